This design comes from an exercise in tuning for small area on the open sky130 flow, not from production work.
Where RTL was checked, it was by simulation tests only, not by an equivalence proof against the original.
Runs are listed by start time; runs that overlapped did not see each other's results, and the first one shown may already differ from the original design.
Some runs may be left out. An edit can pass the tests and still lose a function that they never use.
The RTL of runs 1 and 5 was laid out without a check of its function.
In runs 15 to 19 the design's own scripts or RTL, not TritonCTS, make the clock network.
The clock input has no modelled driver; a real chip could not lean on it and would need a root buffer or a full tree.
Power and IR drop assume default switching activity.

## flow/design.v

```verilog
module rising_edge_detector (
    input clk,
    input rst,
    input signal_in,
    output reg pulse_out
);
    reg signal_prev;
    always @(posedge clk) begin
        if (rst) begin
            pulse_out <= 0;
            signal_prev <= 0;
        end else begin
        pulse_out <= (signal_in && !signal_prev);  
        signal_prev <= signal_in;  
        end
    end
endmodule
module debounce(
    input clock, 
    input reset,
    input enable,
    input [4:0] button, 
    output reg [4:0] out
);
reg [18:0] cnt0, cnt1, cnt2, cnt3, cnt4;
reg [4:0] IV;
parameter dbTime = 10;
always @ (posedge(clock))begin
    if(reset==1)begin
        cnt0<=0;
        cnt1<=0;
        cnt2<=0;
        cnt3<=0;
        cnt4<=0;
        out<=0;
    end
    else if(enable) begin
        if(button[0]==IV[0]) begin 
            if (cnt0==dbTime) begin
                out[0]<=IV[0];
                end
            else begin
                cnt0<=cnt0+1;
                end
        end
        else begin
            cnt0<=0;
            IV[0]<=button[0];
            end
        if(button[1]==IV[1]) begin 
            if (cnt1==dbTime) begin
                out[1]<=IV[1];
            end
            else begin
                cnt1<=cnt1+1;
            end
        end
        else begin
            cnt1<=0;
            IV[1]<=button[1];
        end
        if(button[2]==IV[2]) begin 
            if (cnt2==dbTime) begin
                out[2]<=IV[2];
            end
            else begin
                cnt2<=cnt2+1;
            end
        end
        else begin
            cnt2<=0;
            IV[2]<=button[2];
        end
        if(button[3]==IV[3]) begin 
            if (cnt3==dbTime) begin
                out[3]<=IV[3];
            end
            else begin
                cnt3<=cnt3+1;
            end
        end
        else begin
            cnt3<=0;
            IV[3]<=button[3];
        end
        if(button[4]==IV[4]) begin 
            if (cnt4==dbTime) begin
                out[4]<=IV[4];
                end
            else begin
                cnt4<=cnt4+1;
                end
        end
        else begin
            cnt4<=0;
            IV[4]<=button[4];
            end
        end else begin
            out <= button;
        end
end
endmodule
module coincidence_detector (
    input clk,
    input rst,
    input button_A,   
    input button_B,   
    output wire coincidence_detected
);
    reg coincidence;
    rising_edge_detector coincidence_edge (
        .clk(clk),
        .rst(rst),
        .signal_in(coincidence),
        .pulse_out(coincidence_detected)
    );
    always @(posedge clk) begin
        if (rst)
            coincidence <= 0;
        else
            coincidence <= button_A & button_B;  
    end
endmodule
module suspension_control #(
    parameter SUSPEND_CYCLES = 500_000_000  
)(
    input clk,                    
    input rst,                    
    input coincidence_detected,    
    output reg enable_A_out,       
    output reg enable_B_out        
);
    reg [31:0] suspend_counter;  
    reg suspend;
    always @(posedge clk) begin
        if (rst) begin
            suspend <= 0;
            suspend_counter <= 0;
            enable_A_out <= 1;
            enable_B_out <= 1;
        end else begin
        if (coincidence_detected && !suspend) begin
            suspend <= 1;   
            suspend_counter <= SUSPEND_CYCLES;  
        end
        if (suspend) begin
            enable_A_out <= 0;  
            enable_B_out <= 0;  
            if (suspend_counter > 0) begin
                suspend_counter <= suspend_counter - 1;
            end else begin
                suspend <= 0;
                enable_A_out <= 1;  
                enable_B_out <= 1;  
            end
        end else begin
            enable_A_out <= 1;
            enable_B_out <= 1;
        end
        end
    end
endmodule
module coincidence_system #(
    parameter SUSPEND_CYCLES = 660
)(
    input clk,            
    input rst,            
    input button_A,       
    input button_B,       
    output wire coincidence_detected,  
    output wire enable_A,  
    output wire enable_B   
);
    coincidence_detector coincidence_inst (
        .clk(clk),
        .rst(rst),
        .button_A(button_A),
        .button_B(button_B),
        .coincidence_detected(coincidence_detected)
    );
    suspension_control #(.SUSPEND_CYCLES(SUSPEND_CYCLES)
    ) suspension_inst (
        .clk(clk),
        .rst(rst),
        .coincidence_detected(coincidence_detected),
        .enable_A_out(enable_A),
        .enable_B_out(enable_B)
    );
endmodule
module button_counter (
    input clk,         
    input reset,       
    input button,      
    input enable,      
    output reg [15:0] digits  
);
    reg button_state, button_prev;   
    always @(posedge clk) begin
        if (reset) begin
            digits <= 16'h0000;   
            button_prev <= 0;
            button_state <= 0;
        end else if (enable) begin
            button_prev <= button_state;
            button_state <= button;
            if (button_prev == 0 && button_state == 1) begin
                if (digits[3:0] < 4'd9) begin
                    digits[3:0] <= digits[3:0] + 1;  
                end else begin
                    digits[3:0] <= 4'd0;  
                    if (digits[7:4] < 4'd9) begin
                        digits[7:4] <= digits[7:4] + 1;  
                    end else begin
                        digits[7:4] <= 4'd0;  
                        if (digits[11:8] < 4'd9) begin
                            digits[11:8] <= digits[11:8] + 1;  
                        end else begin
                            digits[11:8] <= 4'd0;  
                            if (digits[15:12] < 4'd9) begin
                                digits[15:12] <= digits[15:12] + 1;  
                            end else begin
                                digits[15:12] <= 4'd0;  
                            end
                        end
                    end
                end
            end
        end
    end
endmodule
module binary_to_bcd (
    input [15:0] binary,   
    output reg [15:0] bcd  
);
    integer i;
    reg [31:0] shift_reg;  
    always @(*) begin
        shift_reg = {16'd0, binary};  
        for (i = 0; i < 16; i = i + 1) begin
            if (shift_reg[19:16] >= 5) shift_reg[19:16] = shift_reg[19:16] + 3;
            if (shift_reg[23:20] >= 5) shift_reg[23:20] = shift_reg[23:20] + 3;
            if (shift_reg[27:24] >= 5) shift_reg[27:24] = shift_reg[27:24] + 3;
            if (shift_reg[31:28] >= 5) shift_reg[31:28] = shift_reg[31:28] + 3;
            shift_reg = shift_reg << 1;
        end
        bcd = shift_reg[31:16];  
    end
endmodule
module tdc_measurement #(
    parameter TIMEOUT_CYCLES = 230   
)(
    input clk,            
    input rst,            
    input coincidence,    
    input button_C,       
    output wire [15:0] time_measurement  
);
    reg [15:0] bin_time_measurement;
    reg [31:0] counter;       
    reg measuring;            
    wire button_C_pulse;       
    rising_edge_detector button_C_edge (
        .clk(clk),
        .rst(rst),
        .signal_in(button_C),
        .pulse_out(button_C_pulse)
    );
    binary_to_bcd bcd_conversion (
        .binary(bin_time_measurement),
        .bcd(time_measurement)
    );
    always @(posedge clk) begin
        if (rst) begin
            bin_time_measurement <= 16'h0000;
            counter <= 0;
            measuring <= 0;
        end else begin
        if (coincidence) begin
            measuring <= 1;   
            counter <= 0;
        end 
        if (measuring) begin
            if (button_C_pulse) begin
                bin_time_measurement <= counter[15:0];   
                measuring <= 0;   
            end 
            else if (counter >= TIMEOUT_CYCLES) begin
                bin_time_measurement <= TIMEOUT_CYCLES[15:0];   
                measuring <= 0;   
            end 
            else begin
                counter <= counter + 1;   
            end
        end
        end
    end
endmodule
module top_core (
    input clk,             
    input rst,             
    input [2:0] buttons,   
    output [15:0] digits_A,  
    output [15:0] digits_B,  
    output [15:0] digits_C,  
    output [15:0] digits_D   
);
    wire [4:0] debounced_buttons;   
    wire coincidence_detected;      
    wire enable_A, enable_B;        
    debounce debounce_inst (
        .clock(clk),
        .reset(1'b0),
        .enable(1'b0),
        .button({2'b00, buttons}),
        .out(debounced_buttons)
    );
    coincidence_system coincidence_inst (
        .clk(clk),
        .rst(rst),
        .button_A(debounced_buttons[0]),
        .button_B(debounced_buttons[1]),
        .coincidence_detected(coincidence_detected),
        .enable_A(enable_A),
        .enable_B(enable_B)
    );
    button_counter counter_A (
        .clk(clk),
        .reset(rst),
        .button(debounced_buttons[0]),
        .enable(enable_A),
        .digits(digits_A)
    );
    button_counter counter_B (
        .clk(clk),
        .reset(rst),
        .button(debounced_buttons[1]),
        .enable(enable_B),
        .digits(digits_B)
    );
    button_counter counter_C (
        .clk(clk),
        .reset(rst),
        .button(coincidence_detected),  
        .enable(1'b1),                  
        .digits(digits_C)
    );
    tdc_measurement #(.TIMEOUT_CYCLES(660)) tdc (
        .clk(clk),
        .rst(rst),
        .coincidence(coincidence_detected),
        .button_C(debounced_buttons[2]),
        .time_measurement(digits_D)
    );
endmodule
module slow_clock (
    input clk,
    input rst,
    output reg clk_1kHz,
    output wire tick_1kHz   
);
    reg [16:0] counter;
    assign tick_1kHz = (counter == 100) && !clk_1kHz;
    always @(posedge clk) begin
        if (rst) begin
            counter <= 0;
            clk_1kHz <= 0;
        end else if (counter == 100) begin  
            counter <= 0;
            clk_1kHz <= ~clk_1kHz;
        end else begin
            counter <= counter + 1;
        end
    end
endmodule
module display_mux (
    input clk,             
    input rst,             
    input tick_1kHz,       
    output reg [7:0] anodes,    
    output reg [2:0] current_digit  
);
    always @(posedge clk) begin
        if (rst)
            current_digit <= 0;
        else if (tick_1kHz)
            current_digit <= current_digit + 1;
    end
    always @(*) begin
        anodes = ~(8'b00000001 << current_digit);  
    end
endmodule
module digit_extractor (
    input [15:0] digits_A,   
    input [15:0] digits_B,   
    input [2:0] digit_index,  
    output reg [3:0] extracted_digit  
);
    always @(*) begin
        if (digit_index < 4) begin
            case (digit_index)
                3'd0: extracted_digit = digits_A[3:0];  
                3'd1: extracted_digit = digits_A[7:4];
                3'd2: extracted_digit = digits_A[11:8];
                3'd3: extracted_digit = digits_A[15:12];
                default: extracted_digit = digits_A[3:0];
            endcase
        end else begin
            case (digit_index - 4)   
                3'd0: extracted_digit = digits_B[3:0];  
                3'd1: extracted_digit = digits_B[7:4];
                3'd2: extracted_digit = digits_B[11:8];
                3'd3: extracted_digit = digits_B[15:12];
                default: extracted_digit = digits_B[3:0];
            endcase
        end
    end
endmodule
module seven_segment_decoder (
	input [3:0] digit,
	output reg [6:0] segments
);
	always @(*) begin
		case (digit)
			4'd0: segments = 7'b0000001;
			4'd1: segments = 7'b1001111;
			4'd2: segments = 7'b0010010;
			4'd3: segments = 7'b0000110;
			4'd4: segments = 7'b1001100;
			4'd5: segments = 7'b0100100;
			4'd6: segments = 7'b0100000;
			4'd7: segments = 7'b0001111;
			4'd8: segments = 7'b0000000;
			4'd9: segments = 7'b0000100;
			default: segments = 7'b1111111;  
		endcase
	end
endmodule
module dual_display_controller (
    input clk,
    input rst,
    input [15:0] digits_A,   
    input [15:0] digits_B,   
    output [6:0] segments,   
    output [7:0] anodes     
);
    wire [3:0] extracted_digit;
    wire [2:0] current_digit;  
    wire clk_1kHz;
    wire tick_1kHz;
    slow_clock slow_clk_inst (
        .clk(clk),
        .rst(rst),
        .clk_1kHz(clk_1kHz),
        .tick_1kHz(tick_1kHz)
    );
    display_mux disp_mux_inst (
        .clk(clk),
        .rst(rst),
        .tick_1kHz(tick_1kHz),
        .anodes(anodes),
        .current_digit(current_digit)
    );
    digit_extractor digit_extract_inst (
        .digits_A(digits_A),
        .digits_B(digits_B),
        .digit_index(current_digit),
        .extracted_digit(extracted_digit)
    );
    seven_segment_decoder decoder_inst (
        .digit(extracted_digit),
        .segments(segments)
    );
endmodule
module mode_select (
    input sw_left,    
    input sw_right,   
    output reg [1:0] mode   
);
    always @(*) begin
        case ({sw_left, sw_right})
            2'b00: mode = 2'b00;   
            2'b01: mode = 2'b01;   
            2'b10: mode = 2'b10;   
            2'b11: mode = 2'b11;   
            default: mode = 2'b00;  
        endcase
    end
endmodule
module mode_mux (
    input [1:0] mode,    
    input [6:0] segments_mode_0, segments_mode_1, segments_mode_2,
    input [7:0] anodes_mode_0, anodes_mode_1, anodes_mode_2,
    output reg [6:0] segments,
    output reg [7:0] anodes
);
    always @(*) begin
        case (mode)
            2'b00: begin
                segments = segments_mode_0;
                anodes = anodes_mode_0;
            end
            2'b01: begin
                segments = segments_mode_1;
                anodes = anodes_mode_1;
            end
            2'b10: begin
                segments = segments_mode_2;
                anodes = anodes_mode_2;
            end
            2'b11: begin
                segments = 7'b1111111;   
                anodes = 8'b11111111;    
            end
            default: begin
                segments = segments_mode_0;
                anodes = anodes_mode_0;
            end
        endcase
    end
endmodule
module display_mode_selector (
    input clk,
    input rst,
    input sw_left,    
    input sw_right,    
    input [15:0] digits_A,   
    input [15:0] digits_B,   
    input [15:0] digits_C,   
    input [15:0] digits_D,   
    output [6:0] segments,   
    output [7:0] anodes      
);
    wire [1:0] mode;   
    wire [6:0] segments_mode_0, segments_mode_1, segments_mode_2;
    wire [7:0] anodes_mode_0, anodes_mode_1, anodes_mode_2;
    mode_select mode_ctrl (
        .sw_left(sw_left),
        .sw_right(sw_right),
        .mode(mode)
    );
    mode_mux mode_select_mux (
        .mode(mode),
        .segments_mode_0(segments_mode_0),
        .segments_mode_1(segments_mode_1),
        .segments_mode_2(segments_mode_2),
        .anodes_mode_0(anodes_mode_0),
        .anodes_mode_1(anodes_mode_1),
        .anodes_mode_2(anodes_mode_2),
        .segments(segments),
        .anodes(anodes)
    );
    dual_display_controller counter_display (
        .clk(clk),
        .rst(rst),
        .digits_A(digits_A),
        .digits_B(digits_B),
        .segments(segments_mode_0),
        .anodes(anodes_mode_0)
    );
    dual_display_controller coincidences_display (
        .clk(clk),
        .rst(rst),
        .digits_A(digits_C),    
        .digits_B(16'hFFFF),    
        .segments(segments_mode_1),
        .anodes(anodes_mode_1)
    );
    dual_display_controller tdc_display (
        .clk(clk),
        .rst(rst),
        .digits_A(digits_D),    
        .digits_B(16'hFFFF),    
        .segments(segments_mode_2),
        .anodes(anodes_mode_2)
    );
endmodule
module top_display (
    input clk,              
    input rst,              
    input sw_left,          
    input sw_right,         
    input [15:0] digits_A,  
    input [15:0] digits_B,  
    input [15:0] digits_C,  
    input [15:0] digits_D,  
    output [6:0] segments,  
    output [7:0] anodes     
);
    display_mode_selector display_selector (
        .clk(clk),
        .rst(rst),
        .sw_left(sw_left),
        .sw_right(sw_right),
        .digits_A(digits_A),
        .digits_B(digits_B),
        .digits_C(digits_C),
        .digits_D(digits_D),
        .segments(segments),
        .anodes(anodes)
    );
endmodule
module top (
    input clk,              
    input rst,              
    input [2:0] buttons,    
    input sw_left,          
    input sw_right,         
    output [6:0] segments,  
    output [7:0] anodes     
);
    wire [15:0] digits_A, digits_B, digits_C;  
    wire [15:0] digits_D;  
    top_core core_inst (
        .clk(clk),
        .rst(rst),
        .buttons(buttons),
        .digits_A(digits_A),
        .digits_B(digits_B),
        .digits_C(digits_C),
        .digits_D(digits_D)
    );
    top_display display_inst (
        .clk(clk),
        .rst(rst),
        .sw_left(sw_left),
        .sw_right(sw_right),
        .digits_A(digits_A),
        .digits_B(digits_B),
        .digits_C(digits_C),
        .digits_D(digits_D),
        .segments(segments),
        .anodes(anodes)
    );
endmodule
```

## flow/constraint.sdc

```tcl
create_clock -name core_clock -period 20.0 [get_ports {clk}]
set_input_delay 4.0000 -clock core_clock [delete_from_list [all_inputs] [get_ports {clk}]]
set_output_delay 4.0000 -clock core_clock [all_outputs]
set_load 0.01 [all_outputs]
```

## flow/run.sh

```bash
#!/bin/bash
# synth_recipe.tcl (not shown) runs the flow's synth.tcl, then flattens the netlist and writes it again
# the make line also repeats each setting of config.mk as NAME=value (left out here)
make -C /OpenROAD-flow-scripts/flow DESIGN_CONFIG=/design/flow/config.mk WORK_HOME=/design/flow/orfs CLKGATE_MAP_FILE= SYNTH_SCRIPT=/design/flow/synth_recipe.tcl finish
```

## flow/config.mk

```make
export PLATFORM = sky130hd
export DESIGN_NAME = top
export DESIGN_NICKNAME = top
export VERILOG_FILES = /design/flow/design.v
export SDC_FILE = /design/flow/constraint.sdc
export NUM_CORES = 4
export LEC_CHECK = 0
export CAP_MARGIN = 20
export CORE_MARGIN = 2
export CORE_UTILIZATION = 40
export SLEW_MARGIN = 20
```

==> impl_metrics.csv, run 1 <==
group,metric,value,unit
clocking,cts.clk_slew.worst_paths,60,ps
floorplanning,start_util,40.4,%
timing,setup_ws,1180,ps
yosys,syn_area_per_cell,7.65,um2
pwr,p_per_area,54.8,mW/mm2
cells_and_area,nets,2114,
timing,relSlewSlack,34.5,%
critical_path,worst_r2r_path_depth,12,
cells_and_area,multi_input_area,0.0105,mm2
yosys,synth_edf_count,0,
drt,vias_per_cell,5.64,
timing,final-setup-viol-count,0,
yosys,ys_seq_area_share,26.7,%
place,globalplace.congestion,0.873,
critical_path,rrSetupSlack,15630,ps
clocking,hold_buffers,0,
pwr,power_frac_seq,46.2,%
yosys,synth.net_count,2149,
pwr,p_switching,0.221,mW
yosys,synth_area,0.0156,mm2
pwr,power_frac_clock,45.0,%
critical_path,required,16000,ps
drt,finalWirelength,35.1,mm
floorplanning,die_y,201,um
clocking,cts_made_buffers,23,
drt,drtAntennaViolNets,0,
cells_and_area,drive_above_1_share,6.99,%
critical_path,crit_type,"reg -> out",
timing,period_share,94.1,%
grt,grt_antenna_before_repair,0,
yosys,ys_warn_count,13,
timing,max_clock_freq,53.1,MHz
yosys,synth_flop_cell,"dfxtp_1",
drt,wire_per_inst,13.9,um
cells_and_area,stdcell_count,2536,
timing,tns,0,ps
floorplanning,die_width,201,um
pwr,p_sw_share,23.8,%
critical_path,worstSetupStartpointType,"register",
cells_and_area,regArea,0.00417,mm2
pwr,p_leak,6.55,nW
place,port_buffers,21,
grt,overflow,0,
critical_path,max_stage_delay,500,ps
critical_path,crit_start,"core_inst.tdc.bin_time_measurement[13]",
cells_and_area,fin_area,0.0169,mm2
floorplanning,coreArea,0.0386,mm2
grt,grt_use_total,17.0,%
timing,worst_slew_pin_slew,978,ps
drt,drcViolationCount,0,
clocking,root_buffer,"clkbuf_16",
clocking,clock_path_buffers,3,
critical_path,path_buf_inv,11,
grt,grt_max_degree,91,
pwr,power.internal,0.707,mW
pwr,comb_power_share,8.9,%
pwr,peakVddDrop,0.0517,mV
floorplanning,die_area,0.0406,mm2
timing,timing.hold.ws,380,ps
place,pre_cts_slack,1010,ps
cells_and_area,syn_to_final_growth,8.60,%
grt,grt_pass1_vias,13400,
floorplanning,ios,22,
critical_path,cpMaxStageDelayCell,"clkdlybuf4s50_1",
flow_run,max-cap-violations,0,
clocking,cts_tree,"done",
timing,period_needed,18820,ps
critical_path,arrival,14820,ps
yosys,ys_ff_latch,208,
critical_path,end_kind,"output port",
critical_path,crit_fanout,12,
place,place_area,0.0161,mm2
drt,vias,14300,
yosys,ys_types,118,
timing,fin_worst_skew,18.6,ps
clocking,htree_levels,1,
min_path,worstHoldPathCells,1,
timing,drv_slew,0,
yosys,synth_async_sr_flop_share,0,%
cells_and_area,fill_cells,3948,
min_path,hold_class,"reg -> reg",
clocking,cts.sinks,208,
status,outcome,"timing/DRC/antenna clean",
clocking,clkLatencyLatePin,510,ps
critical_path,cp_top_family,"compound AO/OA/AOI/OAI gates",
critical_path,worst_path_most_repeated_cell,"ha_1",
drt,drt-initial-drc-count,902,
cells_and_area,n_antenna_cell,0,
yosys,netlist_instances,2039,
drt,dr.pass1.iters,5,
timing,finalHoldViolations,0,
place,dp_hpwl,25.6,mm
place,dp.cells,2494,
grt,grt_pass1_wl,61.7,mm
floorplanning,rows,72,
[synthesized netlist by cell type, types with 16 or more instances]
master / count / area [um2]
nand3_1: 77 / 385
a21oi_1: 143 / 716
o211ai_1: 31 / 233
a31oi_1: 27 / 169
o21a_1: 19 / 143
ha_1: 103 / 1290
nand2b_1: 22 / 138
nand4_1: 25 / 156
nor4_1: 32 / 200
and3_1: 34 / 213
nor3_1: 76 / 380
o21ai_0: 87 / 435
xnor2_1: 41 / 359
a22o_1: 18 / 158
nor2_1: 259 / 972
or3_1: 19 / 119
and2_1: 28 / 175
nand2_1: 129 / 484
clkbuf_1: 70 / 263
xor2_1: 37 / 324
inv_1: 141 / 529
o21ai_1: 16 / 80.1
mux2i_1: 33 / 330
a211oi_1: 27 / 203
nor2b_1: 16 / 100
dfxtp_1: 208 / 4160
[cells in the final DEF, fill, tap and decap left out, types with 26 or more instances in the layout]
master,netlist,layout
a211oi_1,27,26
a21oi_1,143,143
a31oi_1,27,27
and2_1,28,28
and3_1,34,34
dfxtp_1,208,207
ha_1,103,101
inv_1,141,141
mux2i_1,33,32
nand2_1,129,129
nand3_1,77,77
nor2_1,259,259
nor3_1,76,76
nor4_1,32,32
o211ai_1,31,31
o21ai_0,87,87
xnor2_1,41,40
xor2_1,37,37
[kinds of logic (layout without fill, tap and decap cells)]
group                    after synthesis  after routing  synth area share [%]
AND/OR/NAND/NOR                      785            785                  24.7
flip-flops                           208            208                  26.7
adder cells (fa/ha/maj)              104            104                  8.33
multiplexers                          49             49                  3.40
buffers and inverters                239            218                  5.89
AO/OA/AOI/OAI                        571            571                  26.0
XOR/XNOR                              83             83                  4.94
[power by group through the flow]
stage / Clock (mW) / Sequential [mW] / Combinational (mW)
2_1_floorplan: 0 / 0.435 / 0.0644
3_3_place_gp: 0 / 0.437 / 0.0807
4_1_cts: 0.430 / 0.428 / 0.0821
5_1_grt: 0.449 / 0.429 / 0.0935
3_5_place_dp: 0 / 0.437 / 0.0817
6_report: 0.417 / 0.428 / 0.0822
[layout make-up]
cell class	instances	share of cell area, %
clock buffers	27	3.55
clock inverters	12	0.850
inverters	149	3.30
multi-input cells	1592	62.2
flip-flops and latches	208	24.6
well taps	518	3.83
repair buffers	30	1.63
[routing by layer]
layer / global-route usage [%] / routed length, um
met5: 0 / 0
met4: 3.26 / 385
met3: 1.54 / 1050
met2: 29.6 / 16700
met1: 22.9 / 17000
[worst max path at each step]
stage                   to  depth (start not counted)
2_1_floorplan  segments[5]                         70
3_3_place_gp   segments[5]                         66
3_5_place_dp   segments[5]                         66
4_1_cts        segments[5]                         66
5_1_grt        segments[5]                         65
6_report       segments[5]                         65
[stage by stage]
step           total power [mW]  utilization [%]
4_1_cts                   0.941             43.8
5_1_grt                   0.972             43.9
3_3_place_gp              0.518             41.8
2_1_floorplan             0.500                -
6_report                  0.928             43.9
3_5_place_dp              0.519             41.8
[repair_timing]
item / 4_1_cts / 5_1_grt
setup buffers: 0 / 3
gates resized for setup: 0 / 9
setup endpoints to repair: 0 / 7
==> run 2, diff against run 1 <==
==> flow/design.v (replaced) <==
module button_counter (
    input clk,
    input reset,
    input inc,
    output reg [3:0] q,
    output carry
);
    assign carry = inc & q[0] & q[3];
    always @(posedge clk) begin
        if (reset)
            q <= 4'd0;
        else begin
            q[0] <= q[0] ^ inc;
            q[1] <= q[1] ^ (inc & q[0] & ~q[3]);
            q[2] <= q[2] ^ (inc & q[0] & q[1]);
            q[3] <= q[3] ^ (inc & q[0] & (q[3] | (q[1] & q[2])));
        end
    end
endmodule
module top (
    input clk,              
    input rst,              
    input [2:0] buttons,    
    input sw_left,          
    input sw_right,         
    output [6:0] segments,  
    output [7:0] anodes     
);
    reg a_d, b_d, c_d;
    always @(posedge clk) begin
        a_d <= buttons[0];
        b_d <= buttons[1];
        c_d <= buttons[2];
    end
    reg coinc, coinc_prev, cp, cp_d;
    always @(posedge clk) begin
        if (rst) begin
            coinc <= 1'b0;
            coinc_prev <= 1'b0;
            cp <= 1'b0;
            cp_d <= 1'b0;
        end else begin
            coinc <= a_d & b_d;
            coinc_prev <= coinc;
            cp <= coinc & ~coinc_prev;
            cp_d <= cp;
        end
    end
    localparam [9:0] SUSP_FIRST = 10'd124;
    reg [9:0] susp;
    wire susp_idle = (susp & 10'b0011011011) == 10'b0000000000;
    wire susp_last = (susp & 10'b0100110111) == 10'b0000000001;
    wire susp_first = (susp & 10'b1011111011) == 10'b0001111000;
    wire susp_start = cp & susp_idle;
    always @(posedge clk) begin
        if (rst | susp_last)
            susp <= 10'd0;
        else
            susp <= {susp[8:0], susp[9] ^ susp[2]} | (susp_start ? SUSP_FIRST : 10'd0);
    end
    wire en = susp_idle | susp_first;
    reg a_state, a_prev, b_state, b_prev;
    always @(posedge clk) begin
        if (rst) begin
            a_state <= 1'b0;
            a_prev <= 1'b0;
            b_state <= 1'b0;
            b_prev <= 1'b0;
        end else if (en) begin
            a_state <= a_d;
            a_prev <= a_state;
            b_state <= b_d;
            b_prev <= b_state;
        end
    end
    wire inc_a = en & a_state & ~a_prev;
    wire inc_b = en & b_state & ~b_prev;
    wire [15:0] digits_a, digits_b, digits_c;
    wire [4:0] carry_a, carry_b, carry_c;
    assign carry_a[0] = inc_a;
    assign carry_b[0] = inc_b;
    assign carry_c[0] = cp_d;
    genvar i;
    generate
        for (i = 0; i < 4; i = i + 1) begin : bcd
            button_counter ca (.clk(clk), .reset(rst), .inc(carry_a[i]),
                               .q(digits_a[4*i+3:4*i]), .carry(carry_a[i+1]));
            button_counter cb (.clk(clk), .reset(rst), .inc(carry_b[i]),
                               .q(digits_b[4*i+3:4*i]), .carry(carry_b[i+1]));
            button_counter cc (.clk(clk), .reset(rst), .inc(carry_c[i]),
                               .q(digits_c[4*i+3:4*i]), .carry(carry_c[i+1]));
        end
    endgenerate
    reg c_prev, c_pulse;
    always @(posedge clk) begin
        if (rst) begin
            c_prev <= 1'b0;
            c_pulse <= 1'b0;
        end else begin
            c_prev <= c_d;
            c_pulse <= c_d & ~c_prev;
        end
    end
    reg measuring;
    reg [2:0] t_hun, s_hun;
    reg [3:0] t_ten, t_one, s_ten, s_one;
    wire timeout = t_hun[2] & t_hun[1] & t_ten[2] & t_ten[1];  
    wire stop = measuring & (c_pulse | timeout);
    wire run = measuring & ~stop;
    wire one9 = t_one[3] & t_one[0];
    wire ten9 = t_ten[3] & t_ten[0];
    always @(posedge clk) begin
        if (rst)
            measuring <= 1'b0;
        else
            measuring <= measuring ? ~(c_pulse | timeout) : cp;
        if (rst | ~run) begin
            t_one <= 4'd0;
            t_ten <= 4'd0;
            t_hun <= 3'd0;
        end else begin
            t_one <= one9 ? 4'd0 : t_one + 4'd1;
            if (one9) begin
                t_ten <= ten9 ? 4'd0 : t_ten + 4'd1;
                if (ten9)
                    t_hun <= t_hun + 3'd1;
            end
        end
        if (rst) begin
            s_one <= 4'd0;
            s_ten <= 4'd0;
            s_hun <= 3'd0;
        end else if (stop) begin
            s_one <= t_one;
            s_ten <= t_ten;
            s_hun <= t_hun;
        end
    end
    wire [15:0] digits_d = {4'd0, 1'b0, s_hun, s_ten, s_one};
    localparam [7:0] SCAN_RESET = 8'd156;
    localparam [7:0] SCAN_FIRST = 8'd188;
    reg [7:0] scan;
    reg [2:0] cur;
    wire tick = (scan & 8'b11111010) == 8'b10010010;
    always @(posedge clk) begin
        if (rst) begin
            scan <= SCAN_RESET;
            cur <= 3'd0;
        end else begin
            scan <= tick ? SCAN_FIRST : {scan[6:0], scan[7] ^ scan[2]};
            cur <= cur + {2'b00, tick};
        end
    end
    wire [1:0] mode = {sw_left, sw_right};
    reg [3:0] digit;
    always @(*) begin
        case (mode)
            2'b00: digit = cur[2] ? digits_b[4*cur[1:0] +: 4] : digits_a[4*cur[1:0] +: 4];
            2'b01: digit = digits_c[4*cur[1:0] +: 4];
            default: digit = digits_d[4*cur[1:0] +: 4];
        endcase
    end
    wire blank = (sw_left & sw_right) | ((sw_left | sw_right) & cur[2]);
    reg [6:0] seg;
    always @(*) begin
        case (digit)
            4'd0: seg = 7'b0000001;
            4'd1: seg = 7'b1001111;
            4'd2: seg = 7'b0010010;
            4'd3: seg = 7'b0000110;
            4'd4: seg = 7'b1001100;
            4'd5: seg = 7'b0100100;
            4'd6: seg = 7'b0100000;
            4'd7: seg = 7'b0001111;
            4'd8: seg = 7'b0000000;
            4'd9: seg = 7'b0000100;
            default: seg = 7'b1111111;
        endcase
    end
    assign segments = seg | {7{blank}};
    assign anodes = (sw_left & sw_right) ? 8'hFF : ~(8'b00000001 << cur);
endmodule
==> impl_metrics.csv, run 2 <==
group,metric,value,unit
yosys,syn_area_per_cell,9.28,um2
yosys,synth_flop_cell,"dfxtp_1",
cells_and_area,nets,548,
cells_and_area,layout_common_cells,"dfxtp_1 (105), nor2_1 (60), nand2_1 (38), nor2b_1 (37)",
yosys,synth_top_area_share,44.8,%
min_path,min_from,"c_prev",
cells_and_area,drive_above_1_share,6.12,%
yosys,ys_seq_area_share,44.8,%
min_path,hold_class,"reg -> reg",
yosys,synth.net_count,535,
clocking,clkLatencyLatePin,350,ps
min_path,min_to,"c_pulse",
critical_path,required,16000,ps
pwr,p_per_area,81.4,mW/mm2
critical_path,cpMaxStageDelayCell,"nor4_2",
cells_and_area,n_antenna_cell,0,
critical_path,worstSetupStartpointType,"input port",
floorplanning,rows,39,
grt,overflow,0,
grt,grt_antenna_before_repair,0,
critical_path,r2r-end,"bcd[3].ca.q[1]",
cells_and_area,fill_cells,1140,
timing,max_clock_freq,86.6,MHz
pwr,peakVddDrop,0.0502,mV
drt,dr.pass1.iters,4,
timing,relSlewSlack,41.5,%
clocking,cts.sinks,105,
floorplanning,die_width,112,um
floorplanning,die_area,0.0126,mm2
pwr,power_frac_seq,49.6,%
critical_path,worst_path_most_repeated_cell,"clkdlybuf4s50_1",
timing,final-setup-viol-count,0,
place,dp_hpwl,6.26,mm
place,port_buffers,21,
floorplanning,ios,22,
clocking,root_buffer,"clkbuf_16",
yosys,synth_edf_count,0,
drt,drt-initial-drc-count,245,
drt,finalWirelength,8.77,mm
yosys,ys_types,47,
floorplanning,die_y,112,um
drt,dr.max_layer_used,"met4",
critical_path,rrSetupSlack,16730,ps
pwr,comb_power_share,5.5,%
yosys,ys_warn_count,2,
timing,tns,0,ps
place,globalplace.congestion,0.832,
drt,wl_met2,4.01,mm
timing,fin_worst_skew,6.11,ps
critical_path,path_cells,"clkdlybuf4s50_1, nor2_1, a21oi_1, nor4_2, inv_1, ha_1, mux2_4, a32oi_1, clkdlybuf4s50_1",
critical_path,arrival,7550,ps
clocking,post_cts_resized,0,
timing,finalHoldViolations,0,
yosys,synth_most_common_cell,"dfxtp_1",
pwr,p_switching,0.0970,mW
drt,drcViolationCount,0,
drt,wire_per_inst,13.2,um
critical_path,worst_r2r_path_depth,14,
critical_path,max_stage_delay,780,ps
clocking,clock_path_buffers,2,
min_path,worstHoldPathCells,1,
critical_path,crit_fanout,19,
clocking,htree_levels,3,
floorplanning,start_util,41.1,%
yosys,synth_async_sr_flop_share,0,%
critical_path,cp_top_family,"buffers and inverters",
yosys,netlist_instances,505,
yosys,synth_area,0.00469,mm2
cells_and_area,syn_to_final_growth,13.5,%
flow_run,max-cap-violations,0,
clocking,hold_buffers,0,
timing,rsz0062_at_grt,"false",
yosys,synth_area_leader_cell,"dfxtp_1",
cells_and_area,fin_util,46.6,%
pwr,power_frac_clock,44.9,%
yosys,synth.area.top_cells,"dfxtp_1 (45%), ha_1 (6.1%), mux2i_1 (6.0%), nor2b_1 (4.9%), nor2_1 (4.8%)",
pwr,p_leak,2.14,nW
yosys,ys_top_cells_by_count,"dfxtp_1 (105), nor2_1 (60), nand2_1 (38)",
cells_and_area,final_common_cell,"dfxtp_1",
clocking,cts_tree,"done",
critical_path,crit_type,"in -> out",
grt,grt_pass1_vias,3205,
grt,grt_pass1_wl,15.2,mm
critical_path,path_buf_inv,3,
clocking,cts.clk_slew.worst_paths,70,ps
status,outcome,"timing/DRC/antenna clean",
pwr,power.internal,0.336,mW
drt,vias,3365,
critical_path,end_kind,"output port",
floorplanning,coreArea,0.0114,mm2
grt,grt_use_total,15.1,%
drt,met3WireLength,420,um
clocking,cts_made_buffers,9,
cells_and_area,largestRegisters,"bcd.ca.q: 16 flops, bcd.cb.q: 16 flops, bcd.cc.q: 16 flops",
clocking,cts_setup_buffers,0,
critical_path,rr_startpoint,"susp[4]",
timing,drv_slew,0,
yosys,ys_ff_latch,105,
place,dp.cells,650,
drt,wl_met1,4.15,mm
timing,period_needed,11550,ps
cells_and_area,stdcell_count,666,
timing,period_share,57.8,%
grt,grt_max_degree,82,
pwr,p_sw_share,22.4,%
drt,drtAntennaViolNets,0,
timing,worst_slew_pin_slew,871,ps
drt,vias_per_cell,5.05,
## run 2: cell count changes after synthesis, sizes merged, moves of 74 or more
| cell | previous run | this run |
|---|---|---|
| o21ai | 106 | 8 |
| ha | 103 | 23 |
| inv | 148 | 11 |
| nand2 | 129 | 38 |
| dfxtp | 208 | 105 |
| a21oi | 148 | 28 |
| nor3 | 78 | 4 |
| nor2 | 264 | 60 |
## run 2: through the flow
step                      total power, mW  instance area (um2)  worst slack (ps)  hold WS, ps
after floorplan                     0.236                 4690              9900          367
after global placement              0.243                 4980              8650          375
after detailed placement            0.244                 4980              8480          371
after CTS                           0.440                 5320              8480          382
after global routing                0.451                 5320              8180          393
final                               0.433                 5320              8450          381
## run 2: cell type report
| cell class | count | area (um2) | area share (%) |
|---|---|---|---|
| clock buffers | 9 | 225 | 4.23 |
| clock inverters | 7 | 113 | 2.12 |
| inverters | 12 | 45.0 | 0.846 |
| multi-input cells | 367 | 2440 | 45.8 |
| flip-flops and latches | 105 | 2100 | 39.5 |
| well taps | 143 | 179 | 3.36 |
| repair buffers | 23 | 220 | 4.14 |
## run 2: kinds of logic after synthesis
kind of cell / synth area share [%]
adders and majority gates: 6.14
AOI/OAI and AO/OA: 8.86
DFF: 44.8
xor gates and xnor gates: 6.16
and+or+nand+nor: 22.8
buffers and inverters: 3.18
muxes: 7.98
## run 2: power by group through the flow
stage                     registers (mW)  clock network, mW  logic, mW
after floorplan                    0.219                  0     0.0172
after global placement             0.220                  0     0.0236
after detailed placement           0.220                  0     0.0240
after CTS                          0.215              0.201     0.0242
after global routing               0.215              0.209     0.0269
final                              0.215              0.195     0.0239
## run 2: how the worst max path moves through the flow
stage	startpoint	to	slack, ps	cells past startpoint
finish	sw_right	segments[2]	8450	9
detailed placement	sw_right	segments[2]	8480	9
floorplan	sw_left	segments[2]	9900	10
global placement	sw_right	segments[2]	8650	9
global route	sw_right	segments[2]	8180	9
CTS	sw_right	segments[2]	8480	9
## run 2: metal layers
layer | track usage [%] | vias up
met2 | 23.5 | 56
met3 | 4.37 | 11
li1 | - | 1729
met1 | 19.8 | 1569
met4 | 6.26 | 0
met5 | 0 | -
==> run 3, diff against run 2 <==
--- a/flow/config.mk
+++ b/flow/config.mk
@@ -10,2 +10,4 @@
 export CORE_UTILIZATION = 40
+export CTS_BUF_LIST = sky130_fd_sc_hd__clkbuf_8
+export CTS_CLUSTER_SIZE = 20
 export SLEW_MARGIN = 20
==> impl_metrics.csv, run 3 <==
group,metric,value,unit
critical_path,worst_path_most_repeated_cell,"clkdlybuf4s50_1",
clocking,clock_path_buffers,2,
timing,period_share,57.7,%
floorplanning,die_width,112,um
drt,dr.pass1.iters,4,
critical_path,required,16000,ps
timing,setup_ws,8460,ps
critical_path,worst_r2r_path_depth,14,
yosys,ys_top_cells_by_count,"dfxtp_1 (105), nor2_1 (60), nand2_1 (38)",
yosys,synth.net_count,535,
min_path,hold_class,"reg -> reg",
cells_and_area,regArea,0.00210,mm2
timing,period_needed,11540,ps
drt,wire_per_inst,13.1,um
yosys,synth_edf_count,0,
drt,vias_per_cell,5.02,
cells_and_area,stdcell_count,666,
floorplanning,start_util,41.1,%
clocking,clkLatencyLatePin,390,ps
cells_and_area,n_antenna_cell,0,
critical_path,path_buf_inv,3,
clocking,root_buffer,"clkbuf_8",
yosys,synth_most_common_cell,"dfxtp_1",
timing,tns,0,ps
clocking,cts_tree,"done",
cells_and_area,fin_util,45.7,%
clocking,post_cts_resized,0,
grt,grt_antenna_before_repair,0,
cells_and_area,final_common_cell,"dfxtp_1",
timing,fin_worst_skew,15.3,ps
grt,grt_pass1_vias,3159,
critical_path,max_stage_delay,780,ps
yosys,ys_ff_latch,105,
clocking,hold_buffers,0,
cells_and_area,largestRegisters,"bcd.ca.q: 16 flops, bcd.cb.q: 16 flops, bcd.cc.q: 16 flops",
timing,rsz0062_at_grt,"false",
pwr,p_leak,2.09,nW
timing,max_clock_freq,86.6,MHz
cells_and_area,multi_input_area,0.00244,mm2
grt,grt_use_total,15.0,%
yosys,synth_top_family_by_area,"simple AND/OR/NAND/NOR gates",
yosys,synthXorXnorAreaFrac,6.16,%
floorplanning,rows,39,
pwr,p_per_area,74.4,mW/mm2
clocking,cts_setup_buffers,0,
drt,drtAntennaViolNets,0,
cells_and_area,syn_to_final_growth,11.3,%
critical_path,cp_top_family,"buffers and inverters",
yosys,ys_seq_area_share,44.8,%
critical_path,cpMaxStageDelayCell,"nor4_2",
critical_path,worstSetupStartpointType,"input port",
yosys,syn_area_per_cell,9.28,um2
clocking,htree_levels,3,
critical_path,crit_type,"in -> out",
clocking,cts.sinks,105,
cells_and_area,layout_common_cells,"dfxtp_1 (105), nor2_1 (60), nand2_1 (38), nor2b_1 (37)",
floorplanning,die_area,0.0126,mm2
timing,worst_slew_pin_slew,867,ps
timing,final-setup-viol-count,0,
timing,finalHoldViolations,0,
critical_path,rrSetupSlack,16770,ps
yosys,synth_compound_area_share,8.86,%
critical_path,rr_startpoint,"susp[4]",
critical_path,arrival,7540,ps
critical_path,r2r-end,"bcd[3].ca.q[1]",
critical_path,crit_end,"segments[2]",
grt,grt_pass1_wl,15.1,mm
pwr,p_total,0.389,mW
critical_path,crit_start,"sw_right",
timing,relSlewSlack,41.7,%
place,dp_hpwl,6.26,mm
yosys,synth_async_sr_flop_share,0,%
yosys,synth_flop_cell,"dfxtp_1",
timing,drv_slew,0,
yosys,synth.area.mux_share,7.98,%
floorplanning,die_y,112,um
floorplanning,ios,22,
floorplanning,coreArea,0.0114,mm2
clocking,cts_made_buffers,9,
yosys,yosys.area_share.simple,22.8,%
yosys,synth_top_area_share,44.8,%
place,port_buffers,21,
drt,vias,3340,
place,pre_cts_slack,8480,ps
yosys,ys_types,47,
cells_and_area,fill_cells,1145,
critical_path,path_cells,"clkdlybuf4s50_1, nor2_1, a21oi_1, nor4_2, inv_1, ha_1, mux2_4, a32oi_1, clkdlybuf4s50_1",
pwr,peakVddDrop,0.0595,mV
cells_and_area,nets,548,
place,dp.cells,650,
place,globalplace.congestion,0.832,
drt,drcViolationCount,0,
clocking,cts.clk_slew.worst_paths,100,ps
yosys,netlist_instances,505,
critical_path,crit_fanout,19,
grt,grt_max_degree,82,
cells_and_area,drive_above_1_share,6.12,%
yosys,synth_adder_area_share,6.14,%
yosys,synth_area_leader_cell,"dfxtp_1",
drt,drt-initial-drc-count,215,
flow_run,max-cap-violations,0,
grt,overflow,0,
critical_path,crit_cells,9,
status,outcome,"timing/DRC/antenna clean",
yosys,synth_area,0.00469,mm2
yosys,ys_warn_count,2,
drt,finalWirelength,8.75,mm
yosys,synth.area.top_cells,"dfxtp_1 (45%), ha_1 (6.1%), mux2i_1 (6.0%), nor2b_1 (4.9%), nor2_1 (4.8%)",
critical_path,end_kind,"output port",
[run 3: metrics by stage]
stage | hold WS, ps | instance area [um2]
after floorplan | 367 | 4690
after global placement | 375 | 4980
after detailed placement | 371 | 4980
after CTS | 387 | 5220
after global routing | 399 | 5220
final | 385 | 5220
[run 3: where the power goes]
group / switching [mW] / internal (mW) / total [mW]
logic: 0.0128 / 0.0112 / 0.0239
clock network: 0.0770 / 0.0729 / 0.150
registers: 0.00203 / 0.213 / 0.215
[run 3: area by class of cell]
class	instances	share of cell area, %
clock buffer	9	2.37
multi-input combinational	367	46.7
clock inverter	7	2.16
inverter	12	0.863
sequential	105	40.3
timing repair buffer	23	4.22
tap	143	3.43
[run 3: metal layers]
layer  vias up  track usage [%]  part of all wire [%]
met1      1553             19.6                    49
met2        48             23.5                    45
met5         -                0                     0
li1       1728                -                     -
met3        11             4.97                   4.7
met4         0             5.12                   1.5
[run 3: cells by family (layout without fill, tap and decap cells)]
| group | count (synthesis) | after routing |
|---|---|---|
| compound gates | 67 | 67 |
| xor+xnor | 33 | 33 |
| fa+ha+maj | 23 | 23 |
| buf+inv | 33 | 51 |
| flops | 105 | 105 |
| mux | 35 | 35 |
| simple gates | 209 | 209 |
[run 3: how the worst min path moves through the flow]
stage                start       to  slack (ps)  cells past startpoint
CTS                 c_prev  c_pulse         390                      1
floorplan           c_prev  c_pulse         370                      1
finish              c_prev  c_pulse         390                      1
global placement    c_prev  c_pulse         370                      1
global route        c_prev  c_pulse         400                      1
detailed placement  c_prev  c_pulse         370                      1
==> run 4, diff against run 3 <==
--- a/flow/config.mk
+++ b/flow/config.mk
@@ -10,4 +10,4 @@
 export CORE_UTILIZATION = 40
-export CTS_BUF_LIST = sky130_fd_sc_hd__clkbuf_8
-export CTS_CLUSTER_SIZE = 20
+export CTS_CLUSTER_DIAMETER = 200
+export CTS_CLUSTER_SIZE = 30
 export SLEW_MARGIN = 20
==> impl_metrics.csv, run 4 <==
group,metric,value,unit
status,outcome,"timing/DRC/antenna clean",
cells_and_area,nets,548,
floorplanning,die_width,112,um
critical_path,worst_path_most_repeated_cell,"clkdlybuf4s50_1",
drt,finalWirelength,8.77,mm
clocking,htree_levels,3,
clocking,clkLatencyLatePin,350,ps
critical_path,required,16000,ps
yosys,ys_ff_latch,105,
timing,worst_slew_pin_slew,871,ps
grt,grt_pass1_wl,15.2,mm
pwr,peakVddDrop,0.0502,mV
pwr,p_per_area,81.4,mW/mm2
timing,tns,0,ps
critical_path,worstSetupStartpointType,"input port",
cells_and_area,largestRegisters,"bcd.ca.q: 16 flops, bcd.cb.q: 16 flops, bcd.cc.q: 16 flops",
timing,drv_slew,0,
place,globalplace.congestion,0.832,
clocking,cts_setup_buffers,0,
flow_run,max-cap-violations,0,
floorplanning,rows,39,
drt,vias,3365,
clocking,root_buffer,"clkbuf_16",
drt,vias_per_cell,5.05,
yosys,synth_most_common_cell,"dfxtp_1",
timing,period_needed,11550,ps
drt,drtAntennaViolNets,0,
timing,period_share,57.8,%
timing,final-setup-viol-count,0,
clocking,cts_tree,"done",
grt,grt_max_degree,82,
cells_and_area,fill_cells,1140,
clocking,clock_path_buffers,2,
floorplanning,die_area,0.0126,mm2
critical_path,max_stage_delay,780,ps
critical_path,end_kind,"output port",
yosys,synth.area.top_cells,"dfxtp_1 (45%), ha_1 (6.1%), mux2i_1 (6.0%), nor2b_1 (4.9%), nor2_1 (4.8%)",
place,port_buffers,21,
grt,grt_use_total,15.1,%
grt,overflow,0,
cells_and_area,syn_to_final_growth,13.5,%
cells_and_area,drive_above_1_share,6.12,%
pwr,p_leak,2.14,nW
grt,grt_antenna_before_repair,0,
yosys,synth_area_leader_cell,"dfxtp_1",
timing,fin_worst_skew,6.11,ps
drt,drcViolationCount,0,
timing,timing.hold.ws,381,ps
critical_path,crit_type,"in -> out",
yosys,ys_types,47,
floorplanning,die_y,112,um
grt,grt_pass1_vias,3205,
timing,rsz0062_at_grt,"false",
cells_and_area,fin_util,46.6,%
floorplanning,ios,22,
yosys,synth.net_count,535,
timing,max_clock_freq,86.6,MHz
floorplanning,coreArea,0.0114,mm2
drt,dr.pass1.iters,4,
cells_and_area,final_common_cell,"dfxtp_1",
cells_and_area,n_antenna_cell,0,
place,dp_hpwl,6.26,mm
timing,setup_ws,8450,ps
critical_path,cpMaxStageDelayCell,"nor4_2",
cells_and_area,layout_common_cells,"dfxtp_1 (105), nor2_1 (60), nand2_1 (38), nor2b_1 (37)",
min_path,hold_class,"reg -> reg",
yosys,synth_flop_cell,"dfxtp_1",
clocking,cts_made_buffers,9,
yosys,ys_top_cells_by_count,"dfxtp_1 (105), nor2_1 (60), nand2_1 (38)",
yosys,synth_top_area_share,44.8,%
clocking,cts.sinks,105,
yosys,synth_async_sr_flop_share,0,%
clocking,cts.clk_slew.worst_paths,70,ps
clocking,hold_buffers,0,
drt,wire_per_inst,13.2,um
timing,relSlewSlack,41.5,%
yosys,netlist_instances,505,
critical_path,crit_fanout,19,
yosys,ys_seq_area_share,44.8,%
yosys,synth_edf_count,0,
critical_path,arrival,7550,ps
yosys,syn_area_per_cell,9.28,um2
yosys,ys_warn_count,2,
floorplanning,start_util,41.1,%
place,pre_cts_slack,8480,ps
drt,drt-initial-drc-count,245,
yosys,synth_area,0.00469,mm2
timing,finalHoldViolations,0,
clocking,post_cts_resized,0,
critical_path,path_cells,"clkdlybuf4s50_1, nor2_1, a21oi_1, nor4_2, inv_1, ha_1, mux2_4, a32oi_1, clkdlybuf4s50_1",
[run 4: changes by cell type in the layout (fill, tap and decap cells not counted)]
cell / before / now
clkbuf_16: 0 / 9
clkbuf_8: 9 / 0
[run 4: final timing paths]
kind / startpoint / to / slack, ps / cells after the start
worst max-delay path: sw_right / segments[2] / 8450 / 9
worst min-delay path: c_prev / c_pulse / 380 / 1
worst max register to register: susp[4] / bcd[3].ca.q[1] / 16730 / 14
worst min register to register: c_prev / c_pulse / 380 / 1
[run 4: power breakdown]
| part | switching (mW) | internal (mW) |
|---|---|---|
| clock | 0.0823 | 0.112 |
| combinational | 0.0127 | 0.0112 |
| sequential | 0.00203 | 0.213 |
[run 4: per-stage QoR]
stage	power (mW)	instance area, um2	std cells
finish	0.433	5320	666
CTS	0.440	5320	666
detailed placement	0.244	4980	650
floorplan	0.236	4690	505
global placement	0.243	4980	650
global route	0.451	5320	666
[run 4: worst max-delay path: cells and delay by family]
family          cells  cell delay (ps)
compound gates      2              300
fa+ha+maj           1              250
buf+inv             3             1470
mux                 1              250
simple gates        2             1290
[run 4: final cells by class]
class / instances / area (um2) / share of cell area, %
sequential: 105 / 2100 / 39.5
tap: 143 / 179 / 3.36
clock inverter: 7 / 113 / 2.12
clock buffer: 9 / 225 / 4.23
inverter: 12 / 45.0 / 0.846
timing repair buffer: 23 / 220 / 4.14
multi-input combinational: 367 / 2440 / 45.8
[run 4: kinds of logic after synthesis]
group / share of synthesized area (%)
compound gates: 8.86
xor+xnor: 6.16
fa+ha+maj: 6.14
buf+inv: 3.18
flops: 44.8
mux: 7.98
simple gates: 22.8
[run 4: per-layer routing]
layer / GRT usage (%) / wire length (um)
met2: 23.5 / 4010
met1: 19.8 / 4150
met3: 4.37 / 420
met5: 0 / 0
met4: 6.26 / 193
==> run 5, diff against run 4 <==
--- a/flow/design.v
+++ b/flow/design.v
@@ -37,13 +37,23 @@
         if (rst) begin
-            coinc <= 1'b0;
-            coinc_prev <= 1'b0;
-            cp <= 1'b0;
-            cp_d <= 1'b0;
+            coinc <= 1'b0; coinc_prev <= 1'b0; cp <= 1'b0; cp_d <= 1'b0;
         end else begin
-            coinc <= a_d & b_d;
-            coinc_prev <= coinc;
-            cp <= coinc & ~coinc_prev;
-            cp_d <= cp;
+            coinc <= a_d & b_d; coinc_prev <= coinc; cp <= coinc & ~coinc_prev; cp_d <= cp;
         end
     end
+    wire en;
+    m_susp u_susp (.clk(clk), .rst(rst), .cp(cp), .en(en));
+    wire inc_a, inc_b;
+    m_edge u_edge (.clk(clk), .rst(rst), .en(en), .a_d(a_d), .b_d(b_d), .inc_a(inc_a), .inc_b(inc_b));
+    wire [15:0] digits_a, digits_b, digits_c;
+    m_cnt u_cnta (.clk(clk), .rst(rst), .inc(inc_a), .q(digits_a));
+    m_cnt u_cntb (.clk(clk), .rst(rst), .inc(inc_b), .q(digits_b));
+    m_cnt u_cntc (.clk(clk), .rst(rst), .inc(cp_d), .q(digits_c));
+    wire [10:0] digits_d;
+    m_tdc u_tdc (.clk(clk), .rst(rst), .cp(cp), .c_d(c_d), .q(digits_d));
+    wire [2:0] cur;
+    m_scan u_scan (.clk(clk), .rst(rst), .cur(cur));
+    m_disp u_disp (.sw_left(sw_left), .sw_right(sw_right), .cur(cur), .da(digits_a), .db(digits_b),
+                   .dc(digits_c), .dd(digits_d), .segments(segments), .anodes(anodes));
+endmodule
+module m_susp (input clk, input rst, input cp, output en);
     localparam [9:0] SUSP_FIRST = 10'd124;
@@ -60,3 +70,5 @@
     end
-    wire en = susp_idle | susp_first;
+    assign en = susp_idle | susp_first;
+endmodule
+module m_edge (input clk, input rst, input en, input a_d, input b_d, output inc_a, output inc_b);
     reg a_state, a_prev, b_state, b_prev;
@@ -64,20 +76,13 @@
         if (rst) begin
-            a_state <= 1'b0;
-            a_prev <= 1'b0;
-            b_state <= 1'b0;
-            b_prev <= 1'b0;
+            a_state <= 1'b0; a_prev <= 1'b0; b_state <= 1'b0; b_prev <= 1'b0;
         end else if (en) begin
-            a_state <= a_d;
-            a_prev <= a_state;
-            b_state <= b_d;
-            b_prev <= b_state;
+            a_state <= a_d; a_prev <= a_state; b_state <= b_d; b_prev <= b_state;
         end
     end
-    wire inc_a = en & a_state & ~a_prev;
-    wire inc_b = en & b_state & ~b_prev;
-    wire [15:0] digits_a, digits_b, digits_c;
-    wire [4:0] carry_a, carry_b, carry_c;
-    assign carry_a[0] = inc_a;
-    assign carry_b[0] = inc_b;
-    assign carry_c[0] = cp_d;
+    assign inc_a = en & a_state & ~a_prev;
+    assign inc_b = en & b_state & ~b_prev;
+endmodule
+module m_cnt (input clk, input rst, input inc, output [15:0] q);
+    wire [4:0] c;
+    assign c[0] = inc;
     genvar i;
@@ -85,10 +90,7 @@
         for (i = 0; i < 4; i = i + 1) begin : bcd
-            button_counter ca (.clk(clk), .reset(rst), .inc(carry_a[i]),
-                               .q(digits_a[4*i+3:4*i]), .carry(carry_a[i+1]));
-            button_counter cb (.clk(clk), .reset(rst), .inc(carry_b[i]),
-                               .q(digits_b[4*i+3:4*i]), .carry(carry_b[i+1]));
-            button_counter cc (.clk(clk), .reset(rst), .inc(carry_c[i]),
-                               .q(digits_c[4*i+3:4*i]), .carry(carry_c[i+1]));
+            button_counter d (.clk(clk), .reset(rst), .inc(c[i]), .q(q[4*i+3:4*i]), .carry(c[i+1]));
         end
     endgenerate
+endmodule
+module m_tdc (input clk, input rst, input cp, input c_d, output [10:0] q);
     reg c_prev, c_pulse;
@@ -96,7 +98,5 @@
         if (rst) begin
-            c_prev <= 1'b0;
-            c_pulse <= 1'b0;
+            c_prev <= 1'b0; c_pulse <= 1'b0;
         end else begin
-            c_prev <= c_d;
-            c_pulse <= c_d & ~c_prev;
+            c_prev <= c_d; c_pulse <= c_d & ~c_prev;
         end
@@ -106,3 +106,3 @@
     reg [3:0] t_ten, t_one, s_ten, s_one;
-    wire timeout = t_hun[2] & t_hun[1] & t_ten[2] & t_ten[1];  
+    wire timeout = t_hun[2] & t_hun[1] & t_ten[2] & t_ten[1];
     wire stop = measuring & (c_pulse | timeout);
@@ -117,5 +117,3 @@
         if (rst | ~run) begin
-            t_one <= 4'd0;
-            t_ten <= 4'd0;
-            t_hun <= 3'd0;
+            t_one <= 4'd0; t_ten <= 4'd0; t_hun <= 3'd0;
         end else begin
@@ -129,12 +127,10 @@
         if (rst) begin
-            s_one <= 4'd0;
-            s_ten <= 4'd0;
-            s_hun <= 3'd0;
+            s_one <= 4'd0; s_ten <= 4'd0; s_hun <= 3'd0;
         end else if (stop) begin
-            s_one <= t_one;
-            s_ten <= t_ten;
-            s_hun <= t_hun;
+            s_one <= t_one; s_ten <= t_ten; s_hun <= t_hun;
         end
     end
-    wire [15:0] digits_d = {4'd0, 1'b0, s_hun, s_ten, s_one};
+    assign q = {s_hun, s_ten, s_one};
+endmodule
+module m_scan (input clk, input rst, output reg [2:0] cur);
     localparam [7:0] SCAN_RESET = 8'd156;
@@ -142,3 +138,2 @@
     reg [7:0] scan;
-    reg [2:0] cur;
     wire tick = (scan & 8'b11111010) == 8'b10010010;
@@ -146,4 +141,3 @@
         if (rst) begin
-            scan <= SCAN_RESET;
-            cur <= 3'd0;
+            scan <= SCAN_RESET; cur <= 3'd0;
         end else begin
@@ -153,2 +147,6 @@
     end
+endmodule
+module m_disp (input sw_left, input sw_right, input [2:0] cur, input [15:0] da, input [15:0] db,
+               input [15:0] dc, input [10:0] dd, output [6:0] segments, output [7:0] anodes);
+    wire [15:0] digits_d = {5'd0, dd};
     wire [1:0] mode = {sw_left, sw_right};
@@ -157,4 +155,4 @@
         case (mode)
-            2'b00: digit = cur[2] ? digits_b[4*cur[1:0] +: 4] : digits_a[4*cur[1:0] +: 4];
-            2'b01: digit = digits_c[4*cur[1:0] +: 4];
+            2'b00: digit = cur[2] ? db[4*cur[1:0] +: 4] : da[4*cur[1:0] +: 4];
+            2'b01: digit = dc[4*cur[1:0] +: 4];
             default: digit = digits_d[4*cur[1:0] +: 4];
==> flow/flow/run.sh (new file) <==
#!/bin/bash
# Own flow: the standard layout with an area-oriented ABC script in synthesis,
# buf_1 port buffers and a clock tree without dummy loads.
set -euo pipefail
export FLOW_SYNTH_TCL="$PWD/synth_recipe.tcl"
bash standard.sh \
  "SYNTH_SCRIPT=$PWD/flow/synth.tcl" \
  "BUFFER_PORTS_ARGS=-buffer_cell sky130_fd_sc_hd__buf_1" \
  "CTS_ARGS=-sink_clustering_enable -repair_clock_nets -dont_use_dummy_load -buf_list sky130_fd_sc_hd__clkbuf_8 -sink_clustering_size 20" \
  finish > standard.log 2>&1
==> flow/flow/area.abc (new file) <==
strash
dch
amap
topo
==> flow/flow/synth.tcl (new file) <==
# The standard synthesis (synth_recipe.tcl) with ABC run on an area-oriented script.
# Registers are mapped before ABC runs, so they come out as in the standard synthesis.
set area_script [file join [file dirname [info script]] area.abc]
proc abc {args} {
  global area_script
  set i [lsearch -exact $args -script]
  if { $i >= 0 } {
    set args [lreplace $args [expr {$i + 1}] [expr {$i + 1}] $area_script]
  }
  yosys abc {*}$args
}
source $::env(FLOW_SYNTH_TCL)
==> flow/standard.sh (new file) <==
#!/bin/bash
# synth_recipe.tcl (not shown) runs the flow's synth.tcl, then flattens the netlist and writes it again
# the make line also repeats each setting of config.mk as NAME=value (left out here)
make -C /OpenROAD-flow-scripts/flow DESIGN_CONFIG=/design/flow/config.mk WORK_HOME=/design/flow/orfs CLKGATE_MAP_FILE= SYNTH_SCRIPT=/design/flow/synth_recipe.tcl "${@:-finish}"
--- a/flow/config.mk
+++ b/flow/config.mk
@@ -10,4 +10,2 @@
 export CORE_UTILIZATION = 40
-export CTS_CLUSTER_DIAMETER = 200
-export CTS_CLUSTER_SIZE = 30
 export SLEW_MARGIN = 20
removed: flow/run.sh
==> impl_metrics.csv, run 5 <==
group,metric,value,unit
yosys,ys_top_cells_by_count,"dfxtp_1 (105), nor2_1 (95), clkinv_1 (46)",
yosys,synth_edf_count,0,
critical_path,arrival,6910,ps
yosys,synth_flop_cell,"dfxtp_1",
floorplanning,coreArea,0.0103,mm2
critical_path,crit_type,"in -> out",
grt,grt_pass1_vias,3198,
critical_path,worstSetupStartpointType,"input port",
clocking,clkLatencyLatePin,360,ps
cells_and_area,largestRegisters,"u_cnta.bcd.d.q: 16 flops, u_cntb.bcd.d.q: 16 flops, u_cntc.bcd.d.q: 16 flops",
grt,grt_use_total,16.4,%
drt,drcViolationCount,0,
yosys,synth_area_leader_cell,"dfxtp_1",
drt,finalWirelength,8.79,mm
timing,fin_worst_skew,28.1,ps
clocking,cts.sinks,105,
cells_and_area,stdcell_count,655,
cells_and_area,layout_common_cells,"dfxtp_1 (105), nor2_1 (95), clkinv_1 (46), nor3_1 (27), nand2_1 (25)",
critical_path,required,16000,ps
yosys,ys_types,29,
floorplanning,die_width,107,um
critical_path,end_kind,"output port",
clocking,clock_path_buffers,2,
clocking,root_buffer,"clkbuf_8",
yosys,synth_async_sr_flop_share,0,%
yosys,synth_top_area_share,49.3,%
place,dp.cells,645,
min_path,min_to,"cp",
drt,drtAntennaViolNets,0,
drt,vias_per_cell,5.39,
pwr,p_total,0.335,mW
pwr,peakVddDrop,0.0541,mV
min_path,hold_class,"reg -> reg",
yosys,synth_area,0.00426,mm2
floorplanning,rows,37,
clocking,cts.clk_slew.worst_paths,100,ps
clocking,cts_made_buffers,9,
timing,period_share,54.6,%
critical_path,rr_startpoint,"u_susp.susp[1]",
pwr,p_leak,1.69,nW
place,dp_hpwl,6.33,mm
timing,drv_slew,0,
clocking,cts_tree,"done",
timing,relSlewSlack,45.9,%
critical_path,rrSetupSlack,16660,ps
status,outcome,"timing/DRC/antenna clean",
timing,rsz0062_at_grt,"false",
yosys,synth.area.top_cells,"dfxtp_1 (49%), nor2_1 (8.4%), ha_1 (6.8%), clkinv_1 (4.1%), a211oi_1 (3.7%)",
grt,grt_antenna_before_repair,0,
drt,vias,3533,
pwr,p_per_area,72.1,mW/mm2
grt,grt_max_degree,77,
timing,finalHoldViolations,0,
timing,max_clock_freq,91.6,MHz
timing,tns,0,ps
floorplanning,die_area,0.0115,mm2
cells_and_area,n_antenna_cell,0,
clocking,post_cts_resized,0,
yosys,ys_ff_latch,105,
floorplanning,ios,22,
flow_run,max-cap-violations,0,
yosys,netlist_instances,487,
clocking,htree_levels,3,
cells_and_area,final_common_cell,"dfxtp_1",
drt,drt-initial-drc-count,225,
cells_and_area,nets,551,
cells_and_area,syn_to_final_growth,9.13,%
clocking,hold_buffers,0,
yosys,synth.net_count,517,
clocking,cts_setup_buffers,0,
place,globalplace.congestion,0.932,
grt,grt_pass1_wl,15.1,mm
cells_and_area,drive_above_1_share,2.31,%
timing,final-setup-viol-count,0,
cells_and_area,fill_cells,1025,
grt,overflow,0,
critical_path,crit_fanout,14,
drt,wire_per_inst,13.4,um
floorplanning,die_y,107,um
drt,dr.pass1.iters,7,
yosys,synth_most_common_cell,"dfxtp_1",
critical_path,r2r-end,"u_cnta.bcd[3].d.q[3]",
yosys,ys_seq_area_share,49.3,%
critical_path,worst_r2r_path_depth,21,
timing,worst_slew_pin_slew,809,ps
place,port_buffers,21,
timing,period_needed,10910,ps
min_path,worstHoldPathCells,1,
min_path,min_from,"coinc_prev",
yosys,ys_warn_count,7,
floorplanning,start_util,41.3,%
cells_and_area,fin_util,45.0,%
yosys,syn_area_per_cell,8.75,um2
## run 5: cell count changes in the layout (fill, tap and decap cells not counted), moves of 18 or more
cell             delta
a211oi_1           +18
buf_1              +20
clkdlybuf4s50_1    -20
clkinv_1           +45
mux2i_1            -28
nand2b_1           -19
nor2_1             +35
nor3_1             +23
## run 5: power by group
group | internal [mW] | switching [mW] | total [mW] | leakage [nW]
Combinational | 0.00622 | 0.0116 | 0.0178 | 0.770
Clock | 0.0405 | 0.0622 | 0.103 | 0.0647
Sequential | 0.213 | 0.00214 | 0.215 | 0.851
Total | 0.259 | 0.0759 | 0.335 | 1.69
## run 5: kinds of logic (layout without fill, tap and decap cells)
kind of cell	after synthesis	in the layout	synth area share, %
buf+inv	46	78	4.05
simple gates	203	203	21.7
fa+ha+maj	23	23	6.75
flops	105	105	49.3
compound gates	110	110	18.1
## run 5: layer usage
metal  wire (um)  vias to the layer above  GRT usage (%)  share of wire [%]
met5           0                        -              0                  0
met4         161                        0           5.57                1.8
met3         482                       11           5.17                5.5
met2        3910                       72           24.5                 45
met1        4230                     1642           22.3                 48
li1            -                     1808              -                  -
## run 5: final cells by class
type / count / area (um2) / area share (%)
clock buffers: 9 / 124 / 2.66
multi-input cells: 336 / 1990 / 42.7
repair buffers: 23 / 95.1 / 2.05
flip-flops and latches: 105 / 2100 / 45.2
well taps: 136 / 170 / 3.66
inverters: 46 / 173 / 3.71
## run 5: worst max path at each step
stage | from | end | slack [ps] | cells past startpoint
floorplan | sw_right | segments[0] | 9780 | 11
global placement | sw_left | segments[0] | 9260 | 12
detailed placement | sw_left | segments[0] | 9060 | 12
CTS | sw_left | segments[0] | 9050 | 12
global route | sw_left | segments[0] | 8670 | 12
finish | sw_left | segments[0] | 9090 | 12
## run 5: through the flow
step | hold slack [ps] | setup WS, ps | area, um2
4_1_cts | 395 | 9050 | 4640
5_1_grt | 416 | 8670 | 4650
2_1_floorplan | 371 | 9780 | 4260
6_report | 390 | 9090 | 4650
3_5_place_dp | 380 | 9060 | 4520
3_3_place_gp | 377 | 9260 | 4520
## run 5: critical path, cell delays in order
cell	delay, ps
buf_1	220
nor2_1	690
clkinv_1	240
o22ai_1	210
a31oi_1	70
o221ai_1	370
clkinv_1	250
ha_1	240
o21ai_0	230
a21oi_1	60
or2_0	200
buf_1	130
==> run 6, diff against run 5 <==
--- a/flow/design.v
+++ b/flow/design.v
@@ -150,30 +150,25 @@
                input [15:0] dc, input [10:0] dd, output [6:0] segments, output [7:0] anodes);
-    wire [15:0] digits_d = {5'd0, dd};
-    wire [1:0] mode = {sw_left, sw_right};
-    reg [3:0] digit;
+    wire [15:0] ddx = {5'd0, dd};
+    wire m0 = ~sw_left & ~sw_right;
+    wire sa = m0 & ~cur[2];
+    wire sb = m0 & cur[2];
+    wire sc = ~sw_left & sw_right & ~cur[2];
+    wire sd = sw_left & ~sw_right & ~cur[2];
+    reg [3:0] xa, xb, xc, xd;
     always @(*) begin
-        case (mode)
-            2'b00: digit = cur[2] ? db[4*cur[1:0] +: 4] : da[4*cur[1:0] +: 4];
-            2'b01: digit = dc[4*cur[1:0] +: 4];
-            default: digit = digits_d[4*cur[1:0] +: 4];
+        case (cur[1:0])
+            2'd0: begin xa = da[3:0]; xb = db[3:0]; xc = dc[3:0]; xd = ddx[3:0]; end
+            2'd1: begin xa = da[7:4]; xb = db[7:4]; xc = dc[7:4]; xd = ddx[7:4]; end
+            2'd2: begin xa = da[11:8]; xb = db[11:8]; xc = dc[11:8]; xd = ddx[11:8]; end
+            default: begin xa = da[15:12]; xb = db[15:12]; xc = dc[15:12]; xd = ddx[15:12]; end
         endcase
     end
-    wire blank = (sw_left & sw_right) | ((sw_left | sw_right) & cur[2]);
-    reg [6:0] seg;
-    always @(*) begin
-        case (digit)
-            4'd0: seg = 7'b0000001;
-            4'd1: seg = 7'b1001111;
-            4'd2: seg = 7'b0010010;
-            4'd3: seg = 7'b0000110;
-            4'd4: seg = 7'b1001100;
-            4'd5: seg = 7'b0100100;
-            4'd6: seg = 7'b0100000;
-            4'd7: seg = 7'b0001111;
-            4'd8: seg = 7'b0000000;
-            4'd9: seg = 7'b0000100;
-            default: seg = 7'b1111111;
-        endcase
-    end
-    assign segments = seg | {7{blank}};
+    wire [3:0] d = (xa | {4{~sa}}) & (xb | {4{~sb}}) & (xc | {4{~sc}}) & (xd | {4{~sd}});
+    assign segments[6] = (~d[3] & ~d[2] & ~d[1] & d[0]) | (d[2] & ~d[1] & ~d[0]) | (d[3] & d[2]);
+    assign segments[5] = d[2] & ((d[1] ^ d[0]) | d[3]);
+    assign segments[4] = (~d[2] & d[1] & ~d[0]) | (d[3] & d[2]);
+    assign segments[3] = (~d[3] & ~d[2] & ~d[1] & d[0]) | (d[2] & ~d[1] & ~d[0]) | (d[2] & d[1] & d[0]);
+    assign segments[2] = d[0] | (d[2] & ~d[1]);
+    assign segments[1] = (~d[2] & d[1]) | (d[1] & d[0]) | (~d[3] & ~d[2] & d[0]);
+    assign segments[0] = (~d[3] & ~d[2] & ~d[1]) | (d[2] & d[1] & d[0]);
     assign anodes = (sw_left & sw_right) ? 8'hFF : ~(8'b00000001 << cur);
--- a/flow/flow/run.sh
+++ b/flow/flow/run.sh
@@ -6,3 +6,3 @@
 bash standard.sh \
-  "SYNTH_SCRIPT=$PWD/flow/synth.tcl" \
+  "SYNTH_SCRIPT=$PWD/flow/synth.tcl" "ADDER_MAP_FILE=" \
   "BUFFER_PORTS_ARGS=-buffer_cell sky130_fd_sc_hd__buf_1" \
==> flow/flow/area.abc (replaced) <==
strash
dch -f
amap
topo
==> impl_metrics.csv, run 6 <==
group,metric,value,unit
clocking,cts.sinks,105,
pwr,p_sw_share,22.8,%
place,globalplace.congestion,0.837,
critical_path,worst_r2r_path_depth,14,
clocking,post_cts_resized,0,
status,outcome,"timing/DRC/antenna clean",
clocking,clock_path_buffers,2,
yosys,synth.net_count,506,
clocking,hold_buffers,0,
floorplanning,die_area,0.0110,mm2
drt,wire_per_inst,13.0,um
critical_path,r2r-end,"u_cntb.bcd[3].d.q[2]",
pwr,p_leak,1.46,nW
yosys,ys_warn_count,7,
clocking,cts_tree,"done",
pwr,p_switching,0.0767,mW
yosys,netlist_instances,499,
pwr,p_per_area,75.1,mW/mm2
drt,finalWirelength,8.62,mm
yosys,synth.area.top_cells,"dfxtp_1 (51%), nor2_1 (9.6%), a211oi_1 (5.0%), clkinv_1 (4.8%), nand2_1 (3.8%)",
timing,final-setup-viol-count,0,
timing,max_clock_freq,98.6,MHz
pwr,peakVddDrop,0.0455,mV
yosys,synth_area_leader_cell,"dfxtp_1",
flow_run,max-cap-violations,0,
critical_path,required,16000,ps
critical_path,worstSetupStartpointType,"input port",
drt,drcViolationCount,0,
critical_path,arrival,6140,ps
yosys,synth_flop_cell,"dfxtp_1",
timing,rsz0062_at_grt,"false",
timing,timing.hold.ws,380,ps
floorplanning,ios,22,
timing,period_needed,10140,ps
clocking,root_buffer,"clkbuf_8",
timing,tns,0,ps
yosys,ys_seq_area_share,51.4,%
clocking,htree_levels,3,
drt,vias_per_cell,5.19,
floorplanning,die_y,105,um
clocking,cts.clk_slew.worst_paths,70,ps
grt,grt_antenna_before_repair,0,
grt,overflow,0,
yosys,synth_async_sr_flop_share,0,%
timing,finalHoldViolations,0,
clocking,cts_made_buffers,9,
critical_path,rr_startpoint,"u_susp.susp[7]",
cells_and_area,syn_to_final_growth,9.43,%
grt,grt_use_total,16.4,%
drt,drtAntennaViolNets,0,
cells_and_area,largestRegisters,"u_cnta.bcd.d.q: 16 flops, u_cntb.bcd.d.q: 16 flops, u_cntc.bcd.d.q: 16 flops",
place,port_buffers,21,
drt,vias,3447,
critical_path,crit_fanout,5,
floorplanning,start_util,41.4,%
grt,grt_max_degree,67,
cells_and_area,layout_common_cells,"nor2_1 (105), dfxtp_1 (105), clkinv_1 (52), nand2_1 (41), nor3_1 (30)",
critical_path,crit_type,"in -> out",
cells_and_area,n_antenna_cell,0,
cells_and_area,nets,540,
yosys,ys_top_cells_by_count,"dfxtp_1 (105), nor2_1 (105), clkinv_1 (52)",
pwr,p_total,0.336,mW
critical_path,rrSetupSlack,16580,ps
yosys,ys_ff_latch,105,
min_path,min_from,"coinc_prev",
cells_and_area,drive_above_1_share,2.26,%
yosys,synth_area,0.00409,mm2
critical_path,end_kind,"output port",
timing,drv_slew,0,
grt,grt_pass1_vias,3089,
pwr,power.internal,0.259,mW
clocking,cts_setup_buffers,0,
min_path,min_to,"cp",
place,dp_hpwl,6.19,mm
timing,relSlewSlack,28.8,%
min_path,worstHoldPathCells,1,
clocking,clkLatencyLatePin,370,ps
min_path,hold_class,"reg -> reg",
pwr,comb_power_share,5.6,%
yosys,syn_area_per_cell,8.19,um2
yosys,synth_edf_count,0,
critical_path,max_stage_delay,610,ps
drt,dr.pass1.iters,5,
pwr,power_frac_clock,30.5,%
floorplanning,coreArea,0.00986,mm2
pwr,power_frac_seq,63.9,%
yosys,synth_top_area_share,51.4,%
critical_path,cpMaxStageDelayCell,"nor4_1",
floorplanning,rows,36,
timing,fin_worst_skew,24.9,ps
grt,grt_pass1_wl,14.5,mm
critical_path,path_cells,"buf_1, clkinv_1, nand3_1, a2111oi_0, nor4_1, clkinv_1, o21ai_0, o21a_1, or2_0, buf_1",
floorplanning,die_width,105,um
yosys,ys_types,34,
timing,period_share,50.7,%
drt,drt-initial-drc-count,145,
timing,worst_slew_pin_slew,1060,ps
[run 6: how the worst max path moves through the flow]
| stage | from | end | slack (ps) | cells past startpoint |
|---|---|---|---|---|
| after floorplan | sw_right | segments[3] | 10280 | 8 |
| after global placement | sw_right | segments[3] | 10080 | 10 |
| after detailed placement | sw_right | segments[3] | 9890 | 10 |
| after CTS | sw_right | segments[3] | 9880 | 10 |
| after global routing | sw_right | segments[3] | 9520 | 10 |
| final | sw_right | segments[3] | 9860 | 10 |
[run 6: metal layers]
layer,vias to the layer above,GRT usage (%),wire (um)
met5,-,0,0
met4,0,5.43,120
met3,11,4.37,386
met2,69,26.3,3810
met1,1546,21.5,4310
li1,1821,-,-
[run 6: critical path: cells and delay by family]
family	cells	cell delay (ps)
buf+inv	4	660
compound gates	3	580
simple gates	3	910
[run 6: cell families (layout without fill, tap and decap cells)]
| family | count (synthesis) | count (layout) | synth area share [%] |
|---|---|---|---|
| buffers and inverters | 52 | 84 | 4.78 |
| AOI/OAI and AO/OA | 116 | 116 | 19.2 |
| and+or+nand+nor | 226 | 226 | 24.6 |
| DFF | 105 | 105 | 51.4 |
[run 6: cell type report]
cell class              count  area (um2)
repair buffers             23        95.1
inverters                  52         195
well taps                 133         166
multi-input cells         342        1790
clock buffers               9         124
flip-flops and latches    105        2100
fillers                  1012        5390
[run 6: power groups by stage]
stage | clock network (mW) | logic [mW] | registers [mW]
floorplan | 0 | 0.0122 | 0.219
global placement | 0 | 0.0183 | 0.219
detailed placement | 0 | 0.0191 | 0.219
CTS | 0.108 | 0.0191 | 0.215
global route | 0.115 | 0.0214 | 0.215
finish | 0.103 | 0.0189 | 0.215
[run 6: metrics by stage]
| step | util, % | instance area (um2) | std cells | worst slack [ps] |
|---|---|---|---|---|
| 6_report | 45.3 | 4470 | 664 | 9860 |
| 5_1_grt | 45.3 | 4470 | 664 | 9520 |
| 4_1_cts | 45.3 | 4470 | 664 | 9880 |
| 3_5_place_dp | 44.1 | 4350 | 655 | 9890 |
| 3_3_place_gp | 44.1 | 4350 | 655 | 10080 |
| 2_1_floorplan | - | 4090 | 499 | 10280 |
==> run 7, diff against run 6 <==
--- a/flow/flow/run.sh
+++ b/flow/flow/run.sh
@@ -8,3 +8,3 @@
   "BUFFER_PORTS_ARGS=-buffer_cell sky130_fd_sc_hd__buf_1" \
-  "CTS_ARGS=-sink_clustering_enable -repair_clock_nets -dont_use_dummy_load -buf_list sky130_fd_sc_hd__clkbuf_8 -sink_clustering_size 20" \
+  "CTS_ARGS=-sink_clustering_enable -repair_clock_nets -dont_use_dummy_load -buf_list sky130_fd_sc_hd__clkbuf_8 -sink_clustering_size 30" \
   finish > standard.log 2>&1
==> impl_metrics.csv, run 7 <==
group,metric,value,unit
status,outcome,"timing/DRC/antenna clean",
floorplanning,die_width,105,um
pwr,p_switching,0.0767,mW
timing,period_needed,10140,ps
yosys,synth.net_count,506,
clocking,root_buffer,"clkbuf_8",
yosys,synth_area,0.00409,mm2
critical_path,worstSetupStartpointType,"input port",
drt,drtAntennaViolNets,0,
critical_path,crit_fanout,5,
drt,drcViolationCount,0,
drt,drt-initial-drc-count,145,
place,place_area,0.00435,mm2
critical_path,arrival,6140,ps
clocking,cts.clk_slew.worst_paths,70,ps
pwr,power.internal,0.259,mW
floorplanning,coreArea,0.00986,mm2
clocking,post_cts_resized,0,
critical_path,crit_start,"sw_right",
cells_and_area,fill_cells,1012,
pwr,p_per_area,75.1,mW/mm2
grt,grt_use_total,16.4,%
yosys,netlist_instances,499,
timing,relSlewSlack,28.8,%
grt,grt_pass1_wl,14.5,mm
yosys,synth_area_leader_cell,"dfxtp_1",
yosys,synth_flop_cell,"dfxtp_1",
yosys,synth_edf_count,0,
timing,final-setup-viol-count,0,
timing,period_share,50.7,%
yosys,synth_top_area_share,51.4,%
grt,overflow,0,
clocking,cts_setup_buffers,0,
pwr,peakVddDrop,0.0455,mV
clocking,hold_buffers,0,
drt,wire_per_inst,13.0,um
clocking,cts.sinks,105,
timing,fin_worst_skew,24.9,ps
critical_path,end_kind,"output port",
drt,vias_per_cell,5.19,
clocking,clock_path_buffers,2,
pwr,p_sw_share,22.8,%
floorplanning,ios,22,
cells_and_area,layout_common_cells,"nor2_1 (105), dfxtp_1 (105), clkinv_1 (52), nand2_1 (41), nor3_1 (30)",
min_path,hold_class,"reg -> reg",
place,dp_hpwl,6.19,mm
drt,vias,3447,
clocking,clkLatencyLatePin,370,ps
clocking,cts_made_buffers,9,
clocking,cts_tree,"done",
yosys,ys_seq_area_share,51.4,%
timing,rsz0062_at_grt,"false",
cells_and_area,largestRegisters,"u_cnta.bcd.d.q: 16 flops, u_cntb.bcd.d.q: 16 flops, u_cntc.bcd.d.q: 16 flops",
place,globalplace.congestion,0.837,
yosys,ys_ff_latch,105,
min_path,min_from,"coinc_prev",
critical_path,crit_type,"in -> out",
drt,finalWirelength,8.62,mm
critical_path,required,16000,ps
critical_path,rr_startpoint,"u_susp.susp[7]",
timing,timing.hold.ws,380,ps
grt,grt_antenna_before_repair,0,
cells_and_area,fin_area,0.00447,mm2
cells_and_area,nets,540,
yosys,ys_warn_count,7,
floorplanning,rows,36,
timing,tns,0,ps
flow_run,max-cap-violations,0,
timing,finalHoldViolations,0,
drt,dr.pass1.iters,5,
critical_path,rrSetupSlack,16580,ps
yosys,ys_types,34,
grt,grt_pass1_vias,3089,
timing,worst_slew_pin_slew,1060,ps
pwr,power_frac_seq,63.9,%
cells_and_area,n_antenna_cell,0,
yosys,synth.area.top_cells,"dfxtp_1 (51%), nor2_1 (9.6%), a211oi_1 (5.0%), clkinv_1 (4.8%), nand2_1 (3.8%)",
yosys,synth_async_sr_flop_share,0,%
timing,drv_slew,0,
timing,max_clock_freq,98.6,MHz
cells_and_area,syn_to_final_growth,9.43,%
clocking,htree_levels,3,
grt,grt_max_degree,67,
yosys,ys_top_cells_by_count,"dfxtp_1 (105), nor2_1 (105), clkinv_1 (52)",
floorplanning,die_y,105,um
floorplanning,die_area,0.0110,mm2
place,port_buffers,21,
pwr,power_frac_clock,30.5,%
floorplanning,start_util,41.4,%
pwr,p_leak,1.46,nW
pwr,comb_power_share,5.6,%
yosys,syn_area_per_cell,8.19,um2
cells_and_area,drive_above_1_share,2.26,%
==> run 7: cell counts in the layout (fill, tap and decap cells not counted) <==
Identical to the previous run, type by type.
==> run 7: final cells by class <==
cell class | instances | area, um2 | share of cell area [%]
Clock buffer | 9 | 124 | 2.77
Timing Repair Buffer | 23 | 95.1 | 2.13
Sequential cell | 105 | 2100 | 47.0
Inverter | 52 | 195 | 4.36
Multi-Input combinational cell | 342 | 1790 | 40.0
Tap cell | 133 | 166 | 3.72
==> run 7: cells by family (layout without fill, tap and decap cells) <==
group	after synthesis	in the layout	synth area share [%]
compound gates	116	116	19.2
buf+inv	52	84	4.78
flops	105	105	51.4
simple gates	226	226	24.6
==> run 7: stage by stage <==
stage | instances | util (%) | total power, mW | setup slack, ps
2_1_floorplan | 499 | - | 0.231 | 10280
3_3_place_gp | 655 | 44.1 | 0.238 | 10080
3_5_place_dp | 655 | 44.1 | 0.239 | 9890
4_1_cts | 664 | 45.3 | 0.341 | 9880
5_1_grt | 664 | 45.3 | 0.351 | 9520
6_report | 664 | 45.3 | 0.336 | 9860
==> run 7: power by group through the flow <==
| stage | Sequential (mW) | Combinational (mW) | Clock [mW] |
|---|---|---|---|
| after floorplan | 0.219 | 0.0122 | 0 |
| after global placement | 0.219 | 0.0183 | 0 |
| after detailed placement | 0.219 | 0.0191 | 0 |
| after CTS | 0.215 | 0.0191 | 0.108 |
| after global routing | 0.215 | 0.0214 | 0.115 |
| final | 0.215 | 0.0189 | 0.103 |
==> run 7: critical path, cell delays in order <==
cell	delay (ps)
buf_1	130
clkinv_1	140
nand3_1	200
a2111oi_0	120
nor4_1	610
clkinv_1	240
o21ai_0	290
o21a_1	170
or2_0	100
buf_1	150
==> run 7: worst paths after layout <==
kind                                             end  cells after the start
worst max-delay path                     segments[3]                     10
worst min-delay path                              cp                      1
worst max register to register  u_cntb.bcd[3].d.q[2]                     14
worst min register to register                    cp                      1
==> run 7: metal layers <==
layer | track usage, % | part of all wire, % | vias up
met5 | 0 | 0 | -
met1 | 21.5 | 50 | 1546
met2 | 26.3 | 44 | 69
li1 | - | - | 1821
met3 | 4.37 | 4.5 | 11
met4 | 5.43 | 1.4 | 0
==> run 8, diff against run 7 <==
--- a/flow/flow/run.sh
+++ b/flow/flow/run.sh
@@ -8,3 +8,3 @@
   "BUFFER_PORTS_ARGS=-buffer_cell sky130_fd_sc_hd__buf_1" \
-  "CTS_ARGS=-sink_clustering_enable -repair_clock_nets -dont_use_dummy_load -buf_list sky130_fd_sc_hd__clkbuf_8 -sink_clustering_size 30" \
+  "CTS_ARGS=-sink_clustering_enable -repair_clock_nets -dont_use_dummy_load -buf_list sky130_fd_sc_hd__clkbuf_8 -sink_clustering_size 20" \
   finish > standard.log 2>&1
--- a/flow/config.mk
+++ b/flow/config.mk
@@ -9,3 +9,3 @@
 export CORE_MARGIN = 2
-export CORE_UTILIZATION = 40
+export CORE_UTILIZATION = 65
 export SLEW_MARGIN = 20
==> impl_metrics.csv, run 8 <==
group,metric,value,unit
status,outcome,"timing/DRC/antenna clean",
cells_and_area,largestRegisters,"u_cnta.bcd.d.q: 16 flops, u_cntb.bcd.d.q: 16 flops, u_cntc.bcd.d.q: 16 flops",
cells_and_area,fill_cells,471,
grt,grt_max_degree,67,
drt,dr.pass1.iters,5,
critical_path,crit_type,"in -> out",
place,port_buffers,21,
grt,grt_pass1_vias,3244,
drt,vias_per_cell,5.93,
grt,grt_use_total,26.0,%
yosys,ys_ff_latch,105,
clocking,cts.clk_slew.worst_paths,100,ps
yosys,synth_area_leader_cell,"dfxtp_1",
grt,grt_pass1_wl,14.8,mm
grt,grt_antenna_before_repair,0,
critical_path,arrival,6210,ps
timing,setup_ws,9790,ps
timing,finalHoldViolations,0,
cells_and_area,layout_common_cells,"nor2_1 (105), dfxtp_1 (105), clkinv_1 (52), nand2_1 (41), nor3_1 (30)",
timing,tns,0,ps
timing,rsz0062_at_grt,"false",
floorplanning,rows,28,
place,place_area,0.00427,mm2
clocking,clkLatencyLatePin,370,ps
pwr,p_per_area,76.3,mW/mm2
yosys,ys_types,34,
drt,wire_per_inst,14.1,um
timing,final-setup-viol-count,0,
drt,drcViolationCount,0,
floorplanning,die_y,83.3,um
floorplanning,coreArea,0.00599,mm2
timing,period_share,51.1,%
critical_path,cpMaxStageDelayCell,"nor4_1",
critical_path,end_kind,"output port",
clocking,cts_made_buffers,9,
cells_and_area,drive_above_1_share,2.26,%
timing,max_clock_freq,97.9,MHz
flow_run,max-cap-violations,0,
place,dp_hpwl,6.18,mm
clocking,cts_setup_buffers,0,
cells_and_area,syn_to_final_growth,7.59,%
place,pre_cts_slack,9860,ps
yosys,synth_async_sr_flop_share,0,%
yosys,synth.net_count,506,
yosys,syn_area_per_cell,8.19,um2
place,globalplace.congestion,0.884,
critical_path,worstSetupStartpointType,"input port",
yosys,synth_flop_cell,"dfxtp_1",
timing,fin_worst_skew,28.5,ps
yosys,synth.area.top_cells,"dfxtp_1 (51%), nor2_1 (9.6%), a211oi_1 (5.0%), clkinv_1 (4.8%), nand2_1 (3.8%)",
drt,vias,3588,
drt,finalWirelength,8.53,mm
yosys,netlist_instances,499,
yosys,synth_edf_count,0,
floorplanning,start_util,68.2,%
clocking,cts.sinks,105,
cells_and_area,n_antenna_cell,0,
yosys,ys_top_cells_by_count,"dfxtp_1 (105), nor2_1 (105), clkinv_1 (52)",
cells_and_area,fin_area,0.00440,mm2
floorplanning,die_width,83.3,um
timing,relSlewSlack,31.1,%
critical_path,path_buf_inv,4,
floorplanning,die_area,0.00694,mm2
drt,drtAntennaViolNets,0,
clocking,cts_tree,"done",
yosys,ys_seq_area_share,51.4,%
pwr,p_leak,1.45,nW
clocking,post_cts_resized,0,
critical_path,crit_fanout,5,
pwr,p_total,0.336,mW
critical_path,path_cells,"buf_1, clkinv_1, nand3_1, a2111oi_0, nor4_1, clkinv_1, o21ai_0, o21a_1, or2_0, buf_1",
grt,overflow,0,
yosys,ys_warn_count,7,
clocking,root_buffer,"clkbuf_8",
timing,timing.hold.ws,392,ps
critical_path,required,16000,ps
yosys,synth_area,0.00409,mm2
clocking,hold_buffers,0,
drt,drt-initial-drc-count,343,
yosys,synth_top_area_share,51.4,%
clocking,htree_levels,3,
cells_and_area,nets,539,
critical_path,max_stage_delay,620,ps
min_path,hold_class,"reg -> reg",
timing,period_needed,10210,ps
clocking,clock_path_buffers,2,
pwr,peakVddDrop,0.0681,mV
timing,worst_slew_pin_slew,1030,ps
critical_path,cp_top_family,"simple AND/OR/NAND/NOR gates",
floorplanning,ios,22,
timing,drv_slew,0,
==> run 8: cell counts after synthesis <==
No cell type changed its count.
==> run 8: kinds of logic (layout without fill, tap and decap cells) <==
group           Yosys count  count (layout)  synth area share, %
simple gates            226             226                 24.6
compound gates          116             116                 19.2
buf+inv                  52              83                 4.78
flops                   105             105                 51.4
==> run 8: routing by layer <==
metal  vias up  wire, um  GRT usage, %
met3        17       560          6.06
met4         0       183          12.1
met1      1637      3770          34.6
li1       1809         -             -
met2       125      4010          40.2
met5         -         0             0
==> run 8: final timing paths <==
kind / slack, ps / end / cells after the start / from
setup / recovery: 9790 / segments[3] / 10 / sw_right
hold / removal: 390 / u_tdc.c_pulse / 1 / u_tdc.c_prev
setup reg to reg: 16620 / u_cntb.bcd[3].d.q[2] / 14 / u_susp.susp[7]
hold reg to reg: 390 / u_tdc.c_pulse / 1 / u_tdc.c_prev
==> run 8: where the power goes <==
part / total [mW] / internal, mW / switching, mW
Combinational: 0.0196 / 0.00630 / 0.0133
Clock: 0.101 / 0.0405 / 0.0607
Sequential: 0.215 / 0.213 / 0.00206
Total: 0.336 / 0.259 / 0.0761
==> run 8: worst reg2reg max path, delay by kind of cell (launching register included) <==
| kind | cells | cell delay (ps) |
|---|---|---|
| AND/OR/NAND/NOR | 12 | 1970 |
| AO/OA/AOI/OAI | 2 | 1010 |
| flip-flops | 1 | 330 |
==> run 8: through the flow <==
stage / std cells / utilization (%)
3_3_place_gp: 596 / 71.3
2_1_floorplan: 499 / -
5_1_grt: 605 / 73.4
3_5_place_dp: 596 / 71.3
6_report: 605 / 73.4
4_1_cts: 605 / 73.3
==> run 8: layout make-up <==
type	instances	area (um2)	share of cell area, %
Multi-Input combinational cell	342	1800	40.8
Sequential cell	105	2100	47.8
Tap cell	75	93.8	2.13
Timing Repair Buffer	22	87.6	1.99
Clock buffer	9	124	2.82
Inverter	52	195	4.44
==> run 9, diff against run 8 <==
--- a/flow/flow/run.sh
+++ b/flow/flow/run.sh
@@ -8,3 +8,3 @@
   "BUFFER_PORTS_ARGS=-buffer_cell sky130_fd_sc_hd__buf_1" \
-  "CTS_ARGS=-sink_clustering_enable -repair_clock_nets -dont_use_dummy_load -buf_list sky130_fd_sc_hd__clkbuf_8 -sink_clustering_size 20" \
+  "CTS_ARGS=-sink_clustering_enable -repair_clock_nets -dont_use_dummy_load -buf_list {sky130_fd_sc_hd__clkbuf_4 sky130_fd_sc_hd__clkbuf_8} -root_buf sky130_fd_sc_hd__clkbuf_8 -sink_clustering_size 10" \
   finish > standard.log 2>&1
==> impl_metrics.csv, run 9 <==
group,metric,value,unit
status,outcome,"timing/DRC/antenna clean",
drt,drtAntennaViolNets,0,
floorplanning,rows,28,
place,place_area,0.00427,mm2
grt,grt_max_degree,67,
yosys,synth.area.top_cells,"dfxtp_1 (51%), nor2_1 (9.6%), a211oi_1 (5.0%), clkinv_1 (4.8%), nand2_1 (3.8%)",
cells_and_area,regArea,0.00210,mm2
yosys,netlist_instances,499,
yosys,ys_warn_count,7,
floorplanning,die_area,0.00694,mm2
timing,max_clock_freq,97.9,MHz
pwr,p_leak,1.45,nW
critical_path,end_kind,"output port",
critical_path,path_cells,"buf_1, clkinv_1, nand3_1, a2111oi_0, nor4_1, clkinv_1, o21ai_0, o21a_1, or2_0, buf_1",
critical_path,arrival,6210,ps
cells_and_area,largestRegisters,"u_cnta.bcd.d.q: 16 flops, u_cntb.bcd.d.q: 16 flops, u_cntc.bcd.d.q: 16 flops",
clocking,post_cts_resized,0,
grt,overflow,0,
cells_and_area,fin_area,0.00440,mm2
drt,drcViolationCount,0,
yosys,ys_ff_latch,105,
clocking,hold_buffers,0,
yosys,ys_top_cells_by_count,"dfxtp_1 (105), nor2_1 (105), clkinv_1 (52)",
place,port_buffers,21,
grt,grt_pass1_wl,14.8,mm
timing,worst_slew_pin_slew,1030,ps
critical_path,crit_type,"in -> out",
critical_path,path_buf_inv,4,
clocking,cts.clk_slew.worst_paths,100,ps
floorplanning,start_util,68.2,%
critical_path,rr_startpoint,"u_susp.susp[7]",
cells_and_area,fill_cells,471,
place,globalplace.congestion,0.884,
drt,vias,3588,
clocking,cts_tree,"done",
yosys,synth.net_count,506,
cells_and_area,syn_to_final_growth,7.59,%
yosys,ys_types,34,
critical_path,crit_fanout,5,
yosys,synth_area,0.00409,mm2
yosys,synth_flop_cell,"dfxtp_1",
critical_path,max_stage_delay,620,ps
clocking,htree_levels,3,
grt,grt_pass1_vias,3244,
cells_and_area,multi_input_area,0.00180,mm2
min_path,min_from,"u_tdc.c_prev",
yosys,synth_top_area_share,51.4,%
clocking,root_buffer,"clkbuf_8",
yosys,synth_area_leader_cell,"dfxtp_1",
min_path,hold_class,"reg -> reg",
clocking,clock_path_buffers,2,
critical_path,required,16000,ps
drt,finalWirelength,8.53,mm
clocking,cts_made_buffers,9,
timing,final-setup-viol-count,0,
cells_and_area,nets,539,
critical_path,cp_top_family,"simple AND/OR/NAND/NOR gates",
timing,fin_worst_skew,28.5,ps
drt,vias_per_cell,5.93,
cells_and_area,drive_above_1_share,2.26,%
clocking,clkLatencyLatePin,370,ps
critical_path,crit_start,"sw_right",
timing,period_share,51.1,%
drt,drt-initial-drc-count,343,
floorplanning,coreArea,0.00599,mm2
timing,drv_slew,0,
timing,rsz0062_at_grt,"false",
yosys,ys_seq_area_share,51.4,%
clocking,cts_setup_buffers,0,
drt,dr.pass1.iters,5,
critical_path,cpMaxStageDelayCell,"nor4_1",
cells_and_area,n_antenna_cell,0,
yosys,synth_edf_count,0,
critical_path,worstSetupStartpointType,"input port",
place,dp_hpwl,6.18,mm
floorplanning,die_width,83.3,um
grt,grt_use_total,26.0,%
floorplanning,die_y,83.3,um
timing,relSlewSlack,31.1,%
floorplanning,ios,22,
timing,period_needed,10210,ps
pwr,peakVddDrop,0.0681,mV
cells_and_area,fin_util,73.4,%
grt,grt_antenna_before_repair,0,
cells_and_area,layout_common_cells,"nor2_1 (105), dfxtp_1 (105), clkinv_1 (52), nand2_1 (41), nor3_1 (30)",
yosys,syn_area_per_cell,8.19,um2
drt,wire_per_inst,14.1,um
yosys,synth_async_sr_flop_share,0,%
timing,finalHoldViolations,0,
clocking,cts.sinks,105,
timing,tns,0,ps
pwr,p_per_area,76.3,mW/mm2
flow_run,max-cap-violations,0,
run 9: cell counts in the layout (fill, tap and decap cells not counted):
No cell type changed its count.
run 9: final timing paths:
| check | to | slack (ps) | depth (start not counted) |
|---|---|---|---|
| hold reg to reg | u_tdc.c_pulse | 390 | 1 |
| setup / recovery | segments[3] | 9790 | 10 |
| setup reg to reg | u_cntb.bcd[3].d.q[2] | 16620 | 14 |
| hold / removal | u_tdc.c_pulse | 390 | 1 |
run 9: cell families (layout without fill, tap and decap cells):
family          count (synthesis)  after routing  synth area share, %
compound gates                116            116                 19.2
flops                         105            105                 51.4
simple gates                  226            226                 24.6
buf+inv                        52             83                 4.78
run 9: layer usage:
layer,track usage [%],vias to the layer above,part of all wire (%)
li1,-,1809,-
met4,12.1,0,2.1
met3,6.06,17,6.6
met2,40.2,125,47
met5,0,-,0
met1,34.6,1637,44
run 9: area by class of cell:
class	count	share of cell area, %
Sequential cell	105	47.8
Multi-Input combinational cell	342	40.8
Inverter	52	4.44
Clock buffer	9	2.82
Tap cell	75	2.13
Timing Repair Buffer	22	1.99
run 9: stage by stage:
step	total power, mW	hold slack (ps)	worst slack (ps)	instances
6_report	0.336	392	9790	605
5_1_grt	0.347	399	9600	605
4_1_cts	0.336	394	9850	605
3_5_place_dp	0.239	381	9860	596
3_3_place_gp	0.238	374	9960	596
2_1_floorplan	0.231	371	10280	499
run 9: report_power, final:
group	total (mW)	switching, mW	internal [mW]
sequential	0.215	0.00206	0.213
combinational	0.0196	0.0133	0.00630
clock	0.101	0.0607	0.0405
total	0.336	0.0761	0.259
==> run 10, diff against run 9 <==
--- a/flow/flow/run.sh
+++ b/flow/flow/run.sh
@@ -8,3 +8,3 @@
   "BUFFER_PORTS_ARGS=-buffer_cell sky130_fd_sc_hd__buf_1" \
-  "CTS_ARGS=-sink_clustering_enable -repair_clock_nets -dont_use_dummy_load -buf_list {sky130_fd_sc_hd__clkbuf_4 sky130_fd_sc_hd__clkbuf_8} -root_buf sky130_fd_sc_hd__clkbuf_8 -sink_clustering_size 10" \
+  "CTS_ARGS=-sink_clustering_enable -repair_clock_nets -dont_use_dummy_load -buf_list sky130_fd_sc_hd__clkbuf_8 -sink_clustering_size 20" \
   finish > standard.log 2>&1
--- a/flow/config.mk
+++ b/flow/config.mk
@@ -7,5 +7,5 @@
 export LEC_CHECK = 0
-export CAP_MARGIN = 20
+export CAP_MARGIN = 0
 export CORE_MARGIN = 2
-export CORE_UTILIZATION = 65
-export SLEW_MARGIN = 20
+export CORE_UTILIZATION = 40
+export SLEW_MARGIN = 0
==> impl_metrics.csv, run 10 <==
group,metric,value,unit
yosys,synth_area_leader_cell,"dfxtp_1",
cells_and_area,nets,540,
floorplanning,die_width,105,um
clocking,cts.sinks,105,
clocking,root_buffer,"clkbuf_8",
timing,tns,0,ps
clocking,cts_setup_buffers,0,
timing,relSlewSlack,28.8,%
place,globalplace.congestion,0.837,
cells_and_area,drive_above_1_share,2.26,%
floorplanning,start_util,41.4,%
pwr,power_frac_clock,30.5,%
critical_path,path_cells,"buf_1, clkinv_1, nand3_1, a2111oi_0, nor4_1, clkinv_1, o21ai_0, o21a_1, or2_0, buf_1",
grt,overflow,0,
place,place_area,0.00435,mm2
clocking,clkLatencyLatePin,370,ps
cells_and_area,layout_common_cells,"nor2_1 (105), dfxtp_1 (105), clkinv_1 (52), nand2_1 (41), nor3_1 (30)",
pwr,peakVddDrop,0.0455,mV
critical_path,crit_fanout,5,
critical_path,crit_type,"in -> out",
grt,grt_pass1_vias,3089,
timing,rsz0062_at_grt,"false",
clocking,cts_tree,"done",
yosys,ys_seq_area_share,51.4,%
drt,finalWirelength,8.62,mm
pwr,p_total,0.336,mW
drt,drtAntennaViolNets,0,
drt,dr.pass1.iters,5,
cells_and_area,syn_to_final_growth,9.43,%
timing,finalHoldViolations,0,
place,dp_hpwl,6.19,mm
yosys,synth.area.top_cells,"dfxtp_1 (51%), nor2_1 (9.6%), a211oi_1 (5.0%), clkinv_1 (4.8%), nand2_1 (3.8%)",
clocking,post_cts_resized,0,
yosys,synth_async_sr_flop_share,0,%
timing,period_needed,10140,ps
drt,wire_per_inst,13.0,um
cells_and_area,n_antenna_cell,0,
status,outcome,"timing/DRC/antenna clean",
critical_path,path_buf_inv,4,
clocking,clock_path_buffers,2,
critical_path,cp_top_family,"simple AND/OR/NAND/NOR gates",
yosys,synth.net_count,506,
pwr,p_leak,1.46,nW
clocking,hold_buffers,0,
critical_path,cpMaxStageDelayCell,"nor4_1",
flow_run,max-cap-violations,0,
clocking,cts_made_buffers,9,
floorplanning,rows,36,
floorplanning,die_area,0.0110,mm2
grt,grt_antenna_before_repair,0,
min_path,hold_class,"reg -> reg",
grt,grt_use_total,16.4,%
critical_path,end_kind,"output port",
cells_and_area,multi_input_area,0.00179,mm2
grt,grt_pass1_wl,14.5,mm
yosys,synth_edf_count,0,
yosys,synth_top_area_share,51.4,%
floorplanning,ios,22,
cells_and_area,fin_area,0.00447,mm2
drt,drt-initial-drc-count,145,
floorplanning,coreArea,0.00986,mm2
pwr,power.internal,0.259,mW
yosys,syn_area_per_cell,8.19,um2
floorplanning,die_y,105,um
critical_path,required,16000,ps
timing,drv_slew,0,
yosys,netlist_instances,499,
pwr,comb_power_share,5.6,%
timing,final-setup-viol-count,0,
pwr,p_switching,0.0767,mW
clocking,htree_levels,3,
yosys,synth_flop_cell,"dfxtp_1",
critical_path,arrival,6140,ps
pwr,power_frac_seq,63.9,%
timing,period_share,50.7,%
drt,vias_per_cell,5.19,
timing,max_clock_freq,98.6,MHz
yosys,ys_warn_count,7,
cells_and_area,regArea,0.00210,mm2
pwr,p_per_area,75.1,mW/mm2
critical_path,max_stage_delay,610,ps
drt,vias,3447,
yosys,ys_types,34,
cells_and_area,fill_cells,1012,
yosys,synth_area,0.00409,mm2
grt,grt_max_degree,67,
place,port_buffers,21,
pwr,p_sw_share,22.8,%
critical_path,worstSetupStartpointType,"input port",
drt,drcViolationCount,0,
timing,worst_slew_pin_slew,1060,ps
cells_and_area,largestRegisters,"u_cnta.bcd.d.q: 16 flops, u_cntb.bcd.d.q: 16 flops, u_cntc.bcd.d.q: 16 flops",
timing,fin_worst_skew,24.9,ps
yosys,ys_ff_latch,105,
clocking,cts.clk_slew.worst_paths,70,ps
yosys,ys_top_cells_by_count,"dfxtp_1 (105), nor2_1 (105), clkinv_1 (52)",
==> run 10: final timing paths <==
kind | from | endpoint | depth (start not counted) | slack, ps
setup reg to reg | u_susp.susp[7] | u_cntb.bcd[3].d.q[2] | 14 | 16580
setup / recovery | sw_right | segments[3] | 10 | 9860
hold reg to reg | coinc_prev | cp | 1 | 380
hold / removal | coinc_prev | cp | 1 | 380
==> run 10: stage by stage <==
step	hold slack, ps	worst slack, ps	std cells	utilization (%)
floorplan	371	10280	499	-
global placement	380	10080	655	44.1
detailed placement	379	9890	655	44.1
CTS	383	9880	664	45.3
global route	406	9520	664	45.3
finish	380	9860	664	45.3
==> run 10: cells by family (layout without fill, tap and decap cells) <==
group / count (synthesis) / in the layout / synth area share [%]
and+or+nand+nor: 226 / 226 / 24.6
AOI/OAI and AO/OA: 116 / 116 / 19.2
DFF: 105 / 105 / 51.4
buffers and inverters: 52 / 84 / 4.78
==> run 10: layer usage <==
layer  vias up  part of all wire [%]  GRT usage, %  routed length, um
met5         -                     0             0                  0
met4         0                   1.4          5.43                120
met3        11                   4.5          4.37                386
met2        69                    44          26.3               3810
met1      1546                    50          21.5               4310
li1       1821                     -             -                  -
==> run 10: worst reg2reg max path: stages, from the launching register on <==
cell and delay, ps:
dfxtp_1 320, or2_0 210, o41ai_1 820, nand2_1 160, nor2_1 260, nand2_1 120, nor2_1 180, nand2_1 140
nor2_1 180, nand2_1 120, nor2b_1 250, nand2_1 140, nor2_1 170, nor2_1 60, a211oi_1 200
==> run 10: power groups by stage <==
stage	clock (mW)	sequential, mW	combinational [mW]
finish	0.103	0.215	0.0189
CTS	0.108	0.215	0.0191
global route	0.115	0.215	0.0214
global placement	0	0.219	0.0183
floorplan	0	0.219	0.0122
detailed placement	0	0.219	0.0191
==> run 10: cell type report <==
cell class / instances / share of cell area [%]
sequential: 105 / 47.0
multi-input combinational: 342 / 40.0
inverter: 52 / 4.36
tap: 133 / 3.72
clock buffer: 9 / 2.77
timing repair buffer: 23 / 2.13
==> run 11, diff against run 10 <==
==> flow/flow/area.abc (replaced) <==
&get -n
&st
&dch -f
&nf -p -R 1000
&put
&get -n
&st
&dch -f
&nf -p -R 1000
&put
topo
--- a/flow/config.mk
+++ b/flow/config.mk
@@ -7,5 +7,6 @@
 export LEC_CHECK = 0
-export CAP_MARGIN = 0
+export CAP_MARGIN = 20
 export CORE_MARGIN = 2
 export CORE_UTILIZATION = 40
-export SLEW_MARGIN = 0
+export GPL_TIMING_DRIVEN = 0
+export SLEW_MARGIN = 20
==> impl_metrics.csv, run 11 <==
group,metric,value,unit
pwr,p_leak,1.60,nW
min_path,min_from,"u_tdc.c_prev",
pwr,comb_power_share,5.8,%
grt,grt_pass1_vias,3160,
floorplanning,coreArea,0.00982,mm2
drt,dr.pass1.iters,6,
critical_path,crit_fanout,6,
pwr,power.internal,0.260,mW
cells_and_area,nets,507,
floorplanning,die_width,105,um
critical_path,rrSetupSlack,16820,ps
place,globalplace.congestion,0.801,
cells_and_area,regArea,0.00210,mm2
clocking,cts_tree,"done",
timing,max_clock_freq,98.8,MHz
critical_path,worstSetupStartpointType,"input port",
pwr,p_total,0.335,mW
critical_path,required,16000,ps
cells_and_area,final_common_cell,"dfxtp_1",
yosys,synth_top_area_share,51.7,%
pwr,p_sw_share,22.3,%
drt,finalWirelength,8.47,mm
floorplanning,die_y,105,um
floorplanning,die_area,0.0110,mm2
cells_and_area,multi_input_area,0.00194,mm2
yosys,syn_area_per_cell,8.73,um2
drt,drcViolationCount,0,
floorplanning,start_util,41.4,%
cells_and_area,layout_common_cells,"dfxtp_1 (105), nand2_1 (58), a21oi_1 (50), nor2_1 (48), nor3_1 (39)",
yosys,synth_area_leader_cell,"dfxtp_1",
clocking,cts.clk_slew.worst_paths,80,ps
yosys,synth_async_sr_flop_share,0,%
yosys,ys_warn_count,7,
critical_path,crit_end,"segments[6]",
yosys,synth.net_count,473,
floorplanning,ios,22,
grt,grt_pass1_wl,14.5,mm
yosys,synth.area.top_cells,"dfxtp_1 (52%), a21oi_1 (6.2%), nand2_1 (5.4%), nor3_1 (4.8%), nor2_1 (4.5%)",
pwr,power_frac_seq,64.1,%
place,port_buffers,21,
grt,grt_use_total,15.9,%
pwr,power_frac_clock,30.1,%
critical_path,worst_path_most_repeated_cell,"o21ai_0",
place,pre_cts_slack,9860,ps
grt,grt_antenna_before_repair,0,
flow_run,max-cap-violations,0,
yosys,synth_area,0.00407,mm2
critical_path,cpMaxStageDelayCell,"nor4_1",
critical_path,crit_type,"in -> out",
timing,timing.hold.ws,387,ps
clocking,clock_path_buffers,2,
timing,setup_ws,9880,ps
timing,final-setup-viol-count,0,
drt,drt-initial-drc-count,185,
clocking,cts_setup_buffers,0,
yosys,synth_most_common_cell,"dfxtp_1",
floorplanning,rows,36,
yosys,ys_seq_area_share,51.7,%
critical_path,rr_startpoint,"u_susp.susp[1]",
cells_and_area,syn_to_final_growth,9.90,%
yosys,synth_edf_count,0,
cells_and_area,fill_cells,1026,
pwr,peakVddDrop,0.0368,mV
critical_path,end_kind,"output port",
timing,finalHoldViolations,0,
pwr,p_switching,0.0747,mW
drt,vias_per_cell,5.42,
cells_and_area,n_antenna_cell,0,
critical_path,path_cells,"buf_1, nor3b_1, o21ai_0, a21oi_1, nor4_1, clkinv_1, o21ai_0, o21ai_0, nand2_1, buf_1",
clocking,cts.sinks,105,
clocking,hold_buffers,0,
grt,overflow,0,
critical_path,crit_start,"sw_left",
status,outcome,"timing/DRC/antenna clean",
timing,tns,0,ps
clocking,root_buffer,"clkbuf_8",
timing,relSlewSlack,26.2,%
place,dp_hpwl,5.94,mm
critical_path,cp_top_family,"simple AND/OR/NAND/NOR gates",
critical_path,path_buf_inv,3,
critical_path,worst_r2r_path_depth,11,
yosys,ys_ff_latch,105,
yosys,netlist_instances,466,
yosys,synth_flop_cell,"dfxtp_1",
critical_path,crit_cells,10,
drt,wire_per_inst,13.4,um
cells_and_area,drive_above_1_share,2.81,%
min_path,worstHoldPathCells,1,
yosys,ys_types,34,
critical_path,max_stage_delay,710,ps
cells_and_area,largestRegisters,"u_cnta.bcd.d.q: 16 flops, u_cntb.bcd.d.q: 16 flops, u_cntc.bcd.d.q: 16 flops",
clocking,clkLatencyLatePin,350,ps
grt,grt_max_degree,43,
clocking,post_cts_resized,0,
critical_path,r2r-end,"u_cnta.bcd[3].d.q[2]",
pwr,p_per_area,74.9,mW/mm2
timing,period_share,50.6,%
drt,drtAntennaViolNets,0,
critical_path,arrival,6120,ps
timing,rsz0062_at_grt,"false",
min_path,hold_class,"reg -> reg",
timing,fin_worst_skew,20.7,ps
timing,drv_slew,0,
clocking,htree_levels,3,
timing,period_needed,10120,ps
drt,vias,3421,
timing,worst_slew_pin_slew,1100,ps
clocking,cts_made_buffers,9,
yosys,ys_top_cells_by_count,"dfxtp_1 (105), nand2_1 (58), a21oi_1 (50)",
==> run 11: final cells by class <==
class	instances	share of cell area (%)
clock buffers	9	2.77
flip-flops and latches	105	47.0
well taps	133	3.72
multi-input cells	353	43.4
repair buffers	23	2.41
inverters	8	0.672
==> run 11: per-layer routing <==
metal	wire length [um]	GRT usage, %	vias to the layer above
li1	-	-	1744
met1	4190	21.0	1605
met2	3880	26.0	70
met3	367	3.49	2
met4	33	4.67	0
met5	0	0	-
==> run 11: worst min path at each step <==
stage,end
detailed placement,u_tdc.c_pulse
floorplan,cp
finish,u_tdc.c_pulse
global placement,cp
CTS,cp
global route,u_tdc.c_pulse
==> run 11: cell families (layout without fill, tap and decap cells) <==
family	count (synthesis)	count (layout)	synth area share, %
xor gates and xnor gates	12	12	2.58
muxes	2	2	0.492
DFF	105	105	51.7
buffers and inverters	8	40	0.738
AOI/OAI and AO/OA	102	102	16.0
and+or+nand+nor	237	237	28.5
==> run 11: metrics by stage <==
step	instance area, um2	instances	util [%]
4_1_cts	4460	630	45.4
5_1_grt	4470	631	45.5
3_3_place_gp	4310	620	43.9
6_report	4470	631	45.5
2_1_floorplan	4070	466	-
3_5_place_dp	4340	621	44.2
==> run 11: power groups by stage <==
stage / clock (mW) / combinational [mW] / sequential [mW]
2_1_floorplan: 0 / 0.0120 / 0.219
3_3_place_gp: 0 / 0.0186 / 0.220
3_5_place_dp: 0 / 0.0195 / 0.220
4_1_cts: 0.107 / 0.0196 / 0.215
5_1_grt: 0.112 / 0.0222 / 0.215
6_report: 0.101 / 0.0196 / 0.215
==> run 12, diff against run 11 <==
--- a/flow/flow/run.sh
+++ b/flow/flow/run.sh
@@ -8,3 +8,3 @@
   "BUFFER_PORTS_ARGS=-buffer_cell sky130_fd_sc_hd__buf_1" \
-  "CTS_ARGS=-sink_clustering_enable -repair_clock_nets -dont_use_dummy_load -buf_list sky130_fd_sc_hd__clkbuf_8 -sink_clustering_size 20" \
+  "CTS_ARGS=-sink_clustering_enable -repair_clock_nets -dont_use_dummy_load -buf_list sky130_fd_sc_hd__clkbuf_4" \
   finish > standard.log 2>&1
--- a/flow/config.mk
+++ b/flow/config.mk
@@ -9,3 +9,3 @@
 export CORE_MARGIN = 2
-export CORE_UTILIZATION = 40
+export CORE_UTILIZATION = 85
 export GPL_TIMING_DRIVEN = 0
==> impl_metrics.csv, run 12 <==
group,metric,value,unit
yosys,synth_area,0.00407,mm2
yosys,syn_area_per_cell,8.73,um2
yosys,ys_warn_count,7,
yosys,ys_types,34,
yosys,ys_seq_area_share,51.7,%
yosys,synth_top_area_share,51.7,%
yosys,synth.net_count,473,
yosys,synth_most_common_cell,"dfxtp_1",
yosys,synth_flop_cell,"dfxtp_1",
floorplanning,die_width,73.2,um
floorplanning,start_util,87.3,%
floorplanning,rows,25,
floorplanning,die_y,73.2,um
yosys,synth_area_leader_cell,"dfxtp_1",
yosys,synth_edf_count,0,
yosys,synth_async_sr_flop_share,0,%
status,stop_stage,"global placement",
yosys,synth.area.top_cells,"dfxtp_1 (52%), a21oi_1 (6.2%), nand2_1 (5.4%), nor3_1 (4.8%), nor2_1 (4.5%)",
status,first-error,"[ERROR GPL-0301] Utilization 101.085 % exceeds 100%.",
yosys,netlist_instances,466,
yosys,ys_top_cells_by_count,"dfxtp_1 (105), nand2_1 (58), a21oi_1 (50)",
status,outcome,"aborted with a tool error",
floorplanning,ios,22,
place,port_buffers,21,
yosys,ys_ff_latch,105,
run 12: cell families after synthesis:
family	share of synthesized area [%]
muxes	0.492
DFF	51.7
buffers and inverters	0.738
AOI/OAI and AO/OA	16.0
and+or+nand+nor	28.5
xor gates and xnor gates	2.58
==> run 13, diff against run 12 <==
--- a/flow/design.v
+++ b/flow/design.v
@@ -36,6 +36,7 @@
     always @(posedge clk) begin
+        coinc_prev <= coinc;
         if (rst) begin
-            coinc <= 1'b0; coinc_prev <= 1'b0; cp <= 1'b0; cp_d <= 1'b0;
+            coinc <= 1'b0; cp <= 1'b0; cp_d <= 1'b0;
         end else begin
-            coinc <= a_d & b_d; coinc_prev <= coinc; cp <= coinc & ~coinc_prev; cp_d <= cp;
+            coinc <= a_d & b_d; cp <= coinc & ~coinc_prev; cp_d <= cp;
         end
@@ -75,6 +76,9 @@
     always @(posedge clk) begin
+        if (en) begin
+            a_prev <= a_state; b_prev <= b_state;
+        end
         if (rst) begin
-            a_state <= 1'b0; a_prev <= 1'b0; b_state <= 1'b0; b_prev <= 1'b0;
+            a_state <= 1'b0; b_state <= 1'b0;
         end else if (en) begin
-            a_state <= a_d; a_prev <= a_state; b_state <= b_d; b_prev <= b_state;
+            a_state <= a_d; b_state <= b_d;
         end
@@ -97,7 +101,3 @@
     always @(posedge clk) begin
-        if (rst) begin
-            c_prev <= 1'b0; c_pulse <= 1'b0;
-        end else begin
-            c_prev <= c_d; c_pulse <= c_d & ~c_prev;
-        end
+        c_prev <= c_d; c_pulse <= c_d & ~c_prev;
     end
@@ -116,3 +116,3 @@
             measuring <= measuring ? ~(c_pulse | timeout) : cp;
-        if (rst | ~run) begin
+        if (~run) begin
             t_one <= 4'd0; t_ten <= 4'd0; t_hun <= 3'd0;
==> flow/flow/run.sh (replaced) <==
#!/bin/bash
# Own flow: the standard layout with area-oriented ABC scripts in synthesis (synth.tcl),
# buf_1 port buffers and a clock tree without dummy loads.
set -euo pipefail
export FLOW_SYNTH_TCL="$PWD/synth_recipe.tcl"
bash standard.sh \
  "SYNTH_SCRIPT=$PWD/flow/synth.tcl" "ADDER_MAP_FILE=" \
  "BUFFER_PORTS_ARGS=-buffer_cell sky130_fd_sc_hd__buf_1" \
  "CTS_ARGS=-sink_clustering_enable -repair_clock_nets -dont_use_dummy_load -buf_list sky130_fd_sc_hd__clkbuf_8 -sink_clustering_size 20" \
  finish > standard.log 2>&1
==> flow/flow/a1.abc (new file) <==
strash
dch -f
amap
topo
==> flow/flow/a2.abc (new file) <==
&get -n
&st
&dch -f
&nf -p -R 1000 -F 8 -A 8
&put
topo
==> flow/flow/a3.abc (new file) <==
strash
fraig
dch -f
amap
topo
==> flow/flow/a4.abc (new file) <==
&get -n
&st
&dch -f
&nf -p -R 1000
&put
&get -n
&st
&dch -f
&nf -p -R 1000
&put
topo
==> flow/flow/a5.abc (new file) <==
strash
dch
amap
topo
==> flow/flow/a6.abc (new file) <==
strash
if -K 4 -a
mfs2 -a
strash
dc2
dch -f
amap
topo
==> flow/flow/synth.tcl (replaced) <==
# The standard synthesis (synth_recipe.tcl), but ABC maps the logic with each of a
# few area-oriented scripts (a*.abc here) and the smallest result is kept.
# Registers are mapped before ABC runs, so they come out as in the standard synthesis.
set abc_scripts [lsort [glob [file join [file dirname [file normalize [info script]]] a*.abc]]]
proc abc {args} {
  global abc_scripts
  set i [lsearch -exact $args -script]
  set j [lsearch -exact $args -liberty]
  set lib [lindex $args [expr {$j + 1}]]
  set best_area 1e18
  set best_script ""
  yosys design -save before_abc
  foreach s $abc_scripts {
    yosys design -load before_abc
    yosys abc {*}[lreplace $args [expr {$i + 1}] [expr {$i + 1}] $s]
    set report [yosys tee -q -s result.string stat -liberty $lib]
    regexp {Chip area for [^:]*: ([0-9.]+)} $report -> area
    puts "abc script $s: area $area"
    if { $area < $best_area } {
      set best_area $area
      set best_script $s
    }
  }
  yosys design -load before_abc
  puts "abc script kept: $best_script (area $best_area)"
  yosys abc {*}[lreplace $args [expr {$i + 1}] [expr {$i + 1}] $best_script]
}
source $::env(FLOW_SYNTH_TCL)
--- a/flow/config.mk
+++ b/flow/config.mk
@@ -9,3 +9,3 @@
 export CORE_MARGIN = 2
-export CORE_UTILIZATION = 85
+export CORE_UTILIZATION = 40
 export GPL_TIMING_DRIVEN = 0
removed: flow/flow/area.abc
==> impl_metrics.csv, run 13 <==
group,metric,value,unit
clocking,clkLatencyLatePin,370,ps
clocking,cts_tree,"done",
drt,vias,3332,
yosys,ys_ff_latch,105,
yosys,netlist_instances,456,
drt,vias_per_cell,5.37,
pwr,power_frac_seq,64.0,%
critical_path,crit_start,"sw_left",
clocking,htree_levels,3,
yosys,synth_flop_cell,"dfxtp_1",
clocking,hold_buffers,0,
floorplanning,start_util,41.3,%
clocking,cts_setup_buffers,0,
place,globalplace.congestion,0.802,
cells_and_area,n_antenna_cell,0,
grt,grt_max_degree,39,
place,port_buffers,21,
cells_and_area,stdcell_count,621,
yosys,synth_area_leader_cell,"dfxtp_1",
floorplanning,die_y,105,um
timing,setup_ws,10240,ps
min_path,min_from,"c_d",
timing,relSlewSlack,36.9,%
pwr,p_per_area,75.3,mW/mm2
drt,drcViolationCount,0,
cells_and_area,fin_area,0.00448,mm2
yosys,synth_top_area_share,50.8,%
drt,drtAntennaViolNets,0,
grt,grt_pass1_wl,14.3,mm
min_path,hold_class,"reg -> reg",
grt,overflow,0,
cells_and_area,fin_util,45.6,%
pwr,power.internal,0.262,mW
critical_path,required,16000,ps
cells_and_area,drive_above_1_share,3.07,%
place,place_area,0.00436,mm2
timing,finalHoldViolations,0,
place,dp.cells,612,
critical_path,end_kind,"output port",
yosys,synth.area.top_cells,"dfxtp_1 (51%), a21oi_1 (6.2%), nand2_1 (5.0%), nor2_1 (4.5%), nor3_1 (3.3%)",
floorplanning,ios,22,
critical_path,worstSetupStartpointType,"input port",
pwr,power_frac_clock,30.1,%
cells_and_area,syn_to_final_growth,10.4,%
clocking,root_buffer,"clkbuf_8",
timing,max_clock_freq,103,MHz
yosys,synth_async_sr_flop_share,0,%
cells_and_area,final_common_cell,"dfxtp_1",
flow_run,max-cap-violations,0,
drt,finalWirelength,8.29,mm
clocking,post_cts_resized,0,
timing,period_needed,9760,ps
pwr,p_leak,1.57,nW
drt,wire_per_inst,13.4,um
status,outcome,"timing/DRC/antenna clean",
floorplanning,die_area,0.0110,mm2
grt,grt_antenna_before_repair,0,
pwr,p_switching,0.0760,mW
pwr,p_sw_share,22.5,%
floorplanning,die_width,105,um
critical_path,rr_startpoint,"u_susp.susp[1]",
yosys,synth_edf_count,2,
cells_and_area,layout_common_cells,"dfxtp_1 (103), nand2_1 (54), a21oi_1 (50), nor2_1 (48), nor3_1 (27)",
critical_path,arrival,5760,ps
cells_and_area,largestRegisters,"u_cnta.bcd.d.q: 16 flops, u_cntb.bcd.d.q: 16 flops, u_cntc.bcd.d.q: 16 flops",
yosys,synth_area,0.00406,mm2
drt,dr.pass1.iters,5,
place,dp_hpwl,5.80,mm
clocking,cts.sinks,105,
grt,grt_pass1_vias,3086,
timing,rsz0062_at_grt,"false",
floorplanning,rows,36,
yosys,ys_types,38,
floorplanning,coreArea,0.00982,mm2
place,pre_cts_slack,10260,ps
critical_path,crit_type,"in -> out",
pwr,peakVddDrop,0.0475,mV
clocking,cts.clk_slew.worst_paths,80,ps
timing,period_share,48.8,%
clocking,clock_path_buffers,2,
grt,grt_use_total,16.1,%
timing,drv_slew,0,
timing,tns,0,ps
timing,fin_worst_skew,29.7,ps
yosys,synth.net_count,463,
pwr,comb_power_share,5.9,%
yosys,synth_most_common_cell,"dfxtp_1",
yosys,syn_area_per_cell,8.90,um2
critical_path,crit_fanout,7,
yosys,ys_top_cells_by_count,"dfxtp_1 (103), nand2_1 (54), a21oi_1 (50)",
yosys,ys_seq_area_share,52.3,%
timing,final-setup-viol-count,0,
clocking,cts_made_buffers,9,
drt,drt-initial-drc-count,166,
yosys,ys_warn_count,7,
timing,worst_slew_pin_slew,945,ps
cells_and_area,nets,497,
-- run 13: changes by cell type after synthesis, moves of 4 or more --
| cell | previous run | this run |
|---|---|---|
| nor2b_1 | 18 | 10 |
| and2_0 | 16 | 9 |
| a211oi_1 | 1 | 12 |
| and3_1 | 26 | 16 |
| xor2_1 | 3 | 13 |
| nand2_1 | 58 | 54 |
| nor3b_1 | 6 | 10 |
| nor3_1 | 39 | 27 |
| nand3_1 | 10 | 15 |
| a31oi_1 | 3 | 7 |
| xnor2_1 | 9 | 5 |
-- run 13: per-layer routing --
layer	global-route usage (%)	part of all wire, %	vias up
met2	25.6	46	42
met4	5.24	1.3	0
met5	0	0	-
li1	-	-	1712
met1	21.1	49	1566
met3	4.55	3.7	12
-- run 13: cells by family (layout without fill, tap and decap cells) --
logic type      Yosys count  count (layout)  share of synthesized area, %
simple gates            205             205                          24.4
compound gates          115             115                          17.9
flops                   105             105                          52.3
xor+xnor                 18              18                          3.88
buf+inv                  11              43                          1.02
mux                       2               2                         0.493
-- run 13: worst paths after layout --
| kind | slack, ps | to | depth (start not counted) |
|---|---|---|---|
| worst min register to register | 350 | u_tdc.c_prev | 0 |
| worst max-delay path | 10240 | segments[3] | 10 |
| worst max register to register | 16560 | u_cnta.bcd[3].d.q[3] | 13 |
| worst min-delay path | 350 | u_tdc.c_prev | 0 |
-- run 13: per-stage QoR --
step	total power, mW	hold slack, ps
finish	0.338	355
detailed placement	0.241	333
CTS	0.343	355
floorplan	0.232	323
global placement	0.239	335
global route	0.354	369
-- run 13: worst max-delay path: stages --
cell and delay [ps]:
buf_1 130, or3_1 430, a21oi_1 140, o21ai_0 140, nand4_1 270, nand2b_1 130, o21ai_0 160, nand2_1 80
o21ai_0 90, buf_1 180
-- run 13: area by class of cell --
class | count | area (um2)
clock buffer | 9 | 124
fill | 1006 | 5340
inverter | 11 | 41.3
multi-input combinational | 340 | 1910
sequential | 105 | 2120
tap | 133 | 166
timing repair buffer | 23 | 120
-- run 13: power by group through the flow --
| stage | Sequential (mW) | Clock (mW) | Combinational (mW) |
|---|---|---|---|
| 6_report | 0.216 | 0.102 | 0.0198 |
| 5_1_grt | 0.217 | 0.115 | 0.0222 |
| 4_1_cts | 0.216 | 0.107 | 0.0199 |
| 3_5_place_dp | 0.221 | 0 | 0.0198 |
| 3_3_place_gp | 0.221 | 0 | 0.0183 |
| 2_1_floorplan | 0.220 | 0 | 0.0120 |
==> run 14, diff against run 13 <==
--- a/flow/flow/run.sh
+++ b/flow/flow/run.sh
@@ -2,7 +2,11 @@
 # Own flow: the standard layout with area-oriented ABC scripts in synthesis (synth.tcl),
-# buf_1 port buffers and a clock tree without dummy loads.
+# buf_1 port buffers, a clock tree without dummy loads, and no buffers above buf_4
+# for the resizer to insert (the platform's don't-use cells stay don't-use).
 set -euo pipefail
 export FLOW_SYNTH_TCL="$PWD/synth_recipe.tcl"
+PLATFORM_DONT_USE="sky130_fd_sc_hd__probe_p_8 sky130_fd_sc_hd__probec_p_8 sky130_fd_sc_hd__lpflow_bleeder_1 sky130_fd_sc_hd__lpflow_clkbufkapwr_1 sky130_fd_sc_hd__lpflow_clkbufkapwr_16 sky130_fd_sc_hd__lpflow_clkbufkapwr_2 sky130_fd_sc_hd__lpflow_clkbufkapwr_4 sky130_fd_sc_hd__lpflow_clkbufkapwr_8 sky130_fd_sc_hd__lpflow_clkinvkapwr_1 sky130_fd_sc_hd__lpflow_clkinvkapwr_16 sky130_fd_sc_hd__lpflow_clkinvkapwr_2 sky130_fd_sc_hd__lpflow_clkinvkapwr_4 sky130_fd_sc_hd__lpflow_clkinvkapwr_8 sky130_fd_sc_hd__lpflow_decapkapwr_12 sky130_fd_sc_hd__lpflow_decapkapwr_3 sky130_fd_sc_hd__lpflow_decapkapwr_4 sky130_fd_sc_hd__lpflow_decapkapwr_6 sky130_fd_sc_hd__lpflow_decapkapwr_8 sky130_fd_sc_hd__lpflow_inputiso0n_1 sky130_fd_sc_hd__lpflow_inputiso0p_1 sky130_fd_sc_hd__lpflow_inputiso1n_1 sky130_fd_sc_hd__lpflow_inputiso1p_1 sky130_fd_sc_hd__lpflow_inputisolatch_1 sky130_fd_sc_hd__lpflow_isobufsrc_1 sky130_fd_sc_hd__lpflow_isobufsrc_16 sky130_fd_sc_hd__lpflow_isobufsrc_2 sky130_fd_sc_hd__lpflow_isobufsrc_4 sky130_fd_sc_hd__lpflow_isobufsrc_8 sky130_fd_sc_hd__lpflow_isobufsrckapwr_16 sky130_fd_sc_hd__lpflow_lsbuf_lh_hl_isowell_tap_1 sky130_fd_sc_hd__lpflow_lsbuf_lh_hl_isowell_tap_2 sky130_fd_sc_hd__lpflow_lsbuf_lh_hl_isowell_tap_4 sky130_fd_sc_hd__lpflow_lsbuf_lh_isowell_4 sky130_fd_sc_hd__lpflow_lsbuf_lh_isowell_tap_1 sky130_fd_sc_hd__lpflow_lsbuf_lh_isowell_tap_2 sky130_fd_sc_hd__lpflow_lsbuf_lh_isowell_tap_4 "
+EXTRA_DONT_USE="sky130_fd_sc_hd__buf_6 sky130_fd_sc_hd__buf_8 sky130_fd_sc_hd__buf_12 sky130_fd_sc_hd__buf_16 sky130_fd_sc_hd__bufbuf_8 sky130_fd_sc_hd__bufbuf_16 sky130_fd_sc_hd__bufinv_8 sky130_fd_sc_hd__bufinv_16"
 bash standard.sh \
   "SYNTH_SCRIPT=$PWD/flow/synth.tcl" "ADDER_MAP_FILE=" \
+  "DONT_USE_CELLS=$PLATFORM_DONT_USE $EXTRA_DONT_USE" \
   "BUFFER_PORTS_ARGS=-buffer_cell sky130_fd_sc_hd__buf_1" \
==> impl_metrics.csv, run 14 <==
group,metric,value,unit
yosys,synth_flop_cell,"dfxtp_1",
yosys,syn_area_per_cell,8.90,um2
yosys,synth_area,0.00406,mm2
place,dp.cells,612,
grt,grt_antenna_before_repair,0,
timing,worst_slew_pin_slew,957,ps
timing,drv_slew,0,
timing,period_share,48.7,%
clocking,cts_setup_buffers,0,
timing,timing.hold.ws,323,ps
yosys,synth_top_area_share,50.8,%
clocking,cts_tree,"done",
timing,finalHoldViolations,0,
clocking,hold_buffers,0,
pwr,p_total,0.338,mW
drt,vias_per_cell,5.35,
floorplanning,rows,36,
drt,drcViolationCount,0,
clocking,cts_made_buffers,9,
drt,finalWirelength,8.34,mm
pwr,power.internal,0.261,mW
yosys,synth_most_common_cell,"dfxtp_1",
timing,relSlewSlack,36.1,%
critical_path,arrival,5740,ps
cells_and_area,nets,497,
flow_run,max-cap-violations,0,
yosys,synth_edf_count,2,
pwr,p_per_area,75.8,mW/mm2
floorplanning,ios,22,
floorplanning,coreArea,0.00982,mm2
timing,period_needed,9740,ps
pwr,power_frac_seq,64.0,%
drt,drt-initial-drc-count,161,
pwr,power_frac_clock,30.3,%
grt,grt_pass1_vias,3128,
timing,fin_worst_skew,34.1,ps
cells_and_area,fin_area,0.00446,mm2
clocking,clock_path_buffers,2,
critical_path,required,16000,ps
cells_and_area,largestRegisters,"u_cnta.bcd.d.q: 16 flops, u_cntb.bcd.d.q: 16 flops, u_cntc.bcd.d.q: 16 flops",
grt,grt_pass1_wl,14.4,mm
yosys,synth_async_sr_flop_share,0,%
critical_path,end_kind,"output port",
cells_and_area,n_antenna_cell,0,
floorplanning,die_area,0.0110,mm2
drt,wire_per_inst,13.4,um
place,port_buffers,21,
floorplanning,die_width,105,um
floorplanning,die_y,105,um
pwr,p_switching,0.0766,mW
critical_path,crit_type,"in -> out",
cells_and_area,layout_common_cells,"dfxtp_1 (103), nand2_1 (54), a21oi_1 (50), nor2_1 (48), nor3_1 (27)",
yosys,ys_ff_latch,105,
yosys,netlist_instances,456,
cells_and_area,stdcell_count,621,
yosys,synth_area_leader_cell,"dfxtp_1",
place,dp_hpwl,5.76,mm
place,globalplace.congestion,0.802,
cells_and_area,syn_to_final_growth,9.80,%
pwr,comb_power_share,5.7,%
clocking,cts.sinks,105,
drt,vias,3322,
yosys,ys_types,38,
pwr,p_sw_share,22.7,%
pwr,p_leak,1.56,nW
clocking,root_buffer,"clkbuf_8",
timing,tns,0,ps
grt,grt_max_degree,44,
pwr,peakVddDrop,0.0485,mV
clocking,post_cts_resized,0,
floorplanning,start_util,41.3,%
yosys,synth.area.top_cells,"dfxtp_1 (51%), a21oi_1 (6.2%), nand2_1 (5.0%), nor2_1 (4.5%), nor3_1 (3.3%)",
drt,drtAntennaViolNets,0,
critical_path,worstSetupStartpointType,"input port",
cells_and_area,final_common_cell,"dfxtp_1",
yosys,ys_warn_count,7,
grt,grt_use_total,16.1,%
place,place_area,0.00433,mm2
drt,dr.pass1.iters,4,
cells_and_area,drive_above_1_share,3.07,%
timing,max_clock_freq,103,MHz
clocking,clkLatencyLatePin,380,ps
critical_path,crit_fanout,7,
status,outcome,"timing/DRC/antenna clean",
clocking,htree_levels,3,
yosys,synth.net_count,463,
min_path,hold_class,"reg -> reg",
clocking,cts.clk_slew.worst_paths,100,ps
yosys,ys_seq_area_share,52.3,%
grt,overflow,0,
timing,rsz0062_at_grt,"false",
timing,final-setup-viol-count,0,
yosys,ys_top_cells_by_count,"dfxtp_1 (103), nand2_1 (54), a21oi_1 (50)",
==> run 14: cell counts after synthesis <==
No cell type changed its count.
==> run 14: final timing paths <==
| kind | startpoint | to | slack, ps | cells past startpoint |
|---|---|---|---|---|
| worst max-delay path | sw_left | segments[3] | 10260 | 10 |
| worst min-delay path | coinc | coinc_prev | 320 | 0 |
| worst max register to register | u_susp.susp[1] | u_cnta.bcd[3].d.q[3] | 16570 | 13 |
| worst min register to register | coinc | coinc_prev | 320 | 0 |
==> run 14: power by group through the flow <==
stage | Sequential, mW | Clock [mW] | Combinational [mW]
detailed placement | 0.221 | 0 | 0.0192
global route | 0.217 | 0.114 | 0.0216
finish | 0.216 | 0.102 | 0.0192
global placement | 0.221 | 0 | 0.0183
floorplan | 0.220 | 0 | 0.0120
CTS | 0.216 | 0.107 | 0.0193
==> run 14: cell families after synthesis <==
family / synth area share, %
compound gates: 17.9
buf+inv: 1.02
simple gates: 24.4
mux: 0.493
flops: 52.3
xor+xnor: 3.88
==> run 14: cell type report <==
type	count	area [um2]
clock buffer	9	124
fill	1009	5360
sequential	105	2120
multi-input combinational	340	1910
timing repair buffer	23	95.1
inverter	11	41.3
tap	133	166
==> run 14: worst max-delay path, cell delays in order <==
cell and delay [ps]:
buf_1 130, or3_1 430, a21oi_1 150, o21ai_0 140
nand4_1 250, nand2b_1 130, o21ai_0 160, nand2_1 90
o21ai_0 90, buf_1 170
==> run 14: routing by layer <==
| layer | part of all wire [%] | vias up | track usage (%) |
|---|---|---|---|
| li1 | - | 1709 | - |
| met4 | 1.6 | 0 | 6.29 |
| met1 | 49 | 1568 | 20.7 |
| met5 | 0 | - | 0 |
| met3 | 2.9 | 13 | 4.37 |
| met2 | 46 | 32 | 25.6 |
==> run 14: stage by stage <==
step                      worst slack (ps)  utilization, %
final                                10260            45.4
after global routing                 10070            45.4
after CTS                            10260            45.4
after detailed placement             10280            44.1
after global placement               10320            43.8
after floorplan                      10610               -
==> run 15, diff against run 14 <==
==> flow/flow/run.sh (replaced) <==
#!/bin/bash
# Own flow: the standard layout with area-oriented ABC scripts in synthesis (synth.tcl),
# buf_1 port buffers, and the clock buffered by flow/clkbuf.tcl instead of TritonCTS.
set -euo pipefail
export FLOW_SYNTH_TCL="$PWD/synth_recipe.tcl"
export CLK_GROUPS=4
export CLK_GROUP_CELL=sky130_fd_sc_hd__clkbuf_16
bash standard.sh \
  "SYNTH_SCRIPT=$PWD/flow/synth.tcl" "ADDER_MAP_FILE=" \
  "BUFFER_PORTS_ARGS=-buffer_cell sky130_fd_sc_hd__buf_1" \
  "PRE_CTS_TCL=$PWD/flow/clkbuf.tcl" \
  finish > standard.log 2>&1
==> flow/flow/clkbuf.tcl (new file) <==
# Clock buffering in place of TritonCTS (sourced as the PRE_CTS hook): the flip-flops
# are split by location into groups (k-means), each driven by one clock buffer placed
# at the group's centre; the clock port drives these buffers directly.
set nclusters $::env(CLK_GROUPS)
set cell $::env(CLK_GROUP_CELL)

set db [ord::get_db]
set block [ord::get_db_block]
set clk_net [$block findNet clk]
set sinks {}
set xs {}
set ys {}
foreach it [$clk_net getITerms] {
  set bb [[$it getInst] getBBox]
  lappend sinks $it
  lappend xs [expr {([$bb xMin] + [$bb xMax]) / 2.0}]
  lappend ys [expr {([$bb yMin] + [$bb yMax]) / 2.0}]
}
set n [llength $sinks]
set order [lsort -real -indices [lmap x $xs y $ys {expr {$x + $y}}]]
set cx {}
set cy {}
for {set k 0} {$k < $nclusters} {incr k} {
  set idx [lindex $order [expr {int(($k + 0.5) * $n / $nclusters)}]]
  lappend cx [lindex $xs $idx]
  lappend cy [lindex $ys $idx]
}
set assign [lrepeat $n 0]
for {set iter 0} {$iter < 100} {incr iter} {
  for {set i 0} {$i < $n} {incr i} {
    set best 0
    set bd 1e30
    for {set k 0} {$k < $nclusters} {incr k} {
      set d [expr {abs([lindex $xs $i] - [lindex $cx $k]) + abs([lindex $ys $i] - [lindex $cy $k])}]
      if {$d < $bd} {
        set bd $d
        set best $k
      }
    }
    lset assign $i $best
  }
  for {set k 0} {$k < $nclusters} {incr k} {
    set sx 0.0
    set sy 0.0
    set c 0
    for {set i 0} {$i < $n} {incr i} {
      if {[lindex $assign $i] == $k} {
        set sx [expr {$sx + [lindex $xs $i]}]
        set sy [expr {$sy + [lindex $ys $i]}]
        incr c
      }
    }
    if {$c > 0} {
      lset cx $k [expr {$sx / $c}]
      lset cy $k [expr {$sy / $c}]
    }
  }
}
set master [$db findMaster $cell]
for {set k 0} {$k < $nclusters} {incr k} {
  set inst [odb::dbInst_create $block $master "clkbuf_group_$k"]
  set net [odb::dbNet_create $block "clk_group_$k"]
  $net setSigType CLOCK
  [$inst findITerm A] connect $clk_net
  [$inst findITerm X] connect $net
  set c 0
  for {set i 0} {$i < $n} {incr i} {
    if {[lindex $assign $i] == $k} {
      set it [lindex $sinks $i]
      $it disconnect
      $it connect $net
      incr c
    }
  }
  $inst setLocation [expr {int([lindex $cx $k])}] [expr {int([lindex $cy $k])}]
  $inst setPlacementStatus PLACED
  puts "clock group $k: $c flip-flops, $cell"
}
set_propagated_clock [all_clocks]

# The clock tree is built; skip TritonCTS.
rename clock_tree_synthesis tritoncts_unused
proc clock_tree_synthesis {args} {
  puts "clock_tree_synthesis skipped: the clock is buffered by clkbuf.tcl"
}
--- a/flow/config.mk
+++ b/flow/config.mk
@@ -9,3 +9,3 @@
 export CORE_MARGIN = 2
-export CORE_UTILIZATION = 40
+export CORE_UTILIZATION = 72
 export GPL_TIMING_DRIVEN = 0
==> impl_metrics.csv, run 15 <==
group,metric,value,unit
yosys,synth_most_common_cell,"dfxtp_1",
drt,drtAntennaViolNets,0,
clocking,hold_buffers,0,
timing,worst_slew_pin_slew,1210,ps
grt,grt_use_total,26.2,%
timing,finalHoldViolations,0,
floorplanning,die_area,0.00625,mm2
cells_and_area,largestRegisters,"u_cnta.bcd.d.q: 16 flops, u_cntb.bcd.d.q: 16 flops, u_cntc.bcd.d.q: 16 flops",
critical_path,rrSetupSlack,16660,ps
yosys,synth_area_leader_cell,"dfxtp_1",
timing,final-setup-viol-count,0,
cells_and_area,layout_common_cells,"dfxtp_1 (103), nand2_1 (54), a21oi_1 (50), nor2_1 (48), nor3_1 (27)",
grt,grt_pass1_wl,13.8,mm
clocking,clkLatencyLatePin,170,ps
drt,finalWirelength,8.20,mm
critical_path,end_kind,"output port",
timing,period_needed,9780,ps
yosys,ys_top_cells_by_count,"dfxtp_1 (103), nand2_1 (54), a21oi_1 (50)",
pwr,p_switching,0.0645,mW
drt,drt-initial-drc-count,217,
timing,period_share,48.9,%
timing,max_clock_freq,102,MHz
place,place_area,0.00426,mm2
timing,drv_slew,0,
yosys,synth.area.top_cells,"dfxtp_1 (51%), a21oi_1 (6.2%), nand2_1 (5.0%), nor2_1 (4.5%), nor3_1 (3.3%)",
cells_and_area,n_antenna_cell,0,
timing,relSlewSlack,19.3,%
yosys,synth.net_count,463,
yosys,ys_seq_area_share,52.3,%
yosys,syn_area_per_cell,8.90,um2
place,port_buffers,21,
cells_and_area,drive_above_1_share,1.66,%
critical_path,crit_fanout,7,
floorplanning,ios,22,
yosys,synth_async_sr_flop_share,0,%
clocking,cts_setup_buffers,0,
place,dp_hpwl,5.77,mm
cells_and_area,multi_input_area,0.00191,mm2
pwr,comb_power_share,6.1,%
timing,fin_worst_skew,24.9,ps
cells_and_area,syn_to_final_growth,7.40,%
grt,grt_antenna_before_repair,0,
drt,dr.pass1.iters,5,
cells_and_area,regArea,0.00212,mm2
pwr,p_per_area,73.9,mW/mm2
pwr,power_frac_seq,67.2,%
grt,grt_max_degree,41,
drt,drcViolationCount,0,
cells_and_area,stdcell_count,554,
floorplanning,die_width,79.1,um
place,globalplace.congestion,0.816,
clocking,post_cts_resized,0,
critical_path,arrival,5780,ps
cells_and_area,fin_area,0.00436,mm2
pwr,p_sw_share,20.0,%
cells_and_area,nets,491,
timing,tns,0,ps
pwr,power_frac_clock,26.8,%
yosys,synth_top_area_share,50.8,%
yosys,ys_types,38,
floorplanning,coreArea,0.00547,mm2
critical_path,required,16000,ps
flow_run,max-cap-violations,0,
pwr,power.internal,0.258,mW
yosys,ys_ff_latch,105,
grt,grt_pass1_vias,3058,
grt,overflow,0,
min_path,hold_class,"reg -> reg",
pwr,p_total,0.322,mW
critical_path,worstSetupStartpointType,"input port",
floorplanning,rows,27,
status,outcome,"timing/DRC/antenna clean",
timing,rsz0062_at_grt,"false",
cells_and_area,fill_cells,374,
yosys,netlist_instances,456,
critical_path,crit_type,"in -> out",
pwr,p_leak,1.54,nW
yosys,synth_flop_cell,"dfxtp_1",
drt,wire_per_inst,14.8,um
drt,vias,3409,
floorplanning,die_y,79.1,um
yosys,synth_area,0.00406,mm2
yosys,ys_warn_count,7,
place,dp.cells,550,
drt,vias_per_cell,6.15,
yosys,synth_edf_count,2,
clocking,cts.clk_slew.worst_paths,90,ps
cells_and_area,final_common_cell,"dfxtp_1",
floorplanning,start_util,74.2,%
pwr,peakVddDrop,0.0729,mV
## run 15: cell count changes in the layout (fill, tap and decap cells not counted), sizes merged
cell    delta
clkbuf     -5
buf        -1
## run 15: path summary, 6_finish.rpt
| path | startpoint | to | cells after the start |
|---|---|---|---|
| hold / removal | c_d | u_tdc.c_prev | 0 |
| hold reg to reg | c_d | u_tdc.c_prev | 0 |
| setup reg to reg | u_susp.susp[1] | u_cnta.bcd[3].d.q[3] | 13 |
| setup / recovery | sw_left | segments[3] | 10 |
## run 15: layout make-up
| type | instances | share of cell area, % |
|---|---|---|
| Multi-Input combinational cell | 340 | 43.7 |
| Tap cell | 72 | 2.07 |
| Buffer | 4 | 2.30 |
| Timing Repair Buffer | 22 | 2.30 |
| Sequential cell | 105 | 48.7 |
| Inverter | 11 | 0.947 |
## run 15: cells by family (layout without fill, tap and decap cells)
logic type,after synthesis,after routing,synth area share [%]
and+or+nand+nor,205,205,24.4
AOI/OAI and AO/OA,115,115,17.9
DFF,105,105,52.3
xor gates and xnor gates,18,18,3.88
buffers and inverters,11,37,1.02
muxes,2,2,0.493
## run 15: through the flow
stage,worst slack [ps],util [%],hold WS (ps)
after floorplan,10610,-,323
after global placement,10280,77.3,333
after detailed placement,10250,77.8,336
after CTS,10240,79.7,357
after global routing,10050,79.7,367
final,10220,79.7,354
## run 15: worst max-delay path: stages
cell and delay, ps:
buf_1 150, or3_1 440, a21oi_1 130, o21ai_0 170, nand4_1 280, nand2b_1 130
o21ai_0 150, nand2_1 90, o21ai_0 90, buf_1 170
## run 15: power by group through the flow
stage               clock network [mW]  registers [mW]  logic (mW)
floorplan                            0           0.220      0.0120
global placement                     0           0.221      0.0179
detailed placement                   0           0.221      0.0195
CTS                             0.0863           0.216      0.0196
global route                    0.0945           0.217      0.0219
finish                          0.0861           0.216      0.0196
## run 15: layer usage
layer	track usage, %	vias to the layer above	part of all wire, %	wire [um]
li1	-	1708	-	-
met1	35.8	1625	47	3820
met2	47.1	67	48	3970
met3	2.16	9	4.1	337
met4	2.93	0	1.0	82
met5	0	-	0	0
==> run 16, diff against run 15 <==
==> flow/flow/run.sh (replaced) <==
#!/bin/bash
# Own flow: the standard layout with
# - area-oriented ABC scripts in synthesis (synth.tcl),
# - buf_1 port buffers,
# - no buffers above buf_4 for the resizer to insert (the platform's don't-use cells stay don't-use),
# - the clock buffered by flow/clkbuf.tcl (one clock buffer per group of nearby flip-flops)
#   instead of TritonCTS.
set -euo pipefail
export FLOW_SYNTH_TCL="$PWD/synth_recipe.tcl"
export CLK_GROUPS=4
export CLK_GROUP_CELL=sky130_fd_sc_hd__clkbuf_16
PLATFORM_DONT_USE="sky130_fd_sc_hd__probe_p_8 sky130_fd_sc_hd__probec_p_8 sky130_fd_sc_hd__lpflow_bleeder_1 sky130_fd_sc_hd__lpflow_clkbufkapwr_1 sky130_fd_sc_hd__lpflow_clkbufkapwr_16 sky130_fd_sc_hd__lpflow_clkbufkapwr_2 sky130_fd_sc_hd__lpflow_clkbufkapwr_4 sky130_fd_sc_hd__lpflow_clkbufkapwr_8 sky130_fd_sc_hd__lpflow_clkinvkapwr_1 sky130_fd_sc_hd__lpflow_clkinvkapwr_16 sky130_fd_sc_hd__lpflow_clkinvkapwr_2 sky130_fd_sc_hd__lpflow_clkinvkapwr_4 sky130_fd_sc_hd__lpflow_clkinvkapwr_8 sky130_fd_sc_hd__lpflow_decapkapwr_12 sky130_fd_sc_hd__lpflow_decapkapwr_3 sky130_fd_sc_hd__lpflow_decapkapwr_4 sky130_fd_sc_hd__lpflow_decapkapwr_6 sky130_fd_sc_hd__lpflow_decapkapwr_8 sky130_fd_sc_hd__lpflow_inputiso0n_1 sky130_fd_sc_hd__lpflow_inputiso0p_1 sky130_fd_sc_hd__lpflow_inputiso1n_1 sky130_fd_sc_hd__lpflow_inputiso1p_1 sky130_fd_sc_hd__lpflow_inputisolatch_1 sky130_fd_sc_hd__lpflow_isobufsrc_1 sky130_fd_sc_hd__lpflow_isobufsrc_16 sky130_fd_sc_hd__lpflow_isobufsrc_2 sky130_fd_sc_hd__lpflow_isobufsrc_4 sky130_fd_sc_hd__lpflow_isobufsrc_8 sky130_fd_sc_hd__lpflow_isobufsrckapwr_16 sky130_fd_sc_hd__lpflow_lsbuf_lh_hl_isowell_tap_1 sky130_fd_sc_hd__lpflow_lsbuf_lh_hl_isowell_tap_2 sky130_fd_sc_hd__lpflow_lsbuf_lh_hl_isowell_tap_4 sky130_fd_sc_hd__lpflow_lsbuf_lh_isowell_4 sky130_fd_sc_hd__lpflow_lsbuf_lh_isowell_tap_1 sky130_fd_sc_hd__lpflow_lsbuf_lh_isowell_tap_2 sky130_fd_sc_hd__lpflow_lsbuf_lh_isowell_tap_4 "
EXTRA_DONT_USE="sky130_fd_sc_hd__buf_6 sky130_fd_sc_hd__buf_8 sky130_fd_sc_hd__buf_12 sky130_fd_sc_hd__buf_16 sky130_fd_sc_hd__bufbuf_8 sky130_fd_sc_hd__bufbuf_16 sky130_fd_sc_hd__bufinv_8 sky130_fd_sc_hd__bufinv_16"
bash standard.sh \
  "SYNTH_SCRIPT=$PWD/flow/synth.tcl" "ADDER_MAP_FILE=" \
  "DONT_USE_CELLS=$PLATFORM_DONT_USE $EXTRA_DONT_USE" \
  "BUFFER_PORTS_ARGS=-buffer_cell sky130_fd_sc_hd__buf_1" \
  "PRE_CTS_TCL=$PWD/flow/clkbuf.tcl" \
  finish > standard.log 2>&1
==> impl_metrics.csv, run 16 <==
group,metric,value,unit
grt,overflow,0,
floorplanning,start_util,74.2,%
place,dp.cells,550,
yosys,synth_area_leader_cell,"dfxtp_1",
floorplanning,ios,22,
drt,dr.pass1.iters,5,
critical_path,required,16000,ps
clocking,cts.clk_slew.worst_paths,90,ps
yosys,yosys.area_share.simple,24.4,%
drt,drtAntennaViolNets,0,
status,outcome,"timing/DRC/antenna clean",
place,dp_hpwl,5.75,mm
drt,wire_per_inst,15.0,um
drt,vias_per_cell,6.13,
yosys,syn_area_per_cell,8.90,um2
yosys,synth_async_sr_flop_share,0,%
pwr,peakVddDrop,0.0690,mV
clocking,post_cts_resized,0,
critical_path,rr_startpoint,"u_susp.susp[1]",
cells_and_area,fill_cells,385,
yosys,ys_seq_area_share,52.3,%
timing,rsz0062_at_grt,"false",
yosys,synth_adder_area_share,0,%
timing,drv_slew,0,
timing,timing.hold.ws,362,ps
yosys,synth_most_common_cell,"dfxtp_1",
floorplanning,coreArea,0.00547,mm2
grt,grt_pass1_wl,13.8,mm
critical_path,end_kind,"output port",
clocking,clkLatencyLatePin,170,ps
min_path,worstHoldPathCells,0,
place,port_buffers,21,
yosys,ys_warn_count,7,
timing,finalHoldViolations,0,
timing,relSlewSlack,22.9,%
critical_path,worstSetupStartpointType,"input port",
drt,vias,3396,
pwr,p_per_area,74.1,mW/mm2
pwr,p_total,0.322,mW
drt,drcViolationCount,0,
yosys,synth_area,0.00406,mm2
drt,finalWirelength,8.32,mm
timing,period_share,48.9,%
min_path,hold_class,"reg -> reg",
timing,fin_worst_skew,23.2,ps
clocking,hold_buffers,0,
place,globalplace.congestion,0.816,
yosys,ys_ff_latch,105,
yosys,synth_compound_area_share,17.9,%
min_path,min_from,"coinc",
drt,drt-initial-drc-count,240,
floorplanning,rows,27,
timing,period_needed,9770,ps
critical_path,arrival,5770,ps
yosys,synth.area.mux_share,0.493,%
grt,grt_use_total,26.5,%
timing,tns,0,ps
grt,grt_max_degree,41,
grt,grt_pass1_vias,3029,
floorplanning,die_y,79.1,um
yosys,synth.area.top_cells,"dfxtp_1 (51%), a21oi_1 (6.2%), nand2_1 (5.0%), nor2_1 (4.5%), nor3_1 (3.3%)",
cells_and_area,stdcell_count,554,
cells_and_area,layout_common_cells,"dfxtp_1 (103), nand2_1 (54), a21oi_1 (50), nor2_1 (48), nor3_1 (27)",
yosys,synth_top_family_by_area,"simple AND/OR/NAND/NOR gates",
floorplanning,die_width,79.1,um
timing,max_clock_freq,102,MHz
timing,final-setup-viol-count,0,
yosys,synth_top_area_share,50.8,%
yosys,ys_top_cells_by_count,"dfxtp_1 (103), nand2_1 (54), a21oi_1 (50)",
floorplanning,die_area,0.00625,mm2
cells_and_area,fin_util,79.4,%
critical_path,r2r-end,"u_cnta.bcd[3].d.q[1]",
cells_and_area,nets,491,
critical_path,crit_fanout,7,
clocking,cts_setup_buffers,0,
yosys,synth_flop_cell,"dfxtp_1",
cells_and_area,largestRegisters,"u_cnta.bcd.d.q: 16 flops, u_cntb.bcd.d.q: 16 flops, u_cntc.bcd.d.q: 16 flops",
timing,worst_slew_pin_slew,1150,ps
yosys,synth.net_count,463,
critical_path,rrSetupSlack,16650,ps
cells_and_area,syn_to_final_growth,7.09,%
cells_and_area,drive_above_1_share,1.66,%
yosys,synth_edf_count,2,
cells_and_area,final_common_cell,"dfxtp_1",
yosys,ys_types,38,
min_path,min_to,"coinc_prev",
yosys,synthXorXnorAreaFrac,3.88,%
yosys,netlist_instances,456,
flow_run,max-cap-violations,0,
grt,grt_antenna_before_repair,0,
pwr,p_leak,1.54,nW
cells_and_area,n_antenna_cell,0,
critical_path,crit_type,"in -> out",
critical_path,worst_r2r_path_depth,13,
[run 16: cell counts after synthesis]
No cell type changed its count.
[run 16: metrics by stage]
step	cell area [um2]	setup WS, ps
6_report	4350	10230
5_1_grt	4350	10070
4_1_cts	4350	10230
3_5_place_dp	4250	10240
3_3_place_gp	4230	10280
2_1_floorplan	4060	10610
[run 16: worst max-delay path by stage]
stage / slack [ps] / from / to
global placement: 10280 / sw_left / segments[3]
CTS: 10230 / sw_left / segments[3]
global route: 10070 / sw_right / segments[4]
finish: 10230 / sw_left / segments[3]
detailed placement: 10240 / sw_left / segments[3]
floorplan: 10610 / sw_left / segments[3]
[run 16: logic make-up (layout without fill, tap and decap cells)]
logic type,after synthesis,in the layout
simple gates,205,205
compound gates,115,115
mux,2,2
buf+inv,11,37
flops,105,105
xor+xnor,18,18
[run 16: final cells by class]
class,count,area [um2],area share (%)
Buffer,4,100,2.30
Multi-Input combinational cell,340,1910,43.8
Tap cell,72,90.1,2.07
Inverter,11,41.3,0.950
Timing Repair Buffer,22,87.6,2.01
Sequential cell,105,2120,48.8
[run 16: worst max-delay path: stages]
cell,delay (ps)
buf_1,150
or3_1,450
a21oi_1,130
o21ai_0,150
nand4_1,270
nand2b_1,130
o21ai_0,160
nand2_1,90
o21ai_0,80
buf_1,170
[run 16: where the power goes]
group | internal (mW) | switching (mW) | total [mW]
Sequential | 0.214 | 0.00250 | 0.216
Clock | 0.0368 | 0.0496 | 0.0864
Combinational | 0.00675 | 0.0125 | 0.0192
Total | 0.257 | 0.0646 | 0.322
[run 16: metal layers]
metal	part of all wire (%)	GRT usage (%)
met5	0	0
met4	1.3	3.45
met3	3.9	1.70
met2	49	48.1
met1	46	35.9
==> run 17, diff against run 16 <==
--- a/flow/design.v
+++ b/flow/design.v
@@ -59,7 +59,6 @@
 module m_susp (input clk, input rst, input cp, output en);
-    localparam [9:0] SUSP_FIRST = 10'd124;
     reg [9:0] susp;
-    wire susp_idle = (susp & 10'b0011011011) == 10'b0000000000;
-    wire susp_last = (susp & 10'b0100110111) == 10'b0000000001;
-    wire susp_first = (susp & 10'b1011111011) == 10'b0001111000;
+    wire susp_idle = (susp & 10'd411) == 10'd0;
+    wire susp_last = (susp & 10'd891) == 10'd872;
+    wire susp_first = (susp & 10'd223) == 10'd4;
     wire susp_start = cp & susp_idle;
@@ -69,3 +68,3 @@
         else
-            susp <= {susp[8:0], susp[9] ^ susp[2]} | (susp_start ? SUSP_FIRST : 10'd0);
+            susp <= {susp[8:0], susp[9] ^ susp[2]} | (susp_start ? 10'd292 : 10'd0);
     end
==> flow/flow/a7.abc (new file) <==
strash
if -K 6 -a
mfs2 -a
strash
dch -f
amap
topo
==> flow/flow/a8.abc (new file) <==
strash
&get -n
&st
&dch
&nf -R 1000
&put
topo
==> impl_metrics.csv, run 17 <==
group,metric,value,unit
status,outcome,"timing/DRC/antenna clean",
cells_and_area,multi_input_area,0.00190,mm2
critical_path,worstSetupStartpointType,"input port",
yosys,netlist_instances,451,
drt,drcViolationCount,0,
timing,fin_worst_skew,30.7,ps
grt,grt_antenna_before_repair,0,
timing,final-setup-viol-count,0,
cells_and_area,largestRegisters,"u_cnta.bcd.d.q: 16 flops, u_cntb.bcd.d.q: 16 flops, u_cntc.bcd.d.q: 16 flops",
cells_and_area,fill_cells,403,
place,dp_hpwl,5.78,mm
pwr,p_switching,0.0638,mW
yosys,synth_async_sr_flop_share,0,%
grt,grt_use_total,26.4,%
yosys,ys_ff_latch,105,
timing,drv_slew,0,
drt,vias_per_cell,6.06,
floorplanning,die_width,78.9,um
place,globalplace.congestion,0.815,
yosys,ys_seq_area_share,52.6,%
pwr,power_frac_seq,67.3,%
pwr,p_total,0.320,mW
clocking,clkLatencyLatePin,170,ps
floorplanning,rows,27,
timing,period_share,49.8,%
grt,grt_max_degree,45,
drt,dr.pass1.iters,5,
floorplanning,die_y,78.9,um
pwr,comb_power_share,5.6,%
timing,tns,0,ps
yosys,ys_warn_count,7,
yosys,ys_types,35,
yosys,synth_edf_count,2,
flow_run,max-cap-violations,0,
pwr,p_sw_share,19.9,%
timing,finalHoldViolations,0,
yosys,synth_area_leader_cell,"dfxtp_1",
timing,relSlewSlack,39.6,%
min_path,hold_class,"reg -> reg",
drt,drtAntennaViolNets,0,
timing,max_clock_freq,100,MHz
grt,grt_pass1_vias,3058,
critical_path,crit_type,"in -> out",
drt,finalWirelength,8.13,mm
cells_and_area,nets,487,
critical_path,rr_startpoint,"u_susp.susp[1]",
yosys,syn_area_per_cell,8.94,um2
yosys,synth.net_count,458,
place,port_buffers,21,
pwr,power.internal,0.257,mW
floorplanning,die_area,0.00622,mm2
yosys,ys_top_cells_by_count,"dfxtp_1 (103), nand2_1 (56), nor2_1 (45)",
drt,wire_per_inst,14.8,um
min_path,min_from,"coinc",
drt,vias,3334,
cells_and_area,regArea,0.00212,mm2
clocking,cts_setup_buffers,0,
critical_path,arrival,5950,ps
yosys,synth_most_common_cell,"dfxtp_1",
yosys,synth_top_area_share,51.1,%
critical_path,crit_start,"sw_left",
pwr,power_frac_clock,27.2,%
timing,period_needed,9950,ps
yosys,synth_flop_cell,"dfxtp_1",
yosys,synth.area.top_cells,"dfxtp_1 (51%), nand2_1 (5.2%), a21oi_1 (5.1%), nor3_1 (4.8%), and3_1 (4.8%)",
cells_and_area,n_antenna_cell,0,
critical_path,end_kind,"output port",
critical_path,crit_fanout,8,
grt,overflow,0,
floorplanning,start_util,73.7,%
drt,drt-initial-drc-count,225,
critical_path,required,16000,ps
pwr,p_leak,1.55,nW
clocking,hold_buffers,0,
timing,rsz0062_at_grt,"false",
clocking,post_cts_resized,0,
grt,grt_pass1_wl,13.7,mm
floorplanning,coreArea,0.00547,mm2
cells_and_area,final_common_cell,"dfxtp_1",
clocking,cts.clk_slew.worst_paths,100,ps
pwr,p_per_area,74.0,mW/mm2
cells_and_area,syn_to_final_growth,7.26,%
place,pre_cts_slack,10100,ps
cells_and_area,layout_common_cells,"dfxtp_1 (103), nand2_1 (56), nor2_1 (44), a21oi_1 (41), nor3_1 (39)",
pwr,peakVddDrop,0.0828,mV
timing,worst_slew_pin_slew,904,ps
yosys,synth_area,0.00403,mm2
floorplanning,ios,22,
timing,setup_ws,10050,ps
cells_and_area,drive_above_1_share,2.09,%
-- run 17: stage by stage --
stage	area [um2]	utilization (%)	cells	hold WS [ps]
floorplan	4030	-	451	323
global placement	4200	76.8	544	333
detailed placement	4220	77.1	546	338
CTS	4320	79.0	550	359
global route	4330	79.1	550	373
finish	4330	79.1	550	359
-- run 17: worst paths after layout --
check	to	slack, ps	cells past startpoint
worst max-delay path	segments[3]	10050	10
worst min-delay path	coinc_prev	360	0
worst max register to register	u_cnta.bcd[3].d.q[3]	16890	10
worst min register to register	coinc_prev	360	0
-- run 17: area by class of cell --
class,count,share of cell area [%]
repair buffers,23,2.20
inverters,6,0.521
plain buffers,4,2.31
multi-input cells,340,43.8
well taps,72,2.08
flip-flops and latches,105,49.0
-- run 17: power groups by stage --
stage               Combinational, mW  Clock, mW  Sequential (mW)
floorplan                      0.0109          0            0.220
global placement               0.0167          0            0.220
detailed placement             0.0177          0            0.220
CTS                            0.0178     0.0878            0.215
global route                   0.0199     0.0957            0.216
finish                         0.0179     0.0870            0.216
-- run 17: per-layer routing --
layer  global-route usage [%]  vias to the layer above  share of wire, %  wire, um
li1                         -                     1676                 -         -
met1                     35.4                     1576                47      3790
met2                     48.0                       71                48      3930
met3                     1.59                       11               3.5       286
met4                     4.14                        0               1.5       119
met5                        0                        -                 0         0
-- run 17: critical path: stages --
cell	delay, ps
buf_1	170
nor3b_1	440
o21ai_0	170
a21oi_1	200
a31oi_1	70
and3_1	280
o21ai_0	260
nand2_1	110
o21ai_0	80
buf_1	170
-- run 17: kinds of logic after synthesis --
family          synth area share (%)
flops                           52.6
compound gates                  14.0
mux                            0.496
simple gates                    29.3
buf+inv                        0.558
xor+xnor                        3.04
==> run 18, diff against run 17 <==
--- a/flow/flow/run.sh
+++ b/flow/flow/run.sh
@@ -3,3 +3,3 @@
 # - area-oriented ABC scripts in synthesis (synth.tcl),
-# - buf_1 port buffers,
+# - buf_1 port buffers (buf_4 for the reset, flow/rstbuf.tcl),
 # - no buffers above buf_4 for the resizer to insert (the platform's don't-use cells stay don't-use),
@@ -18,2 +18,3 @@
   "PRE_CTS_TCL=$PWD/flow/clkbuf.tcl" \
+  "PRE_RESIZE_TCL=$PWD/flow/rstbuf.tcl" \
   finish > standard.log 2>&1
==> flow/flow/a9.abc (new file) <==
strash
&get -n
&st
&dch -f
&nf -p -R 1000 -E 100
&put
topo
==> flow/flow/rstbuf.tcl (new file) <==
# PRE_RESIZE hook: the reset port fans out to most flip-flops, so its port buffer is a
# buf_4 rather than the buf_1 the other ports get; repair_design then has no slew
# violation to fix on that net.
set rst_net [[ord::get_db_block] findNet rst]
foreach it [$rst_net getITerms] {
  set inst [$it getInst]
  if {[string match "sky130_fd_sc_hd__buf_*" [[$inst getMaster] getName]]} {
    replace_cell [$inst getName] sky130_fd_sc_hd__buf_4
    puts "reset port buffer [$inst getName] is now sky130_fd_sc_hd__buf_4"
  }
}
==> impl_metrics.csv, run 18 <==
group,metric,value,unit
status,outcome,"timing/DRC/antenna clean",
grt,grt_pass1_wl,13.7,mm
cells_and_area,drive_above_1_share,1.67,%
drt,dr.pass1.iters,6,
yosys,ys_warn_count,7,
timing,relSlewSlack,45.1,%
yosys,synth.area.top_cells,"dfxtp_1 (51%), nor2_1 (5.8%), nor3_1 (5.3%), nand2_1 (4.9%), and3_1 (4.5%)",
yosys,synth_edf_count,2,
place,globalplace.congestion,0.803,
drt,drtAntennaViolNets,0,
grt,grt_use_total,26.2,%
cells_and_area,final_common_cell,"dfxtp_1",
yosys,synth_flop_cell,"dfxtp_1",
clocking,hold_buffers,0,
clocking,clkLatencyLatePin,170,ps
pwr,p_leak,1.59,nW
grt,overflow,0,
drt,vias,3363,
drt,drcViolationCount,0,
floorplanning,start_util,74.1,%
critical_path,worstSetupStartpointType,"input port",
pwr,p_per_area,74.2,mW/mm2
timing,max_clock_freq,101,MHz
drt,vias_per_cell,6.10,
critical_path,rrSetupSlack,17060,ps
floorplanning,die_width,78.8,um
pwr,peakVddDrop,0.0626,mV
critical_path,arrival,5910,ps
pwr,comb_power_share,5.5,%
pwr,p_sw_share,19.8,%
floorplanning,coreArea,0.00544,mm2
critical_path,crit_fanout,6,
drt,wire_per_inst,14.5,um
yosys,ys_top_cells_by_count,"dfxtp_1 (103), nor2_1 (62), nand2_1 (53)",
timing,fin_worst_skew,26.8,ps
timing,worst_slew_pin_slew,818,ps
timing,period_needed,9910,ps
grt,top_usage_layer,"met2",
floorplanning,die_y,78.8,um
yosys,synth_area_leader_cell,"dfxtp_1",
place,pre_cts_slack,10120,ps
yosys,ys_ff_latch,105,
clocking,cts_setup_buffers,0,
cells_and_area,nets,488,
cells_and_area,n_antenna_cell,0,
yosys,netlist_instances,454,
timing,drv_slew,0,
clocking,post_cts_resized,0,
timing,tns,0,ps
grt,grt_util_met3,2.27,%
yosys,synth_async_sr_flop_share,0,%
yosys,ys_types,34,
drt,finalWirelength,8.02,mm
grt,grt_antenna_before_repair,0,
yosys,synth_most_common_cell,"dfxtp_1",
yosys,synth.net_count,461,
clocking,cts.clk_slew.worst_paths,110,ps
pwr,p_switching,0.0633,mW
grt,grtUsageMet2,49.1,%
timing,finalHoldViolations,0,
yosys,ys_seq_area_share,52.7,%
place,dp_hpwl,5.54,mm
timing,period_share,49.5,%
flow_run,max-cap-violations,0,
cells_and_area,syn_to_final_growth,6.96,%
floorplanning,rows,27,
cells_and_area,layout_common_cells,"dfxtp_1 (103), nor2_1 (61), nand2_1 (53), nor3_1 (43), a21oi_1 (33)",
timing,final-setup-viol-count,0,
critical_path,required,16000,ps
critical_path,end_kind,"output port",
pwr,power_frac_clock,27.0,%
grt,grt_use_met1,32.6,%
yosys,synth_area,0.00403,mm2
grt,grt_max_degree,79,
yosys,syn_area_per_cell,8.87,um2
cells_and_area,largestRegisters,"u_cnta.bcd.d.q: 16 flops, u_cntb.bcd.d.q: 16 flops, u_cntc.bcd.d.q: 16 flops",
pwr,power_frac_seq,67.5,%
floorplanning,die_area,0.00621,mm2
grt,grt_pass1_vias,3122,
timing,setup_ws,10090,ps
critical_path,crit_type,"in -> out",
timing,rsz0062_at_grt,"false",
pwr,power.internal,0.256,mW
yosys,synth_top_area_share,51.2,%
drt,drt-initial-drc-count,291,
place,port_buffers,21,
min_path,hold_class,"reg -> reg",
floorplanning,ios,22,
## run 18: worst paths after layout
kind	from	end	depth (start not counted)
worst min register to register	coinc	coinc_prev	0
worst max-delay path	sw_right	segments[3]	8
worst max register to register	u_susp.susp[1]	u_cntb.bcd[3].d.q[2]	10
worst min-delay path	coinc	coinc_prev	0
## run 18: power groups by stage
stage	clock, mW	combinational (mW)	sequential (mW)
after floorplan	0	0.0109	0.220
after global placement	0	0.0168	0.220
after detailed placement	0	0.0174	0.220
after CTS	0.0872	0.0175	0.216
after global routing	0.0946	0.0197	0.216
final	0.0864	0.0175	0.216
## run 18: layout make-up
cell class	instances	area, um2
multi-input combinational	343	1890
sequential	105	2120
fill	386	1130
timing repair buffer	21	82.6
buffer	4	100
tap	72	90.1
inverter	6	22.5
## run 18: through the flow
stage	power, mW	cells	util [%]	cell area, um2	hold slack, ps
after floorplan	0.231	454	-	4030	323
after global placement	0.237	547	77.2	4200	333
after detailed placement	0.238	547	77.3	4210	339
after CTS	0.320	551	79.2	4310	351
after global routing	0.330	551	79.2	4310	367
final	0.320	551	79.2	4310	348
## run 18: cells by family (layout without fill, tap and decap cells)
| kind of cell | Yosys count | in the layout | synth area share (%) |
|---|---|---|---|
| XOR/XNOR | 19 | 19 | 4.13 |
| AND/OR/NAND/NOR | 246 | 246 | 29.5 |
| buffers and inverters | 6 | 31 | 0.559 |
| flip-flops | 105 | 105 | 52.7 |
| multiplexers | 2 | 2 | 0.497 |
| AO/OA/AOI/OAI | 76 | 76 | 12.6 |
## run 18: metal layers
metal	share of wire (%)	vias to the layer above
met1	44	1580
met3	4.4	13
met4	1.6	0
met2	50	88
met5	0	-
li1	-	1682
## run 18: critical path, stage by stage
cell,delay (ps)
buf_1,220
nor3_1,150
a32o_1,260
a311oi_1,650
o21ai_0,200
o21ai_0,150
o21ai_0,120
buf_1,140
==> run 19, diff against run 18 <==
==> flow/flow/a10.abc (new file) <==
strash
&get -n
&st
&dch -f
&nf -p -R 1000 -E 100 -F 8 -A 8
&put
topo
==> flow/flow/a11.abc (new file) <==
strash
&get -n
&st
&dch
&nf -p -R 1000 -E 100 -F 8 -A 8
&put
topo
==> flow/flow/a12.abc (new file) <==
strash
&get -n
&st
&dch -f
&nf -p -R 1000 -E 80 -F 8 -A 8
&put
topo
==> impl_metrics.csv, run 19 <==
group,metric,value,unit
yosys,ys_seq_area_share,52.9,%
yosys,synth.net_count,455,
flow_run,max-cap-violations,0,
yosys,ys_top_cells_by_count,"dfxtp_1 (103), nor2_1 (63), nand2_1 (54)",
pwr,peakVddDrop,0.0766,mV
critical_path,crit_cells,8,
cells_and_area,final_common_cell,"dfxtp_1",
pwr,comb_power_share,5.5,%
clocking,post_cts_resized,0,
yosys,synth_top_area_share,51.4,%
cells_and_area,fill_cells,397,
timing,timing.hold.ws,353,ps
pwr,p_per_area,74.5,mW/mm2
pwr,power_frac_seq,67.4,%
critical_path,path_buf_inv,2,
timing,worst_slew_pin_slew,855,ps
yosys,synth_area_leader_cell,"dfxtp_1",
cells_and_area,largestRegisters,"u_cnta.bcd.d.q: 16 flops, u_cntb.bcd.d.q: 16 flops, u_cntc.bcd.d.q: 16 flops",
cells_and_area,nets,482,
drt,drtAntennaViolNets,0,
min_path,worstHoldPathCells,0,
clocking,clkLatencyLatePin,180,ps
cells_and_area,drive_above_1_share,1.69,%
cells_and_area,layout_common_cells,"dfxtp_1 (103), nor2_1 (62), nand2_1 (54), a21oi_1 (32), nor3_1 (31)",
drt,drcViolationCount,0,
yosys,synth_most_common_cell,"dfxtp_1",
grt,overflow,0,
yosys,netlist_instances,448,
timing,drv_slew,0,
floorplanning,rows,27,
drt,drt-initial-drc-count,223,
floorplanning,coreArea,0.00544,mm2
clocking,hold_buffers,0,
yosys,syn_area_per_cell,8.95,um2
critical_path,path_cells,"buf_1, nor3_1, a32o_1, a311oi_1, o21ai_0, o21ai_0, o21ai_0, buf_1",
place,port_buffers,21,
grt,grt_pass1_wl,13.1,mm
floorplanning,ios,22,
yosys,synth.area.top_cells,"dfxtp_1 (51%), nor2_1 (5.9%), nand2_1 (5.1%), a21oi_1 (4.0%), nor3_1 (3.9%)",
floorplanning,die_width,78.6,um
timing,period_share,49.4,%
grt,grt_pass1_vias,2958,
pwr,power.internal,0.256,mW
yosys,synth_area,0.00401,mm2
timing,relSlewSlack,42.6,%
critical_path,crit_fanout,6,
drt,dr.pass1.iters,5,
timing,finalHoldViolations,0,
place,globalplace.congestion,0.890,
cells_and_area,syn_to_final_growth,6.99,%
drt,finalWirelength,7.49,mm
grt,grt_use_total,25.2,%
floorplanning,start_util,73.7,%
timing,tns,0,ps
yosys,synth_edf_count,2,
floorplanning,die_y,78.6,um
drt,vias,3217,
critical_path,worst_path_most_repeated_cell,"o21ai_0",
clocking,cts.clk_slew.worst_paths,70,ps
yosys,ys_types,33,
yosys,ys_warn_count,7,
critical_path,worstSetupStartpointType,"input port",
pwr,p_sw_share,19.8,%
status,outcome,"timing/DRC/antenna clean",
grt,grt_antenna_before_repair,0,
grt,grt_max_degree,79,
critical_path,cp_top_family,"compound AO/OA/AOI/OAI gates",
critical_path,arrival,5880,ps
critical_path,worst_r2r_path_depth,12,
cells_and_area,n_antenna_cell,0,
drt,wire_per_inst,13.7,um
timing,fin_worst_skew,43.7,ps
clocking,cts_setup_buffers,0,
pwr,p_switching,0.0634,mW
timing,rsz0062_at_grt,"false",
critical_path,end_kind,"output port",
critical_path,cpMaxStageDelayCell,"a311oi_1",
min_path,hold_class,"reg -> reg",
yosys,synth_async_sr_flop_share,0,%
timing,period_needed,9880,ps
timing,max_clock_freq,101,MHz
yosys,ys_ff_latch,105,
yosys,synth_flop_cell,"dfxtp_1",
floorplanning,die_area,0.00618,mm2
drt,vias_per_cell,5.90,
place,dp_hpwl,5.18,mm
critical_path,crit_type,"in -> out",
pwr,power_frac_clock,27.1,%
critical_path,required,16000,ps
pwr,p_leak,1.49,nW
critical_path,max_stage_delay,670,ps
timing,final-setup-viol-count,0,
-- run 19: layout make-up --
cell class,instances,area [um2],area share (%)
sequential,105,2120,49.5
multi-input combinational,335,1860,43.5
buffer,4,100,2.33
tap,72,90.1,2.10
timing repair buffer,21,82.6,1.93
inverter,8,30.0,0.700
-- run 19: cells by family after synthesis --
logic type | synth area share, %
simple gates | 27.3
flops | 52.9
compound gates | 13.5
xor+xnor | 5.03
buf+inv | 0.749
mux | 0.499
-- run 19: path summary, 6_finish.rpt --
kind,startpoint,to,slack (ps)
hold / removal,c_d,u_tdc.c_prev,350
hold reg to reg,c_d,u_tdc.c_prev,350
setup / recovery,sw_right,segments[3],10120
setup reg to reg,u_susp.susp[1],u_cntb.bcd[3].d.q[1],16740
-- run 19: power groups by stage --
stage	clock network (mW)	logic, mW	registers, mW
after floorplan	0	0.0109	0.220
after global placement	0	0.0169	0.220
after detailed placement	0	0.0174	0.220
after CTS	0.0875	0.0176	0.216
after global routing	0.0944	0.0198	0.216
final	0.0867	0.0175	0.216
-- run 19: metrics by stage --
step	area (um2)	setup slack [ps]	total power, mW	utilization, %	cells
2_1_floorplan	4010	10540	0.231	-	448
3_5_place_dp	4190	10160	0.238	77.0	541
5_1_grt	4290	9840	0.330	78.9	545
3_3_place_gp	4180	10200	0.237	76.8	541
6_report	4290	10120	0.320	78.9	545
4_1_cts	4290	10130	0.321	78.8	545
-- run 19: metal layers --
metal  track usage, %  up-vias  wire (um)
met2             44.0       69       3500
li1                 -     1650          -
met5                0        -          0
met3             1.61       10        292
met1             35.7     1488       3590
met4             2.81        0         98

-- static timing again, ports no longer ideal --
How much do the figures lean on ideal ports? The routed layouts below were timed once more, with nothing changed but the port constraints. Step 1 assumes that a clkbuf_16 drives the clock port and a buf_2 every other input. Step 2 adds t to the input delays and takes it off the output delays; t is the mean of the earliest and latest rising clock arrival at the registers after step 1. Input paths then give back, and output paths get back, about the clock's delay inside the block. Slacks: no drivers / after step 1 / after step 2; pairs: no drivers / after step 1.
| run | t (ns) | setup WS [ns] | worst register clock-pin slew, ns |
|---|---|---|---|
| run 1 | 0.544 | 1.180 / 1.133 / 1.677 | 0.06 / 0.06 |
| run 2 | 0.385 | 8.447 / 8.424 / 8.424 | 0.07 / 0.07 |
| run 3 | 0.417 | 8.455 / 8.431 / 8.431 | 0.11 / 0.11 |
| run 4 | 0.385 | 8.447 / 8.424 / 8.424 | 0.07 / 0.07 |
| run 5 | 0.383 | 9.088 / 9.067 / 9.067 | 0.10 / 0.10 |
| run 6 | 0.391 | 9.855 / 9.832 / 9.832 | 0.10 / 0.10 |
| run 7 | 0.391 | 9.855 / 9.832 / 9.832 | 0.10 / 0.10 |
| run 8 | 0.382 | 9.787 / 9.763 / 9.763 | 0.10 / 0.10 |
| run 9 | 0.382 | 9.787 / 9.763 / 9.763 | 0.10 / 0.10 |
| run 10 | 0.391 | 9.855 / 9.832 / 9.832 | 0.10 / 0.10 |
| run 11 | 0.371 | 9.876 / 9.849 / 9.849 | 0.10 / 0.10 |
| run 13 | 0.390 | 10.244 / 10.220 / 10.220 | 0.10 / 0.10 |
| run 14 | 0.393 | 10.259 / 10.233 / 10.233 | 0.10 / 0.10 |
| run 15 | 0.238 | 10.218 / 10.198 / 10.198 | 0.11 / 0.11 |
| run 16 | 0.231 | 10.226 / 10.204 / 10.204 | 0.11 / 0.11 |
| run 17 | 0.234 | 10.047 / 10.022 / 10.022 | 0.11 / 0.11 |
| run 18 | 0.232 | 10.093 / 10.065 / 10.065 | 0.11 / 0.11 |
| run 19 | 0.230 | 10.120 / 10.098 / 10.098 | 0.12 / 0.12 |
After both steps setup and hold are still met in every run listed. The setup slack of run 18, which loses most, moves by -0.028 ns with the drivers and by -0.028 ns with both steps.
